This is an optimization exercise on Yosys and OpenROAD, whose aim is small area, not a production implementation. Where RTL was checked, it was by simulation tests only, not by an equivalence proof against the original. Runs are listed by start time; runs that overlapped did not see each other's results, and the first one shown may already differ from the original design. Some runs may be left out. An edit can pass the tests and still lose a function that they never use. Only the layout flow was run in runs 1 to 3; the RTL was not checked for function there. Power figures rest on the tool's default switching activity, not on a simulated workload.

## flow/run.sh

```bash
#!/bin/bash
# synth_recipe.tcl (not shown) runs the flow's synth.tcl, then flattens the netlist and writes it again
# the make line also repeats each setting of config.mk as NAME=value (left out here)
make -C /OpenROAD-flow-scripts/flow DESIGN_CONFIG=/design/flow/config.mk WORK_HOME=/design/flow/orfs CLKGATE_MAP_FILE= SYNTH_SCRIPT=/design/flow/synth_recipe.tcl finish
```

## flow/config.mk

```make
export PLATFORM = sky130hd
export DESIGN_NAME = Pong
export DESIGN_NICKNAME = Pong
export VERILOG_FILES = /design/flow/design.v
export SDC_FILE = /design/flow/constraint.sdc
export NUM_CORES = 4
export LEC_CHECK = 0
export CAP_MARGIN = 20
export CORE_MARGIN = 2
export CORE_UTILIZATION = 40
export SLEW_MARGIN = 20
```

## flow/constraint.sdc

```tcl
create_clock -name core_clock -period 12.0 [get_ports {clock}]
set_input_delay 2.4000 -clock core_clock [delete_from_list [all_inputs] [get_ports {clock}]]
set_output_delay 2.4000 -clock core_clock [all_outputs]
set_load 0.01 [all_outputs]
```

## flow/design.v

```verilog
module Pong #(
    parameter CLOCK_FREQ = 25000
)(    
    input clock, 
    input reset,    
    input key0,  
    input key1,  
    input key2,  
    input key3,  
    output [6:0] segZero, 
    output [6:0] segOne,
    output [6:0] segFour, 
    output [6:0] segFive,
    output             resetApp,
    output             LT24Wr_n,
    output             LT24Rd_n,
    output             LT24CS_n,
    output             LT24RS,
    output             LT24Reset_n,
    output [15:0]      LT24Data,
    output             LT24LCDOn
); 
wire engineReset;
wire synchronisedkey2;
wire synchronisedkey3;
GameEngine #(
    .CLOCK_FREQ         (CLOCK_FREQ     )
) GameEngine (
    .clock              (clock          ),
    .reset              (engineReset    ),
    .rightPaddleUp      (key0           ),
    .rightPaddleDown    (key1           ),
    .segFour            (segFour        ),
    .segFive            (segFive        ),
    .segZero            (segZero        ),
    .segOne             (segOne         ),
    .resetApp           (resetApp       ),
    .LT24Wr_n           (LT24Wr_n       ),
    .LT24Rd_n           (LT24Rd_n       ),
    .LT24CS_n           (LT24CS_n       ),
    .LT24RS             (LT24RS         ),
    .LT24Reset_n        (LT24Reset_n    ),
    .LT24Data           (LT24Data       ),
    .LT24LCDOn          (LT24LCDOn      )
);
Debouncer DebouncerKey2 (
    .clock      (clock),
    .asyncIn    (key2),
    .syncOut    (synchronisedkey2)
);
Debouncer DebouncerKey3 (
    .clock      (clock),
    .asyncIn    (key3),
    .syncOut    (synchronisedkey3)
);
reg state, nextState;
localparam PLAY_STATE = 1'b0;
localparam MENU_STATE = 1'b1;
assign engineReset = reset || (state == MENU_STATE) || !synchronisedkey3;
always @* begin
    nextState = state;
    case (state)
        PLAY_STATE: begin
            if (!synchronisedkey3 && !key3) begin 
                nextState = MENU_STATE;
            end
        end
        MENU_STATE: begin 
            if (!synchronisedkey2) begin
                nextState = PLAY_STATE;
            end
        end
    endcase
end
always @(posedge clock) begin 
    if (reset) begin
        state <= MENU_STATE;
    end else begin
        state <= nextState;
    end
end
endmodule
module GameEngine #(
    parameter CLOCK_FREQ = 50000000,
    parameter BALL_SIZE = 5,
    parameter PADDLE_WIDTH = 5,
    parameter PADDLE_HIGHT = 15
)(
    input              clock,
    input              reset,
    output             resetApp,
    input              rightPaddleUp,
    input              rightPaddleDown,
    output [6:0]       segFour,
    output [6:0]       segFive,
    output [6:0]       segZero,
    output [6:0]       segOne,
    output             LT24Wr_n,
    output             LT24Rd_n,
    output             LT24CS_n,
    output             LT24RS,
    output             LT24Reset_n,
    output [15:0]      LT24Data,
    output             LT24LCDOn
);
reg  [ 7:0] xAddr;
reg  [ 8:0] yAddr;
reg  [15:0] pixelData;
wire        pixelReady;
reg         pixelWrite;
wire        refreshClockPaddles;
wire        refreshClockBall;
wire [7:0] xBallPosition;
wire [8:0] yBallPosition;
wire       ballPaddleCollision;  
wire [1:0] ballPaddleHalfCollision;  
wire       direction;
reg        resetBall;
wire       tickPaddles;
wire       tickBall;
wire [7:0] xPaddleRightPosition;
wire [8:0] yPaddleRightPosition;
reg       leftPaddleUp;
reg       leftPaddleDown;
wire [7:0] xPaddleLeftPosition;
wire [8:0] yPaddleLeftPosition;
reg  [7:0] leftPaddleScore;
reg  [7:0] rightPaddleScore;
wire [11:0] leftPaddleBCD;
wire [11:0] rightPaddleBCD;
assign ballPaddleCollision = (yBallPosition >= yPaddleRightPosition - PADDLE_HIGHT - BALL_SIZE &&
                              yBallPosition <= yPaddleRightPosition + PADDLE_HIGHT + BALL_SIZE &&
                              xBallPosition == xPaddleRightPosition - PADDLE_WIDTH - BALL_SIZE ||
                              yBallPosition >= yPaddleLeftPosition - PADDLE_HIGHT - BALL_SIZE &&
                              yBallPosition <= yPaddleLeftPosition + PADDLE_HIGHT + BALL_SIZE &&
                              xBallPosition == xPaddleLeftPosition + PADDLE_WIDTH + BALL_SIZE 
                             ) ? 1'b1 : 1'b0;
assign ballPaddleHalfCollision[1] = (yBallPosition >= yPaddleRightPosition - PADDLE_HIGHT - BALL_SIZE &&
                                  yBallPosition <= yPaddleRightPosition &&
                                  xBallPosition == xPaddleRightPosition - PADDLE_WIDTH - BALL_SIZE ||
                                  yBallPosition >= yPaddleLeftPosition - PADDLE_HIGHT - BALL_SIZE &&
                                  yBallPosition <= yPaddleLeftPosition &&
                                  xBallPosition == xPaddleLeftPosition + PADDLE_WIDTH + BALL_SIZE  
                                 ) ? 1'b1 : 1'b0;
assign ballPaddleHalfCollision[0] = (yBallPosition <= yPaddleRightPosition + PADDLE_HIGHT + BALL_SIZE &&
                                  yBallPosition >= yPaddleRightPosition &&
                                  xBallPosition == xPaddleRightPosition - PADDLE_WIDTH - BALL_SIZE ||
                                  yBallPosition <= yPaddleLeftPosition + PADDLE_HIGHT + BALL_SIZE &&
                                  yBallPosition >= yPaddleLeftPosition &&
                                  xBallPosition == xPaddleLeftPosition - PADDLE_WIDTH - BALL_SIZE  
                                 ) ? 1'b1 : 1'b0;
localparam LCD_WIDTH  = 240;
localparam LCD_HEIGHT = 320;
LT24Display #(
    .WIDTH       (LCD_WIDTH  ),
    .HEIGHT      (LCD_HEIGHT ),
    .CLOCK_FREQ  (CLOCK_FREQ )
) Display (
    .clock       (clock      ),
    .globalReset (reset      ),
    .resetApp    (resetApp   ),
    .xAddr       (xAddr      ),
    .yAddr       (yAddr      ),
    .pixelData   (pixelData  ),
    .pixelWrite  (pixelWrite ),
    .pixelReady  (pixelReady ),
    .pixelRawMode(1'b0       ),
    .cmdData     (8'b0       ),
    .cmdWrite    (1'b0       ),
    .cmdDone     (1'b0       ),
    .cmdReady    (           ),
    .LT24Wr_n    (LT24Wr_n   ),
    .LT24Rd_n    (LT24Rd_n   ),
    .LT24CS_n    (LT24CS_n   ),
    .LT24RS      (LT24RS     ),
    .LT24Reset_n (LT24Reset_n),
    .LT24Data    (LT24Data   ),
    .LT24LCDOn   (LT24LCDOn  )
);
wire [7:0] xCount;
UpCounterNbit #(
    .WIDTH     (         8 ),
    .MAX_VALUE (LCD_WIDTH-1)
) xCounter (
    .clock     (clock     ),
    .reset     (resetApp  ),
    .enable    (pixelReady),
    .countValue(xCount    )
);
wire [8:0] yCount;
wire yCntEnable = pixelReady && (xCount == (LCD_WIDTH-1));
UpCounterNbit #(
    .WIDTH     (           9),
    .MAX_VALUE (LCD_HEIGHT-1)
) yCounter (
    .clock     (clock     ),
    .reset     (resetApp  ),
    .enable    (yCntEnable),
    .countValue(yCount    )
);
RefreshRate #(
    .CLOCK_FREQ   (CLOCK_FREQ),
    .REFRESH_RATE (110)				
) RefreshRatePaddles (
    .clock              (clock	  	            ),			
    .reset		  	    (reset	                ),
    .refreshRate    	(refreshClockPaddles    ),
    .tick               (tickPaddles            )
);
RefreshRate #(
    .CLOCK_FREQ   (CLOCK_FREQ),
    .REFRESH_RATE (140)				
) RefreshRateBall (
    .clock              (clock	  	        ),			
    .reset		  	    (reset	            ),
    .refreshRate    	(refreshClockBall   ),
    .tick               (tickBall           )
);
MoveBall #(
    .BALL_X_VELOCITY      (1),
    .BALL_Y_VELOCITY      (1)
) MoveBall (
    .clock              (clock                      ),
    .globalReset        (reset                      ),
    .enable             (tickBall                   ),
    .reset              (resetBall                  ),
    .changeXDirection   (ballPaddleCollision        ),
    .changeYDirection   (ballPaddleHalfCollision    ),
    .ballXValue         (xBallPosition              ),
    .ballYValue         (yBallPosition              ),
    .direction          (direction                  )
);
MovePaddle #(
    .PADDLE_X_START_POSITION    (220),
    .PADDLE_Y_START_POSITION    (240)
) MovePaddleRight (
    .clock              (clock                           ),
    .globalReset        (reset                           ),
    .enable             (tickPaddles                     ),
    .reset              (resetApp                        ),
    .button             ({rightPaddleUp,rightPaddleDown} ),
    .paddleXValue       (xPaddleRightPosition            ),
    .paddleYValue       (yPaddleRightPosition            )
);
MovePaddle #(
    .PADDLE_X_START_POSITION    (20 ),
    .PADDLE_Y_START_POSITION    (240)
) MovePaddleLeft (
    .clock              (clock                            ),
    .globalReset        (reset                            ),
    .enable             (tickPaddles                      ),
    .reset              (resetApp                         ),
    .button             ({leftPaddleUp,leftPaddleDown}    ),
    .paddleXValue       (xPaddleLeftPosition              ),
    .paddleYValue       (yPaddleLeftPosition              )
);
HexTo7Segment LeftPaddleScoreFive (
	.hex (leftPaddleBCD[7:4]),
	.seg (segFive)   
);
HexTo7Segment LeftPaddleScoreFour (
	.hex (leftPaddleBCD[3:0]),
	.seg (segFour)   
);
BinaryToBCD LeftPaddleBCD (
    .bin (leftPaddleScore),
    .bcd (leftPaddleBCD)
);
HexTo7Segment RightPaddleScoreOne (
	.hex (rightPaddleBCD[7:4]),
	.seg (segOne)   
);
HexTo7Segment RightPaddleScoreZero (
	.hex (rightPaddleBCD[3:0]),
	.seg (segZero)   
);
BinaryToBCD RightPaddleBCD (
    .bin (rightPaddleScore),
    .bcd (rightPaddleBCD)
);
always @ (posedge clock) begin
    if (resetApp) begin
        pixelWrite <= 1'b0;
    end else begin
        pixelWrite <= 1'b1;
    end
end
always @ (posedge clock) begin
    if (resetApp) begin
        pixelData           <= 16'b0;
        xAddr               <= 8'b0;
        yAddr               <= 9'b0;
    end else if (pixelReady) begin
        xAddr               <= xCount;
        yAddr               <= yCount;
        pixelData    <= 16'h0000;  
        if (xCount > xBallPosition - BALL_SIZE && xCount < xBallPosition + BALL_SIZE && 
        yCount > yBallPosition - BALL_SIZE && yCount < yBallPosition + BALL_SIZE) begin 
            pixelData    <= 16'hFFFF;
        end 
        if (xCount > xPaddleRightPosition - PADDLE_WIDTH && xCount < xPaddleRightPosition + PADDLE_WIDTH && 
        yCount > yPaddleRightPosition - PADDLE_HIGHT && yCount < yPaddleRightPosition + PADDLE_HIGHT) begin 
            pixelData    <= 16'hFFFF;
        end 
        if (xCount > xPaddleLeftPosition - PADDLE_WIDTH && xCount < xPaddleLeftPosition + PADDLE_WIDTH && 
        yCount > yPaddleLeftPosition - PADDLE_HIGHT && yCount < yPaddleLeftPosition + PADDLE_HIGHT) begin 
            pixelData    <= 16'hFFFF;
        end 
        if (xCount > 0 && xCount < 239 && 
        yCount > 165 && yCount < 170) begin 
            pixelData    <= 16'h3186;
        end
    end
end
always @(posedge clock) begin
    leftPaddleDown <= 1'b1;
    leftPaddleUp <= 1'b1;
    if (direction == 0) begin
        if (yPaddleLeftPosition >= yBallPosition) begin
            leftPaddleDown <= 1'b1;
            leftPaddleUp <= 1'b0;
        end else if (yPaddleLeftPosition < yBallPosition)begin
            leftPaddleUp <= 1'b1;
            leftPaddleDown <= 1'b0;
        end
    end else begin 
        if (yPaddleLeftPosition > 241) begin
            leftPaddleDown <= 1'b1;
            leftPaddleUp <= 1'b0;
        end else if (yPaddleLeftPosition < 239)begin
            leftPaddleUp <= 1'b1;
            leftPaddleDown <= 1'b0;
        end else begin
            leftPaddleDown <= 1'b1;
            leftPaddleUp <= 1'b1;
        end 
    end 
end
always @(posedge clock) begin 
    if (reset) begin
        leftPaddleScore <= 8'b0;
        rightPaddleScore <= 8'b0;
        resetBall <= 1'b0;
    end else if (!tickBall) begin
    end else if (resetApp) begin
        leftPaddleScore <= 4'b0;
        rightPaddleScore <= 4'b0;
    end else begin
        resetBall <= 1'b0;
        if (xBallPosition == 230) begin 
            resetBall <= 1'b1;
            leftPaddleScore <= (leftPaddleScore + 1'b1);
        end else if (xBallPosition == 5) begin 
            resetBall <= 1'b1;
            rightPaddleScore <= (rightPaddleScore + 1'b1);
        end 
    end
    if (!reset && tickBall && (rightPaddleScore == 11 || leftPaddleScore == 11)) begin
        leftPaddleScore <= 4'b0;
        rightPaddleScore <= 4'b0;
    end
end 
endmodule
module LT24Display #(
    parameter CLOCK_FREQ = 50000000,
    parameter WIDTH = 240,
    parameter HEIGHT = 320,
    parameter XBITS = 
    (WIDTH <= 2) ? 1 : 
    (WIDTH <= 4) ? 2 : 
    (WIDTH <= 8) ? 3 : 
    (WIDTH <= 16) ? 4 : 
    (WIDTH <= 32) ? 5 : 
    (WIDTH <= 64) ? 6 : 
    (WIDTH <= 128) ? 7 : 
    (WIDTH <= 256) ? 8 : 
    (WIDTH <= 512) ? 9 : 
    (WIDTH <= 1024) ? 10 : 
    (WIDTH <= 2048) ? 11 : 
    (WIDTH <= 4096) ? 12 : 
    (WIDTH <= 8192) ? 13 : 
    (WIDTH <= 16384) ? 14 : 
    (WIDTH <= 32768) ? 15 : 
    (WIDTH <= 65536) ? 16 : 
    (WIDTH <= 131072) ? 17 : 
    (WIDTH <= 262144) ? 18 : 
    (WIDTH <= 524288) ? 19 : 
    (WIDTH <= 1048576) ? 20 : 
    (WIDTH <= 2097152) ? 21 : 
    (WIDTH <= 4194304) ? 22 : 
    (WIDTH <= 8388608) ? 23 : 
    (WIDTH <= 16777216) ? 24 : 
    -1,
    parameter YBITS = 
    (HEIGHT <= 2) ? 1 : 
    (HEIGHT <= 4) ? 2 : 
    (HEIGHT <= 8) ? 3 : 
    (HEIGHT <= 16) ? 4 : 
    (HEIGHT <= 32) ? 5 : 
    (HEIGHT <= 64) ? 6 : 
    (HEIGHT <= 128) ? 7 : 
    (HEIGHT <= 256) ? 8 : 
    (HEIGHT <= 512) ? 9 : 
    (HEIGHT <= 1024) ? 10 : 
    (HEIGHT <= 2048) ? 11 : 
    (HEIGHT <= 4096) ? 12 : 
    (HEIGHT <= 8192) ? 13 : 
    (HEIGHT <= 16384) ? 14 : 
    (HEIGHT <= 32768) ? 15 : 
    (HEIGHT <= 65536) ? 16 : 
    (HEIGHT <= 131072) ? 17 : 
    (HEIGHT <= 262144) ? 18 : 
    (HEIGHT <= 524288) ? 19 : 
    (HEIGHT <= 1048576) ? 20 : 
    (HEIGHT <= 2097152) ? 21 : 
    (HEIGHT <= 4194304) ? 22 : 
    (HEIGHT <= 8388608) ? 23 : 
    (HEIGHT <= 16777216) ? 24 : 
    -1
)(
    input              clock,
    input              globalReset,
    output             resetApp,
    input  [XBITS-1:0] xAddr,
    input  [YBITS-1:0] yAddr,
    input  [     15:0] pixelData,
    input              pixelWrite,
    output reg         pixelReady,
    input              pixelRawMode,
    input  [      7:0] cmdData,
    input              cmdWrite,
    input              cmdDone,
    output reg         cmdReady,
    output             LT24Wr_n,
    output             LT24Rd_n,
    output             LT24CS_n,
    output             LT24RS,
    output             LT24Reset_n,
    output [     15:0] LT24Data,
    output             LT24LCDOn
);
assign LT24LCDOn = 1'b1;  
wire reset;  
ResetSynchroniser resetGen (
    .clock   (clock      ),  
    .resetIn (globalReset),  
    .resetOut(reset      )   
);
reg  [6:0] initDataRomAddr;
wire [6:0] initRomMaxAddr;
wire [8:0] initData;
LT24InitialData #(
    .WIDTH(WIDTH),
    .HEIGHT(HEIGHT)
) initDataRom (
    .clock   (clock          ),
    .addr    (initDataRomAddr),
    .initData(initData       ),
    .maxAddr (initRomMaxAddr )
);
reg        displayInitialised;
wire       displayReady;
reg        displayRegSelect;
reg [15:0] displayData;
reg        displayWrite;
reg [15:0] xAddrTemp;  
reg [15:0] yAddrTemp;  
reg [15:0] pixelDataTemp;
reg [3:0] stateMachine;
localparam INIT_STATE   = 4'b0000;  
localparam LOAD_STATE   = 4'b0001;  
localparam IDLE_STATE   = 4'b1111;  
localparam CASET_STATE  = 4'b1110;  
localparam XHADDR_STATE = 4'b1101;  
localparam XLADDR_STATE = 4'b1100;  
localparam PASET_STATE  = 4'b1011;  
localparam YHADDR_STATE = 4'b1010;  
localparam YLADDR_STATE = 4'b1001;  
localparam WRITE_STATE  = 4'b1000;  
localparam CMD_STATE    = 4'b0111;  
always @ (posedge clock) begin
    if (reset) begin
        displayRegSelect                <= 1'b1;
        displayData                     <= 16'b0;
        displayWrite                    <= 1'b0;
        displayInitialised              <= 1'b0;
        initDataRomAddr                 <= 7'b0;
        cmdReady                        <= 1'b0;                         
        pixelReady                      <= 1'b0;                         
        stateMachine                    <= INIT_STATE;                   
    end else begin
        case (stateMachine)
            INIT_STATE: begin  
                displayInitialised      <= 1'b0;                         
                initDataRomAddr         <= 7'b0;                         
                stateMachine            <= LOAD_STATE;                   
            end
            LOAD_STATE: begin  
                if (displayReady) begin  
                    displayData         <= {8'b0,initData[7:0]};         
                    displayRegSelect    <= initData[8];                  
                    displayWrite        <= 1'b1;                         
                    if (initDataRomAddr < initRomMaxAddr) begin
                        initDataRomAddr <= initDataRomAddr + 7'b1;       
                    end else begin
                        stateMachine    <= IDLE_STATE;                   
                    end
                end
            end
            IDLE_STATE: begin
                displayInitialised      <= 1'b1;                         
                if (displayReady && cmdWrite) begin
                    cmdReady            <= 1'b1;                         
                    pixelReady          <= 1'b0;                         
                    displayData         <= {8'b0,cmdData};               
                    displayWrite        <= 1'b1;                         
                    displayRegSelect    <= 1'b0;                         
                    stateMachine        <= CMD_STATE;                    
                end else if (displayReady && pixelWrite) begin
                    cmdReady            <= 1'b0;                         
                    pixelReady          <= 1'b1;                         
                    xAddrTemp           <= {{(16-XBITS){1'b0}},xAddr};   
                    yAddrTemp           <= {{(16-YBITS){1'b0}},yAddr};   
                    pixelDataTemp       <= pixelData;                    
                    if (pixelRawMode) begin
                        displayRegSelect<= 1'b1;                         
                        displayData     <= pixelData;                    
                    end else begin
                        displayRegSelect<= 1'b0;                         
                        displayData     <= 16'h2A;                       
                        stateMachine    <= CASET_STATE;                  
                    end
                    displayWrite        <= 1'b1;                         
                end else begin
                    cmdReady            <= 1'b0;                         
                    pixelReady          <= 1'b0;                         
                    displayWrite        <= 1'b0;                         
                end
            end
            CMD_STATE: begin
                cmdReady                <= displayReady;                 
                if (displayReady && cmdWrite) begin
                    displayData         <= {8'b0,cmdData};               
                    displayWrite        <= 1'b1;                         
                    if (cmdDone) begin
                        stateMachine    <= IDLE_STATE;
                    end
                end else begin
                    displayWrite        <= 1'b0;                         
                end
            end
            CASET_STATE: begin  
                pixelReady              <= 1'b0;                         
                if (displayReady) begin
                    displayRegSelect    <= 1'b1;                         
                    displayData         <= {8'b0,xAddrTemp[15:8]};       
                    displayWrite        <= 1'b1;                         
                    stateMachine        <= XHADDR_STATE;                 
                end
            end
            XHADDR_STATE: begin  
                if (displayReady) begin
                    displayRegSelect    <= 1'b1;                         
                    displayData         <= {8'b0,xAddrTemp[7:0]};        
                    displayWrite        <= 1'b1;                         
                    stateMachine        <= XLADDR_STATE;                 
                end
            end
            XLADDR_STATE: begin  
                if (displayReady) begin
                    stateMachine        <= PASET_STATE;                  
                    displayRegSelect    <= 1'b0;                         
                    displayData         <= 16'h2B;                       
                    displayWrite        <= 1'b1;                         
                end
            end
            PASET_STATE: begin  
                if (displayReady) begin
                    stateMachine        <= YHADDR_STATE;                 
                    displayRegSelect    <= 1'b1;                         
                    displayData         <= {8'b0,yAddrTemp[15:8]};       
                    displayWrite        <= 1'b1;                         
                end
            end
            YHADDR_STATE: begin  
                if (displayReady) begin
                    stateMachine        <= YLADDR_STATE;                 
                    displayRegSelect    <= 1'b1;                         
                    displayData         <= {8'b0,yAddrTemp[7:0]};        
                    displayWrite        <= 1'b1;                         
                end
            end
            YLADDR_STATE: begin  
                if (displayReady) begin
                    stateMachine        <= WRITE_STATE;                  
                    displayRegSelect    <= 1'b0;                         
                    displayData         <= 16'h2C;                       
                    displayWrite        <= 1'b1;                         
                end
            end
            WRITE_STATE: begin  
                if (displayReady) begin
                    stateMachine        <= IDLE_STATE;                   
                    displayRegSelect    <= 1'b1;                         
                    displayData         <= pixelDataTemp;                
                    displayWrite        <= 1'b1;                         
                end
            end
            default: begin
                stateMachine            <= INIT_STATE;                   
            end
        endcase        
    end
end
assign resetApp = reset || !displayInitialised;
LT24DisplayInterface #(
    .CLOCK_FREQ(CLOCK_FREQ)
) LT24Interface (
    .clock      (clock           ),  
    .reset      (reset           ),  
    .regSelect  (displayRegSelect),
    .data       (displayData     ),
    .write      (displayWrite    ),
    .ready      (displayReady    ),
    .LT24Wr_n   (LT24Wr_n        ),
    .LT24Rd_n   (LT24Rd_n        ),
    .LT24CS_n   (LT24CS_n        ),
    .LT24RS     (LT24RS          ),
    .LT24Reset_n(LT24Reset_n     ),
    .LT24Data   (LT24Data        )
);
endmodule
module LT24DisplayInterface #(
    parameter CLOCK_FREQ = 64'd50000000
)(
    input              clock,
    input              reset,
    input              regSelect,  
    input      [ 15:0] data,
    input              write,      
    output             ready,      
    output             LT24Wr_n,
    output             LT24Rd_n,
    output             LT24CS_n,
    output             LT24RS,
    output             LT24Reset_n,
    output     [ 15:0] LT24Data
);
localparam RESETTIME = 64'd120;  
localparam RESETCOUNT = (RESETTIME * CLOCK_FREQ) / 64'd1000;
localparam RESETBITS = 
    (RESETCOUNT+1 <= 2) ? 1 : 
    (RESETCOUNT+1 <= 4) ? 2 : 
    (RESETCOUNT+1 <= 8) ? 3 : 
    (RESETCOUNT+1 <= 16) ? 4 : 
    (RESETCOUNT+1 <= 32) ? 5 : 
    (RESETCOUNT+1 <= 64) ? 6 : 
    (RESETCOUNT+1 <= 128) ? 7 : 
    (RESETCOUNT+1 <= 256) ? 8 : 
    (RESETCOUNT+1 <= 512) ? 9 : 
    (RESETCOUNT+1 <= 1024) ? 10 : 
    (RESETCOUNT+1 <= 2048) ? 11 : 
    (RESETCOUNT+1 <= 4096) ? 12 : 
    (RESETCOUNT+1 <= 8192) ? 13 : 
    (RESETCOUNT+1 <= 16384) ? 14 : 
    (RESETCOUNT+1 <= 32768) ? 15 : 
    (RESETCOUNT+1 <= 65536) ? 16 : 
    (RESETCOUNT+1 <= 131072) ? 17 : 
    (RESETCOUNT+1 <= 262144) ? 18 : 
    (RESETCOUNT+1 <= 524288) ? 19 : 
    (RESETCOUNT+1 <= 1048576) ? 20 : 
    (RESETCOUNT+1 <= 2097152) ? 21 : 
    (RESETCOUNT+1 <= 4194304) ? 22 : 
    (RESETCOUNT+1 <= 8388608) ? 23 : 
    (RESETCOUNT+1 <= 16777216) ? 24 : 
    -1;  
localparam ZERO = 0;
localparam ONE = 1;
reg [RESETBITS-1:0] counter;
always @ (posedge clock) begin
    if (reset) begin
        counter <= ZERO[RESETBITS-1:0];                  
    end else if (counter < RESETCOUNT) begin  
        counter <= counter + ONE[RESETBITS-1:0];         
    end
end
reg writeDly;
always @ (posedge clock) begin
    if (reset) begin
        writeDly <= 1'b0;
    end else begin
        writeDly <= write && !writeDly;
    end
end
assign ready = !(counter < RESETCOUNT) && !(write && !writeDly);
assign LT24CS_n     = 1'b0;
assign LT24Rd_n     = 1'b1;
assign LT24Data     = data;
assign LT24RS       = regSelect;
assign LT24Wr_n     = writeDly;
assign LT24Reset_n  = !reset;
endmodule
module ResetSynchroniser (
    input clock,
    input resetIn,
    output resetOut
);
reg [3:0] resetSync;
always @ (posedge clock) begin
    if (resetIn) begin
        resetSync <= 4'hF;  
    end else begin
        resetSync <= {resetSync[2:0],1'b0};  
    end
end
assign resetOut = resetSync[3];
endmodule
module LT24InitialData #(
    parameter WIDTH  = 240,
    parameter HEIGHT = 320
)(
    input            clock,
    input      [6:0] addr,
    output reg [8:0] initData,
    output     [6:0] maxAddr
);
localparam MAX_X_PIXEL = WIDTH - 1;
localparam MAX_Y_PIXEL = HEIGHT - 1;
localparam INIT_LENGTH = 102;
assign maxAddr = INIT_LENGTH[6:0];  
localparam ROM_LENGTH = 2**(
    (INIT_LENGTH <= 2) ? 1 : 
    (INIT_LENGTH <= 4) ? 2 : 
    (INIT_LENGTH <= 8) ? 3 : 
    (INIT_LENGTH <= 16) ? 4 : 
    (INIT_LENGTH <= 32) ? 5 : 
    (INIT_LENGTH <= 64) ? 6 : 
    (INIT_LENGTH <= 128) ? 7 : 
    (INIT_LENGTH <= 256) ? 8 : 
    (INIT_LENGTH <= 512) ? 9 : 
    (INIT_LENGTH <= 1024) ? 10 : 
    (INIT_LENGTH <= 2048) ? 11 : 
    (INIT_LENGTH <= 4096) ? 12 : 
    (INIT_LENGTH <= 8192) ? 13 : 
    (INIT_LENGTH <= 16384) ? 14 : 
    (INIT_LENGTH <= 32768) ? 15 : 
    (INIT_LENGTH <= 65536) ? 16 : 
    (INIT_LENGTH <= 131072) ? 17 : 
    (INIT_LENGTH <= 262144) ? 18 : 
    (INIT_LENGTH <= 524288) ? 19 : 
    (INIT_LENGTH <= 1048576) ? 20 : 
    (INIT_LENGTH <= 2097152) ? 21 : 
    (INIT_LENGTH <= 4194304) ? 22 : 
    (INIT_LENGTH <= 8388608) ? 23 : 
    (INIT_LENGTH <= 16777216) ? 24 : 
    -1);  
reg [8:0] romData;
always @* begin
    case (addr)
        7'd000: romData = {1'b0,8'hEF};
        7'd001: romData = {1'b1,8'h03};
        7'd002: romData = {1'b1,8'h80};
        7'd003: romData = {1'b1,8'h02};
        7'd004: romData = {1'b0,8'hCF};
        7'd005: romData = {1'b1,8'h00};
        7'd006: romData = {1'b1,8'h81};
        7'd007: romData = {1'b1,8'hc0};
        7'd008: romData = {1'b0,8'hED};
        7'd009: romData = {1'b1,8'h64};
        7'd010: romData = {1'b1,8'h03};
        7'd011: romData = {1'b1,8'h12};
        7'd012: romData = {1'b1,8'h81};
        7'd013: romData = {1'b0,8'hE8};
        7'd014: romData = {1'b1,8'h85};
        7'd015: romData = {1'b1,8'h01};
        7'd016: romData = {1'b1,8'h78};
        7'd017: romData = {1'b0,8'hCB};
        7'd018: romData = {1'b1,8'h39};
        7'd019: romData = {1'b1,8'h2C};
        7'd020: romData = {1'b1,8'h00};
        7'd021: romData = {1'b1,8'h34};
        7'd022: romData = {1'b1,8'h02};
        7'd023: romData = {1'b0,8'hF7};
        7'd024: romData = {1'b1,8'h20};
        7'd025: romData = {1'b0,8'hEA};
        7'd026: romData = {1'b1,8'h00};
        7'd027: romData = {1'b1,8'h00};
        7'd028: romData = {1'b0,8'hC0};
        7'd029: romData = {1'b1,8'h23};
        7'd030: romData = {1'b0,8'hC1};
        7'd031: romData = {1'b1,8'h10};
        7'd032: romData = {1'b0,8'hC5};
        7'd033: romData = {1'b1,8'h3E};
        7'd034: romData = {1'b1,8'h28};
        7'd035: romData = {1'b0,8'hC7};
        7'd036: romData = {1'b1,8'h86};
        7'd037: romData = {1'b0,8'h36};
        7'd038: romData = {1'b1,8'h48};
        7'd039: romData = {1'b0,8'h3A};
        7'd040: romData = {1'b1,8'h55};
        7'd041: romData = {1'b0,8'hB1};
        7'd042: romData = {1'b1,8'h00};
        7'd043: romData = {1'b1,8'h1b};
        7'd044: romData = {1'b0,8'hB6};
        7'd045: romData = {1'b1,8'h08};
        7'd046: romData = {1'b1,8'h82};
        7'd047: romData = {1'b1,8'h27};
        7'd048: romData = {1'b0,8'hF2};
        7'd049: romData = {1'b1,8'h00};
        7'd050: romData = {1'b0,8'h26};
        7'd051: romData = {1'b1,8'h01};
        7'd052: romData = {1'b0,8'hE0};
        7'd053: romData = {1'b1,8'h0F};
        7'd054: romData = {1'b1,8'h31};
        7'd055: romData = {1'b1,8'h2B};
        7'd056: romData = {1'b1,8'h0C};
        7'd057: romData = {1'b1,8'h0E};
        7'd058: romData = {1'b1,8'h08};
        7'd059: romData = {1'b1,8'h4E};
        7'd060: romData = {1'b1,8'hF1};
        7'd061: romData = {1'b1,8'h37};
        7'd062: romData = {1'b1,8'h07};
        7'd063: romData = {1'b1,8'h10};
        7'd064: romData = {1'b1,8'h03};
        7'd065: romData = {1'b1,8'h0E};
        7'd066: romData = {1'b1,8'h09};
        7'd067: romData = {1'b1,8'h00};
        7'd068: romData = {1'b0,8'hE1};
        7'd069: romData = {1'b1,8'h00};
        7'd070: romData = {1'b1,8'h0E};
        7'd071: romData = {1'b1,8'h14};
        7'd072: romData = {1'b1,8'h03};
        7'd073: romData = {1'b1,8'h11};
        7'd074: romData = {1'b1,8'h07};
        7'd075: romData = {1'b1,8'h31};
        7'd076: romData = {1'b1,8'hC1};
        7'd077: romData = {1'b1,8'h48};
        7'd078: romData = {1'b1,8'h08};
        7'd079: romData = {1'b1,8'h0F};
        7'd080: romData = {1'b1,8'h0C};
        7'd081: romData = {1'b1,8'h31};
        7'd082: romData = {1'b1,8'h36};
        7'd083: romData = {1'b1,8'h0f};
        7'd084: romData = {1'b0,8'hB1};
        7'd085: romData = {1'b1,8'h00};
        7'd086: romData = {1'b1,8'h01};
        7'd087: romData = {1'b0,8'hf6};
        7'd088: romData = {1'b1,8'h01};
        7'd089: romData = {1'b1,8'h10};
        7'd090: romData = {1'b1,8'h00};
        7'd091: romData = {1'b0,8'h11};
        7'd092: romData = {1'b0,8'h2A};
        7'd093: romData = {1'b1,8'h00};
        7'd094: romData = {1'b1,8'h00};
        7'd095: romData = {1'b1,MAX_X_PIXEL[15:8]};
        7'd096: romData = {1'b1,MAX_X_PIXEL[ 7:0]};
        7'd097: romData = {1'b0,8'h2B};
        7'd098: romData = {1'b1,8'h00};
        7'd099: romData = {1'b1,8'h00};
        7'd100: romData = {1'b1,MAX_Y_PIXEL[15:8]};
        7'd101: romData = {1'b1,MAX_Y_PIXEL[ 7:0]};
        7'd102: romData = {1'b0,8'h29};
        default: romData = {1'b0,8'h00};  
    endcase
end
always @ (posedge clock) begin
    initData <= romData;
end
endmodule
module MoveBall #(
    parameter BALL_X_START_POSITION = 115,
    parameter BALL_Y_START_POSITION = 240,
    parameter BALL_X_VELOCITY = 1,
    parameter BALL_Y_VELOCITY = 1,
    parameter MAX_TOP_POSITION = 175,
    parameter MIN_BOTTOM_POSITION = 310
)(   
    input           clock,
    input           globalReset,  
    input           enable,       
    input           reset,
    input           changeXDirection,  
    input   [1:0]   changeYDirection,  
    output  [7:0]   ballXValue,
    output  [8:0]   ballYValue,
    output          direction
);
reg  [7:0]  xBallPosition;
reg  [8:0]  yBallPosition; 
reg         xDirection;  
reg         yDirection;  
always @ (posedge clock) begin
    if (globalReset) begin
        xBallPosition <= BALL_X_START_POSITION;
        yBallPosition <= BALL_Y_START_POSITION;
        xDirection <= 1'b0;
        yDirection <= 1'b0;
    end else if (!enable) begin
    end else if (reset) begin 
        xBallPosition <= BALL_X_START_POSITION;
    end else begin
        if (changeXDirection) begin
            if (ballXValue >= 220 - 5 - 5) begin
                 xDirection <= 1'b0;
            end
            if (ballXValue <= 20 + 5 + 5) begin
                 xDirection <= 1'b1;
            end
        end
        if (xDirection) begin
            xBallPosition <= xBallPosition + BALL_X_VELOCITY;
        end else if (~xDirection) begin
            xBallPosition <= xBallPosition - BALL_X_VELOCITY;
        end
        if (changeYDirection[1]) begin
            if (yDirection == 1'b1) begin
                yDirection <= 1'b0;  
            end
        end else if (changeYDirection[0]) begin 
            if (yDirection == 1'b0) begin
                yDirection <= 1'b1;  
            end
        end
        if (yDirection && yBallPosition >  MIN_BOTTOM_POSITION) begin 
            yDirection <= ~yDirection;
        end else if (~yDirection && yBallPosition <  MAX_TOP_POSITION) begin
            yDirection <= ~yDirection;
        end 
        if (yDirection) begin
            yBallPosition <= yBallPosition + BALL_Y_VELOCITY;
        end else if (~yDirection ) begin
            yBallPosition <= yBallPosition - BALL_Y_VELOCITY;
        end
    end
end
assign ballXValue = xBallPosition;
assign ballYValue = yBallPosition;
assign direction = xDirection;
endmodule
module MovePaddle #(
    parameter PADDLE_X_START_POSITION = 115,
    parameter PADDLE_Y_START_POSITION = 240,
    parameter PADDLE_Y_VELOCITY = 1,
    parameter MAX_TOP_POSITION = 185,
    parameter MIN_BOTTOM_POSITION = 305
)(   
    input           clock,
    input           globalReset,  
    input           enable,       
    input           reset,
    input   [1:0]   button,
    output  [7:0]   paddleXValue,
    output  [8:0]   paddleYValue
);
reg  [7:0]  xPaddlePosition;
reg  [8:0]  yPaddlePosition;  
always @ (posedge clock) begin
    if (globalReset) begin
        xPaddlePosition <= PADDLE_X_START_POSITION;
        yPaddlePosition <= PADDLE_Y_START_POSITION;
    end else if (!enable) begin
    end else if (reset) begin 
        xPaddlePosition <= PADDLE_X_START_POSITION;
        yPaddlePosition <= PADDLE_Y_START_POSITION;
    end else begin
        if (~button[0] && yPaddlePosition < MIN_BOTTOM_POSITION) begin
            yPaddlePosition <= yPaddlePosition + PADDLE_Y_VELOCITY;
        end else if (~button[1] && yPaddlePosition > MAX_TOP_POSITION) begin
            yPaddlePosition <= yPaddlePosition - PADDLE_Y_VELOCITY;
        end
    end
end
assign paddleXValue = xPaddlePosition;
assign paddleYValue = yPaddlePosition;
endmodule
module RefreshRate #(														
	parameter   CLOCK_FREQ = 50000000,           
	parameter 	REFRESH_RATE = 100,				 
	parameter 	MAX_VALUE = (CLOCK_FREQ/REFRESH_RATE)/2,     
	parameter	WIDTH = 32,								
	parameter   INCREMENT = 1                                   
)(
    input     	clock,														
    input       reset,														
    output reg 	refreshRate,
    output      tick           
);
wire [(WIDTH-1):0] countValue; 								
CounterNBit #(
	.WIDTH			(WIDTH   	),
	.MAX_VALUE	  	(MAX_VALUE	),
	.INCREMENT	  	(INCREMENT	)
) CounterNBit(
	.clock		  	(clock		),
	.reset	  		(reset		),
	.enable      	(1'b1		),
	.countValue	    (countValue	)
);
always @(posedge clock) begin
	if (reset) begin
		refreshRate <= 1'b0;	
	end else if (countValue == MAX_VALUE - 1 ) begin 
		refreshRate <= ~ refreshRate;							
	end
end
assign tick = (countValue == MAX_VALUE - 1) && !refreshRate;
endmodule
module CounterNBit #(
    parameter WIDTH = 10,                 
    parameter INCREMENT = 1,              
    parameter MAX_VALUE = (2**WIDTH)-1    
)(
    input                    clock, 
    input                    reset,
    input                    enable,
    output reg [(WIDTH-1):0] countValue   
);
localparam ZERO = {(WIDTH){1'b0}};  
always @(posedge clock) begin
    if (reset) begin
    countValue <= ZERO;
    end else if (countValue == MAX_VALUE) begin
    countValue <= ZERO;
    end else if (enable) begin 
    countValue <= countValue + INCREMENT;
    end
end
endmodule
module UpCounterNbit #(
    parameter WIDTH = 10,                
    parameter INCREMENT = 1,             
    parameter MAX_VALUE = (2**WIDTH)-1   
)(   
    input                    clock,
    input                    reset,
    input                    enable,     
    output reg [(WIDTH-1):0] countValue  
);
always @ (posedge clock) begin
    if (reset) begin
        countValue <= {(WIDTH){1'b0}};
    end else if (enable) begin
        if (countValue >= MAX_VALUE[WIDTH-1:0]) begin
            countValue <= {(WIDTH){1'b0}};    
        end else begin
            countValue <= countValue + INCREMENT[WIDTH-1:0];
        end
    end
end
endmodule
module BinaryToBCD(
    bin,
    bcd
    );
    input [7:0] bin;
    output [11:0] bcd;
    reg [11 : 0] bcd; 
     reg [3:0] i;   
     always @(bin)
        begin
            bcd = 0;  
            for (i = 0; i < 8; i = i+1)  
            begin
                bcd = {bcd[10:0],bin[7-i]};  
                if(i < 7 && bcd[3:0] > 4) 
                    bcd[3:0] = bcd[3:0] + 3;
                if(i < 7 && bcd[7:4] > 4)
                    bcd[7:4] = bcd[7:4] + 3;
                if(i < 7 && bcd[11:8] > 4)
                    bcd[11:8] = bcd[11:8] + 3;  
            end
        end     
endmodule
 module HexTo7Segment#(
	parameter INVERT_OUTPUT = 1
 )( 
    input  [3:0] hex,
    output reg [6:0] seg
);
    always @ * begin
        case (hex)
            4'b0000 :      	 
					if (INVERT_OUTPUT) begin 
						seg = ~7'b1111110;
					end else begin
						seg = 7'b1111110;
					end
            4'b0001 :    	 
					if (INVERT_OUTPUT) begin 
						seg = ~7'b0110000;
					end else begin
						seg = 7'b0110000;
					end
            4'b0010 :  		 
					if (INVERT_OUTPUT) begin 
						seg = ~7'b1101101;
					end else begin
						seg = 7'b1101101;
					end
            4'b0011 : 		 
					if (INVERT_OUTPUT) begin 
						seg = ~7'b1111001;
					end else begin
						seg = 7'b1111001;
					end
            4'b0100 :		 
					if (INVERT_OUTPUT) begin 
						seg = ~7'b0110011;
					end else begin
						seg = 7'b0110011;
					end
            4'b0101 :		 
					if (INVERT_OUTPUT) begin 
						seg = ~7'b1011011;
					end else begin
						seg = 7'b1011011;
					end	
            4'b0110 :		 
					if (INVERT_OUTPUT) begin 
						seg = ~7'b1011111;
					end else begin
						seg = 7'b1011111;
					end
            4'b0111 :		 
					if (INVERT_OUTPUT) begin 
						seg = ~7'b1110000;
					end else begin
						seg = 7'b1110000;
					end
            4'b1000 :     	 
					if (INVERT_OUTPUT) begin 
						seg = ~7'b1111111;
					end else begin
						seg = 7'b1111111;
					end
            4'b1001 :    	 
					if (INVERT_OUTPUT) begin 
						seg = ~7'b1111011;
					end else begin
						seg = 7'b1111011;
					end
            4'b1010 :  		 
					if (INVERT_OUTPUT) begin 
						seg = ~7'b1110111;
					end else begin
						seg = 7'b1110111;
					end
            4'b1011 : 		 
					if (INVERT_OUTPUT) begin 
						seg = ~7'b0011111;
					end else begin
						seg = 7'b0011111;
					end
            4'b1100 :		 
					if (INVERT_OUTPUT) begin 
						seg = ~7'b1001110;
					end else begin
						seg = 7'b1001110;
					end
            4'b1101 :		 
					if (INVERT_OUTPUT) begin 
						seg = ~7'b0111101;
					end else begin
						seg = 7'b0111101;
					end
            4'b1110 :		 
					if (INVERT_OUTPUT) begin 
						seg = ~7'b1001111;
					end else begin
						seg = 7'b1001111;
					end
            4'b1111 :		 
					if (INVERT_OUTPUT) begin 
						seg = ~7'b1000111;
					end else begin
						seg = 7'b1000111;
					end
        endcase
    end
endmodule
module Debouncer #(
    parameter WIDTH = 1,   
    parameter LENGTH = 2   
)(
    input  [WIDTH-1:0] asyncIn,
    input              clock,
    output [WIDTH-1:0] syncOut
);
reg [WIDTH-1:0] syncChain [LENGTH-1:0];
always @ (posedge clock) begin
    syncChain[0] <= asyncIn;
end
genvar i;
generate for (i = 1; i < LENGTH; i = i + 1) begin : sync_loop
    always @ (posedge clock) begin
        syncChain[i] <= syncChain[i-1];
    end
end endgenerate
assign syncOut = syncChain[LENGTH-1];
endmodule
```

==> flow_results.xml, run 1 <==
<?xml version="1.0" encoding="UTF-8"?>
<metrics>
  <group name="worst_setup_path">
    <metric name="worstSetupStartpointType" unit="">flop</metric>
    <metric name="cp_common_cell" unit="">sky130_fd_sc_hd__ha_1</metric>
    <metric name="crit_type" unit="">reg2out</metric>
    <metric name="critical_path.max_stage_delay" unit="ns">0.58</metric>
    <metric name="crit_fanout" unit="">10</metric>
    <metric name="worstSetupEndpointType" unit="">output port</metric>
    <metric name="timing.critical_path.slowest_stage_cell" unit="">sky130_fd_sc_hd__o41ai_1</metric>
    <metric name="crit_arrival" unit="ns">8.43</metric>
    <metric name="required" unit="ns">9.60</metric>
  </group>
  <group name="final_layout">
    <metric name="area.sequential" unit="sq um">4870</metric>
    <metric name="ratio_of_cells_with_drive_above_1_in_the_final_layout" unit="%">4.73</metric>
    <metric name="final.fill_count" unit="">4689</metric>
    <metric name="antennaDiodeCount" unit="">0</metric>
    <metric name="area_delta_synth_final" unit="%">9.37</metric>
    <metric name="nets" unit="">2651</metric>
    <metric name="final_cell_area" unit="sq um">21100</metric>
    <metric name="multiInputGateArea" unit="sq um">13500</metric>
  </group>
  <group name="clock_network">
    <metric name="cts_resized" unit="">0</metric>
    <metric name="clkLatencyLatePin" unit="ns">0.56</metric>
    <metric name="cts_buffers" unit="">28</metric>
    <metric name="root_buffer" unit="">sky130_fd_sc_hd__clkbuf_16</metric>
    <metric name="cts.hold.buffers_added" unit="">0</metric>
    <metric name="clk_pin_slew_worst_paths" unit="ns">0.06</metric>
    <metric name="cts_post_setup_buffers_inserted" unit="">0</metric>
    <metric name="htreeDepth" unit="">1</metric>
    <metric name="cts-root-to-sink-buffers" unit="">3</metric>
    <metric name="clock_sink_count" unit="">234</metric>
    <metric name="cts_tree" unit="">done</metric>
  </group>
  <group name="routing">
    <metric name="drt_first_iter_violations" unit="">1210</metric>
    <metric name="post_detailed_route_drc_marker_count" unit="">0</metric>
    <metric name="vias" unit="">17400</metric>
    <metric name="detailedRoute.firstPassIterationCount" unit="">7</metric>
    <metric name="ant_nets" unit="">0</metric>
    <metric name="avgViaCountPerCell" unit="">5.68</metric>
    <metric name="wl_per_cell" unit="microns">15.8</metric>
    <metric name="finalWirelength" unit="mm">48.4</metric>
  </group>
  <group name="synthesis">
    <metric name="ys.warnings.count" unit="">19</metric>
    <metric name="ys_seq_elements" unit="">234</metric>
    <metric name="async_sr_flop_fraction" unit="%">0</metric>
    <metric name="syn-cell-area" unit="sq um">19300</metric>
    <metric name="synth.avg_cell_area" unit="sq um">7.85</metric>
    <metric name="synthTopCellsByArea" unit="">sky130_fd_sc_hd__dfxtp_1, sky130_fd_sc_hd__ha_1, sky130_fd_sc_hd__xnor2_1, sky130_fd_sc_hd__nor2_1, sky130_fd_sc_hd__a21oi_1</metric>
    <metric name="synth_ff_type" unit="">sky130_fd_sc_hd__dfxtp_1</metric>
    <metric name="synth_seq_area_share" unit="%">25.2</metric>
    <metric name="synth_enable_flop_cells" unit="">19</metric>
    <metric name="postSynthCellCount" unit="">2461</metric>
    <metric name="number_of_different_library_cells_in_the_post_synthesis_netlist" unit="">103</metric>
    <metric name="yosys.area.top_type_share" unit="%">22.3</metric>
    <metric name="yosysTopAreaCell" unit="">sky130_fd_sc_hd__dfxtp_1</metric>
  </group>
  <group name="timing">
    <metric name="final_hold_viol_count" unit="">0</metric>
    <metric name="rsz0062_at_grt" unit="">no</metric>
    <metric name="final.min_clock_period" unit="ns">10.83</metric>
    <metric name="clock-skew-final" unit="ns">0.0136</metric>
    <metric name="worst_slew_pin_slew" unit="ns">1.02</metric>
    <metric name="min_period_over_period" unit="%">90.3</metric>
    <metric name="setup_total_negative_slack" unit="ns">0</metric>
    <metric name="relSlewSlack" unit="%">31.9</metric>
    <metric name="timing.fmax" unit="MHz">92.3</metric>
    <metric name="setup-violations-final" unit="">0</metric>
    <metric name="final_critical_path_setup_slack" unit="ns">1.17</metric>
    <metric name="maxSlewViolCount" unit="">0</metric>
  </group>
  <group name="place">
    <metric name="place_worst_setup_slack" unit="ns">1.74</metric>
    <metric name="globalplace.congestion" unit="">0.880</metric>
    <metric name="hpwlAfterDp" unit="mm">35.2</metric>
    <metric name="place.port_buffers" unit="">53</metric>
    <metric name="placed_cell_area" unit="sq um">20200</metric>
  </group>
  <group name="die">
    <metric name="ios" unit="">57</metric>
    <metric name="initial_utilization" unit="%">40.5</metric>
    <metric name="core_area" unit="sq um">47700</metric>
    <metric name="floorplan.die.width" unit="microns">224</metric>
    <metric name="fp.dieH" unit="microns">224</metric>
    <metric name="area_enclosed_by_the_die_boundary" unit="sq um">50100</metric>
    <metric name="fp-row-count" unit="">80</metric>
  </group>
  <group name="min_path">
    <metric name="hold_class" unit="">reg2reg</metric>
  </group>
  <group name="outcome">
    <metric name="status" unit="">complete, no violations</metric>
  </group>
  <group name="grt">
    <metric name="grt_first_pass_wirelength" unit="mm">79.3</metric>
    <metric name="grt_max_degree" unit="">58</metric>
    <metric name="grt.overflow.total" unit="">0</metric>
    <metric name="grtUsageTotal" unit="%">18.7</metric>
    <metric name="grt_antenna_before_repair" unit="">1</metric>
    <metric name="first_global_vias" unit="">16100</metric>
  </group>
  <group name="run">
    <metric name="drv_cap" unit="">0</metric>
  </group>
</metrics>
-- registers in the layout (all words and copies together), names as in the netlist, 10 cells and up --
signal	cells
GameEngine.Display.displayData	10
GameEngine.RefreshRateBall.CounterNBit.countValue	32
GameEngine.RefreshRatePaddles.CounterNBit.countValue	32
GameEngine.Display.LT24Interface.counter	12
-- logic make-up after synthesis --
| group | count (synthesis) | share of synthesized area (%) |
|---|---|---|
| simple gates | 912 | 22.8 |
| xor+xnor | 221 | 10.2 |
| mux | 60 | 3.29 |
| compound gates | 573 | 19.3 |
| fa+ha+maj | 216 | 14.2 |
| other cells | 2 | 0.0389 |
| flops | 234 | 25.2 |
| buf+inv | 243 | 4.97 |
-- layout make-up --
cell class | instances | area share, %
Clock inverter | 12 | 0.551
Tap cell | 615 | 3.64
Inverter | 115 | 2.04
Clock buffer | 39 | 3.80
Timing Repair Buffer | 68 | 3.04
Multi-Input combinational cell | 1985 | 63.8
Sequential cell | 234 | 23.1
-- worst paths after layout --
kind                                                 from  slack (ns)                             end  depth (start not counted)
max                         GameEngine.leftPaddleScore[5]        1.17                      segFour[1]                         28
min                            DebouncerKey2.syncChain[0]        0.32      DebouncerKey2.syncChain[1]                          0
max reg2reg  GameEngine.MovePaddleLeft.yPaddlePosition[0]        7.57  GameEngine.MoveBall.xDirection                         16
min reg2reg                    DebouncerKey2.syncChain[0]        0.32      DebouncerKey2.syncChain[1]                          0
-- through the flow --
step	utilization, %	hold WS, ns	std cells
CTS	44.2	0.324	3068
global placement	42.3	0.315	3017
detailed placement	42.3	0.312	3017
finish	44.2	0.323	3068
global route	44.2	0.331	3068
floorplan	-	0.310	2462
-- critical path, delay by kind of cell, from the launching register on --
| family | cells | cell delay (ns) |
|---|---|---|
| AO/OA/AOI/OAI | 6 | 1.73 |
| XOR/XNOR | 2 | 0.60 |
| adder cells (fa/ha/maj) | 7 | 2.11 |
| buffers and inverters | 7 | 1.16 |
| flip-flops | 1 | 0.42 |
| multiplexers | 2 | 0.83 |
| AND/OR/NAND/NOR | 4 | 1.02 |
-- placed cells by master (no fill, tap or decap), types with 9 or more instances in the layout --
cell type and n:
sky130_fd_sc_hd__dfxtp_1 215, sky130_fd_sc_hd__and2_1 13, sky130_fd_sc_hd__nor3_1 71, sky130_fd_sc_hd__clkdlybuf4s50_1 53, sky130_fd_sc_hd__mux2i_1 45, sky130_fd_sc_hd__mux2_2 12, sky130_fd_sc_hd__nand4_1 44, sky130_fd_sc_hd__xor2_1 91
sky130_fd_sc_hd__inv_1 108, sky130_fd_sc_hd__a2111oi_0 10, sky130_fd_sc_hd__a21oi_1 173, sky130_fd_sc_hd__edfxtp_1 19, sky130_fd_sc_hd__xnor2_1 127, sky130_fd_sc_hd__o21ai_0 116, sky130_fd_sc_hd__nand2_1 202, sky130_fd_sc_hd__a211oi_1 24
sky130_fd_sc_hd__o21bai_1 11, sky130_fd_sc_hd__o31ai_1 13, sky130_fd_sc_hd__nand2b_1 39, sky130_fd_sc_hd__ha_1 208, sky130_fd_sc_hd__o21a_1 32, sky130_fd_sc_hd__clkbuf_16 28, sky130_fd_sc_hd__nor2b_1 31, sky130_fd_sc_hd__o211ai_1 21
sky130_fd_sc_hd__o221ai_1 10, sky130_fd_sc_hd__o22ai_1 15, sky130_fd_sc_hd__nor2_1 291, sky130_fd_sc_hd__nand3_1 77, sky130_fd_sc_hd__nor4_1 31, sky130_fd_sc_hd__buf_4 15, sky130_fd_sc_hd__a21o_1 25, sky130_fd_sc_hd__or4_1 9
sky130_fd_sc_hd__and3_1 31, sky130_fd_sc_hd__a31oi_1 25, sky130_fd_sc_hd__or3_1 23
-- cell usage after synthesis, types with 9 or more instances --
| master | instances |
|---|---|
| sky130_fd_sc_hd__o31ai_1 | 13 |
| sky130_fd_sc_hd__a2111oi_0 | 10 |
| sky130_fd_sc_hd__ha_1 | 208 |
| sky130_fd_sc_hd__inv_1 | 108 |
| sky130_fd_sc_hd__o21a_1 | 32 |
| sky130_fd_sc_hd__nor2b_1 | 31 |
| sky130_fd_sc_hd__a21o_1 | 25 |
| sky130_fd_sc_hd__o221ai_1 | 10 |
| sky130_fd_sc_hd__buf_4 | 9 |
| sky130_fd_sc_hd__and2_1 | 13 |
| sky130_fd_sc_hd__edfxtp_1 | 19 |
| sky130_fd_sc_hd__clkbuf_1 | 99 |
| sky130_fd_sc_hd__or4_1 | 9 |
| sky130_fd_sc_hd__o211ai_1 | 21 |
| sky130_fd_sc_hd__nand2b_1 | 39 |
| sky130_fd_sc_hd__xor2_1 | 91 |
| sky130_fd_sc_hd__mux2i_1 | 45 |
| sky130_fd_sc_hd__or3_1 | 23 |
| sky130_fd_sc_hd__nor3_1 | 71 |
| sky130_fd_sc_hd__buf_1 | 14 |
| sky130_fd_sc_hd__nand3_1 | 77 |
| sky130_fd_sc_hd__o21ai_0 | 116 |
| sky130_fd_sc_hd__nand4_1 | 44 |
| sky130_fd_sc_hd__mux2_2 | 12 |
| sky130_fd_sc_hd__a21oi_1 | 173 |
| sky130_fd_sc_hd__xnor2_1 | 127 |
| sky130_fd_sc_hd__and3_1 | 31 |
| sky130_fd_sc_hd__o21bai_1 | 11 |
| sky130_fd_sc_hd__nand2_1 | 203 |
| sky130_fd_sc_hd__dfxtp_1 | 215 |
| sky130_fd_sc_hd__o22ai_1 | 15 |
| sky130_fd_sc_hd__a211oi_1 | 24 |
| sky130_fd_sc_hd__a31oi_1 | 25 |
| sky130_fd_sc_hd__nor2_1 | 291 |
| sky130_fd_sc_hd__nor4_1 | 31 |
-- layer usage --
layer | part of all wire [%] | vias to the layer above | global-route usage (%)
met1 | 47 | 8198 | 25.0
met4 | 2.2 | 2 | 4.04
met5 | 0.027 | - | 0
li1 | - | 8737 | -
met3 | 4.1 | 81 | 2.44
met2 | 46 | 403 | 32.0
Power of run 1 is not shown: the default activity estimate is doubtful for this run.
==> run 2: changes to the inputs <==
==> flow/design.v (replaced) <==
module Pong #(
    parameter CLOCK_FREQ = 25000
)(
    input clock,
    input reset,
    input key0,
    input key1,
    input key2,
    input key3,
    output [6:0] segZero,
    output [6:0] segOne,
    output [6:0] segFour,
    output [6:0] segFive,
    output             resetApp,
    output             LT24Wr_n,
    output             LT24Rd_n,
    output             LT24CS_n,
    output             LT24RS,
    output             LT24Reset_n,
    output [15:0]      LT24Data,
    output             LT24LCDOn
);
reg syncKey2a, syncKey2, syncKey3a, syncKey3;
reg menuState;
always @(posedge clock) begin
    syncKey2a <= key2;
    syncKey2  <= syncKey2a;
    syncKey3a <= key3;
    syncKey3  <= syncKey3a;
    if (reset)          menuState <= 1'b1;
    else if (menuState) menuState <= syncKey2;
    else                menuState <= !syncKey3 && !key3;
end
wire engineReset = reset || menuState || !syncKey3;
reg        engineResetDly;
reg [11:0] seqCnt;
localparam [11:0] SEQ_START = 12'd68;
localparam [7:0]  LOOP_BLK  = 8'hCE;      
wire loopBlk = (seqCnt[11:4] == LOOP_BLK);
always @(posedge clock) begin
    engineResetDly <= engineReset;
    if (engineResetDly) seqCnt <= SEQ_START;
    else seqCnt <= {seqCnt[11:4] + {7'b0, (&seqCnt[3:0]) & !loopBlk}, seqCnt[3:0] + 4'd1};
end
wire rstStates  = (seqCnt < SEQ_START + 12'd3);
wire dispReset  = engineResetDly || rstStates;
wire appRun     = (seqCnt >= 12'hCCD);      
wire sendRegion = (seqCnt >= 12'hC00);
wire pixMode    = (seqCnt >= 12'hCCF);
wire [3:0] phase = seqCnt[3:0];             
assign resetApp    = engineResetDly || !appRun;
assign LT24Reset_n = !dispReset;
assign LT24CS_n    = 1'b0;
assign LT24Rd_n    = 1'b1;
assign LT24LCDOn   = 1'b1;
reg [5:0] padTimer, ballTimer;
wire stepSlot  = (seqCnt[1:0] == 2'd0);
wire tickSlot  = (seqCnt[1:0] == 2'd3);
wire tickPaddles = tickSlot && (padTimer == 6'd28);
wire tickBall    = tickSlot && (ballTimer == 6'd22);
always @(posedge clock) begin
    if (engineReset || engineResetDly) begin
        padTimer  <= 6'd0;
        ballTimer <= 6'd0;
    end else if (stepSlot) begin
        padTimer  <= (padTimer == 6'd56) ? 6'd0 : padTimer + 6'd1;
        ballTimer <= (ballTimer == 6'd44) ? 6'd0 : ballTimer + 6'd1;
    end
end
reg [7:0] xBall;
reg [8:0] yBall;
reg       xDir, yDir;
reg [8:0] yPadR, yPadL;
reg [3:0] scoreL, scoreR;
reg       resetBall;
wire [9:0] dR = {1'b0, yBall} - {1'b0, yPadR};
wire [9:0] dL = {1'b0, yBall} - {1'b0, yPadL};
wire inR20 = ($signed(dR) >= -10'sd20) && ($signed(dR) <= 10'sd20);
wire inL20 = ($signed(dL) >= -10'sd20) && ($signed(dL) <= 10'sd20);
wire rLe0  = dR[9] || (dR == 10'd0);
wire lLe0  = dL[9] || (dL == 10'd0);
wire rGe0  = !dR[9];
wire lGe0  = !dL[9];
wire x210  = (xBall == 8'd210);
wire x30   = (xBall == 8'd30);
wire x10   = (xBall == 8'd10);
wire colR  = x210 && inR20;
wire colL  = x30 && inL20;
wire hc1   = (colR && rLe0) || (colL && lLe0);
wire hc0   = (colR && rGe0) || (x10 && inL20 && lGe0);
always @(posedge clock) begin
    if (engineReset) begin
        xBall <= 8'd115;
        yBall <= 9'd240;
        xDir  <= 1'b0;
        yDir  <= 1'b0;
    end else if (tickBall) begin
        if (resetBall) begin
            xBall <= 8'd115;
        end else begin
            if (colR)      xDir <= 1'b0;
            else if (colL) xDir <= 1'b1;
            xBall <= xDir ? xBall + 8'd1 : xBall - 8'd1;
            if (yDir) yDir <= !(hc1 || yBall > 9'd310);
            else      yDir <= (!hc1 && hc0) || yBall < 9'd175;
            yBall <= yDir ? yBall + 9'd1 : yBall - 9'd1;
        end
    end
end
wire leftDown = xDir ? (yPadL < 9'd239) : !lLe0;
wire leftUp   = xDir ? (yPadL > 9'd241) : lLe0;
always @(posedge clock) begin
    if (engineReset) begin
        yPadR <= 9'd240;
        yPadL <= 9'd240;
    end else if (tickPaddles) begin
        if (resetApp) begin
            yPadR <= 9'd240;
            yPadL <= 9'd240;
        end else begin
            if (!key1 && yPadR < 9'd305)      yPadR <= yPadR + 9'd1;
            else if (!key0 && yPadR > 9'd185) yPadR <= yPadR - 9'd1;
            if (leftDown && yPadL < 9'd305)   yPadL <= yPadL + 9'd1;
            else if (leftUp && yPadL > 9'd185) yPadL <= yPadL - 9'd1;
        end
    end
end
wire scoreWrap = (scoreL == 4'd11) || (scoreR == 4'd11);
always @(posedge clock) begin
    if (engineReset) begin
        scoreL <= 4'd0;
        scoreR <= 4'd0;
        resetBall <= 1'b0;
    end else if (tickBall) begin
        if (!resetApp) resetBall <= (xBall == 8'd230) || (xBall == 8'd5);
        if (resetApp || scoreWrap) begin
            scoreL <= 4'd0;
            scoreR <= 4'd0;
        end else if (xBall == 8'd230) begin
            scoreL <= scoreL + 4'd1;
        end else if (xBall == 8'd5) begin
            scoreR <= scoreR + 4'd1;
        end
    end
end
function [6:0] units7;
    input [3:0] s;
    case (s)
        4'd0, 4'd10: units7 = 7'b0000001;
        4'd1, 4'd11: units7 = 7'b1001111;
        4'd2: units7 = 7'b0010010;
        4'd3: units7 = 7'b0000110;
        4'd4: units7 = 7'b1001100;
        4'd5: units7 = 7'b0100100;
        4'd6: units7 = 7'b0100000;
        4'd7: units7 = 7'b0001111;
        4'd8: units7 = 7'b0000000;
        4'd9: units7 = 7'b0000100;
        default: units7 = 7'b0000001;
    endcase
endfunction
function [6:0] tens7;
    input [3:0] s;
    tens7 = (s >= 4'd10) ? 7'b1001111 : 7'b0000001;
endfunction
assign segZero = units7(scoreR);
assign segOne  = tens7(scoreR);
assign segFour = units7(scoreL);
assign segFive = tens7(scoreL);
reg [7:0] xPix;        
reg [8:0] yPix;
reg nbNext, whNext;    
reg nbCur, whCur;      
wire [8:0] dxBall = {1'b0, xPix} - {1'b0, xBall};
wire [9:0] dyBall = {1'b0, yPix} - {1'b0, yBall};
wire [9:0] dyPR   = {1'b0, yPix} - {1'b0, yPadR};
wire [9:0] dyPL   = {1'b0, yPix} - {1'b0, yPadL};
wire drawBall = (xBall >= 8'd5) && ($signed(dxBall) >= -9'sd5) && ($signed(dxBall) <= 9'sd3)
             && ($signed(dyBall) >= -10'sd4) && ($signed(dyBall) <= 10'sd4);
wire drawPR   = (xPix >= 8'd215) && (xPix <= 8'd223) && ($signed(dyPR) >= -10'sd14) && ($signed(dyPR) <= 10'sd14);
wire drawPL   = (xPix >= 8'd15) && (xPix <= 8'd23) && ($signed(dyPL) >= -10'sd14) && ($signed(dyPL) <= 10'sd14);
wire drawWall = (xPix <= 8'd237) && (yPix >= 9'd166) && (yPix <= 9'd169);
wire white    = drawBall || drawPR || drawPL;
wire advance = loopBlk && (phase == 4'hE);
always @(posedge clock) begin
    if (resetApp) begin
        xPix <= 8'd0;
        yPix <= 9'd0;
        nbNext <= 1'b0;
        whNext <= 1'b0;
        nbCur <= 1'b0;
        whCur <= 1'b0;
    end else begin
        if (advance) begin
            if (xPix == 8'd239) begin
                xPix <= 8'd0;
                yPix <= (yPix == 9'd319) ? 9'd0 : yPix + 9'd1;
            end else begin
                xPix <= xPix + 8'd1;
            end
        end
        if (phase == 4'hF) begin
            nbNext <= drawWall || white;
            whNext <= !drawWall && white;
        end
        if (phase == 4'hE) begin
            nbCur <= nbNext;
            whCur <= whNext;
        end
    end
end
reg [8:0] romv;
always @* begin
    case (seqCnt[7:1])
        7'd0: romv = 9'h0ef;
        7'd1: romv = 9'h103;
        7'd2: romv = 9'h180;
        7'd3: romv = 9'h102;
        7'd4: romv = 9'h0cf;
        7'd5: romv = 9'h100;
        7'd6: romv = 9'h181;
        7'd7: romv = 9'h1c0;
        7'd8: romv = 9'h0ed;
        7'd9: romv = 9'h164;
        7'd10: romv = 9'h103;
        7'd11: romv = 9'h112;
        7'd12: romv = 9'h181;
        7'd13: romv = 9'h0e8;
        7'd14: romv = 9'h185;
        7'd15: romv = 9'h101;
        7'd16: romv = 9'h178;
        7'd17: romv = 9'h0cb;
        7'd18: romv = 9'h139;
        7'd19: romv = 9'h12c;
        7'd20: romv = 9'h100;
        7'd21: romv = 9'h134;
        7'd22: romv = 9'h102;
        7'd23: romv = 9'h0f7;
        7'd24: romv = 9'h120;
        7'd25: romv = 9'h0ea;
        7'd26: romv = 9'h100;
        7'd27: romv = 9'h100;
        7'd28: romv = 9'h0c0;
        7'd29: romv = 9'h123;
        7'd30: romv = 9'h0c1;
        7'd31: romv = 9'h110;
        7'd32: romv = 9'h0c5;
        7'd33: romv = 9'h13e;
        7'd34: romv = 9'h128;
        7'd35: romv = 9'h0c7;
        7'd36: romv = 9'h186;
        7'd37: romv = 9'h036;
        7'd38: romv = 9'h148;
        7'd39: romv = 9'h03a;
        7'd40: romv = 9'h155;
        7'd41: romv = 9'h0b1;
        7'd42: romv = 9'h100;
        7'd43: romv = 9'h11b;
        7'd44: romv = 9'h0b6;
        7'd45: romv = 9'h108;
        7'd46: romv = 9'h182;
        7'd47: romv = 9'h127;
        7'd48: romv = 9'h0f2;
        7'd49: romv = 9'h100;
        7'd50: romv = 9'h026;
        7'd51: romv = 9'h101;
        7'd52: romv = 9'h0e0;
        7'd53: romv = 9'h10f;
        7'd54: romv = 9'h131;
        7'd55: romv = 9'h12b;
        7'd56: romv = 9'h10c;
        7'd57: romv = 9'h10e;
        7'd58: romv = 9'h108;
        7'd59: romv = 9'h14e;
        7'd60: romv = 9'h1f1;
        7'd61: romv = 9'h137;
        7'd62: romv = 9'h107;
        7'd63: romv = 9'h110;
        7'd64: romv = 9'h103;
        7'd65: romv = 9'h10e;
        7'd66: romv = 9'h109;
        7'd67: romv = 9'h100;
        7'd68: romv = 9'h0e1;
        7'd69: romv = 9'h100;
        7'd70: romv = 9'h10e;
        7'd71: romv = 9'h114;
        7'd72: romv = 9'h103;
        7'd73: romv = 9'h111;
        7'd74: romv = 9'h107;
        7'd75: romv = 9'h131;
        7'd76: romv = 9'h1c1;
        7'd77: romv = 9'h148;
        7'd78: romv = 9'h108;
        7'd79: romv = 9'h10f;
        7'd80: romv = 9'h10c;
        7'd81: romv = 9'h131;
        7'd82: romv = 9'h136;
        7'd83: romv = 9'h10f;
        7'd84: romv = 9'h0b1;
        7'd85: romv = 9'h100;
        7'd86: romv = 9'h101;
        7'd87: romv = 9'h0f6;
        7'd88: romv = 9'h101;
        7'd89: romv = 9'h110;
        7'd90: romv = 9'h100;
        7'd91: romv = 9'h011;
        7'd92: romv = 9'h02a;
        7'd93: romv = 9'h100;
        7'd94: romv = 9'h100;
        7'd95: romv = 9'h100;
        7'd96: romv = 9'h1ef;
        7'd97: romv = 9'h02b;
        7'd98: romv = 9'h100;
        7'd99: romv = 9'h100;
        7'd100: romv = 9'h101;
        7'd101: romv = 9'h13f;
        7'd102: romv = 9'h029;
        7'd103: romv = 9'h029;
        default: romv = 9'h029;
    endcase
end
localparam [15:0] PIXMASK = 16'h3186;
reg [15:0] pixData;
reg        pixRS;
always @* begin
    case (phase)
        4'hF, 4'h0: begin pixData = 16'h002A; pixRS = 1'b0; end
        4'h1, 4'h2: begin pixData = 16'h0000; pixRS = 1'b1; end
        4'h3, 4'h4: begin pixData = {8'h00, xPix}; pixRS = 1'b1; end
        4'h5, 4'h6: begin pixData = 16'h002B; pixRS = 1'b0; end
        4'h7, 4'h8: begin pixData = {15'h0000, yPix[8]}; pixRS = 1'b1; end
        4'h9, 4'hA: begin pixData = {8'h00, yPix[7:0]}; pixRS = 1'b1; end
        4'hB, 4'hC: begin pixData = 16'h002C; pixRS = 1'b0; end
        default:    begin pixData = (PIXMASK & {16{nbCur}}) | (~PIXMASK & {16{whCur}}); pixRS = 1'b1; end
    endcase
end
assign LT24Data = pixMode ? pixData : (sendRegion ? {8'b0, romv[7:0]} : 16'h0000);
assign LT24RS   = pixMode ? pixRS   : (sendRegion ? romv[8] : 1'b1);
assign LT24Wr_n = pixMode ? !seqCnt[0] : (sendRegion && seqCnt[0]);
endmodule
==> flow_results.xml, run 2 <==
<?xml version="1.0" encoding="UTF-8"?>
<metrics>
  <group name="timing">
    <metric name="relSlewSlack" unit="%">29.2</metric>
    <metric name="final_hold_viol_count" unit="">0</metric>
    <metric name="rsz0062_at_grt" unit="">no</metric>
    <metric name="clock-skew-final" unit="ns">0.0153</metric>
    <metric name="worst_slew_pin_slew" unit="ns">1.06</metric>
    <metric name="min_period_over_period" unit="%">49.8</metric>
    <metric name="maxSlewViolCount" unit="">0</metric>
    <metric name="final.min_clock_period" unit="ns">5.98</metric>
    <metric name="setup-violations-final" unit="">0</metric>
    <metric name="final_hold_slack" unit="ns">0.328</metric>
    <metric name="timing.fmax" unit="MHz">167</metric>
    <metric name="setup_total_negative_slack" unit="ns">0</metric>
  </group>
  <group name="place">
    <metric name="place.port_buffers" unit="">47</metric>
    <metric name="placed_cell_area" unit="sq um">11800</metric>
    <metric name="hpwlAfterDp" unit="mm">22.3</metric>
    <metric name="globalplace.congestion" unit="">0.894</metric>
  </group>
  <group name="synthesis">
    <metric name="yosys.area.top_type_share" unit="%">21.5</metric>
    <metric name="async_sr_flop_fraction" unit="%">0</metric>
    <metric name="yosysTopAreaCell" unit="">sky130_fd_sc_hd__dfxtp_1</metric>
    <metric name="synth_ff_type" unit="">sky130_fd_sc_hd__dfxtp_1</metric>
    <metric name="ys.warnings.count" unit="">1</metric>
    <metric name="synth_seq_area_share" unit="%">21.5</metric>
    <metric name="postSynthCellCount" unit="">1455</metric>
    <metric name="synthTopCellsByArea" unit="">sky130_fd_sc_hd__dfxtp_1, sky130_fd_sc_hd__ha_1, sky130_fd_sc_hd__nor2_1, sky130_fd_sc_hd__a21oi_1, sky130_fd_sc_hd__xnor2_1</metric>
    <metric name="netlist_top_cells_count" unit="">sky130_fd_sc_hd__nor2_1, sky130_fd_sc_hd__ha_1, sky130_fd_sc_hd__dfxtp_1, sky130_fd_sc_hd__nand2_1, sky130_fd_sc_hd__a21oi_1</metric>
    <metric name="synth_enable_flop_cells" unit="">0</metric>
    <metric name="number_of_different_library_cells_in_the_post_synthesis_netlist" unit="">96</metric>
    <metric name="syn-cell-area" unit="sq um">11200</metric>
    <metric name="ys_seq_elements" unit="">120</metric>
    <metric name="synth.avg_cell_area" unit="sq um">7.68</metric>
    <metric name="yosysMostFrequentCell" unit="">sky130_fd_sc_hd__nor2_1</metric>
  </group>
  <group name="die">
    <metric name="fp.dieH" unit="microns">171</metric>
    <metric name="floorplan.die.width" unit="microns">171</metric>
    <metric name="area_enclosed_by_the_die_boundary" unit="sq um">29300</metric>
    <metric name="fp-row-count" unit="">61</metric>
    <metric name="ios" unit="">57</metric>
    <metric name="initial_utilization" unit="%">40.4</metric>
    <metric name="core_area" unit="sq um">27600</metric>
  </group>
  <group name="routing">
    <metric name="wl_per_cell" unit="microns">16.5</metric>
    <metric name="finalWirelength" unit="mm">30.5</metric>
    <metric name="avgViaCountPerCell" unit="">5.75</metric>
    <metric name="vias" unit="">10600</metric>
    <metric name="post_detailed_route_drc_marker_count" unit="">0</metric>
    <metric name="detailedRoute.firstPassIterationCount" unit="">6</metric>
    <metric name="drt_first_iter_violations" unit="">907</metric>
    <metric name="ant_nets" unit="">0</metric>
  </group>
  <group name="clock_network">
    <metric name="root_buffer" unit="">sky130_fd_sc_hd__clkbuf_16</metric>
    <metric name="cts_tree" unit="">done</metric>
    <metric name="cts-root-to-sink-buffers" unit="">2</metric>
    <metric name="cts_buffers" unit="">17</metric>
    <metric name="clk_pin_slew_worst_paths" unit="ns">0.06</metric>
    <metric name="clkLatencyLatePin" unit="ns">0.43</metric>
    <metric name="cts.hold.buffers_added" unit="">0</metric>
    <metric name="clock_sink_count" unit="">120</metric>
    <metric name="cts_post_setup_buffers_inserted" unit="">0</metric>
    <metric name="cts_resized" unit="">0</metric>
    <metric name="htreeDepth" unit="">4</metric>
  </group>
  <group name="final_layout">
    <metric name="most_frequent_cells_in_the_layout" unit="">sky130_fd_sc_hd__nor2_1, sky130_fd_sc_hd__ha_1, sky130_fd_sc_hd__nand2_1, sky130_fd_sc_hd__dfxtp_1, sky130_fd_sc_hd__a21oi_1</metric>
    <metric name="antennaDiodeCount" unit="">0</metric>
    <metric name="flip_flop_count_of_the_largest_register_after_layout" unit="">12</metric>
    <metric name="finish.utilization" unit="%">44.7</metric>
    <metric name="area_delta_synth_final" unit="%">10.5</metric>
    <metric name="final_cell_area" unit="sq um">12300</metric>
    <metric name="nets" unit="">1593</metric>
    <metric name="ratio_of_cells_with_drive_above_1_in_the_final_layout" unit="%">6.13</metric>
    <metric name="layout.cells.most_common" unit="">sky130_fd_sc_hd__nor2_1</metric>
    <metric name="register_bank_with_the_most_flops" unit="">seqCnt</metric>
  </group>
  <group name="grt">
    <metric name="first_global_vias" unit="">9904</metric>
    <metric name="grt_max_degree" unit="">40</metric>
    <metric name="grtUsageTotal" unit="%">21.1</metric>
    <metric name="grt_first_pass_wirelength" unit="mm">49.9</metric>
    <metric name="grt_antenna_before_repair" unit="">0</metric>
    <metric name="grt.overflow.total" unit="">0</metric>
  </group>
  <group name="worst_setup_path">
    <metric name="worstSetupEndpointType" unit="">output port</metric>
    <metric name="crit_type" unit="">reg2out</metric>
    <metric name="crit_fanout" unit="">10</metric>
    <metric name="required" unit="ns">9.60</metric>
    <metric name="setup.reg_to_reg.worst_slack" unit="ns">6.94</metric>
    <metric name="crit_arrival" unit="ns">3.58</metric>
    <metric name="worstSetupStartpointType" unit="">flop</metric>
  </group>
  <group name="min_path">
    <metric name="hold_class" unit="">reg2reg</metric>
  </group>
  <group name="outcome">
    <metric name="status" unit="">complete, no violations</metric>
  </group>
  <group name="run">
    <metric name="drv_cap" unit="">0</metric>
  </group>
</metrics>
==> run 2: cell types whose count changed in the layout (fill, tap and decap cells not counted), sizes merged, moves of 37 or more <==
cell / delta
dfxtp: -95
nand3: -45
xor2: -52
xnor2: -72
nor2: -155
nand2: -84
mux2i: -37
a21oi: -72
ha: -85
==> run 2: layout make-up <==
type / count / area [sq um]
Sequential cell: 120 / 2400
Tap cell: 378 / 473
Clock inverter: 12 / 103
Multi-Input combinational cell: 1166 / 8030
Timing Repair Buffer: 58 / 553
Clock buffer: 20 / 437
Inverter: 91 / 342
Fill cell: 2829 / 15300
==> run 2: layer usage <==
layer / track usage [%] / part of all wire [%] / vias up
li1: - / - / 5269
met1: 28.5 / 48 / 4944
met2: 34.1 / 44 / 340
met3: 3.35 / 5.4 / 58
met4: 7.44 / 2.1 / 0
met5: 0 / 0 / -
==> run 2: logic make-up after synthesis <==
kind of cell    synth area share (%)
compound gates                  24.9
simple gates                    21.9
buf+inv                         6.82
xor+xnor                        7.60
other cells                   0.0672
mux                             1.59
flops                           21.5
fa+ha+maj                       15.6
==> run 2: path summary, 6_finish.rpt <==
kind	from	to	cells after the start
worst max-delay path	seqCnt[0]	LT24Data[2]	9
worst min register to register	syncKey3a	syncKey3	0
worst min-delay path	syncKey3a	syncKey3	0
worst max register to register	yPadL[0]	yPadL[8]	22
==> run 2: metrics by stage <==
step                setup WS (ns)  std cells
global route                 5.69       1845
CTS                          5.99       1845
global placement             6.53       1813
finish                       6.02       1845
floorplan                    7.43       1462
detailed placement           6.45       1813
==> run 2: critical path, cell delays in order (launching register included) <==
cell and delay, ns:
sky130_fd_sc_hd__dfxtp_1 0.42, sky130_fd_sc_hd__ha_1 0.38, sky130_fd_sc_hd__and2_1 0.25, sky130_fd_sc_hd__nand2_1 0.10, sky130_fd_sc_hd__nand2_1 0.10, sky130_fd_sc_hd__nand2_1 0.05
sky130_fd_sc_hd__a21oi_1 0.40, sky130_fd_sc_hd__nor2b_1 0.60, sky130_fd_sc_hd__a221o_1 0.29, sky130_fd_sc_hd__clkdlybuf4s50_1 0.55
Power of run 2 is not shown: the default activity estimate is doubtful for this run.
==> run 3: changes to the inputs <==
==> flow/design.v (replaced) <==
module Pong #(
    parameter CLOCK_FREQ = 25000
)(
    input clock,
    input reset,
    input key0,
    input key1,
    input key2,
    input key3,
    output [6:0] segZero,
    output [6:0] segOne,
    output [6:0] segFour,
    output [6:0] segFive,
    output             resetApp,
    output             LT24Wr_n,
    output             LT24Rd_n,
    output             LT24CS_n,
    output             LT24RS,
    output             LT24Reset_n,
    output [15:0]      LT24Data,
    output             LT24LCDOn
);
reg syncKey2a, syncKey2, syncKey3a, syncKey3;
reg menuState;
always @(posedge clock) begin
    syncKey2a <= key2;
    syncKey2  <= syncKey2a;
    syncKey3a <= key3;
    syncKey3  <= syncKey3a;
    if (reset)          menuState <= 1'b1;
    else if (menuState) menuState <= syncKey2;
    else                menuState <= !syncKey3 && !key3;
end
wire engineReset = reset || menuState || !syncKey3;
reg        engineResetDly;
reg [11:0] seqCnt;
wire loopBlk = (seqCnt[11:4] == 8'hCB);
always @(posedge clock) begin
    engineResetDly <= engineReset;
    if (engineResetDly) seqCnt <= 12'd16;
    else seqCnt <= {seqCnt[11:4] + {7'b0, (&seqCnt[3:0]) && !loopBlk}, seqCnt[3:0] + 4'd1};
end
wire dispReset  = engineResetDly || (seqCnt[11:2] == 10'd4 && !(seqCnt[1] && seqCnt[0]));
wire appRun     = (seqCnt >= 12'hC99);      
wire sendRegion = (seqCnt >= 12'hBCC);      
wire pixMode    = (seqCnt >= 12'hC9B);      
wire [3:0] phase = seqCnt[3:0];             
assign resetApp    = engineResetDly || !appRun;
assign LT24Reset_n = !dispReset;
assign LT24CS_n    = 1'b0;
assign LT24Rd_n    = 1'b1;
assign LT24LCDOn   = 1'b1;
reg [5:0] padTimer, ballTimer;
wire stepSlot    = (seqCnt[1:0] == 2'd0);
wire tickSlot    = (seqCnt[1:0] == 2'd3);
wire tickPaddles = tickSlot && (padTimer == 6'd28);
wire tickBall    = tickSlot && (ballTimer == 6'd22);
always @(posedge clock) begin
    if (engineReset || engineResetDly || (stepSlot && padTimer == 6'd56)) padTimer <= 6'd0;
    else padTimer <= padTimer + {5'd0, stepSlot};
    if (engineReset || engineResetDly || (stepSlot && ballTimer == 6'd44)) ballTimer <= 6'd0;
    else ballTimer <= ballTimer + {5'd0, stepSlot};
end
reg [7:0] xBall;
reg [8:0] yBall;
reg       xDir, yDir;
reg [8:0] yPadR, yPadL;
reg [3:0] scoreL, scoreR;
reg       resetBall;
reg [7:0] xPix;        
reg [8:0] yPix;
wire       xDirNext, yDirNext, nonBlack, white;
wire       padRUp, padRDown, padLUp, padLDown;
GameLogic gameLogic (
    .xBall(xBall), .yBall(yBall), .xDir(xDir), .yDir(yDir),
    .yPadR(yPadR), .yPadL(yPadL), .xPix(xPix), .yPix(yPix),
    .key0(key0), .key1(key1),
    .xDirNext(xDirNext), .yDirNext(yDirNext),
    .padRUp(padRUp), .padRDown(padRDown), .padLUp(padLUp), .padLDown(padLDown),
    .nonBlack(nonBlack), .white(white)
);
wire ballMove = tickBall && !resetBall;
always @(posedge clock) begin
    if (engineReset || (tickBall && resetBall)) xBall <= 8'd115;
    else xBall <= xBall + {{7{ballMove && !xDir}}, ballMove};
    if (engineReset) yBall <= 9'd240;
    else yBall <= yBall + {{8{ballMove && !yDir}}, ballMove};
    if (engineReset) begin
        xDir <= 1'b0;
        yDir <= 1'b0;
    end else if (ballMove) begin
        xDir <= xDirNext;
        yDir <= yDirNext;
    end
end
wire padReset = engineReset || (tickPaddles && resetApp);
wire padStep  = tickPaddles && !resetApp;
always @(posedge clock) begin
    if (padReset) begin
        yPadR <= 9'd240;
        yPadL <= 9'd240;
    end else begin
        yPadR <= yPadR + {{8{padStep && padRUp}}, padStep && (padRUp || padRDown)};
        yPadL <= yPadL + {{8{padStep && padLUp}}, padStep && (padLUp || padLDown)};
    end
end
wire scoreWrap = (scoreL == 4'd11) || (scoreR == 4'd11);
always @(posedge clock) begin
    if (engineReset) begin
        scoreL <= 4'd0;
        scoreR <= 4'd0;
        resetBall <= 1'b0;
    end else if (tickBall) begin
        if (!resetApp) resetBall <= (xBall == 8'd230) || (xBall == 8'd5);
        if (resetApp || scoreWrap) begin
            scoreL <= 4'd0;
            scoreR <= 4'd0;
        end else begin
            scoreL <= scoreL + {3'd0, xBall == 8'd230};
            scoreR <= scoreR + {3'd0, xBall == 8'd5};
        end
    end
end
ScoreTo7Segment scoreRightSeg (.score(scoreR), .seg({segOne, segZero}));
ScoreTo7Segment scoreLeftSeg  (.score(scoreL), .seg({segFive, segFour}));
reg nbNext, whNext;    
reg nbCur, whCur;      
wire advance = loopBlk && (phase == 4'h7);
always @(posedge clock) begin
    if (resetApp) begin
        xPix <= 8'd0;
        yPix <= 9'd0;
        nbNext <= 1'b0;
        whNext <= 1'b0;
        nbCur <= 1'b0;
        whCur <= 1'b0;
    end else begin
        if (advance) begin
            if (xPix == 8'd239) begin
                xPix <= 8'd0;
                yPix <= (yPix == 9'd319) ? 9'd0 : yPix + 9'd1;
            end else begin
                xPix <= xPix + 8'd1;
            end
        end
        if (phase == 4'hB) begin
            nbNext <= nonBlack;
            whNext <= white;
        end
        if (phase == 4'hA) begin
            nbCur <= nbNext;
            whCur <= whNext;
        end
    end
end
wire [8:0] romv;
InitRom initRom (.romIdx(seqCnt[7:1]), .romv(romv));
localparam [15:0] PIXMASK = 16'h3186;
reg [15:0] pixData;
reg        pixRS;
always @* begin
    case (phase)
        4'hB, 4'hC: begin pixData = 16'h002A; pixRS = 1'b0; end
        4'hD, 4'hE: begin pixData = 16'h0000; pixRS = 1'b1; end
        4'hF, 4'h0: begin pixData = {8'h00, xPix}; pixRS = 1'b1; end
        4'h1, 4'h2: begin pixData = 16'h002B; pixRS = 1'b0; end
        4'h3, 4'h4: begin pixData = {15'h0000, yPix[8]}; pixRS = 1'b1; end
        4'h5, 4'h6: begin pixData = {8'h00, yPix[7:0]}; pixRS = 1'b1; end
        4'h7, 4'h8: begin pixData = 16'h002C; pixRS = 1'b0; end
        default:    begin pixData = (PIXMASK & {16{nbCur}}) | (~PIXMASK & {16{whCur}}); pixRS = 1'b1; end
    endcase
end
assign LT24Data = pixMode ? pixData : (sendRegion ? {8'h00, romv[7:0]} : 16'h0000);
assign LT24RS   = pixMode ? pixRS   : (sendRegion ? romv[8] : 1'b1);
assign LT24Wr_n = pixMode ? !seqCnt[0] : (sendRegion && seqCnt[0]);
endmodule
module GameLogic (
    input  [7:0] xBall,
    input  [8:0] yBall,
    input        xDir,
    input        yDir,
    input  [8:0] yPadR,
    input  [8:0] yPadL,
    input  [7:0] xPix,
    input  [8:0] yPix,
    input        key0,
    input        key1,
    output       xDirNext,
    output       yDirNext,
    output       padRUp,
    output       padRDown,
    output       padLUp,
    output       padLDown,
    output       nonBlack,
    output       white
);
wire [9:0] dR = {1'b0, yBall} - {1'b0, yPadR};
wire [9:0] dL = {1'b0, yBall} - {1'b0, yPadL};
wire inR20 = ($signed(dR) >= -10'sd20) && ($signed(dR) <= 10'sd20);
wire inL20 = ($signed(dL) >= -10'sd20) && ($signed(dL) <= 10'sd20);
wire rLe0  = dR[9] || (dR == 10'd0);
wire lLe0  = dL[9] || (dL == 10'd0);
wire rGe0  = !dR[9];
wire lGe0  = !dL[9];
wire x210  = (xBall == 8'd210);
wire x30   = (xBall == 8'd30);
wire x10   = (xBall == 8'd10);
wire colR  = x210 && inR20;
wire colL  = x30 && inL20;
wire hc1   = (colR && rLe0) || (colL && lLe0);
wire hc0   = (colR && rGe0) || (x10 && inL20 && lGe0);
assign xDirNext = colR ? 1'b0 : (colL ? 1'b1 : xDir);
assign yDirNext = yDir ? !(hc1 || yBall > 9'd310) : ((!hc1 && hc0) || yBall < 9'd175);
wire leftDown = xDir ? (yPadL < 9'd239) : !lLe0;
wire leftUp   = xDir ? (yPadL > 9'd241) : lLe0;
assign padRDown = !key1 && (yPadR < 9'd305);
assign padRUp   = !padRDown && !key0 && (yPadR > 9'd185);
assign padLDown = leftDown && (yPadL < 9'd305);
assign padLUp   = !padLDown && leftUp && (yPadL > 9'd185);
wire [8:0] dxBall = {1'b0, xPix} - {1'b0, xBall};
wire [9:0] dyBall = {1'b0, yPix} - {1'b0, yBall};
wire [8:0] yPad   = xPix[7] ? yPadR : yPadL;
wire [9:0] dyPad  = {1'b0, yPix} - {1'b0, yPad};
wire drawBall = (xBall >= 8'd5) && ($signed(dxBall) >= -9'sd5) && ($signed(dxBall) <= 9'sd3)
             && ($signed(dyBall) >= -10'sd4) && ($signed(dyBall) <= 10'sd4);
wire padCol   = ((xPix >= 8'd215) && (xPix <= 8'd223)) || ((xPix >= 8'd15) && (xPix <= 8'd23));
wire drawPad  = padCol && ($signed(dyPad) >= -10'sd14) && ($signed(dyPad) <= 10'sd14);
wire drawWall = (xPix <= 8'd237) && (yPix >= 9'd166) && (yPix <= 9'd169);
wire drawWhite = drawBall || drawPad;
assign nonBlack = drawWall || drawWhite;
assign white    = !drawWall && drawWhite;
endmodule
module InitRom(romIdx, romv);
  input [6:0] romIdx;
  wire [6:0] romIdx;
  output [8:0] romv;
  wire [8:0] romv;
  wire _0_;
  wire _100_;
  wire _101_;
  wire _102_;
  wire _103_;
  wire _104_;
  wire _105_;
  wire _106_;
  wire _107_;
  wire _108_;
  wire _109_;
  wire _10_;
  wire _110_;
  wire _111_;
  wire _112_;
  wire _113_;
  wire _114_;
  wire _115_;
  wire _116_;
  wire _117_;
  wire _118_;
  wire _119_;
  wire _11_;
  wire _120_;
  wire _121_;
  wire _122_;
  wire _123_;
  wire _124_;
  wire _125_;
  wire _126_;
  wire _127_;
  wire _128_;
  wire _129_;
  wire _12_;
  wire _130_;
  wire _131_;
  wire _132_;
  wire _133_;
  wire _134_;
  wire _135_;
  wire _136_;
  wire _137_;
  wire _138_;
  wire _139_;
  wire _13_;
  wire _140_;
  wire _141_;
  wire _142_;
  wire _143_;
  wire _144_;
  wire _145_;
  wire _146_;
  wire _147_;
  wire _148_;
  wire _149_;
  wire _14_;
  wire _150_;
  wire _151_;
  wire _152_;
  wire _153_;
  wire _154_;
  wire _155_;
  wire _156_;
  wire _157_;
  wire _158_;
  wire _159_;
  wire _15_;
  wire _160_;
  wire _161_;
  wire _162_;
  wire _163_;
  wire _164_;
  wire _165_;
  wire _166_;
  wire _167_;
  wire _168_;
  wire _169_;
  wire _16_;
  wire _170_;
  wire _171_;
  wire _172_;
  wire _173_;
  wire _174_;
  wire _175_;
  wire _176_;
  wire _177_;
  wire _178_;
  wire _179_;
  wire _17_;
  wire _180_;
  wire _181_;
  wire _182_;
  wire _183_;
  wire _184_;
  wire _185_;
  wire _186_;
  wire _187_;
  wire _188_;
  wire _189_;
  wire _18_;
  wire _190_;
  wire _191_;
  wire _192_;
  wire _193_;
  wire _194_;
  wire _195_;
  wire _196_;
  wire _197_;
  wire _198_;
  wire _199_;
  wire _19_;
  wire _1_;
  wire _200_;
  wire _201_;
  wire _202_;
  wire _203_;
  wire _204_;
  wire _205_;
  wire _206_;
  wire _207_;
  wire _208_;
  wire _209_;
  wire _20_;
  wire _210_;
  wire _211_;
  wire _212_;
  wire _213_;
  wire _214_;
  wire _215_;
  wire _216_;
  wire _217_;
  wire _218_;
  wire _219_;
  wire _21_;
  wire _220_;
  wire _221_;
  wire _222_;
  wire _223_;
  wire _224_;
  wire _225_;
  wire _226_;
  wire _227_;
  wire _228_;
  wire _229_;
  wire _22_;
  wire _230_;
  wire _231_;
  wire _232_;
  wire _233_;
  wire _234_;
  wire _235_;
  wire _236_;
  wire _237_;
  wire _238_;
  wire _239_;
  wire _23_;
  wire _240_;
  wire _241_;
  wire _242_;
  wire _243_;
  wire _244_;
  wire _245_;
  wire _246_;
  wire _247_;
  wire _248_;
  wire _249_;
  wire _24_;
  wire _250_;
  wire _251_;
  wire _25_;
  wire _26_;
  wire _27_;
  wire _28_;
  wire _29_;
  wire _2_;
  wire _30_;
  wire _31_;
  wire _32_;
  wire _33_;
  wire _34_;
  wire _35_;
  wire _36_;
  wire _37_;
  wire _38_;
  wire _39_;
  wire _3_;
  wire _40_;
  wire _41_;
  wire _42_;
  wire _43_;
  wire _44_;
  wire _45_;
  wire _46_;
  wire _47_;
  wire _48_;
  wire _49_;
  wire _4_;
  wire _50_;
  wire _51_;
  wire _52_;
  wire _53_;
  wire _54_;
  wire _55_;
  wire _56_;
  wire _57_;
  wire _58_;
  wire _59_;
  wire _5_;
  wire _60_;
  wire _61_;
  wire _62_;
  wire _63_;
  wire _64_;
  wire _65_;
  wire _66_;
  wire _67_;
  wire _68_;
  wire _69_;
  wire _6_;
  wire _70_;
  wire _71_;
  wire _72_;
  wire _73_;
  wire _74_;
  wire _75_;
  wire _76_;
  wire _77_;
  wire _78_;
  wire _79_;
  wire _7_;
  wire _80_;
  wire _81_;
  wire _82_;
  wire _83_;
  wire _84_;
  wire _85_;
  wire _86_;
  wire _87_;
  wire _88_;
  wire _89_;
  wire _8_;
  wire _90_;
  wire _91_;
  wire _92_;
  wire _93_;
  wire _94_;
  wire _95_;
  wire _96_;
  wire _97_;
  wire _98_;
  wire _99_;
  wire _9_;
  assign _235_ = ~romIdx[6];
  assign _234_ = romIdx[5] | ~(romIdx[3]);
  assign _233_ = romIdx[4] ? _235_ : _234_;
  assign _232_ = romIdx[2] | ~(romIdx[1]);
  assign _231_ = _232_ | _233_;
  assign _230_ = ~(romIdx[4] | romIdx[6]);
  assign _229_ = romIdx[5] | ~(romIdx[1]);
  assign _228_ = _230_ & ~(_229_);
  assign _227_ = _231_ & ~(_228_);
  assign _226_ = romIdx[3] & ~(_227_);
  assign _225_ = ~romIdx[0];
  assign _224_ = romIdx[1] | ~(romIdx[4]);
  assign _223_ = ~(romIdx[3] & romIdx[2]);
  assign _222_ = _223_ | _224_;
  assign _221_ = romIdx[5] & ~(_222_);
  assign _220_ = _221_ | _225_;
  assign _219_ = ~romIdx[5];
  assign _218_ = romIdx[3] | ~(romIdx[1]);
  assign _217_ = _218_ | _219_;
  assign _216_ = ~romIdx[2];
  assign _215_ = romIdx[4] | romIdx[6];
  assign _214_ = _215_ | _216_;
  assign _213_ = _217_ & ~(_214_);
  assign _212_ = romIdx[5] & ~(romIdx[6]);
  assign _211_ = ~romIdx[4];
  assign _210_ = ~(romIdx[1] & romIdx[2]);
  assign _209_ = _210_ | _211_;
  assign _208_ = _212_ & ~(_209_);
  assign _207_ = _208_ | _213_;
  assign _206_ = _207_ | _220_;
  assign _205_ = _206_ | _226_;
  assign _204_ = romIdx[3] | romIdx[1];
  assign _203_ = ~_204_;
  assign _202_ = _230_ | romIdx[2];
  assign _201_ = _203_ & ~(_202_);
  assign _200_ = _201_ | _205_;
  assign _199_ = romIdx[2] | ~(romIdx[5]);
  assign _198_ = romIdx[0] | ~(romIdx[4]);
  assign _197_ = _198_ | _218_;
  assign _196_ = _199_ & ~(_197_);
  assign _195_ = _196_ | _212_;
  assign _194_ = romIdx[3] & ~(romIdx[2]);
  assign _193_ = _212_ & ~(_194_);
  assign _192_ = _193_ | _211_;
  assign _191_ = _195_ & ~(_192_);
  assign _190_ = _225_ & ~(_191_);
  assign _189_ = romIdx[6] & ~(_224_);
  assign _188_ = _189_ & _194_;
  assign _187_ = _219_ & ~(_222_);
  assign _186_ = _187_ | _188_;
  assign _185_ = _190_ & ~(_186_);
  assign _184_ = _200_ & ~(_185_);
  assign _183_ = _234_ | romIdx[4];
  assign _182_ = ~(_210_ | _183_);
  assign _181_ = _211_ & ~(_199_);
  assign _180_ = _181_ & ~(_218_);
  assign _179_ = _180_ | _182_;
  assign romv[4] = _179_ | _184_;
  assign _178_ = _235_ & ~(_183_);
  assign _177_ = _178_ & ~(_205_);
  assign _176_ = romIdx[2] & ~(_212_);
  assign _175_ = romIdx[0] | ~(romIdx[5]);
  assign _174_ = _175_ | _204_;
  assign _173_ = _176_ & ~(_174_);
  assign _172_ = _173_ | _177_;
  assign _171_ = romIdx[6] & ~(romIdx[2]);
  assign _170_ = _171_ & ~(_217_);
  assign _169_ = ~(_210_ | _233_);
  assign _168_ = romIdx[4] | ~(romIdx[6]);
  assign _167_ = romIdx[5] & ~(_168_);
  assign _166_ = romIdx[2] ? romIdx[1] : romIdx[5];
  assign _165_ = _167_ & ~(_166_);
  assign _164_ = _165_ | _220_;
  assign _163_ = _164_ | _169_;
  assign _162_ = _176_ | ~(_232_);
  assign _161_ = ~(_223_ & _235_);
  assign _160_ = _162_ & ~(_161_);
  assign _159_ = ~(_160_ | _167_);
  assign _158_ = _210_ | _235_;
  assign _157_ = _219_ & ~(_158_);
  assign _156_ = _157_ | romIdx[0];
  assign _155_ = _159_ & ~(_156_);
  assign _154_ = _163_ & ~(_155_);
  assign _153_ = _154_ | _170_;
  assign romv[7] = _153_ | _172_;
  assign _152_ = ~_166_;
  assign _151_ = ~romIdx[3];
  assign _150_ = _215_ | _151_;
  assign _149_ = _151_ & ~(_168_);
  assign _148_ = _149_ | ~(_150_);
  assign _147_ = _148_ & ~(_152_);
  assign _146_ = _211_ & ~(_148_);
  assign _145_ = _224_ | romIdx[6];
  assign _144_ = romIdx[3] & ~(_145_);
  assign _143_ = romIdx[0] | ~(romIdx[2]);
  assign _142_ = _143_ | _144_;
  assign _141_ = _142_ | _146_;
  assign _140_ = romIdx[3] | ~(romIdx[4]);
  assign _139_ = romIdx[4] | ~(romIdx[1]);
  assign _138_ = _225_ & ~(_139_);
  assign _137_ = _140_ & ~(_138_);
  assign _136_ = _137_ | _219_;
  assign _135_ = ~(romIdx[2] | romIdx[0]);
  assign _134_ = romIdx[2] & romIdx[0];
  assign _133_ = ~(_134_ | _135_);
  assign _132_ = _133_ | _189_;
  assign _131_ = _136_ & ~(_132_);
  assign _130_ = _141_ & ~(_131_);
  assign _129_ = _130_ | _147_;
  assign _128_ = _129_ | _172_;
  assign _127_ = _178_ | romIdx[1];
  assign _126_ = romIdx[1] & ~(_150_);
  assign _125_ = _234_ & ~(_230_);
  assign _124_ = _125_ | _225_;
  assign _123_ = _124_ | _126_;
  assign _122_ = _127_ & ~(_123_);
  assign _121_ = ~(romIdx[5] | romIdx[0]);
  assign _120_ = _218_ | _230_;
  assign _119_ = _121_ & ~(_120_);
  assign _118_ = ~_224_;
  assign _117_ = _223_ | _235_;
  assign _116_ = _118_ & ~(_117_);
  assign _115_ = _116_ | _119_;
  assign _114_ = ~(_115_ | _122_);
  assign _113_ = ~(_168_ | _204_);
  assign _112_ = romIdx[2] | ~(romIdx[0]);
  assign _111_ = _112_ | ~(_145_);
  assign _110_ = _111_ | _113_;
  assign _109_ = _114_ & ~(_110_);
  assign _108_ = _128_ & ~(_109_);
  assign _107_ = _203_ & ~(_108_);
  assign _106_ = romIdx[6] ? _211_ : _223_;
  assign _105_ = _157_ | _178_;
  assign _104_ = _106_ & ~(_105_);
  assign _103_ = _225_ & ~(_104_);
  assign _102_ = ~(romIdx[1] & romIdx[0]);
  assign _101_ = _104_ & ~(_102_);
  assign _100_ = romIdx[5] & ~(romIdx[1]);
  assign _99_ = ~_100_;
  assign _98_ = _99_ & ~(_193_);
  assign _97_ = _222_ & ~(_98_);
  assign _96_ = _97_ | _101_;
  assign _95_ = _96_ | _103_;
  assign _94_ = _95_ | _107_;
  assign _93_ = _167_ & ~(_94_);
  assign _92_ = _94_ & ~(_216_);
  assign _91_ = _230_ & ~(_92_);
  assign _90_ = _122_ & ~(_91_);
  assign _89_ = _90_ | _93_;
  assign _88_ = _99_ & ~(_117_);
  assign _87_ = _88_ | _180_;
  assign _86_ = ~(romIdx[4] & romIdx[0]);
  assign _85_ = _86_ | romIdx[5];
  assign _84_ = ~(_194_ & romIdx[6]);
  assign _83_ = _175_ & ~(_84_);
  assign _82_ = _83_ | ~(_85_);
  assign romv[8] = _82_ | _94_;
  assign _81_ = _87_ & ~(romv[8]);
  assign _80_ = ~romIdx[1];
  assign _79_ = _80_ & ~(_234_);
  assign _78_ = ~(_79_ | _150_);
  assign _77_ = _197_ & ~(_78_);
  assign _76_ = _152_ & ~(_77_);
  assign _75_ = _100_ | _171_;
  assign _74_ = _86_ | _151_;
  assign _73_ = _75_ & ~(_74_);
  assign _72_ = _73_ | _76_;
  assign _71_ = _216_ & ~(_72_);
  assign _70_ = _224_ & ~(_216_);
  assign _69_ = _235_ & ~(_70_);
  assign _68_ = _212_ & ~(romIdx[0]);
  assign _67_ = _158_ & ~(_68_);
  assign _66_ = _67_ & ~(_69_);
  assign _65_ = romIdx[3] & ~(_168_);
  assign _64_ = _65_ | _66_;
  assign _63_ = _64_ | _71_;
  assign _62_ = romIdx[4] & romIdx[5];
  assign _61_ = ~(_62_ & _223_);
  assign _60_ = ~(_61_ | _63_);
  assign _59_ = _157_ | _188_;
  assign _58_ = _79_ & _134_;
  assign _57_ = _138_ & _149_;
  assign _56_ = _57_ | _58_;
  assign _55_ = _56_ | _59_;
  assign _54_ = _181_ & ~(_204_);
  assign _53_ = ~(_209_ | _234_);
  assign _52_ = _53_ | _54_;
  assign _51_ = _112_ | _140_;
  assign _50_ = _99_ & ~(_51_);
  assign _49_ = ~(romIdx[1] | romIdx[0]);
  assign _48_ = _49_ & ~(_150_);
  assign _47_ = _48_ | _50_;
  assign _46_ = _47_ | _52_;
  assign _45_ = _46_ | _55_;
  assign _44_ = _45_ | _60_;
  assign _43_ = _44_ | _81_;
  assign romv[3] = _43_ | _89_;
  assign _42_ = _234_ | ~(_139_);
  assign _41_ = _42_ | ~(_69_);
  assign _40_ = ~(_41_ & _190_);
  assign _39_ = _140_ | romIdx[6];
  assign _38_ = _39_ | _152_;
  assign _37_ = _38_ | _160_;
  assign _36_ = _220_ | ~(_227_);
  assign _35_ = _37_ & ~(_36_);
  assign _34_ = _40_ & ~(_35_);
  assign _33_ = _80_ & ~(_85_);
  assign _32_ = ~(romIdx[3] & romIdx[1]);
  assign _31_ = _68_ & ~(_32_);
  assign _30_ = ~(_31_ | _33_);
  assign _29_ = ~(_30_ | _133_);
  assign _28_ = _55_ | _87_;
  assign _27_ = _28_ | _29_;
  assign romv[5] = _27_ | _34_;
  assign _26_ = ~(_68_ | _140_);
  assign _25_ = _135_ & ~(_145_);
  assign _24_ = _25_ & ~(_26_);
  assign _23_ = romIdx[3] | ~(romIdx[0]);
  assign _22_ = _181_ & ~(_23_);
  assign _21_ = _22_ | _24_;
  assign _20_ = _21_ | _89_;
  assign _19_ = _20_ & ~(romIdx[2]);
  assign _18_ = _198_ & ~(_63_);
  assign _17_ = _135_ | romIdx[5];
  assign _16_ = _17_ & ~(_171_);
  assign _15_ = _16_ | _140_;
  assign _14_ = _167_ & ~(_112_);
  assign _13_ = _15_ & ~(_14_);
  assign _12_ = _13_ | romIdx[1];
  assign _11_ = ~(_12_ & _114_);
  assign _10_ = _11_ | _18_;
  assign romv[1] = _10_ | _19_;
  assign _9_ = _234_ | _235_;
  assign _8_ = _9_ | ~(_162_);
  assign _7_ = ~(_8_ & _30_);
  assign romv[0] = _7_ | _108_;
  assign _6_ = _18_ & ~(_204_);
  assign _5_ = _121_ | ~(_140_);
  assign _4_ = _5_ | _65_;
  assign _3_ = _26_ | _210_;
  assign _2_ = _4_ & ~(_3_);
  assign _1_ = _2_ | _72_;
  assign _0_ = _1_ | _172_;
  assign _251_ = _0_ | _6_;
  assign romv[2] = _251_ | _20_;
  assign _250_ = ~(_136_ | _159_);
  assign _249_ = _183_ & ~(_232_);
  assign _248_ = _249_ & ~(_125_);
  assign _247_ = _218_ & ~(_230_);
  assign _246_ = _176_ & ~(_247_);
  assign _245_ = _246_ | romIdx[0];
  assign _244_ = _245_ | _248_;
  assign _243_ = romIdx[5] & ~(_117_);
  assign _242_ = romIdx[4] & romIdx[6];
  assign _241_ = _242_ & ~(_218_);
  assign _240_ = _241_ | _54_;
  assign _239_ = _240_ | _243_;
  assign _238_ = _239_ | _220_;
  assign _237_ = ~(_238_ | _172_);
  assign _236_ = _244_ & ~(_237_);
  assign romv[6] = _236_ | _250_;
endmodule
module ScoreTo7Segment(score, seg);
  input [3:0] score;
  wire [3:0] score;
  output [13:0] seg;
  wire [13:0] seg;
  wire _0_;
  wire _1_;
  wire _2_;
  wire _3_;
  wire _4_;
  wire _5_;
  wire _6_;
  wire _7_;
  wire _8_;
  wire _9_;
  assign _7_ = score[0] | score[1];
  assign _6_ = score[2] & ~(_7_);
  assign _5_ = ~score[0];
  assign _4_ = ~(score[2] | score[3]);
  assign _8_ = score[1] ? score[3] : _4_;
  assign _9_ = _8_ & ~(_5_);
  assign seg[6] = _9_ | _6_;
  assign seg[2] = _6_ | score[0];
  assign _0_ = ~(score[0] & score[1]);
  assign _1_ = ~(_4_ & _7_);
  assign seg[1] = ~(_1_ & _0_);
  assign _2_ = score[2] & ~(_0_);
  assign seg[3] = _2_ | seg[6];
  assign _3_ = ~(_7_ & score[2]);
  assign seg[5] = _0_ & ~(_3_);
  assign seg[0] = _2_ | _8_;
  assign seg[8] = score[1] & score[3];
  assign seg[4] = _5_ & ~(_1_);
  assign { seg[13:9], seg[7] } = { seg[8], 2'h0, seg[8], seg[8], 1'h1 };
endmodule
==> flow_results.xml, run 3 <==
<?xml version="1.0" encoding="UTF-8"?>
<metrics>
  <group name="final_layout">
    <metric name="register_bank_with_the_most_flops" unit="">seqCnt</metric>
    <metric name="most_frequent_cells_in_the_layout" unit="">sky130_fd_sc_hd__nor2_1, sky130_fd_sc_hd__nand2_1, sky130_fd_sc_hd__ha_1</metric>
    <metric name="nets" unit="">1370</metric>
    <metric name="antennaDiodeCount" unit="">0</metric>
    <metric name="final.fill_count" unit="">2397</metric>
    <metric name="flip_flop_count_of_the_largest_register_after_layout" unit="">12</metric>
    <metric name="layout.cells.most_common" unit="">sky130_fd_sc_hd__nor2_1</metric>
    <metric name="ratio_of_cells_with_drive_above_1_in_the_final_layout" unit="%">3.57</metric>
    <metric name="area_delta_synth_final" unit="%">9.82</metric>
    <metric name="finish.utilization" unit="%">44.3</metric>
  </group>
  <group name="grt">
    <metric name="grt.overflow.total" unit="">0</metric>
    <metric name="grt_antenna_before_repair" unit="">0</metric>
    <metric name="grt_max_degree" unit="">43</metric>
    <metric name="grtUsageTotal" unit="%">20.9</metric>
    <metric name="grt_first_pass_wirelength" unit="mm">41.8</metric>
    <metric name="first_global_vias" unit="">8182</metric>
  </group>
  <group name="clock_network">
    <metric name="cts-root-to-sink-buffers" unit="">2</metric>
    <metric name="cts_post_setup_buffers_inserted" unit="">0</metric>
    <metric name="clkLatencyLatePin" unit="ns">0.36</metric>
    <metric name="clk_pin_slew_worst_paths" unit="ns">0.07</metric>
    <metric name="cts.hold.buffers_added" unit="">0</metric>
    <metric name="cts_tree" unit="">done</metric>
    <metric name="cts_resized" unit="">0</metric>
    <metric name="clock_sink_count" unit="">97</metric>
    <metric name="cts_buffers" unit="">9</metric>
    <metric name="htreeDepth" unit="">3</metric>
    <metric name="root_buffer" unit="">sky130_fd_sc_hd__clkbuf_16</metric>
  </group>
  <group name="routing">
    <metric name="vias" unit="">8937</metric>
    <metric name="finalWirelength" unit="mm">25.9</metric>
    <metric name="detailedRoute.firstPassIterationCount" unit="">5</metric>
    <metric name="avgViaCountPerCell" unit="">5.66</metric>
    <metric name="ant_nets" unit="">0</metric>
    <metric name="drt_first_iter_violations" unit="">573</metric>
    <metric name="wl_per_cell" unit="microns">16.4</metric>
    <metric name="post_detailed_route_drc_marker_count" unit="">0</metric>
  </group>
  <group name="timing">
    <metric name="final.min_clock_period" unit="ns">6.23</metric>
    <metric name="maxSlewViolCount" unit="">0</metric>
    <metric name="final_hold_viol_count" unit="">0</metric>
    <metric name="setup_total_negative_slack" unit="ns">0</metric>
    <metric name="rsz0062_at_grt" unit="">no</metric>
    <metric name="min_period_over_period" unit="%">51.9</metric>
    <metric name="worst_slew_pin_slew" unit="ns">1.00</metric>
    <metric name="clock-skew-final" unit="ns">0.00978</metric>
    <metric name="setup-violations-final" unit="">0</metric>
    <metric name="relSlewSlack" unit="%">32.8</metric>
    <metric name="timing.fmax" unit="MHz">161</metric>
  </group>
  <group name="synthesis">
    <metric name="synth_seq_area_share" unit="%">20.7</metric>
    <metric name="async_sr_flop_fraction" unit="%">0</metric>
    <metric name="synth_enable_flop_cells" unit="">0</metric>
    <metric name="synthTopCellsByArea" unit="">sky130_fd_sc_hd__dfxtp_1, sky130_fd_sc_hd__ha_1, sky130_fd_sc_hd__nor2_1, sky130_fd_sc_hd__xnor2_1, sky130_fd_sc_hd__a21oi_1</metric>
    <metric name="synth_ff_type" unit="">sky130_fd_sc_hd__dfxtp_1</metric>
    <metric name="synth.avg_cell_area" unit="sq um">7.50</metric>
    <metric name="syn-cell-area" unit="sq um">9390</metric>
    <metric name="number_of_different_library_cells_in_the_post_synthesis_netlist" unit="">78</metric>
    <metric name="yosys.area.top_type_share" unit="%">20.7</metric>
    <metric name="postSynthCellCount" unit="">1252</metric>
    <metric name="ys.warnings.count" unit="">1</metric>
    <metric name="yosysMostFrequentCell" unit="">sky130_fd_sc_hd__nor2_1</metric>
    <metric name="netlist_top_cells_count" unit="">sky130_fd_sc_hd__nor2_1, sky130_fd_sc_hd__nand2_1, sky130_fd_sc_hd__ha_1, sky130_fd_sc_hd__dfxtp_1, sky130_fd_sc_hd__a21oi_1</metric>
    <metric name="ys_seq_elements" unit="">97</metric>
    <metric name="yosysTopAreaCell" unit="">sky130_fd_sc_hd__dfxtp_1</metric>
  </group>
  <group name="die">
    <metric name="initial_utilization" unit="%">40.4</metric>
    <metric name="floorplan.die.width" unit="microns">157</metric>
    <metric name="ios" unit="">57</metric>
    <metric name="core_area" unit="sq um">23300</metric>
    <metric name="area_enclosed_by_the_die_boundary" unit="sq um">24700</metric>
    <metric name="fp.dieH" unit="microns">157</metric>
    <metric name="fp-row-count" unit="">56</metric>
  </group>
  <group name="worst_setup_path">
    <metric name="critical_path.max_stage_delay" unit="ns">0.91</metric>
    <metric name="required" unit="ns">9.60</metric>
    <metric name="critical_path.cell_chain" unit="">inv_1 &gt; nand2_1 &gt; a32oi_1 &gt; o211ai_1 &gt; nand2_1 &gt; o31ai_1 &gt; o21ai_0 &gt; a221o_1 &gt; clkdlybuf4s50_1</metric>
    <metric name="worstSetupEndpointType" unit="">output port</metric>
    <metric name="cp_common_cell" unit="">sky130_fd_sc_hd__nand2_1</metric>
    <metric name="crit_arrival" unit="ns">3.83</metric>
    <metric name="critPathLaunch" unit="">seqCnt[4]</metric>
    <metric name="timing.critical_path.max_delay_family" unit="">compound AO/OA/AOI/OAI gates</metric>
    <metric name="worst_r2r_startpoint" unit="">yBall[0]</metric>
    <metric name="r2r_cells" unit="">23</metric>
    <metric name="crit_type" unit="">reg2out</metric>
    <metric name="timing.critical_path.slowest_stage_cell" unit="">sky130_fd_sc_hd__dfxtp_1</metric>
    <metric name="cp.depth" unit="">9</metric>
    <metric name="setup.reg_to_reg.worst_slack" unit="ns">6.96</metric>
    <metric name="path_buf_inv" unit="">2</metric>
    <metric name="crit_fanout" unit="">25</metric>
    <metric name="worstSetupStartpointType" unit="">flop</metric>
  </group>
  <group name="min_path">
    <metric name="hold_class" unit="">reg2reg</metric>
    <metric name="launch_instance_of_the_worst_min_delay_path" unit="">syncKey3a</metric>
    <metric name="holdPathStages" unit="">0</metric>
  </group>
  <group name="place">
    <metric name="hpwlAfterDp" unit="mm">19.6</metric>
    <metric name="place.port_buffers" unit="">47</metric>
    <metric name="globalplace.congestion" unit="">0.949</metric>
  </group>
  <group name="run">
    <metric name="drv_cap" unit="">0</metric>
  </group>
  <group name="outcome">
    <metric name="status" unit="">complete, no violations</metric>
  </group>
</metrics>
run 3: cell count changes after synthesis, sizes merged, moves of 8 or more:
cell,delta
ha,-24
or3,-9
o21ai,-23
a21oi,-11
clkbuf,-14
nor2b,+8
a31oi,-10
inv,-9
nand2,-19
dfxtp,-23
a22oi,-9
xor2,-9
o311ai,-9
run 3: cell type report:
class                      instances  area [sq um]  area share [%]
timing repair buffer              58           553            5.36
multi-input combinational       1008          6810            66.1
clock inverter                     7          72.6           0.704
clock buffer                       9           225            2.18
tap                              319           399            3.87
sequential                        97          1940            18.8
inverter                          82           308            2.99
run 3: cell families after synthesis:
kind of cell	after synthesis	synth area share, %
AO/OA/AOI/OAI	339	23.7
XOR/XNOR	87	8.12
adder cells (fa/ha/maj)	109	15.2
buffers and inverters	154	7.12
flip-flops	97	20.7
multiplexers	13	1.41
other	2	0.0800
AND/OR/NAND/NOR	451	23.6
run 3: stage by stage:
stage / area, sq um / cells / setup slack [ns] / hold slack (ns)
floorplan: 9410 / 1259 / 7.28 / 0.310
global placement: 10000 / 1564 / 6.20 / 0.313
detailed placement: 10000 / 1564 / 6.26 / 0.316
CTS: 10300 / 1580 / 5.87 / 0.338
global route: 10300 / 1580 / 5.44 / 0.347
finish: 10300 / 1580 / 5.77 / 0.336
run 3: worst paths after layout:
path,end
worst max-delay path,LT24Data[6]
worst min register to register,syncKey3
worst max register to register,yPadL[8]
worst min-delay path,syncKey3
run 3: worst register-to-register path, delay by kind of cell, from the launching register on:
family | cells | cell delay (ns)
AO/OA/AOI/OAI | 8 | 1.79
adder cells (fa/ha/maj) | 4 | 1.16
AND/OR/NAND/NOR | 5 | 0.89
buffers and inverters | 4 | 0.45
flip-flops | 1 | 0.34
XOR/XNOR | 2 | 0.28
run 3: routing by layer:
metal	global-route usage (%)	part of all wire (%)	routed length, microns
met1	29.5	49	12700
met2	33.1	44	11400
met3	2.81	5.2	1340
met4	5.89	2.0	517
met5	0	0	0
Power of run 3 is not shown: the default activity estimate is doubtful for this run.
==> run 4: changes to the inputs <==
--- a/flow/design.v
+++ b/flow/design.v
@@ -72,5 +72,13 @@
 wire       xDirNext, yDirNext, nonBlack, white;
 wire       padRUp, padRDown, padLUp, padLDown;
+reg        aiFlag, drawFlag;
+wire       aiFlagNext, drawFlagNext;
+always @(posedge clock) begin
+    aiFlag   <= aiFlagNext;
+    drawFlag <= drawFlagNext;
+end
 GameLogic gameLogic (
+    .slot(seqCnt[1:0]), .aiFlag(aiFlag), .drawFlag(drawFlag),
+    .aiFlagNext(aiFlagNext), .drawFlagNext(drawFlagNext),
     .xBall(xBall), .yBall(yBall), .xDir(xDir), .yDir(yDir),
     .yPadR(yPadR), .yPadL(yPadL), .xPix(xPix), .yPix(yPix),
@@ -176,4 +184,5 @@
 endmodule
 module GameLogic (
+    input  [1:0] slot,
     input  [7:0] xBall,
     input  [8:0] yBall,
@@ -186,4 +195,8 @@
     input        key0,
     input        key1,
+    input        aiFlag,
+    input        drawFlag,
+    output       aiFlagNext,
+    output       drawFlagNext,
     output       xDirNext,
     output       yDirNext,
@@ -195,23 +208,29 @@
     output       white
 );
-wire [9:0] dR = {1'b0, yBall} - {1'b0, yPadR};
-wire [9:0] dL = {1'b0, yBall} - {1'b0, yPadL};
-wire inR20 = ($signed(dR) >= -10'sd20) && ($signed(dR) <= 10'sd20);
-wire inL20 = ($signed(dL) >= -10'sd20) && ($signed(dL) <= 10'sd20);
-wire rLe0  = dR[9] || (dR == 10'd0);
-wire lLe0  = dL[9] || (dL == 10'd0);
-wire rGe0  = !dR[9];
-wire lGe0  = !dL[9];
+wire s0 = (slot == 2'd0);
+wire s1 = (slot == 2'd1);
+wire s2 = (slot == 2'd2);
+wire       padSel = s2 ? xPix[7] : (!s0 && xBall[7]);
+wire [8:0] opA = (s1 || s2) ? yPix : yBall;
+wire [8:0] opB = s1 ? yBall : (padSel ? yPadR : yPadL);
+wire [9:0] d   = {1'b0, opA} - {1'b0, opB};
+wire dZero = (d == 10'd0);
+wire dLe0  = d[9] || dZero;
+wire dGe0  = !d[9];
+wire in4   = d[9] ? (d >= 10'd1020) : (d <= 10'd4);      
+wire in14  = d[9] ? (d >= 10'd1010) : (d <= 10'd14);     
+wire in20  = d[9] ? (d >= 10'd1004) : (d <= 10'd20);     
 wire x210  = (xBall == 8'd210);
 wire x30   = (xBall == 8'd30);
 wire x10   = (xBall == 8'd10);
-wire colR  = x210 && inR20;
-wire colL  = x30 && inL20;
-wire hc1   = (colR && rLe0) || (colL && lLe0);
-wire hc0   = (colR && rGe0) || (x10 && inL20 && lGe0);
+wire colR  = x210 && in20;
+wire colL  = x30 && in20;
+wire hc1   = (colR || colL) && dLe0;
+wire hc0   = (colR || (x10 && in20)) && dGe0;
 assign xDirNext = colR ? 1'b0 : (colL ? 1'b1 : xDir);
 assign yDirNext = yDir ? !(hc1 || yBall > 9'd310) : ((!hc1 && hc0) || yBall < 9'd175);
-wire leftDown = xDir ? (yPadL < 9'd239) : !lLe0;
-wire leftUp   = xDir ? (yPadL > 9'd241) : lLe0;
+assign aiFlagNext = s0 ? dLe0 : aiFlag;
+wire leftDown = xDir ? (yPadL < 9'd239) : !aiFlag;
+wire leftUp   = xDir ? (yPadL > 9'd241) : aiFlag;
 assign padRDown = !key1 && (yPadR < 9'd305);
 assign padRUp   = !padRDown && !key0 && (yPadR > 9'd185);
@@ -219,15 +238,10 @@
 assign padLUp   = !padLDown && leftUp && (yPadL > 9'd185);
 wire [8:0] dxBall = {1'b0, xPix} - {1'b0, xBall};
-wire [9:0] dyBall = {1'b0, yPix} - {1'b0, yBall};
-wire [8:0] yPad   = xPix[7] ? yPadR : yPadL;
-wire [9:0] dyPad  = {1'b0, yPix} - {1'b0, yPad};
-wire drawBall = (xBall >= 8'd5) && ($signed(dxBall) >= -9'sd5) && ($signed(dxBall) <= 9'sd3)
-             && ($signed(dyBall) >= -10'sd4) && ($signed(dyBall) <= 10'sd4);
+wire ballCol  = (xBall >= 8'd5) && (dxBall[8] ? (dxBall >= 9'd507) : (dxBall <= 9'd3));   
 wire padCol   = ((xPix >= 8'd215) && (xPix <= 8'd223)) || ((xPix >= 8'd15) && (xPix <= 8'd23));
-wire drawPad  = padCol && ($signed(dyPad) >= -10'sd14) && ($signed(dyPad) <= 10'sd14);
+assign drawFlagNext = s1 ? (ballCol && in4) : (s2 ? (drawFlag || (padCol && in14)) : drawFlag);
 wire drawWall = (xPix <= 8'd237) && (yPix >= 9'd166) && (yPix <= 9'd169);
-wire drawWhite = drawBall || drawPad;
-assign nonBlack = drawWall || drawWhite;
-assign white    = !drawWall && drawWhite;
+assign nonBlack = drawWall || drawFlag;
+assign white    = !drawWall && drawFlag;
 endmodule
 module InitRom(romIdx, romv);
==> flow_results.xml, run 4 <==
<?xml version="1.0" encoding="UTF-8"?>
<metrics>
  <group name="clock_network">
    <metric name="cts_buffers" unit="">9</metric>
    <metric name="cts.hold.buffers_added" unit="">0</metric>
    <metric name="cts_post_setup_buffers_inserted" unit="">0</metric>
    <metric name="clkLatencyLatePin" unit="ns">0.36</metric>
    <metric name="htreeDepth" unit="">3</metric>
    <metric name="clk_pin_slew_worst_paths" unit="ns">0.07</metric>
    <metric name="cts_tree" unit="">done</metric>
    <metric name="root_buffer" unit="">sky130_fd_sc_hd__clkbuf_16</metric>
    <metric name="clock_sink_count" unit="">99</metric>
    <metric name="cts_resized" unit="">0</metric>
    <metric name="cts-root-to-sink-buffers" unit="">2</metric>
  </group>
  <group name="final_layout">
    <metric name="layout.cells.most_common" unit="">sky130_fd_sc_hd__nor2_1</metric>
    <metric name="final_cell_area" unit="sq um">9410</metric>
    <metric name="nets" unit="">1217</metric>
    <metric name="register_bank_with_the_most_flops" unit="">seqCnt</metric>
    <metric name="area_delta_synth_final" unit="%">9.60</metric>
    <metric name="most_frequent_cells_in_the_layout" unit="">sky130_fd_sc_hd__nor2_1, sky130_fd_sc_hd__dfxtp_1, sky130_fd_sc_hd__nand2_1</metric>
    <metric name="final.fill_count" unit="">2111</metric>
    <metric name="flip_flop_count_of_the_largest_register_after_layout" unit="">12</metric>
    <metric name="final_cells" unit="">1412</metric>
    <metric name="antennaDiodeCount" unit="">0</metric>
    <metric name="ratio_of_cells_with_drive_above_1_in_the_final_layout" unit="%">4.05</metric>
  </group>
  <group name="power">
    <metric name="p_per_area" unit="nW/um^2">72.4</metric>
    <metric name="worst_voltage_drop_across_the_vdd_grid" unit="mV">0.0580</metric>
    <metric name="power_leakage" unit="nW">3.64</metric>
  </group>
  <group name="synthesis">
    <metric name="synth.avg_cell_area" unit="sq um">7.54</metric>
    <metric name="syn-cell-area" unit="sq um">8590</metric>
    <metric name="number_of_different_library_cells_in_the_post_synthesis_netlist" unit="">83</metric>
    <metric name="yosysTopAreaCell" unit="">sky130_fd_sc_hd__dfxtp_1</metric>
    <metric name="synthTopCellsByArea" unit="">sky130_fd_sc_hd__dfxtp_1, sky130_fd_sc_hd__ha_1, sky130_fd_sc_hd__nor2_1, sky130_fd_sc_hd__a21oi_1, sky130_fd_sc_hd__nand2_1</metric>
    <metric name="netlist_top_cells_count" unit="">sky130_fd_sc_hd__nor2_1, sky130_fd_sc_hd__dfxtp_1, sky130_fd_sc_hd__nand2_1, sky130_fd_sc_hd__a21oi_1, sky130_fd_sc_hd__ha_1</metric>
    <metric name="synth_seq_area_share" unit="%">23.3</metric>
    <metric name="synth_enable_flop_cells" unit="">2</metric>
    <metric name="ys_seq_elements" unit="">99</metric>
    <metric name="async_sr_flop_fraction" unit="%">0</metric>
    <metric name="postSynthCellCount" unit="">1139</metric>
    <metric name="yosys.area.top_type_share" unit="%">22.6</metric>
    <metric name="yosysMostFrequentCell" unit="">sky130_fd_sc_hd__nor2_1</metric>
    <metric name="synth_ff_type" unit="">sky130_fd_sc_hd__dfxtp_1</metric>
    <metric name="ys.warnings.count" unit="">1</metric>
  </group>
  <group name="grt">
    <metric name="grtUsageMet1" unit="%">29.9</metric>
    <metric name="met3_usage" unit="%">3.58</metric>
    <metric name="gr-usage-met2" unit="%">31.8</metric>
    <metric name="globalRoute.busiestLayer" unit="">met2</metric>
    <metric name="grtUsageTotal" unit="%">20.6</metric>
    <metric name="grt_antenna_before_repair" unit="">0</metric>
    <metric name="grt_max_degree" unit="">39</metric>
    <metric name="first_global_vias" unit="">7454</metric>
    <metric name="grt.overflow.total" unit="">0</metric>
    <metric name="grt_first_pass_wirelength" unit="mm">38.2</metric>
  </group>
  <group name="die">
    <metric name="area_enclosed_by_the_die_boundary" unit="sq um">22700</metric>
    <metric name="initial_utilization" unit="%">40.9</metric>
    <metric name="core_area" unit="sq um">21000</metric>
    <metric name="fp.dieH" unit="microns">151</metric>
    <metric name="fp-row-count" unit="">53</metric>
    <metric name="floorplan.die.width" unit="microns">151</metric>
    <metric name="ios" unit="">57</metric>
  </group>
  <group name="routing">
    <metric name="wl_per_cell" unit="microns">16.2</metric>
    <metric name="drt_first_iter_violations" unit="">724</metric>
    <metric name="finalWirelength" unit="mm">22.9</metric>
    <metric name="vias" unit="">8189</metric>
    <metric name="post_detailed_route_drc_marker_count" unit="">0</metric>
    <metric name="detailedRoute.firstPassIterationCount" unit="">5</metric>
    <metric name="ant_nets" unit="">0</metric>
    <metric name="avgViaCountPerCell" unit="">5.80</metric>
  </group>
  <group name="place">
    <metric name="placedCellCount" unit="">1397</metric>
    <metric name="hpwlAfterDp" unit="mm">17.0</metric>
    <metric name="globalplace.congestion" unit="">0.942</metric>
    <metric name="place.port_buffers" unit="">47</metric>
    <metric name="place_worst_setup_slack" unit="ns">5.73</metric>
    <metric name="placed_cell_area" unit="sq um">9100</metric>
  </group>
  <group name="timing">
    <metric name="setup-violations-final" unit="">0</metric>
    <metric name="setup_total_negative_slack" unit="ns">0</metric>
    <metric name="maxSlewViolCount" unit="">0</metric>
    <metric name="clock-skew-final" unit="ns">0.0139</metric>
    <metric name="timing.fmax" unit="MHz">149</metric>
    <metric name="worst_slew_pin_slew" unit="ns">1.09</metric>
    <metric name="rsz0062_at_grt" unit="">no</metric>
    <metric name="final_hold_viol_count" unit="">0</metric>
    <metric name="final_critical_path_setup_slack" unit="ns">5.30</metric>
    <metric name="min_period_over_period" unit="%">55.8</metric>
    <metric name="relSlewSlack" unit="%">27.5</metric>
    <metric name="final.min_clock_period" unit="ns">6.70</metric>
  </group>
  <group name="worst_setup_path">
    <metric name="crit_type" unit="">reg2out</metric>
    <metric name="crit_fanout" unit="">28</metric>
    <metric name="path_buf_inv" unit="">2</metric>
    <metric name="critical_path.cell_chain" unit="">inv_1 &gt; ha_1 &gt; nor2_1 &gt; nor2_1 &gt; nor3_1 &gt; nor2_1 &gt; a22oi_1 &gt; o2111ai_1 &gt; a311oi_1 &gt; a211oi_1 &gt; clkdlybuf4s50_1</metric>
    <metric name="cp_common_cell" unit="">sky130_fd_sc_hd__nor2_1</metric>
    <metric name="worstSetupStartpointType" unit="">flop</metric>
    <metric name="crit_arrival" unit="ns">4.30</metric>
    <metric name="timing.critical_path.slowest_stage_cell" unit="">sky130_fd_sc_hd__dfxtp_1</metric>
    <metric name="required" unit="ns">9.60</metric>
    <metric name="timing.critical_path.max_delay_family" unit="">buffers and inverters</metric>
    <metric name="setup.reg_to_reg.worst_slack" unit="ns">5.94</metric>
    <metric name="critical_path.max_stage_delay" unit="ns">0.87</metric>
    <metric name="worstSetupEndpointType" unit="">output port</metric>
  </group>
  <group name="outcome">
    <metric name="status" unit="">complete, no violations</metric>
  </group>
  <group name="run">
    <metric name="drv_cap" unit="">0</metric>
  </group>
  <group name="min_path">
    <metric name="hold_class" unit="">reg2reg</metric>
  </group>
</metrics>
-- run 4: through the flow --
step                      total power, mW  hold WS [ns]  util [%]
after floorplan                     0.371         0.310         -
after global placement              0.379         0.311      43.3
after detailed placement            0.380         0.314      43.3
after CTS                           0.691         0.332      44.8
after global routing                0.709         0.348      44.8
final                               0.682         0.328      44.8
-- run 4: kinds of logic after synthesis --
logic type,share of synthesized area (%)
other,0.0874
buffers and inverters,6.86
AO/OA/AOI/OAI,23.7
adder cells (fa/ha/maj),12.0
XOR/XNOR,6.83
flip-flops,23.3
multiplexers,3.28
AND/OR/NAND/NOR,24.0
-- run 4: per-layer routing --
metal,part of all wire [%],vias up
met5,0,-
met4,1.6,0
met3,5.9,35
met2,44,286
met1,48,3804
li1,-,4064
-- run 4: layout make-up --
type,instances,area [sq um],area share (%)
multi-input cells,916,6030,64.1
clock inverters,4,57.6,0.611
repair buffers,55,531,5.64
inverters,52,195,2.07
clock buffers,11,254,2.70
well taps,275,344,3.66
flip-flops and latches,99,2000,21.3
-- run 4: path summary, 6_finish.rpt --
path | startpoint | endpoint | cells after the start
max | seqCnt[1] | LT24Data[1] | 11
min | syncKey3a | syncKey3 | 0
max reg2reg | seqCnt[1] | xDir | 16
min reg2reg | syncKey3a | syncKey3 | 0
-- run 4: report_power, final --
group / internal (mW) / switching (mW)
sequential: 0.332 / 0.00178
combinational: 0.0149 / 0.0242
clock: 0.176 / 0.133
total: 0.523 / 0.159
==> run 5: changes to the inputs <==
==> flow/flow/run.sh (new file) <==
#!/bin/bash
# Layout flow: the standard layout (standard.sh, all ORFS steps and settings)
# with two changes:
#  - synthesis: the final ABC technology mapping uses the area-oriented script
#    flow/area.abc instead of ORFS's; the rest of synth_recipe.tcl is unchanged,
#    so the registers are the standard synthesis's;
#  - port buffering uses the smallest buffer cell (sky130_fd_sc_hd__buf_1).
# The make output goes to flow_make.log; ORFS writes each step's log under orfs/logs.
set -euo pipefail
W=$(pwd)
cat "$W/flow/abc_override.tcl" "$W/synth_recipe.tcl" > "$W/area_synth.tcl"
export AREA_ABC_SCRIPT="$W/flow/area.abc"
sed -e "s#SYNTH_SCRIPT=[^ ]*#SYNTH_SCRIPT=$W/area_synth.tcl 'BUFFER_PORTS_ARGS=-buffer_cell sky130_fd_sc_hd__buf_1'#" \
    "$W/standard.sh" > "$W/area_standard.sh"
bash "$W/area_standard.sh" > "$W/flow_make.log" 2>&1
test -s "$W/out/final.def"
==> flow/flow/abc_override.tcl (new file) <==
# Run ABC's final technology mapping with an area-oriented script (AREA_ABC_SCRIPT)
# instead of ORFS's; everything else in the standard synthesis is unchanged.
proc abc {args} {
  set out {}
  set i 0
  while {$i < [llength $args]} {
    set a [lindex $args $i]
    if {$a eq "-script"} {
      incr i
      lappend out -script $::env(AREA_ABC_SCRIPT)
    } else {
      lappend out $a
    }
    incr i
  }
  yosys abc {*}$out
}
==> flow/flow/area.abc (new file) <==
strash
dc2
dch -f
amap
strash
dc2
dch -f
amap
==> flow/standard.sh (new file) <==
#!/bin/bash
# synth_recipe.tcl (not shown) runs the flow's synth.tcl, then flattens the netlist and writes it again
# the make line also repeats each setting of config.mk as NAME=value (left out here)
make -C /OpenROAD-flow-scripts/flow DESIGN_CONFIG=/design/flow/config.mk WORK_HOME=/design/flow/orfs CLKGATE_MAP_FILE= SYNTH_SCRIPT=/design/flow/synth_recipe.tcl "${@:-finish}"
removed: flow/run.sh
==> flow_results.xml, run 5 <==
<?xml version="1.0" encoding="UTF-8"?>
<metrics>
  <group name="routing">
    <metric name="finalWirelength" unit="mm">20.9</metric>
    <metric name="vias" unit="">7623</metric>
    <metric name="post_detailed_route_drc_marker_count" unit="">0</metric>
    <metric name="wl_per_cell" unit="microns">15.5</metric>
    <metric name="drt_first_iter_violations" unit="">595</metric>
    <metric name="ant_nets" unit="">0</metric>
    <metric name="avgViaCountPerCell" unit="">5.65</metric>
    <metric name="detailedRoute.firstPassIterationCount" unit="">7</metric>
  </group>
  <group name="die">
    <metric name="area_enclosed_by_the_die_boundary" unit="sq um">20000</metric>
    <metric name="initial_utilization" unit="%">40.6</metric>
    <metric name="fp-row-count" unit="">50</metric>
    <metric name="core_area" unit="sq um">18600</metric>
    <metric name="ios" unit="">57</metric>
    <metric name="fp.dieH" unit="microns">142</metric>
    <metric name="floorplan.die.width" unit="microns">142</metric>
  </group>
  <group name="clock_network">
    <metric name="root_buffer" unit="">sky130_fd_sc_hd__clkbuf_16</metric>
    <metric name="clock_sink_count" unit="">99</metric>
    <metric name="cts.hold.buffers_added" unit="">0</metric>
    <metric name="cts_resized" unit="">0</metric>
    <metric name="clkLatencyLatePin" unit="ns">0.35</metric>
    <metric name="cts_tree" unit="">done</metric>
    <metric name="cts_post_setup_buffers_inserted" unit="">0</metric>
    <metric name="cts-root-to-sink-buffers" unit="">2</metric>
    <metric name="cts_buffers" unit="">9</metric>
    <metric name="clk_pin_slew_worst_paths" unit="ns">0.07</metric>
    <metric name="htreeDepth" unit="">3</metric>
  </group>
  <group name="timing">
    <metric name="timing.fmax" unit="MHz">135</metric>
    <metric name="clock-skew-final" unit="ns">0.00558</metric>
    <metric name="rsz0062_at_grt" unit="">no</metric>
    <metric name="final_critical_path_setup_slack" unit="ns">4.58</metric>
    <metric name="worst_slew_pin_slew" unit="ns">1.03</metric>
    <metric name="setup_total_negative_slack" unit="ns">0</metric>
    <metric name="min_period_over_period" unit="%">61.9</metric>
    <metric name="setup-violations-final" unit="">0</metric>
    <metric name="final_hold_viol_count" unit="">0</metric>
    <metric name="relSlewSlack" unit="%">31.5</metric>
    <metric name="final.min_clock_period" unit="ns">7.42</metric>
    <metric name="maxSlewViolCount" unit="">0</metric>
  </group>
  <group name="grt">
    <metric name="grt_antenna_before_repair" unit="">0</metric>
    <metric name="gr-usage-met2" unit="%">32.8</metric>
    <metric name="met3_usage" unit="%">3.14</metric>
    <metric name="globalRoute.busiestLayer" unit="">met2</metric>
    <metric name="grtUsageTotal" unit="%">21.2</metric>
    <metric name="grt_max_degree" unit="">21</metric>
    <metric name="grt_first_pass_wirelength" unit="mm">34.5</metric>
    <metric name="grt.overflow.total" unit="">0</metric>
    <metric name="first_global_vias" unit="">6925</metric>
    <metric name="grtUsageMet1" unit="%">30.7</metric>
  </group>
  <group name="final_layout">
    <metric name="area_delta_synth_final" unit="%">8.32</metric>
    <metric name="layout.cells.most_common" unit="">sky130_fd_sc_hd__nor2_1</metric>
    <metric name="register_bank_with_the_most_flops" unit="">seqCnt</metric>
    <metric name="most_frequent_cells_in_the_layout" unit="">sky130_fd_sc_hd__nor2_1, sky130_fd_sc_hd__clkinv_1, sky130_fd_sc_hd__dfxtp_1</metric>
    <metric name="ratio_of_cells_with_drive_above_1_in_the_final_layout" unit="%">1.52</metric>
    <metric name="finish.utilization" unit="%">44.0</metric>
    <metric name="final.fill_count" unit="">1924</metric>
    <metric name="final_cell_area" unit="sq um">8200</metric>
    <metric name="flip_flop_count_of_the_largest_register_after_layout" unit="">12</metric>
    <metric name="nets" unit="">1195</metric>
    <metric name="antennaDiodeCount" unit="">0</metric>
  </group>
  <group name="power">
    <metric name="worst_voltage_drop_across_the_vdd_grid" unit="mV">0.0830</metric>
    <metric name="report.power.total" unit="mW">0.639</metric>
    <metric name="p_per_area" unit="nW/um^2">78.0</metric>
    <metric name="power_leakage" unit="nW">2.76</metric>
  </group>
  <group name="worst_setup_path">
    <metric name="critical_path.max_stage_delay" unit="ns">0.81</metric>
    <metric name="required" unit="ns">9.60</metric>
    <metric name="timing.critical_path.slowest_stage_cell" unit="">sky130_fd_sc_hd__nor2_1</metric>
    <metric name="critical_path.cell_chain" unit="">clkinv_1 &gt; nor2_1 &gt; clkinv_1 &gt; nor3_1 &gt; nor3_1 &gt; nor2_1 &gt; a21oi_1 &gt; nor2_1 &gt; o21ai_0 &gt; a21oi_1 &gt; o22ai_1 &gt; a311oi_1 &gt; or2_0 &gt; a31oi_1 &gt; or3_1 &gt; buf_1</metric>
    <metric name="crit_type" unit="">reg2out</metric>
    <metric name="worstSetupEndpointType" unit="">output port</metric>
    <metric name="crit_fanout" unit="">18</metric>
    <metric name="worstSetupStartpointType" unit="">flop</metric>
    <metric name="cp_common_cell" unit="">sky130_fd_sc_hd__nor2_1</metric>
    <metric name="crit_arrival" unit="ns">5.02</metric>
  </group>
  <group name="min_path">
    <metric name="hold_class" unit="">reg2reg</metric>
  </group>
  <group name="place">
    <metric name="hpwlAfterDp" unit="mm">16.4</metric>
    <metric name="placed_cell_area" unit="sq um">7910</metric>
    <metric name="place_worst_setup_slack" unit="ns">5.16</metric>
    <metric name="globalplace.congestion" unit="">1.06</metric>
    <metric name="place.port_buffers" unit="">47</metric>
  </group>
  <group name="synthesis">
    <metric name="synth.avg_cell_area" unit="sq um">7.10</metric>
    <metric name="syn-cell-area" unit="sq um">7570</metric>
    <metric name="netlist_top_cells_count" unit="">sky130_fd_sc_hd__nor2_1, sky130_fd_sc_hd__clkinv_1, sky130_fd_sc_hd__dfxtp_1, sky130_fd_sc_hd__ha_1, sky130_fd_sc_hd__a21oi_1</metric>
    <metric name="synth_enable_flop_cells" unit="">2</metric>
    <metric name="yosysTopAreaCell" unit="">sky130_fd_sc_hd__dfxtp_1</metric>
    <metric name="yosysMostFrequentCell" unit="">sky130_fd_sc_hd__nor2_1</metric>
    <metric name="synth_ff_type" unit="">sky130_fd_sc_hd__dfxtp_1</metric>
    <metric name="postSynthCellCount" unit="">1066</metric>
    <metric name="synthTopCellsByArea" unit="">sky130_fd_sc_hd__dfxtp_1, sky130_fd_sc_hd__ha_1, sky130_fd_sc_hd__nor2_1, sky130_fd_sc_hd__clkinv_1, sky130_fd_sc_hd__a21oi_1</metric>
    <metric name="async_sr_flop_fraction" unit="%">0</metric>
    <metric name="yosys.area.top_type_share" unit="%">25.7</metric>
    <metric name="synth_seq_area_share" unit="%">26.5</metric>
    <metric name="ys_seq_elements" unit="">99</metric>
    <metric name="number_of_different_library_cells_in_the_post_synthesis_netlist" unit="">49</metric>
    <metric name="ys.warnings.count" unit="">1</metric>
  </group>
  <group name="outcome">
    <metric name="status" unit="">complete, no violations</metric>
  </group>
  <group name="run">
    <metric name="drv_cap" unit="">0</metric>
  </group>
</metrics>
[run 5: worst paths after layout]
kind	startpoint	to	slack (ns)	depth (start not counted)
min reg2reg	syncKey2a	syncKey2	0.33	0
min	syncKey2a	syncKey2	0.33	0
max reg2reg	seqCnt[3]	yPadL[8]	5.52	26
max	seqCnt[3]	LT24Data[1]	4.58	16
[run 5: kinds of logic after synthesis]
group,synth area share (%)
AOI/OAI and AO/OA,25.9
adders and majority gates,13.5
buffers and inverters,8.73
other,0.0992
and+or+nand+nor,25.4
DFF,26.5
[run 5: where the power goes]
| part | internal, mW | switching (mW) | total, mW |
|---|---|---|---|
| clock network | 0.146 | 0.129 | 0.275 |
| logic | 0.0103 | 0.0201 | 0.0304 |
| registers | 0.332 | 0.00212 | 0.334 |
| total | 0.489 | 0.151 | 0.639 |
[run 5: final cells by class]
| cell class | count | area [sq um] | share of cell area [%] |
|---|---|---|---|
| clock buffer | 12 | 246 | 3.01 |
| clock inverter | 4 | 25.0 | 0.305 |
| sequential | 99 | 2000 | 24.4 |
| inverter | 134 | 503 | 6.14 |
| tap | 234 | 293 | 3.57 |
| timing repair buffer | 48 | 184 | 2.24 |
| multi-input combinational | 819 | 4940 | 60.3 |
[run 5: critical path: cells and delay by family, from the launching register on]
kind | cells | cell delay [ns]
simple gates | 7 | 2.05
buf+inv | 3 | 0.97
compound gates | 6 | 0.91
flops | 1 | 0.75
[run 5: stage by stage]
step	instances	hold WS, ns
after floorplan	1073	0.310
after global placement	1334	0.310
after detailed placement	1334	0.315
after CTS	1350	0.332
after global routing	1350	0.335
final	1350	0.329
[run 5: routing by layer]
layer,part of all wire [%],up-vias
met5,0,-
met4,2.1,0
met3,6.0,37
met2,42,268
met1,50,3428
li1,-,3890
==> run 6: changes to the inputs <==
--- a/flow/design.v
+++ b/flow/design.v
@@ -63,7 +63,7 @@
 end
 reg [7:0] xBall;
-reg [8:0] yBall;
+reg [7:0] yBallOff;    
 reg       xDir, yDir;
-reg [8:0] yPadR, yPadL;
+reg [6:0] yPadROff, yPadLOff;    
 reg [3:0] scoreL, scoreR;
 reg       resetBall;
@@ -81,6 +81,6 @@
     .slot(seqCnt[1:0]), .aiFlag(aiFlag), .drawFlag(drawFlag),
     .aiFlagNext(aiFlagNext), .drawFlagNext(drawFlagNext),
-    .xBall(xBall), .yBall(yBall), .xDir(xDir), .yDir(yDir),
-    .yPadR(yPadR), .yPadL(yPadL), .xPix(xPix), .yPix(yPix),
+    .xBall(xBall), .yBallOff(yBallOff), .xDir(xDir), .yDir(yDir),
+    .yPadROff(yPadROff), .yPadLOff(yPadLOff), .xPix(xPix), .yPix(yPix),
     .key0(key0), .key1(key1),
     .xDirNext(xDirNext), .yDirNext(yDirNext),
@@ -92,6 +92,6 @@
     if (engineReset || (tickBall && resetBall)) xBall <= 8'd115;
     else xBall <= xBall + {{7{ballMove && !xDir}}, ballMove};
-    if (engineReset) yBall <= 9'd240;
-    else yBall <= yBall + {{8{ballMove && !yDir}}, ballMove};
+    if (engineReset) yBallOff <= 8'd67;    
+    else yBallOff <= yBallOff + {{7{ballMove && !yDir}}, ballMove};
     if (engineReset) begin
         xDir <= 1'b0;
@@ -106,9 +106,9 @@
 always @(posedge clock) begin
     if (padReset) begin
-        yPadR <= 9'd240;
-        yPadL <= 9'd240;
+        yPadROff <= 7'd55;    
+        yPadLOff <= 7'd55;
     end else begin
-        yPadR <= yPadR + {{8{padStep && padRUp}}, padStep && (padRUp || padRDown)};
-        yPadL <= yPadL + {{8{padStep && padLUp}}, padStep && (padLUp || padLDown)};
+        yPadROff <= yPadROff + {{6{padStep && padRUp}}, padStep && (padRUp || padRDown)};
+        yPadLOff <= yPadLOff + {{6{padStep && padLUp}}, padStep && (padLUp || padLDown)};
     end
 end
@@ -186,9 +186,9 @@
     input  [1:0] slot,
     input  [7:0] xBall,
-    input  [8:0] yBall,
+    input  [7:0] yBallOff,
     input        xDir,
     input        yDir,
-    input  [8:0] yPadR,
-    input  [8:0] yPadL,
+    input  [6:0] yPadROff,
+    input  [6:0] yPadLOff,
     input  [7:0] xPix,
     input  [8:0] yPix,
@@ -212,13 +212,13 @@
 wire s2 = (slot == 2'd2);
 wire       padSel = s2 ? xPix[7] : (!s0 && xBall[7]);
-wire [8:0] opA = (s1 || s2) ? yPix : yBall;
-wire [8:0] opB = s1 ? yBall : (padSel ? yPadR : yPadL);
-wire [9:0] d   = {1'b0, opA} - {1'b0, opB};
-wire dZero = (d == 10'd0);
-wire dLe0  = d[9] || dZero;
-wire dGe0  = !d[9];
-wire in4   = d[9] ? (d >= 10'd1020) : (d <= 10'd4);      
-wire in14  = d[9] ? (d >= 10'd1010) : (d <= 10'd14);     
-wire in20  = d[9] ? (d >= 10'd1004) : (d <= 10'd20);     
+wire [8:0] opA = (s1 || s2) ? yPix : {1'b0, yBallOff};
+wire [7:0] opB = s1 ? yBallOff : {1'b0, (padSel ? yPadROff : yPadLOff)};
+wire [9:0] d   = {1'b0, opA} - {2'b0, opB};
+wire [9:0] dB  = d + 10'd8;            
+wire padLe0 = d[9] || (d <= 10'd12);
+wire padGe0 = !d[9] && (d >= 10'd12);
+wire in20   = (dB <= 10'd40);
+wire in4    = (d >= 10'd169) && (d <= 10'd177);
+wire in14   = (d >= 10'd171) && (d <= 10'd199);
 wire x210  = (xBall == 8'd210);
 wire x30   = (xBall == 8'd30);
@@ -226,15 +226,15 @@
 wire colR  = x210 && in20;
 wire colL  = x30 && in20;
-wire hc1   = (colR || colL) && dLe0;
-wire hc0   = (colR || (x10 && in20)) && dGe0;
+wire hc1   = (colR || colL) && padLe0;
+wire hc0   = (colR || (x10 && in20)) && padGe0;
 assign xDirNext = colR ? 1'b0 : (colL ? 1'b1 : xDir);
-assign yDirNext = yDir ? !(hc1 || yBall > 9'd310) : ((!hc1 && hc0) || yBall < 9'd175);
-assign aiFlagNext = s0 ? dLe0 : aiFlag;
-wire leftDown = xDir ? (yPadL < 9'd239) : !aiFlag;
-wire leftUp   = xDir ? (yPadL > 9'd241) : aiFlag;
-assign padRDown = !key1 && (yPadR < 9'd305);
-assign padRUp   = !padRDown && !key0 && (yPadR > 9'd185);
-assign padLDown = leftDown && (yPadL < 9'd305);
-assign padLUp   = !padLDown && leftUp && (yPadL > 9'd185);
+assign yDirNext = yDir ? !(hc1 || yBallOff > 8'd137) : ((!hc1 && hc0) || yBallOff < 8'd2);
+assign aiFlagNext = s0 ? padLe0 : aiFlag;
+wire leftDown = xDir ? (yPadLOff < 7'd54) : !aiFlag;    
+wire leftUp   = xDir ? (yPadLOff > 7'd56) : aiFlag;     
+assign padRDown = !key1 && (yPadROff != 7'd120);
+assign padRUp   = !padRDown && !key0 && (yPadROff != 7'd0);
+assign padLDown = leftDown && (yPadLOff != 7'd120);
+assign padLUp   = !padLDown && leftUp && (yPadLOff != 7'd0);
 wire [8:0] dxBall = {1'b0, xPix} - {1'b0, xBall};
 wire ballCol  = (xBall >= 8'd5) && (dxBall[8] ? (dxBall >= 9'd507) : (dxBall <= 9'd3));   
==> flow/flow/run.sh (replaced) <==
#!/bin/bash
# Layout flow: the standard layout (standard.sh, all ORFS steps and settings)
# with two changes:
#  - synthesis: the final ABC technology mapping uses the area-oriented script
#    flow/area.abc instead of ORFS's; the rest of synth_recipe.tcl is unchanged,
#    so the registers are the standard synthesis's;
#  - port buffering uses the smallest buffer cell (sky130_fd_sc_hd__buf_1);
#  - adders are left to ABC (ADDER_MAP_FILE empty) instead of being mapped to
#    half/full adder cells before it.
# The make output goes to flow_make.log; ORFS writes each step's log under orfs/logs.
set -euo pipefail
W=$(pwd)
cat "$W/flow/abc_override.tcl" "$W/synth_recipe.tcl" > "$W/area_synth.tcl"
export AREA_ABC_SCRIPT="$W/flow/area.abc"
sed -e "s#SYNTH_SCRIPT=[^ ]*#SYNTH_SCRIPT=$W/area_synth.tcl 'BUFFER_PORTS_ARGS=-buffer_cell sky130_fd_sc_hd__buf_1' ADDER_MAP_FILE=#" \
    "$W/standard.sh" > "$W/area_standard.sh"
bash "$W/area_standard.sh" > "$W/flow_make.log" 2>&1
test -s "$W/out/final.def"
==> flow_results.xml, run 6 <==
<?xml version="1.0" encoding="UTF-8"?>
<metrics>
  <group name="outcome">
    <metric name="status" unit="">complete, no violations</metric>
  </group>
  <group name="clock_network">
    <metric name="cts_buffers" unit="">9</metric>
    <metric name="clock_sink_count" unit="">94</metric>
    <metric name="clkLatencyLatePin" unit="ns">0.35</metric>
    <metric name="cts_tree" unit="">done</metric>
    <metric name="cts-root-to-sink-buffers" unit="">2</metric>
    <metric name="cts_resized" unit="">0</metric>
    <metric name="cts_post_setup_buffers_inserted" unit="">0</metric>
    <metric name="cts.hold.buffers_added" unit="">0</metric>
    <metric name="root_buffer" unit="">sky130_fd_sc_hd__clkbuf_16</metric>
    <metric name="clk_pin_slew_worst_paths" unit="ns">0.07</metric>
    <metric name="htreeDepth" unit="">3</metric>
  </group>
  <group name="worst_setup_path">
    <metric name="timing.critical_path.slowest_stage_cell" unit="">sky130_fd_sc_hd__dfxtp_1</metric>
    <metric name="cp_common_cell" unit="">sky130_fd_sc_hd__o21ai_0</metric>
    <metric name="crit_fanout" unit="">17</metric>
    <metric name="worstSetupStartpointType" unit="">flop</metric>
    <metric name="worstSetupEndpointType" unit="">output port</metric>
    <metric name="required" unit="ns">9.60</metric>
    <metric name="critical_path.cell_chain" unit="">clkinv_1 &gt; nor2_1 &gt; a211oi_1 &gt; a311oi_1 &gt; o21ai_0 &gt; o31ai_1 &gt; o21ai_0 &gt; a221oi_1 &gt; o21ai_0 &gt; a21oi_1 &gt; o22ai_1 &gt; a311oi_1 &gt; or2_0 &gt; a31oi_1 &gt; or3_1 &gt; buf_1</metric>
    <metric name="critical_path.max_stage_delay" unit="ns">0.65</metric>
    <metric name="crit_arrival" unit="ns">5.36</metric>
    <metric name="crit_type" unit="">reg2out</metric>
  </group>
  <group name="grt">
    <metric name="first_global_vias" unit="">6530</metric>
    <metric name="grt_max_degree" unit="">19</metric>
    <metric name="grt.overflow.total" unit="">0</metric>
    <metric name="grt_first_pass_wirelength" unit="mm">32.5</metric>
    <metric name="grtUsageTotal" unit="%">22.7</metric>
    <metric name="grt_antenna_before_repair" unit="">0</metric>
  </group>
  <group name="final_layout">
    <metric name="nets" unit="">1067</metric>
    <metric name="most_frequent_cells_in_the_layout" unit="">sky130_fd_sc_hd__nor2_1, sky130_fd_sc_hd__clkinv_1, sky130_fd_sc_hd__o21ai_0</metric>
    <metric name="register_bank_with_the_most_flops" unit="">seqCnt</metric>
    <metric name="layout.cells.most_common" unit="">sky130_fd_sc_hd__nor2_1</metric>
    <metric name="ratio_of_cells_with_drive_above_1_in_the_final_layout" unit="%">1.59</metric>
    <metric name="biggestRegsByFlops" unit="">seqCnt x12, yPix x9</metric>
    <metric name="final.fill_count" unit="">1769</metric>
    <metric name="flip_flop_count_of_the_largest_register_after_layout" unit="">12</metric>
    <metric name="area_delta_synth_final" unit="%">9.51</metric>
    <metric name="antennaDiodeCount" unit="">0</metric>
  </group>
  <group name="routing">
    <metric name="drt_first_iter_violations" unit="">778</metric>
    <metric name="wl_per_cell" unit="microns">15.3</metric>
    <metric name="finalWirelength" unit="mm">19.6</metric>
    <metric name="avgViaCountPerCell" unit="">5.63</metric>
    <metric name="detailedRoute.firstPassIterationCount" unit="">5</metric>
    <metric name="post_detailed_route_drc_marker_count" unit="">0</metric>
    <metric name="ant_nets" unit="">0</metric>
    <metric name="vias" unit="">7219</metric>
  </group>
  <group name="place">
    <metric name="place_worst_setup_slack" unit="ns">4.85</metric>
    <metric name="place.port_buffers" unit="">47</metric>
    <metric name="hpwlAfterDp" unit="mm">15.3</metric>
    <metric name="globalplace.congestion" unit="">0.972</metric>
  </group>
  <group name="synthesis">
    <metric name="yosys.area.top_type_share" unit="%">28.2</metric>
    <metric name="async_sr_flop_fraction" unit="%">0</metric>
    <metric name="ys.warnings.count" unit="">1</metric>
    <metric name="synth_enable_flop_cells" unit="">2</metric>
    <metric name="synth_ff_type" unit="">sky130_fd_sc_hd__dfxtp_1</metric>
    <metric name="yosysTopAreaCell" unit="">sky130_fd_sc_hd__dfxtp_1</metric>
    <metric name="number_of_different_library_cells_in_the_post_synthesis_netlist" unit="">49</metric>
    <metric name="synth_seq_area_share" unit="%">29.1</metric>
    <metric name="postSynthCellCount" unit="">1015</metric>
    <metric name="synthTopCellsByArea" unit="">sky130_fd_sc_hd__dfxtp_1, sky130_fd_sc_hd__nor2_1, sky130_fd_sc_hd__clkinv_1, sky130_fd_sc_hd__o21ai_0, sky130_fd_sc_hd__a21oi_1</metric>
    <metric name="ys_seq_elements" unit="">94</metric>
    <metric name="yosysMostFrequentCell" unit="">sky130_fd_sc_hd__nor2_1</metric>
    <metric name="synth.avg_cell_area" unit="sq um">6.43</metric>
    <metric name="syn-cell-area" unit="sq um">6530</metric>
    <metric name="netlist_top_cells_count" unit="">sky130_fd_sc_hd__nor2_1, sky130_fd_sc_hd__clkinv_1, sky130_fd_sc_hd__o21ai_0, sky130_fd_sc_hd__dfxtp_1, sky130_fd_sc_hd__nand2_1</metric>
  </group>
  <group name="power">
    <metric name="power_leakage" unit="nW">2.14</metric>
    <metric name="p_per_area" unit="nW/um^2">88.1</metric>
    <metric name="worst_voltage_drop_across_the_vdd_grid" unit="mV">0.0672</metric>
  </group>
  <group name="timing">
    <metric name="relSlewSlack" unit="%">26.3</metric>
    <metric name="worst_slew_pin_slew" unit="ns">1.08</metric>
    <metric name="min_period_over_period" unit="%">64.6</metric>
    <metric name="clock-skew-final" unit="ns">0.0105</metric>
    <metric name="setup_total_negative_slack" unit="ns">0</metric>
    <metric name="final_critical_path_setup_slack" unit="ns">4.24</metric>
    <metric name="final_hold_viol_count" unit="">0</metric>
    <metric name="timing.fmax" unit="MHz">129</metric>
    <metric name="rsz0062_at_grt" unit="">no</metric>
    <metric name="setup-violations-final" unit="">0</metric>
    <metric name="final.min_clock_period" unit="ns">7.76</metric>
    <metric name="maxSlewViolCount" unit="">0</metric>
  </group>
  <group name="die">
    <metric name="fp.dieH" unit="microns">132</metric>
    <metric name="initial_utilization" unit="%">40.9</metric>
    <metric name="fp-row-count" unit="">46</metric>
    <metric name="floorplan.die.width" unit="microns">132</metric>
    <metric name="area_enclosed_by_the_die_boundary" unit="sq um">17400</metric>
    <metric name="ios" unit="">57</metric>
    <metric name="core_area" unit="sq um">15900</metric>
  </group>
  <group name="run">
    <metric name="drv_cap" unit="">0</metric>
  </group>
  <group name="min_path">
    <metric name="hold_class" unit="">reg2reg</metric>
  </group>
</metrics>
-- run 6: changes by cell type in the layout (fill, tap and decap cells not counted), sizes merged, moves of 6 or more --
| cell | change |
|---|---|
| a21oi | -11 |
| fa | -6 |
| ha | -72 |
| nand2b | -6 |
| nor2 | +28 |
| nor2b | -7 |
| o21a | -21 |
| o21ai | +50 |
| o21bai | -6 |
| o22ai | -8 |
-- run 6: worst paths after layout --
kind | cells after the start | slack, ns | end | from
worst max-delay path | 16 | 4.24 | LT24Data[1] | seqCnt[2]
worst min-delay path | 0 | 0.33 | syncKey3 | syncKey3a
worst max register to register | 29 | 5.70 | drawFlag | seqCnt[1]
worst min register to register | 0 | 0.33 | syncKey3 | syncKey3a
-- run 6: critical path: cells and delay by family (launching register included) --
kind / cells / cell delay, ns
AND/OR/NAND/NOR: 3 / 1.08
flip-flops: 1 / 0.65
AO/OA/AOI/OAI: 11 / 2.54
buffers and inverters: 2 / 0.71
-- run 6: area by class of cell --
cell class                 count  area [sq um]  area share [%]
clock buffer                  10           229            3.20
clock inverter                 6          61.3           0.858
inverter                     136           510            7.14
multi-input combinational    771          3980            55.7
sequential                    94          1900            26.6
tap                          216           270            3.78
timing repair buffer          49           191            2.68
-- run 6: where the power goes --
group          internal [mW]  leakage [nW]  switching (mW)  total (mW)
Clock                  0.161         0.143           0.126       0.287
Combinational        0.00749          1.24          0.0182      0.0257
Sequential             0.315         0.763         0.00141       0.317
-- run 6: per-stage QoR --
stage	hold WS, ns	instance area (sq um)	instances	total power [mW]	utilization [%]
after floorplan	0.310	6550	1022	0.344	-
after global placement	0.311	6860	1266	0.349	43.0
after detailed placement	0.314	6860	1266	0.349	43.0
after CTS	0.331	7150	1282	0.638	44.8
after global routing	0.336	7150	1282	0.657	44.8
final	0.328	7150	1282	0.630	44.8
-- run 6: kinds of logic (layout without fill, tap and decap cells) --
group / Yosys count / in the layout / synth area share [%]
simple gates: 449 / 449 / 30.1
compound gates: 312 / 312 / 30.3
buf+inv: 157 / 201 / 10.2
flops: 94 / 94 / 29.1
other cells: 2 / 9 / 0.115
xor+xnor: 1 / 1 / 0.134
-- run 6: per-layer routing --
metal  global-route usage [%]  wire length (microns)
met5                        0                      0
met4                     7.85                    476
met3                     4.15                   1040
met2                     34.4                   8250
met1                     32.3                   9860
==> run 7: changes to the inputs <==
==> flow/design.v (replaced) <==
module Pong #(
    parameter CLOCK_FREQ = 25000
)(
    input clock,
    input reset,
    input key0,
    input key1,
    input key2,
    input key3,
    output [6:0] segZero,
    output [6:0] segOne,
    output [6:0] segFour,
    output [6:0] segFive,
    output             resetApp,
    output             LT24Wr_n,
    output             LT24Rd_n,
    output             LT24CS_n,
    output             LT24RS,
    output             LT24Reset_n,
    output [15:0]      LT24Data,
    output             LT24LCDOn
);
reg syncKey2a, syncKey2, syncKey3a, syncKey3;
reg menuState;
always @(posedge clock) begin
    syncKey2a <= key2;
    syncKey2  <= syncKey2a;
    syncKey3a <= key3;
    syncKey3  <= syncKey3a;
    if (reset)          menuState <= 1'b1;
    else if (menuState) menuState <= syncKey2;
    else                menuState <= !syncKey3 && !key3;
end
wire engineReset = reset || menuState || !syncKey3;
reg        engineResetDly;
reg [3:0]  phase;
reg [7:0]  xPix;       
reg [8:0]  yPix;       
reg        pixLoop;
wire phaseWrap = &phase;
wire xZero     = (xPix == 8'd0);
wire enterLoop = !pixLoop && xZero && phaseWrap;
always @(posedge clock) begin
    engineResetDly <= engineReset;
    if (engineResetDly) begin
        phase   <= 4'd8;
        xPix    <= 8'h37;
        yPix    <= 9'd0;
        pixLoop <= 1'b0;
    end else begin
        phase <= phase + 4'd1;
        if (enterLoop) pixLoop <= 1'b1;
        if (phaseWrap && !enterLoop) begin
            if (pixLoop && xPix == 8'd239) begin
                xPix <= 8'd0;
                yPix <= (yPix == 9'd319) ? 9'd0 : yPix + 9'd1;
            end else begin
                xPix <= xPix + 8'd1;
            end
        end
    end
end
wire dispReset  = engineResetDly ||
                  (!pixLoop && xPix == 8'h37 && phase[3:2] == 2'b10 && !(phase[1] && phase[0]));
wire appRun     = pixLoop || (xZero && phase != 4'd0);    
wire pixMode    = pixLoop || (xZero && phase >= 4'd3);    
wire sendRegion = xZero || (xPix[7:4] == 4'hF &&           
                  (xPix[3:0] > 4'd3 || (xPix[3:0] == 4'd3 && phase >= 4'd4)));
assign resetApp    = engineResetDly || !appRun;
assign LT24Reset_n = !dispReset;
assign LT24CS_n    = 1'b0;
assign LT24Rd_n    = 1'b1;
assign LT24LCDOn   = 1'b1;
reg [5:0] padTimer, ballTimer;
wire stepSlot    = (phase[1:0] == 2'd0);
wire tickSlot    = (phase[1:0] == 2'd3);
wire tickPaddles = tickSlot && (padTimer == 6'd28);
wire tickBall    = tickSlot && (ballTimer == 6'd22);
always @(posedge clock) begin
    if (engineReset || engineResetDly || (stepSlot && padTimer == 6'd56)) padTimer <= 6'd0;
    else padTimer <= padTimer + {5'd0, stepSlot};
    if (engineReset || engineResetDly || (stepSlot && ballTimer == 6'd44)) ballTimer <= 6'd0;
    else ballTimer <= ballTimer + {5'd0, stepSlot};
end
reg [7:0] xBall;
reg [7:0] yBallOff;    
reg       xDir, yDir;
reg [6:0] yPadROff, yPadLOff;    
reg [3:0] scoreL, scoreR;
reg       resetBall;
wire       xDirNext, yDirNext;
wire       padRUp, padRDown, padLUp, padLDown;
reg        aiFlag, drawFlag;
wire       aiFlagNext, drawFlagNext;
always @(posedge clock) begin
    aiFlag   <= aiFlagNext;
    drawFlag <= drawFlagNext;
end
GameLogic gameLogic (
    .slot(phase[1:0]), .aiFlag(aiFlag), .drawFlag(drawFlag),
    .aiFlagNext(aiFlagNext), .drawFlagNext(drawFlagNext),
    .xBall(xBall), .yBallOff(yBallOff), .xDir(xDir), .yDir(yDir),
    .yPadROff(yPadROff), .yPadLOff(yPadLOff), .xPix(xPix), .yPix(yPix),
    .key0(key0), .key1(key1),
    .xDirNext(xDirNext), .yDirNext(yDirNext),
    .padRUp(padRUp), .padRDown(padRDown), .padLUp(padLUp), .padLDown(padLDown)
);
wire ballMove = tickBall && !resetBall;
always @(posedge clock) begin
    if (engineReset || (tickBall && resetBall)) xBall <= 8'd115;
    else xBall <= xBall + {{7{ballMove && !xDir}}, ballMove};
    if (engineReset) yBallOff <= 8'd67;    
    else yBallOff <= yBallOff + {{7{ballMove && !yDir}}, ballMove};
    if (engineReset) begin
        xDir <= 1'b0;
        yDir <= 1'b0;
    end else if (ballMove) begin
        xDir <= xDirNext;
        yDir <= yDirNext;
    end
end
wire padReset = engineReset || (tickPaddles && resetApp);
wire padStep  = tickPaddles && !resetApp;
always @(posedge clock) begin
    if (padReset) begin
        yPadROff <= 7'd55;    
        yPadLOff <= 7'd55;
    end else begin
        yPadROff <= yPadROff + {{6{padStep && padRUp}}, padStep && (padRUp || padRDown)};
        yPadLOff <= yPadLOff + {{6{padStep && padLUp}}, padStep && (padLUp || padLDown)};
    end
end
wire scoreWrap = (scoreL == 4'd11) || (scoreR == 4'd11);
always @(posedge clock) begin
    if (engineReset) begin
        scoreL <= 4'd0;
        scoreR <= 4'd0;
        resetBall <= 1'b0;
    end else if (tickBall) begin
        if (!resetApp) resetBall <= (xBall == 8'd230) || (xBall == 8'd5);
        if (resetApp || scoreWrap) begin
            scoreL <= 4'd0;
            scoreR <= 4'd0;
        end else begin
            scoreL <= scoreL + {3'd0, xBall == 8'd230};
            scoreR <= scoreR + {3'd0, xBall == 8'd5};
        end
    end
end
ScoreTo7Segment scoreRightSeg (.score(scoreR), .seg({segOne, segZero}));
ScoreTo7Segment scoreLeftSeg  (.score(scoreL), .seg({segFive, segFour}));
reg objNext, objCur;
always @(posedge clock) begin
    if (resetApp) begin
        objNext <= 1'b0;
        objCur  <= 1'b0;
    end else begin
        if (phase == 4'h3) objNext <= drawFlag;
        if (phase == 4'h2) objCur  <= objNext;
    end
end
wire wallCur = (xPix >= 8'd2) && (yPix >= 9'd166) && (yPix <= 9'd169);
wire [8:0] romv;
InitRom initRom (.romIdx({xPix[3:0], phase[3:1]}), .romv(romv));
localparam [15:0] PIXMASK = 16'h3186;
reg [15:0] pixData;
reg        pixRS;
always @* begin
    case (phase)
        4'h3, 4'h4: begin pixData = 16'h002A; pixRS = 1'b0; end
        4'h5, 4'h6: begin pixData = 16'h0000; pixRS = 1'b1; end
        4'h7, 4'h8: begin pixData = {8'h00, xPix}; pixRS = 1'b1; end
        4'h9, 4'hA: begin pixData = 16'h002B; pixRS = 1'b0; end
        4'hB, 4'hC: begin pixData = {15'h0000, yPix[8]}; pixRS = 1'b1; end
        4'hD, 4'hE: begin pixData = {8'h00, yPix[7:0]}; pixRS = 1'b1; end
        4'hF, 4'h0: begin pixData = 16'h002C; pixRS = 1'b0; end
        default:    begin pixData = (PIXMASK & {16{wallCur || objCur}}) | (~PIXMASK & {16{!wallCur && objCur}}); pixRS = 1'b1; end
    endcase
end
assign LT24Data = pixMode ? pixData : (sendRegion ? {8'h00, romv[7:0]} : 16'h0000);
assign LT24RS   = pixMode ? pixRS   : (sendRegion ? romv[8] : 1'b1);
assign LT24Wr_n = pixMode ? !phase[0] : (sendRegion && phase[0]);
endmodule
module GameLogic (
    input  [1:0] slot,
    input  [7:0] xBall,
    input  [7:0] yBallOff,
    input        xDir,
    input        yDir,
    input  [6:0] yPadROff,
    input  [6:0] yPadLOff,
    input  [7:0] xPix,
    input  [8:0] yPix,
    input        key0,
    input        key1,
    input        aiFlag,
    input        drawFlag,
    output       aiFlagNext,
    output       drawFlagNext,
    output       xDirNext,
    output       yDirNext,
    output       padRUp,
    output       padRDown,
    output       padLUp,
    output       padLDown
);
wire s0 = (slot == 2'd0);
wire s1 = (slot == 2'd1);
wire s2 = (slot == 2'd2);
wire       padSel = s2 ? xPix[7] : (!s0 && xBall[7]);
wire [8:0] opA = (s1 || s2) ? yPix : {1'b0, yBallOff};
wire [7:0] opB = s1 ? yBallOff : {1'b0, (padSel ? yPadROff : yPadLOff)};
wire [9:0] d   = {1'b0, opA} - {2'b0, opB};
wire [9:0] dB  = d + 10'd8;            
wire padLe0 = d[9] || (d <= 10'd12);
wire padGe0 = !d[9] && (d >= 10'd12);
wire in20   = (dB <= 10'd40);
wire in4    = (d >= 10'd169) && (d <= 10'd177);
wire in14   = (d >= 10'd171) && (d <= 10'd199);
wire x210  = (xBall == 8'd210);
wire x30   = (xBall == 8'd30);
wire x10   = (xBall == 8'd10);
wire colR  = x210 && in20;
wire colL  = x30 && in20;
wire hc1   = (colR || colL) && padLe0;
wire hc0   = (colR || (x10 && in20)) && padGe0;
assign xDirNext = colR ? 1'b0 : (colL ? 1'b1 : xDir);
assign yDirNext = yDir ? !(hc1 || yBallOff > 8'd137) : ((!hc1 && hc0) || yBallOff < 8'd2);
assign aiFlagNext = s0 ? padLe0 : aiFlag;
wire leftDown = xDir ? (yPadLOff < 7'd54) : !aiFlag;    
wire leftUp   = xDir ? (yPadLOff > 7'd56) : aiFlag;     
assign padRDown = !key1 && (yPadROff != 7'd120);
assign padRUp   = !padRDown && !key0 && (yPadROff != 7'd0);
assign padLDown = leftDown && (yPadLOff != 7'd120);
assign padLUp   = !padLDown && leftUp && (yPadLOff != 7'd0);
wire [8:0] dxBall = {1'b0, xPix} - {1'b0, xBall};
wire ballCol  = (xBall >= 8'd5) && (dxBall[8] ? (dxBall >= 9'd507) : (dxBall <= 9'd3));   
wire padCol   = ((xPix >= 8'd215) && (xPix <= 8'd223)) || ((xPix >= 8'd15) && (xPix <= 8'd23));
assign drawFlagNext = s1 ? (ballCol && in4) : (s2 ? (drawFlag || (padCol && in14)) : drawFlag);
endmodule
module InitRom(romIdx, romv);
  input [6:0] romIdx;
  wire [6:0] romIdx;
  output [8:0] romv;
  wire [8:0] romv;
  wire _0_;
  wire _100_;
  wire _101_;
  wire _102_;
  wire _103_;
  wire _104_;
  wire _105_;
  wire _106_;
  wire _107_;
  wire _108_;
  wire _109_;
  wire _10_;
  wire _110_;
  wire _111_;
  wire _112_;
  wire _113_;
  wire _114_;
  wire _115_;
  wire _116_;
  wire _117_;
  wire _118_;
  wire _119_;
  wire _11_;
  wire _120_;
  wire _121_;
  wire _122_;
  wire _123_;
  wire _124_;
  wire _125_;
  wire _126_;
  wire _127_;
  wire _128_;
  wire _129_;
  wire _12_;
  wire _130_;
  wire _131_;
  wire _132_;
  wire _133_;
  wire _134_;
  wire _135_;
  wire _136_;
  wire _137_;
  wire _138_;
  wire _139_;
  wire _13_;
  wire _140_;
  wire _141_;
  wire _142_;
  wire _143_;
  wire _144_;
  wire _145_;
  wire _146_;
  wire _147_;
  wire _148_;
  wire _149_;
  wire _14_;
  wire _150_;
  wire _151_;
  wire _152_;
  wire _153_;
  wire _154_;
  wire _155_;
  wire _156_;
  wire _157_;
  wire _158_;
  wire _159_;
  wire _15_;
  wire _160_;
  wire _161_;
  wire _162_;
  wire _163_;
  wire _164_;
  wire _165_;
  wire _166_;
  wire _167_;
  wire _168_;
  wire _169_;
  wire _16_;
  wire _170_;
  wire _171_;
  wire _172_;
  wire _173_;
  wire _174_;
  wire _175_;
  wire _176_;
  wire _177_;
  wire _178_;
  wire _179_;
  wire _17_;
  wire _180_;
  wire _181_;
  wire _182_;
  wire _183_;
  wire _184_;
  wire _185_;
  wire _186_;
  wire _187_;
  wire _188_;
  wire _189_;
  wire _18_;
  wire _190_;
  wire _191_;
  wire _192_;
  wire _193_;
  wire _194_;
  wire _195_;
  wire _196_;
  wire _197_;
  wire _198_;
  wire _199_;
  wire _19_;
  wire _1_;
  wire _200_;
  wire _201_;
  wire _202_;
  wire _203_;
  wire _204_;
  wire _205_;
  wire _206_;
  wire _207_;
  wire _208_;
  wire _209_;
  wire _20_;
  wire _210_;
  wire _211_;
  wire _212_;
  wire _213_;
  wire _214_;
  wire _215_;
  wire _216_;
  wire _217_;
  wire _218_;
  wire _219_;
  wire _21_;
  wire _220_;
  wire _221_;
  wire _222_;
  wire _223_;
  wire _224_;
  wire _225_;
  wire _226_;
  wire _227_;
  wire _228_;
  wire _229_;
  wire _22_;
  wire _230_;
  wire _231_;
  wire _232_;
  wire _233_;
  wire _234_;
  wire _235_;
  wire _236_;
  wire _237_;
  wire _238_;
  wire _239_;
  wire _23_;
  wire _240_;
  wire _241_;
  wire _242_;
  wire _243_;
  wire _244_;
  wire _245_;
  wire _246_;
  wire _247_;
  wire _248_;
  wire _249_;
  wire _24_;
  wire _250_;
  wire _251_;
  wire _252_;
  wire _253_;
  wire _254_;
  wire _255_;
  wire _256_;
  wire _257_;
  wire _258_;
  wire _259_;
  wire _25_;
  wire _260_;
  wire _261_;
  wire _262_;
  wire _263_;
  wire _264_;
  wire _265_;
  wire _266_;
  wire _267_;
  wire _268_;
  wire _269_;
  wire _26_;
  wire _27_;
  wire _28_;
  wire _29_;
  wire _2_;
  wire _30_;
  wire _31_;
  wire _32_;
  wire _33_;
  wire _34_;
  wire _35_;
  wire _36_;
  wire _37_;
  wire _38_;
  wire _39_;
  wire _3_;
  wire _40_;
  wire _41_;
  wire _42_;
  wire _43_;
  wire _44_;
  wire _45_;
  wire _46_;
  wire _47_;
  wire _48_;
  wire _49_;
  wire _4_;
  wire _50_;
  wire _51_;
  wire _52_;
  wire _53_;
  wire _54_;
  wire _55_;
  wire _56_;
  wire _57_;
  wire _58_;
  wire _59_;
  wire _5_;
  wire _60_;
  wire _61_;
  wire _62_;
  wire _63_;
  wire _64_;
  wire _65_;
  wire _66_;
  wire _67_;
  wire _68_;
  wire _69_;
  wire _6_;
  wire _70_;
  wire _71_;
  wire _72_;
  wire _73_;
  wire _74_;
  wire _75_;
  wire _76_;
  wire _77_;
  wire _78_;
  wire _79_;
  wire _7_;
  wire _80_;
  wire _81_;
  wire _82_;
  wire _83_;
  wire _84_;
  wire _85_;
  wire _86_;
  wire _87_;
  wire _88_;
  wire _89_;
  wire _8_;
  wire _90_;
  wire _91_;
  wire _92_;
  wire _93_;
  wire _94_;
  wire _95_;
  wire _96_;
  wire _97_;
  wire _98_;
  wire _99_;
  wire _9_;
  assign _253_ = ~(romIdx[1] & romIdx[2]);
  assign _252_ = romIdx[6] | ~(romIdx[4]);
  assign _251_ = ~romIdx[5];
  assign _250_ = romIdx[6] & ~(romIdx[4]);
  assign _249_ = _250_ | _251_;
  assign _248_ = _252_ & ~(_249_);
  assign _247_ = ~(_248_ | _253_);
  assign _246_ = romIdx[5] | romIdx[4];
  assign _245_ = _246_ | romIdx[2];
  assign _244_ = ~romIdx[1];
  assign _243_ = ~(romIdx[5] | romIdx[6]);
  assign _242_ = ~romIdx[2];
  assign _241_ = romIdx[6] | romIdx[4];
  assign _240_ = _242_ & ~(_241_);
  assign _239_ = _240_ ? _244_ : _243_;
  assign _238_ = _245_ & ~(_239_);
  assign _237_ = romIdx[3] & ~(_238_);
  assign _236_ = _237_ | _247_;
  assign _235_ = romIdx[3] | romIdx[4];
  assign _234_ = _235_ | romIdx[6];
  assign _233_ = _234_ | _253_;
  assign _232_ = romIdx[2] & ~(romIdx[3]);
  assign _231_ = romIdx[2] | ~(romIdx[3]);
  assign _230_ = _232_ | ~(_231_);
  assign _229_ = ~(_230_ | _252_);
  assign _228_ = _233_ & ~(_229_);
  assign _227_ = romIdx[2] | ~(romIdx[1]);
  assign _226_ = ~(_227_ | _246_);
  assign _225_ = _228_ & ~(_226_);
  assign _224_ = ~(_225_ | _236_);
  assign _223_ = ~romIdx[0];
  assign _222_ = ~(romIdx[1] & romIdx[3]);
  assign _221_ = _222_ | romIdx[2];
  assign _220_ = ~(_221_ | _241_);
  assign _219_ = _220_ | _223_;
  assign _218_ = _219_ | _224_;
  assign _217_ = romIdx[3] & romIdx[4];
  assign _216_ = romIdx[2] | romIdx[6];
  assign _215_ = _217_ & ~(_216_);
  assign _214_ = _215_ | romIdx[0];
  assign _213_ = _253_ | _251_;
  assign _212_ = _250_ & ~(_213_);
  assign _211_ = _212_ | _214_;
  assign _210_ = ~(_211_ | _236_);
  assign _209_ = _218_ & ~(_210_);
  assign _208_ = romIdx[1] | romIdx[4];
  assign _207_ = romIdx[5] & romIdx[6];
  assign _206_ = romIdx[1] | romIdx[3];
  assign _205_ = _207_ & ~(_206_);
  assign _204_ = romIdx[0] & ~(_205_);
  assign _203_ = _208_ & ~(_204_);
  assign _202_ = _228_ & ~(_203_);
  assign _201_ = romIdx[1] | romIdx[2];
  assign _200_ = romIdx[5] & ~(_201_);
  assign _199_ = _200_ | ~(_202_);
  assign _198_ = _199_ & ~(_234_);
  assign _197_ = _198_ | _209_;
  assign _196_ = _232_ & ~(_244_);
  assign _195_ = ~_196_;
  assign _194_ = ~(_195_ | _197_);
  assign _193_ = romIdx[5] & romIdx[3];
  assign _192_ = ~_193_;
  assign _191_ = _230_ | romIdx[6];
  assign _190_ = ~(_191_ | _192_);
  assign _189_ = _190_ & _197_;
  assign _188_ = _189_ | romIdx[0];
  assign _187_ = _188_ | _194_;
  assign _186_ = _250_ & ~(_251_);
  assign _185_ = _186_ | romIdx[3];
  assign _184_ = _193_ | romIdx[2];
  assign _183_ = _185_ & ~(_184_);
  assign _182_ = _183_ | _187_;
  assign _181_ = ~(_182_ | _236_);
  assign _180_ = romIdx[4] & ~(romIdx[5]);
  assign _179_ = _180_ & _232_;
  assign _178_ = _244_ & ~(_231_);
  assign _177_ = _178_ & _250_;
  assign _176_ = _177_ | _179_;
  assign _175_ = _176_ | _190_;
  assign _174_ = ~(_201_ | _204_);
  assign _173_ = _175_ ? _204_ : _174_;
  assign _172_ = _173_ & ~(_181_);
  assign _171_ = ~_243_;
  assign _170_ = ~romIdx[3];
  assign _169_ = _170_ & ~(_246_);
  assign _168_ = _171_ & ~(_169_);
  assign _167_ = _168_ | romIdx[0];
  assign _166_ = ~(_180_ & romIdx[6]);
  assign _165_ = _166_ | _223_;
  assign _164_ = romIdx[0] | ~(romIdx[3]);
  assign _163_ = _207_ & ~(_164_);
  assign _162_ = _180_ & ~(romIdx[3]);
  assign _161_ = _162_ | ~(_234_);
  assign _160_ = _161_ | _163_;
  assign _159_ = _165_ & ~(_160_);
  assign _158_ = _242_ & ~(_159_);
  assign _157_ = _167_ & ~(_158_);
  assign _156_ = romIdx[1] & ~(_157_);
  assign _155_ = _223_ & ~(_246_);
  assign _154_ = _186_ | romIdx[1];
  assign _153_ = _154_ | _155_;
  assign _152_ = romIdx[5] & romIdx[4];
  assign _151_ = _246_ & ~(_152_);
  assign _150_ = romIdx[0] & ~(_151_);
  assign _149_ = romIdx[1] & ~(_150_);
  assign _148_ = romIdx[5] & ~(romIdx[0]);
  assign _147_ = _170_ & ~(_148_);
  assign _146_ = _147_ | _242_;
  assign _145_ = _146_ | _149_;
  assign _144_ = _153_ & ~(_145_);
  assign _143_ = romIdx[1] | ~(romIdx[0]);
  assign _142_ = _179_ & ~(_143_);
  assign _141_ = _152_ & ~(_222_);
  assign _140_ = _201_ & _253_;
  assign _139_ = _148_ | ~(_217_);
  assign _138_ = ~(_139_ & _140_);
  assign _137_ = _141_ & ~(_138_);
  assign _136_ = ~(romIdx[2] | romIdx[3]);
  assign _135_ = _143_ | ~(_152_);
  assign _134_ = _136_ & ~(_135_);
  assign _133_ = _134_ | _137_;
  assign _132_ = _133_ | _142_;
  assign _131_ = romIdx[1] & ~(_193_);
  assign _130_ = _131_ | _252_;
  assign _129_ = romIdx[1] & ~(_130_);
  assign _128_ = _129_ | _132_;
  assign _127_ = _128_ | _144_;
  assign _126_ = _127_ | _156_;
  assign romv[2] = _126_ | _172_;
  assign _125_ = ~romIdx[4];
  assign _124_ = ~(_193_ & _125_);
  assign _123_ = _138_ | _191_;
  assign _122_ = _222_ & ~(_245_);
  assign _121_ = _207_ | ~(_213_);
  assign _120_ = romIdx[1] | ~(romIdx[2]);
  assign _119_ = ~(_120_ | _235_);
  assign _118_ = ~romIdx[6];
  assign _117_ = _221_ & ~(_118_);
  assign _116_ = _117_ & ~(_119_);
  assign _115_ = _121_ & ~(_116_);
  assign _114_ = _115_ | _122_;
  assign _113_ = _141_ | _223_;
  assign _112_ = ~(_113_ | _133_);
  assign _111_ = _114_ | ~(_112_);
  assign _110_ = _232_ & ~(romIdx[4]);
  assign _109_ = ~(_110_ | _217_);
  assign _108_ = _109_ | ~(_156_);
  assign _107_ = _222_ | ~(_216_);
  assign _106_ = romIdx[2] & romIdx[3];
  assign _105_ = _244_ & ~(_106_);
  assign _104_ = _105_ | _252_;
  assign _103_ = romIdx[3] ? romIdx[1] : _180_;
  assign _102_ = _104_ & ~(_103_);
  assign _101_ = _107_ & ~(_102_);
  assign _100_ = _101_ | _177_;
  assign _99_ = _112_ & ~(_100_);
  assign _98_ = _182_ & ~(_99_);
  assign _97_ = _108_ & ~(_98_);
  assign _96_ = _236_ & ~(_97_);
  assign _95_ = _96_ | ~(_187_);
  assign _94_ = _106_ & ~(_246_);
  assign _93_ = _94_ | _110_;
  assign _92_ = _97_ & ~(_93_);
  assign _91_ = _92_ | _95_;
  assign _90_ = _118_ ? romIdx[2] : _253_;
  assign _89_ = _251_ & ~(_90_);
  assign _88_ = _240_ & ~(_244_);
  assign _87_ = ~(_222_ | _246_);
  assign _86_ = _106_ & _250_;
  assign _85_ = _86_ | _87_;
  assign _84_ = _85_ | _88_;
  assign _83_ = ~(_84_ | _89_);
  assign _82_ = ~(_83_ & _223_);
  assign _81_ = _91_ & ~(_82_);
  assign _80_ = _111_ & ~(_81_);
  assign _79_ = _123_ & ~(_80_);
  assign _78_ = ~(_79_ | _124_);
  assign _77_ = _162_ & ~(_140_);
  assign _76_ = _226_ | romIdx[0];
  assign _75_ = _76_ | _77_;
  assign _74_ = _75_ | _78_;
  assign _73_ = _248_ & ~(_221_);
  assign _72_ = _136_ & ~(romIdx[5]);
  assign _71_ = _72_ | _73_;
  assign _70_ = ~(_71_ | _74_);
  assign _69_ = ~_180_;
  assign _68_ = _202_ & ~(_71_);
  assign _67_ = _69_ & ~(_68_);
  assign _66_ = _67_ | _70_;
  assign _65_ = romIdx[3] & ~(romIdx[6]);
  assign _64_ = ~(_65_ | _83_);
  assign _63_ = _253_ | _125_;
  assign _62_ = _192_ & ~(_63_);
  assign _61_ = ~(_62_ | _214_);
  assign _60_ = _61_ & ~(_64_);
  assign romv[8] = _60_ | ~(_66_);
  assign _59_ = romIdx[0] & ~(_213_);
  assign _58_ = _195_ & ~(_59_);
  assign _57_ = romv[2] & ~(_58_);
  assign _56_ = _186_ & ~(_244_);
  assign _55_ = _130_ & ~(_56_);
  assign _54_ = _242_ & ~(_55_);
  assign _53_ = _178_ | _69_;
  assign _52_ = ~(_136_ & romIdx[6]);
  assign _51_ = _119_ | _180_;
  assign _50_ = _52_ & ~(_51_);
  assign _49_ = _53_ & ~(_50_);
  assign _48_ = _49_ | _54_;
  assign _47_ = _204_ & ~(_48_);
  assign _46_ = _74_ & ~(_47_);
  assign romv[4] = _46_ | _57_;
  assign _45_ = romIdx[3] | romIdx[6];
  assign _44_ = romIdx[0] & ~(romIdx[5]);
  assign _43_ = _44_ & ~(_206_);
  assign _42_ = _45_ & ~(_43_);
  assign _41_ = _48_ & ~(_42_);
  assign _40_ = _41_ | _144_;
  assign romv[1] = _40_ | ~(_97_);
  assign _39_ = romIdx[6] & ~(romIdx[2]);
  assign _38_ = _39_ & _141_;
  assign _37_ = _38_ | _77_;
  assign romv[5] = _37_ | ~(_79_);
  assign romv[7] = _133_ | _197_;
  assign _36_ = _61_ | _71_;
  assign _35_ = _197_ & ~(_36_);
  assign _34_ = _39_ & ~(_235_);
  assign _33_ = romIdx[2] & ~(_166_);
  assign _32_ = _33_ | _34_;
  assign _31_ = ~(_32_ | _190_);
  assign _30_ = _31_ & _222_;
  assign _29_ = _155_ & ~(_30_);
  assign _28_ = _186_ & _196_;
  assign _27_ = _28_ | _88_;
  assign _26_ = _27_ | _132_;
  assign _25_ = _26_ | _29_;
  assign romv[6] = _25_ | _35_;
  assign _24_ = _223_ & ~(_31_);
  assign _23_ = _120_ | romIdx[0];
  assign _22_ = _124_ | ~(_216_);
  assign _21_ = _169_ | romIdx[1];
  assign _20_ = _21_ | _43_;
  assign _19_ = _22_ & ~(_20_);
  assign _18_ = _23_ & ~(_19_);
  assign _17_ = _18_ | _24_;
  assign _16_ = _171_ & ~(_240_);
  assign _15_ = _16_ & ~(_158_);
  assign _14_ = _219_ & ~(_15_);
  assign _13_ = _14_ | _244_;
  assign _12_ = _91_ & ~(_13_);
  assign romv[3] = _17_ & ~(_12_);
  assign _11_ = _244_ & ~(_39_);
  assign _10_ = _95_ & ~(_11_);
  assign _9_ = _10_ | _66_;
  assign _8_ = _66_ & ~(_11_);
  assign _7_ = _95_ & ~(_114_);
  assign _6_ = _7_ | _8_;
  assign _5_ = _9_ & ~(_6_);
  assign _4_ = _242_ & ~(_124_);
  assign _3_ = _250_ & ~(_120_);
  assign _2_ = _94_ | _223_;
  assign _1_ = _2_ | _3_;
  assign _0_ = _1_ | _4_;
  assign _269_ = _243_ & ~(_244_);
  assign _268_ = _166_ & ~(_269_);
  assign _267_ = _268_ | _170_;
  assign _266_ = _222_ & ~(_241_);
  assign _265_ = _152_ & ~(_52_);
  assign _264_ = _265_ | _266_;
  assign _263_ = _264_ | _211_;
  assign _262_ = _267_ & ~(_263_);
  assign _261_ = _0_ & ~(_262_);
  assign _260_ = _227_ | _235_;
  assign _259_ = _260_ & ~(_141_);
  assign _258_ = romIdx[6] & ~(_259_);
  assign _257_ = _243_ & ~(romIdx[2]);
  assign _256_ = _257_ | _77_;
  assign _255_ = _256_ | _258_;
  assign _254_ = _255_ | _261_;
  assign romv[0] = _254_ | _5_;
endmodule
module ScoreTo7Segment(score, seg);
  input [3:0] score;
  wire [3:0] score;
  output [13:0] seg;
  wire [13:0] seg;
  wire _0_;
  wire _1_;
  wire _2_;
  wire _3_;
  wire _4_;
  wire _5_;
  wire _6_;
  wire _7_;
  wire _8_;
  wire _9_;
  assign _7_ = score[0] | score[1];
  assign _6_ = score[2] & ~(_7_);
  assign _5_ = ~score[0];
  assign _4_ = ~(score[2] | score[3]);
  assign _8_ = score[1] ? score[3] : _4_;
  assign _9_ = _8_ & ~(_5_);
  assign seg[6] = _9_ | _6_;
  assign seg[2] = _6_ | score[0];
  assign _0_ = ~(score[0] & score[1]);
  assign _1_ = ~(_4_ & _7_);
  assign seg[1] = ~(_1_ & _0_);
  assign _2_ = score[2] & ~(_0_);
  assign seg[3] = _2_ | seg[6];
  assign _3_ = ~(_7_ & score[2]);
  assign seg[5] = _0_ & ~(_3_);
  assign seg[0] = _2_ | _8_;
  assign seg[8] = score[1] & score[3];
  assign seg[4] = _5_ & ~(_1_);
  assign { seg[13:9], seg[7] } = { seg[8], 2'h0, seg[8], seg[8], 1'h1 };
endmodule
--- a/flow/flow/run.sh
+++ b/flow/flow/run.sh
@@ -1,5 +1,5 @@
 #!/bin/bash
 # Layout flow: the standard layout (standard.sh, all ORFS steps and settings)
-# with two changes:
+# with three changes:
 #  - synthesis: the final ABC technology mapping uses the area-oriented script
 #    flow/area.abc instead of ORFS's; the rest of synth_recipe.tcl is unchanged,
==> flow_results.xml, run 7 <==
<?xml version="1.0" encoding="UTF-8"?>
<metrics>
  <group name="outcome">
    <metric name="status" unit="">complete, no violations</metric>
  </group>
  <group name="synthesis">
    <metric name="syn-cell-area" unit="sq um">6250</metric>
    <metric name="yosys.area.top_type_share" unit="%">26.6</metric>
    <metric name="synth_ff_type" unit="">sky130_fd_sc_hd__dfxtp_1</metric>
    <metric name="ys_seq_elements" unit="">85</metric>
    <metric name="yosysTopAreaCell" unit="">sky130_fd_sc_hd__dfxtp_1</metric>
    <metric name="netlist_top_cells_count" unit="">sky130_fd_sc_hd__nor2_1, sky130_fd_sc_hd__clkinv_1, sky130_fd_sc_hd__o21ai_0, sky130_fd_sc_hd__nand2_1, sky130_fd_sc_hd__dfxtp_1</metric>
    <metric name="number_of_different_library_cells_in_the_post_synthesis_netlist" unit="">52</metric>
    <metric name="synth_enable_flop_cells" unit="">2</metric>
    <metric name="yosysMostFrequentCell" unit="">sky130_fd_sc_hd__nor2_1</metric>
    <metric name="synthTopCellsByArea" unit="">sky130_fd_sc_hd__dfxtp_1, sky130_fd_sc_hd__nor2_1, sky130_fd_sc_hd__clkinv_1, sky130_fd_sc_hd__o21ai_0, sky130_fd_sc_hd__nand2_1</metric>
    <metric name="postSynthCellCount" unit="">997</metric>
    <metric name="synth_seq_area_share" unit="%">27.5</metric>
    <metric name="ys.warnings.count" unit="">1</metric>
    <metric name="synth.avg_cell_area" unit="sq um">6.27</metric>
    <metric name="async_sr_flop_fraction" unit="%">0</metric>
  </group>
  <group name="routing">
    <metric name="avgViaCountPerCell" unit="">5.76</metric>
    <metric name="post_detailed_route_drc_marker_count" unit="">0</metric>
    <metric name="ant_nets" unit="">0</metric>
    <metric name="finalWirelength" unit="mm">20.7</metric>
    <metric name="drt_first_iter_violations" unit="">693</metric>
    <metric name="detailedRoute.firstPassIterationCount" unit="">5</metric>
    <metric name="wl_per_cell" unit="microns">16.4</metric>
    <metric name="vias" unit="">7280</metric>
  </group>
  <group name="min_path">
    <metric name="launch_instance_of_the_worst_min_delay_path" unit="">syncKey3a</metric>
    <metric name="hold_class" unit="">reg2reg</metric>
    <metric name="holdPathStages" unit="">0</metric>
    <metric name="min_to" unit="">syncKey3</metric>
  </group>
  <group name="place">
    <metric name="place.port_buffers" unit="">47</metric>
    <metric name="placed_cell_area" unit="sq um">6610</metric>
    <metric name="globalplace.congestion" unit="">1.00</metric>
    <metric name="hpwlAfterDp" unit="mm">16.2</metric>
  </group>
  <group name="grt">
    <metric name="grtUsageMet1" unit="%">34.7</metric>
    <metric name="met3_usage" unit="%">4.87</metric>
    <metric name="grt_first_pass_wirelength" unit="mm">32.5</metric>
    <metric name="grt.overflow.total" unit="">0</metric>
    <metric name="first_global_vias" unit="">6291</metric>
    <metric name="globalRoute.busiestLayer" unit="">met2</metric>
    <metric name="grt_max_degree" unit="">22</metric>
    <metric name="grtUsageTotal" unit="%">25.0</metric>
    <metric name="grt_antenna_before_repair" unit="">0</metric>
    <metric name="gr-usage-met2" unit="%">37.5</metric>
  </group>
  <group name="timing">
    <metric name="final_hold_slack" unit="ns">0.330</metric>
    <metric name="maxSlewViolCount" unit="">0</metric>
    <metric name="timing.fmax" unit="MHz">123</metric>
    <metric name="rsz0062_at_grt" unit="">no</metric>
    <metric name="worst_slew_pin_slew" unit="ns">0.902</metric>
    <metric name="min_period_over_period" unit="%">67.7</metric>
    <metric name="clock-skew-final" unit="ns">0.00787</metric>
    <metric name="relSlewSlack" unit="%">39.2</metric>
    <metric name="setup_total_negative_slack" unit="ns">0</metric>
    <metric name="final_hold_viol_count" unit="">0</metric>
    <metric name="setup-violations-final" unit="">0</metric>
    <metric name="final.min_clock_period" unit="ns">8.12</metric>
  </group>
  <group name="worst_setup_path">
    <metric name="setup.reg_to_reg.worst_slack" unit="ns">5.42</metric>
    <metric name="worstSetupEndpointType" unit="">output port</metric>
    <metric name="r2r_cells" unit="">34</metric>
    <metric name="required" unit="ns">9.60</metric>
    <metric name="crit_fanout" unit="">21</metric>
    <metric name="endpoint_of_the_lowest_slack_register_to_register_path" unit="">yDir</metric>
    <metric name="crit_type" unit="">reg2out</metric>
    <metric name="worst_r2r_startpoint" unit="">phase[1]</metric>
    <metric name="worstSetupStartpointType" unit="">flop</metric>
    <metric name="crit_arrival" unit="ns">5.72</metric>
  </group>
  <group name="power">
    <metric name="worst_voltage_drop_across_the_vdd_grid" unit="mV">0.0638</metric>
    <metric name="report.power.total" unit="mW">0.645</metric>
    <metric name="p_per_area" unit="nW/um^2">92.7</metric>
    <metric name="power_leakage" unit="nW">2.28</metric>
  </group>
  <group name="final_layout">
    <metric name="layout.cells.most_common" unit="">sky130_fd_sc_hd__nor2_1</metric>
    <metric name="antennaDiodeCount" unit="">0</metric>
    <metric name="register_bank_with_the_most_flops" unit="">yPix</metric>
    <metric name="ratio_of_cells_with_drive_above_1_in_the_final_layout" unit="%">2.09</metric>
    <metric name="flip_flop_count_of_the_largest_register_after_layout" unit="">9</metric>
    <metric name="nets" unit="">1053</metric>
    <metric name="final.fill_count" unit="">1634</metric>
    <metric name="final_cell_area" unit="sq um">6960</metric>
    <metric name="area_delta_synth_final" unit="%">11.3</metric>
    <metric name="most_frequent_cells_in_the_layout" unit="">sky130_fd_sc_hd__nor2_1, sky130_fd_sc_hd__clkinv_1, sky130_fd_sc_hd__o21ai_0</metric>
  </group>
  <group name="die">
    <metric name="fp-row-count" unit="">45</metric>
    <metric name="floorplan.die.width" unit="microns">129</metric>
    <metric name="area_enclosed_by_the_die_boundary" unit="sq um">16600</metric>
    <metric name="initial_utilization" unit="%">41.0</metric>
    <metric name="core_area" unit="sq um">15300</metric>
    <metric name="fp.dieH" unit="microns">129</metric>
    <metric name="ios" unit="">57</metric>
  </group>
  <group name="clock_network">
    <metric name="clkLatencyLatePin" unit="ns">0.36</metric>
    <metric name="cts_buffers" unit="">9</metric>
    <metric name="cts.hold.buffers_added" unit="">0</metric>
    <metric name="clk_pin_slew_worst_paths" unit="ns">0.07</metric>
    <metric name="cts-root-to-sink-buffers" unit="">2</metric>
    <metric name="cts_resized" unit="">0</metric>
    <metric name="cts_tree" unit="">done</metric>
    <metric name="htreeDepth" unit="">3</metric>
    <metric name="cts_post_setup_buffers_inserted" unit="">0</metric>
    <metric name="root_buffer" unit="">sky130_fd_sc_hd__clkbuf_16</metric>
    <metric name="clock_sink_count" unit="">85</metric>
  </group>
  <group name="run">
    <metric name="drv_cap" unit="">0</metric>
  </group>
</metrics>
run 7: cell types whose count changed after synthesis, sizes merged, moves of 5 or more:
| cell | before | now |
|---|---|---|
| nand2 | 67 | 87 |
| a2111oi | 5 | 0 |
| nand4 | 10 | 5 |
| o32ai | 2 | 11 |
| nor3 | 47 | 42 |
| dfxtp | 92 | 83 |
| o21ai | 97 | 88 |
run 7: power by group:
group	internal [mW]	total (mW)	leakage, nW	switching [mW]
logic	0.00875	0.0288	1.41	0.0200
clock network	0.198	0.329	0.171	0.131
registers	0.285	0.287	0.691	0.00155
total	0.493	0.645	2.28	0.152
run 7: cell type report:
type                       count  area [sq um]  share of cell area (%)
clock buffer                  10           250                    3.60
timing repair buffer          53           221                    3.18
inverter                     134           503                    7.23
multi-input combinational    764          3890                    56.0
tap                          211           264                    3.79
clock inverter                 6           103                    1.47
sequential                    85          1720                    24.7
run 7: cell families (layout without fill, tap and decap cells):
kind of cell              count (synthesis)  after routing  synth area share (%)
xor gates and xnor gates                  2              2                 0.280
other                                     2              9                 0.120
and+or+nand+nor                         456            456                  31.4
AOI/OAI and AO/OA                       297            297                  30.1
DFF                                      85             85                  27.5
buffers and inverters                   155            203                  10.6
run 7: worst max-delay path by stage:
stage                        endpoint  slack [ns]  cells after the start     start
after global routing      LT24Data[0]        3.45                     22  phase[3]
final                     LT24Data[0]        3.88                     21  phase[3]
after global placement    LT24Data[0]        4.43                     21  phase[3]
after detailed placement  LT24Data[0]        4.46                     21  phase[3]
after floorplan           LT24Data[0]        5.37                     20  phase[3]
after CTS                 LT24Data[0]        4.01                     21  phase[3]
run 7: worst max-delay path, cell delays in order, from the launching register on:
cell and delay [ns]:
sky130_fd_sc_hd__dfxtp_1 0.81, sky130_fd_sc_hd__clkinv_1 0.47, sky130_fd_sc_hd__nor2_1 0.55, sky130_fd_sc_hd__clkinv_1 0.25
sky130_fd_sc_hd__o22ai_1 0.30, sky130_fd_sc_hd__a21oi_1 0.07, sky130_fd_sc_hd__o22ai_1 0.17, sky130_fd_sc_hd__o31ai_1 0.13
sky130_fd_sc_hd__o211ai_1 0.24, sky130_fd_sc_hd__a211oi_1 0.10, sky130_fd_sc_hd__o32a_1 0.22, sky130_fd_sc_hd__o21ai_0 0.26
sky130_fd_sc_hd__a21oi_1 0.11, sky130_fd_sc_hd__o32ai_1 0.24, sky130_fd_sc_hd__o21a_1 0.19, sky130_fd_sc_hd__o2111ai_1 0.16
sky130_fd_sc_hd__o22a_1 0.24, sky130_fd_sc_hd__o21a_1 0.12, sky130_fd_sc_hd__o311ai_0 0.32, sky130_fd_sc_hd__a21oi_1 0.12
sky130_fd_sc_hd__o21ai_0 0.10, sky130_fd_sc_hd__buf_1 0.17
run 7: metal layers:
metal,vias to the layer above,routed length [microns]
li1,3612,-
met1,3268,9480
met2,324,8420
met3,76,1670
met4,0,1100
met5,-,0
run 7: stage by stage:
step / utilization (%) / cells / worst slack (ns)
2_1_floorplan: - / 1004 / 5.37
3_3_place_gp: 43.3 / 1247 / 4.43
3_5_place_dp: 43.3 / 1247 / 4.46
4_1_cts: 45.6 / 1263 / 4.01
5_1_grt: 45.6 / 1263 / 3.45
6_report: 45.6 / 1263 / 3.88
==> run 8: changes to the inputs <==
--- a/flow/design.v
+++ b/flow/design.v
@@ -98,5 +98,5 @@
 end
 GameLogic gameLogic (
-    .slot(phase[1:0]), .aiFlag(aiFlag), .drawFlag(drawFlag),
+    .slot(phase[1:0]), .drawGroup(phase[3:2] == 2'd0), .aiFlag(aiFlag), .drawFlag(drawFlag),
     .aiFlagNext(aiFlagNext), .drawFlagNext(drawFlagNext),
     .xBall(xBall), .yBallOff(yBallOff), .xDir(xDir), .yDir(yDir),
@@ -184,4 +184,5 @@
 module GameLogic (
     input  [1:0] slot,
+    input        drawGroup,
     input  [7:0] xBall,
     input  [7:0] yBallOff,
@@ -208,14 +209,15 @@
 wire s1 = (slot == 2'd1);
 wire s2 = (slot == 2'd2);
+wire xSlot = s0 && drawGroup;
 wire       padSel = s2 ? xPix[7] : (!s0 && xBall[7]);
-wire [8:0] opA = (s1 || s2) ? yPix : {1'b0, yBallOff};
-wire [7:0] opB = s1 ? yBallOff : {1'b0, (padSel ? yPadROff : yPadLOff)};
+wire [8:0] opA = (s1 || s2) ? yPix : (xSlot ? {1'b0, xPix} : {1'b0, yBallOff});
+wire [7:0] opB = s1 ? yBallOff : (xSlot ? xBall : {1'b0, (padSel ? yPadROff : yPadLOff)});
 wire [9:0] d   = {1'b0, opA} - {2'b0, opB};
-wire [9:0] dB  = d + 10'd8;            
 wire padLe0 = d[9] || (d <= 10'd12);
 wire padGe0 = !d[9] && (d >= 10'd12);
-wire in20   = (dB <= 10'd40);
+wire in20   = d[9] ? (d >= 10'd1016) : (d <= 10'd32);
 wire in4    = (d >= 10'd169) && (d <= 10'd177);
 wire in14   = (d >= 10'd171) && (d <= 10'd199);
+wire inX    = d[9] ? (d >= 10'd1019) : (d <= 10'd3);
 wire x210  = (xBall == 8'd210);
 wire x30   = (xBall == 8'd30);
@@ -227,5 +229,5 @@
 assign xDirNext = colR ? 1'b0 : (colL ? 1'b1 : xDir);
 assign yDirNext = yDir ? !(hc1 || yBallOff > 8'd137) : ((!hc1 && hc0) || yBallOff < 8'd2);
-assign aiFlagNext = s0 ? padLe0 : aiFlag;
+assign aiFlagNext = (s0 && !drawGroup) ? padLe0 : aiFlag;
 wire leftDown = xDir ? (yPadLOff < 7'd54) : !aiFlag;    
 wire leftUp   = xDir ? (yPadLOff > 7'd56) : aiFlag;     
@@ -234,8 +236,8 @@
 assign padLDown = leftDown && (yPadLOff != 7'd120);
 assign padLUp   = !padLDown && leftUp && (yPadLOff != 7'd0);
-wire [8:0] dxBall = {1'b0, xPix} - {1'b0, xBall};
-wire ballCol  = (xBall >= 8'd5) && (dxBall[8] ? (dxBall >= 9'd507) : (dxBall <= 9'd3));   
 wire padCol   = ((xPix >= 8'd215) && (xPix <= 8'd223)) || ((xPix >= 8'd15) && (xPix <= 8'd23));
-assign drawFlagNext = s1 ? (ballCol && in4) : (s2 ? (drawFlag || (padCol && in14)) : drawFlag);
+assign drawFlagNext = xSlot ? ((xBall >= 8'd5) && inX) :
+                      s1    ? (drawFlag && in4) :
+                      s2    ? (drawFlag || (padCol && in14)) : drawFlag;
 endmodule
 module InitRom(romIdx, romv);
==> flow/flow/run.sh (replaced) <==
#!/bin/bash
# Layout flow: the standard layout (standard.sh, all ORFS steps and settings)
# with these changes:
#  - synthesis: the final ABC technology mapping uses the area-oriented script
#    flow/area.abc instead of ORFS's; the rest of synth_recipe.tcl is unchanged,
#    so the registers are the standard synthesis's;
#  - port buffering uses the smallest buffer cell (sky130_fd_sc_hd__buf_1);
#  - adders are left to ABC (ADDER_MAP_FILE empty) instead of being mapped to
#    half/full adder cells before it;
#  - clock tree: clkbuf_8 buffers and no dummy loads (CTS_ARGS).
# The make output goes to flow_make.log; ORFS writes each step's log under orfs/logs.
set -euo pipefail
W=$(pwd)
cat "$W/flow/abc_override.tcl" "$W/synth_recipe.tcl" > "$W/area_synth.tcl"
export AREA_ABC_SCRIPT="$W/flow/area.abc"
sed -e "s#SYNTH_SCRIPT=[^ ]*#SYNTH_SCRIPT=$W/area_synth.tcl 'BUFFER_PORTS_ARGS=-buffer_cell sky130_fd_sc_hd__buf_1' ADDER_MAP_FILE= 'CTS_ARGS=-sink_clustering_enable -repair_clock_nets -buf_list sky130_fd_sc_hd__clkbuf_8 -dont_use_dummy_load'#" \
    "$W/standard.sh" > "$W/area_standard.sh"
bash "$W/area_standard.sh" > "$W/flow_make.log" 2>&1
test -s "$W/out/final.def"
==> flow_results.xml, run 8 <==
<?xml version="1.0" encoding="UTF-8"?>
<metrics>
  <group name="grt">
    <metric name="grt_antenna_before_repair" unit="">0</metric>
    <metric name="first_global_vias" unit="">6322</metric>
    <metric name="grt_first_pass_wirelength" unit="mm">34.0</metric>
    <metric name="grtUsageTotal" unit="%">26.4</metric>
    <metric name="grt.overflow.total" unit="">0</metric>
    <metric name="grt_max_degree" unit="">23</metric>
  </group>
  <group name="clock_network">
    <metric name="clkLatencyLatePin" unit="ns">0.38</metric>
    <metric name="cts.hold.buffers_added" unit="">0</metric>
    <metric name="cts-root-to-sink-buffers" unit="">2</metric>
    <metric name="clock_sink_count" unit="">85</metric>
    <metric name="root_buffer" unit="">sky130_fd_sc_hd__clkbuf_8</metric>
    <metric name="cts_resized" unit="">0</metric>
    <metric name="cts_buffers" unit="">9</metric>
    <metric name="cts_tree" unit="">done</metric>
    <metric name="htreeDepth" unit="">3</metric>
    <metric name="cts_post_setup_buffers_inserted" unit="">0</metric>
    <metric name="clk_pin_slew_worst_paths" unit="ns">0.09</metric>
  </group>
  <group name="power">
    <metric name="p_per_area" unit="nW/um^2">73.0</metric>
    <metric name="power_leakage" unit="nW">2.08</metric>
    <metric name="worst_voltage_drop_across_the_vdd_grid" unit="mV">0.0803</metric>
  </group>
  <group name="synthesis">
    <metric name="synth.avg_cell_area" unit="sq um">6.33</metric>
    <metric name="number_of_different_library_cells_in_the_post_synthesis_netlist" unit="">44</metric>
    <metric name="netlist_top_cells_count" unit="">sky130_fd_sc_hd__nor2_1, sky130_fd_sc_hd__clkinv_1, sky130_fd_sc_hd__o21ai_0, sky130_fd_sc_hd__dfxtp_1, sky130_fd_sc_hd__nand2_1</metric>
    <metric name="postSynthCellCount" unit="">974</metric>
    <metric name="synth_ff_type" unit="">sky130_fd_sc_hd__dfxtp_1</metric>
    <metric name="synth_seq_area_share" unit="%">27.9</metric>
    <metric name="syn-cell-area" unit="sq um">6160</metric>
    <metric name="yosysMostFrequentCell" unit="">sky130_fd_sc_hd__nor2_1</metric>
    <metric name="yosysTopAreaCell" unit="">sky130_fd_sc_hd__dfxtp_1</metric>
    <metric name="synth_enable_flop_cells" unit="">2</metric>
    <metric name="ys.warnings.count" unit="">1</metric>
    <metric name="synthTopCellsByArea" unit="">sky130_fd_sc_hd__dfxtp_1, sky130_fd_sc_hd__nor2_1, sky130_fd_sc_hd__clkinv_1, sky130_fd_sc_hd__o21ai_0, sky130_fd_sc_hd__a21oi_1</metric>
    <metric name="async_sr_flop_fraction" unit="%">0</metric>
    <metric name="yosys.area.top_type_share" unit="%">27.0</metric>
    <metric name="ys_seq_elements" unit="">85</metric>
  </group>
  <group name="worst_setup_path">
    <metric name="worst_r2r_startpoint" unit="">phase[1]</metric>
    <metric name="worstSetupStartpointType" unit="">flop</metric>
    <metric name="crit_fanout" unit="">22</metric>
    <metric name="required" unit="ns">9.60</metric>
    <metric name="crit_arrival" unit="ns">5.97</metric>
    <metric name="critPathLaunch" unit="">phase[3]</metric>
    <metric name="setup.reg_to_reg.worst_slack" unit="ns">4.91</metric>
    <metric name="crit_type" unit="">reg2out</metric>
    <metric name="worstSetupEndpointType" unit="">output port</metric>
  </group>
  <group name="routing">
    <metric name="route.top_layer_used" unit="">met4</metric>
    <metric name="finalWirelength" unit="mm">21.3</metric>
    <metric name="met2_wirelength" unit="mm">8.83</metric>
    <metric name="detailedRoute.firstPassIterationCount" unit="">7</metric>
    <metric name="wl_per_cell" unit="microns">17.6</metric>
    <metric name="avgViaCountPerCell" unit="">5.79</metric>
    <metric name="vias" unit="">6997</metric>
    <metric name="post_detailed_route_drc_marker_count" unit="">0</metric>
    <metric name="drt_first_iter_violations" unit="">743</metric>
    <metric name="wl_met3" unit="mm">1.94</metric>
    <metric name="ant_nets" unit="">0</metric>
    <metric name="routedLengthMet1" unit="mm">10.2</metric>
  </group>
  <group name="timing">
    <metric name="worst_slew_pin_slew" unit="ns">0.963</metric>
    <metric name="min_period_over_period" unit="%">69.8</metric>
    <metric name="rsz0062_at_grt" unit="">no</metric>
    <metric name="relSlewSlack" unit="%">35.3</metric>
    <metric name="maxSlewViolCount" unit="">0</metric>
    <metric name="setup-violations-final" unit="">0</metric>
    <metric name="final_hold_slack" unit="ns">0.332</metric>
    <metric name="final.min_clock_period" unit="ns">8.37</metric>
    <metric name="setup_total_negative_slack" unit="ns">0</metric>
    <metric name="clock-skew-final" unit="ns">0.0271</metric>
    <metric name="timing.fmax" unit="MHz">119</metric>
    <metric name="final_hold_viol_count" unit="">0</metric>
  </group>
  <group name="final_layout">
    <metric name="ratio_of_cells_with_drive_above_1_in_the_final_layout" unit="%">1.27</metric>
    <metric name="most_frequent_cells_in_the_layout" unit="">sky130_fd_sc_hd__nor2_1, sky130_fd_sc_hd__clkinv_1, sky130_fd_sc_hd__o21ai_0</metric>
    <metric name="flip_flop_count_of_the_largest_register_after_layout" unit="">9</metric>
    <metric name="area_delta_synth_final" unit="%">7.05</metric>
    <metric name="nets" unit="">1028</metric>
    <metric name="antennaDiodeCount" unit="">0</metric>
    <metric name="register_bank_with_the_most_flops" unit="">yPix</metric>
    <metric name="layout.cells.most_common" unit="">sky130_fd_sc_hd__nor2_1</metric>
    <metric name="final_cells" unit="">1208</metric>
  </group>
  <group name="outcome">
    <metric name="status" unit="">complete, no violations</metric>
  </group>
  <group name="die">
    <metric name="fp-row-count" unit="">45</metric>
    <metric name="ios" unit="">57</metric>
    <metric name="core_area" unit="sq um">15100</metric>
    <metric name="initial_utilization" unit="%">40.7</metric>
    <metric name="fp.dieH" unit="microns">128</metric>
    <metric name="floorplan.die.width" unit="microns">128</metric>
    <metric name="area_enclosed_by_the_die_boundary" unit="sq um">16400</metric>
  </group>
  <group name="place">
    <metric name="globalplace.congestion" unit="">1.01</metric>
    <metric name="place.port_buffers" unit="">47</metric>
    <metric name="hpwlAfterDp" unit="mm">16.9</metric>
    <metric name="placedCellCount" unit="">1199</metric>
  </group>
  <group name="min_path">
    <metric name="launch_instance_of_the_worst_min_delay_path" unit="">syncKey3a</metric>
    <metric name="hold_class" unit="">reg2reg</metric>
  </group>
  <group name="run">
    <metric name="drv_cap" unit="">0</metric>
  </group>
</metrics>
==> run 8: cell types whose count changed after synthesis, sizes merged, moves of 6 or more <==
| cell | change |
|---|---|
| nor2 | -13 |
| nor3 | -9 |
| a221oi | +8 |
| nand2 | -8 |
| a21o | +6 |
| nor4 | -6 |
==> run 8: final timing paths <==
kind / endpoint / cells after the start
min reg2reg: syncKey3 / 0
max reg2reg: yDir / 35
min: syncKey3 / 0
max: LT24Data[0] / 22
==> run 8: logic make-up (layout without fill, tap and decap cells) <==
kind of cell | Yosys count | count (layout) | synth area share, %
and+or+nand+nor | 416 | 416 | 28.7
xor gates and xnor gates | 1 | 1 | 0.142
other | 2 | 9 | 0.122
DFF | 85 | 85 | 27.9
AOI/OAI and AO/OA | 313 | 313 | 32.3
buffers and inverters | 157 | 196 | 10.8
==> run 8: worst max-delay path, cell delays in order, from the launching register on <==
cell                        delay (ns)
sky130_fd_sc_hd__dfxtp_1          0.32
sky130_fd_sc_hd__buf_4            0.25
sky130_fd_sc_hd__clkinv_1         0.47
sky130_fd_sc_hd__nor2_1           0.57
sky130_fd_sc_hd__clkinv_1         0.33
sky130_fd_sc_hd__o22ai_1          0.36
sky130_fd_sc_hd__a21oi_1          0.08
sky130_fd_sc_hd__o22ai_1          0.16
sky130_fd_sc_hd__o21ai_0          0.16
sky130_fd_sc_hd__o211ai_1         0.24
sky130_fd_sc_hd__a221oi_1         0.10
sky130_fd_sc_hd__o21a_1           0.24
sky130_fd_sc_hd__o21ai_0          0.32
sky130_fd_sc_hd__a21oi_1          0.11
sky130_fd_sc_hd__o32ai_1          0.25
sky130_fd_sc_hd__o21a_1           0.18
sky130_fd_sc_hd__o2111ai_1        0.14
sky130_fd_sc_hd__o21ai_0          0.35
sky130_fd_sc_hd__a221oi_1         0.15
sky130_fd_sc_hd__nor4_1           0.20
sky130_fd_sc_hd__a21oi_1          0.09
sky130_fd_sc_hd__or3_1            0.36
sky130_fd_sc_hd__buf_1            0.14
==> run 8: per-layer routing <==
metal	up-vias	track usage (%)
met4	0	5.62
met5	-	0
met1	3174	37.8
met3	27	8.56
met2	267	38.5
li1	3529	-
==> run 8: power breakdown <==
part,internal (mW),switching (mW)
Sequential,0.285,0.00155
Combinational,0.0101,0.0225
Clock,0.0672,0.0945
==> run 8: cell type report <==
class	count	area, sq um
Clock buffer	9	124
Fill cell	1659	8550
Inverter	136	510
Multi-Input combinational cell	739	3800
Sequential cell	85	1720
Tap cell	188	235
Timing Repair Buffer	51	206
==> run 8: per-stage QoR <==
stage	worst slack [ns]	total power [mW]	utilization, %	area [sq um]
after floorplan	5.05	0.319	-	6190
after global placement	4.30	0.325	42.7	6470
after detailed placement	4.27	0.325	42.7	6470
after CTS	3.80	0.489	43.5	6600
after global routing	3.18	0.503	43.5	6600
final	3.63	0.481	43.5	6600
==> run 9: changes to the inputs <==
--- a/flow/design.v
+++ b/flow/design.v
@@ -52,7 +52,7 @@
         if (enterLoop) pixLoop <= 1'b1;
         if (phaseWrap && !enterLoop) begin
-            if (pixLoop && xPix == 8'd239) begin
+            if (pixLoop && xPix[7:5] == 3'b111 && xPix[3:0] == 4'hF) begin    
                 xPix <= 8'd0;
-                yPix <= (yPix == 9'd319) ? 9'd0 : yPix + 9'd1;
+                yPix <= (yPix[8] && yPix[5:0] == 6'h3F) ? 9'd0 : yPix + 9'd1;    
             end else begin
                 xPix <= xPix + 8'd1;
@@ -78,7 +78,7 @@
 wire tickBall    = tickSlot && (ballTimer == 6'd22);
 always @(posedge clock) begin
-    if (engineReset || engineResetDly || (stepSlot && padTimer == 6'd56)) padTimer <= 6'd0;
+    if (engineReset || engineResetDly || (stepSlot && padTimer[5:3] == 3'b111)) padTimer <= 6'd0;    
     else padTimer <= padTimer + {5'd0, stepSlot};
-    if (engineReset || engineResetDly || (stepSlot && ballTimer == 6'd44)) ballTimer <= 6'd0;
+    if (engineReset || engineResetDly || (stepSlot && ballTimer[5] && ballTimer[3] && ballTimer[2])) ballTimer <= 6'd0;    
     else ballTimer <= ballTimer + {5'd0, stepSlot};
 end
@@ -107,9 +107,18 @@
 );
 wire ballMove = tickBall && !resetBall;
+wire [7:0] xBallT, yBallT;
+wire [6:0] yPadRT, yPadLT;
+assign xBallT[0] = ballMove;
+assign yBallT[0] = ballMove;
+genvar gi;
+generate for (gi = 1; gi < 8; gi = gi + 1) begin : ballToggle
+    assign xBallT[gi] = xBallT[gi-1] && (xBall[gi-1] ^ !xDir);
+    assign yBallT[gi] = yBallT[gi-1] && (yBallOff[gi-1] ^ !yDir);
+end endgenerate
 always @(posedge clock) begin
     if (engineReset || (tickBall && resetBall)) xBall <= 8'd115;
-    else xBall <= xBall + {{7{ballMove && !xDir}}, ballMove};
+    else xBall <= xBall ^ xBallT;
     if (engineReset) yBallOff <= 8'd67;    
-    else yBallOff <= yBallOff + {{7{ballMove && !yDir}}, ballMove};
+    else yBallOff <= yBallOff ^ yBallT;
     if (engineReset) begin
         xDir <= 1'b0;
@@ -127,9 +136,17 @@
         yPadLOff <= 7'd55;
     end else begin
-        yPadROff <= yPadROff + {{6{padStep && padRUp}}, padStep && (padRUp || padRDown)};
-        yPadLOff <= yPadLOff + {{6{padStep && padLUp}}, padStep && (padLUp || padLDown)};
+        yPadROff <= yPadROff ^ yPadRT;
+        yPadLOff <= yPadLOff ^ yPadLT;
     end
 end
-wire scoreWrap = (scoreL == 4'd11) || (scoreR == 4'd11);
+assign yPadRT[0] = padStep && (padRUp || padRDown);
+assign yPadLT[0] = padStep && (padLUp || padLDown);
+generate for (gi = 1; gi < 7; gi = gi + 1) begin : padToggle
+    assign yPadRT[gi] = yPadRT[gi-1] && (yPadROff[gi-1] ^ padRUp);
+    assign yPadLT[gi] = yPadLT[gi-1] && (yPadLOff[gi-1] ^ padLUp);
+end endgenerate
+wire xAt230 = (xBall[7:5] == 3'b111) && (xBall[2:0] == 3'b110);
+wire xAt5   = (xBall[7:3] == 5'd0) && (xBall[1:0] == 2'b01);
+wire scoreWrap = (scoreL[3] && scoreL[1] && scoreL[0]) || (scoreR[3] && scoreR[1] && scoreR[0]);
 always @(posedge clock) begin
     if (engineReset) begin
@@ -138,11 +155,11 @@
         resetBall <= 1'b0;
     end else if (tickBall) begin
-        if (!resetApp) resetBall <= (xBall == 8'd230) || (xBall == 8'd5);
+        if (!resetApp) resetBall <= xAt230 || xAt5;
         if (resetApp || scoreWrap) begin
             scoreL <= 4'd0;
             scoreR <= 4'd0;
         end else begin
-            scoreL <= scoreL + {3'd0, xBall == 8'd230};
-            scoreR <= scoreR + {3'd0, xBall == 8'd5};
+            scoreL <= scoreL + {3'd0, xAt230};
+            scoreR <= scoreR + {3'd0, xAt5};
         end
     end
@@ -228,5 +245,7 @@
 wire hc0   = (colR || (x10 && in20)) && padGe0;
 assign xDirNext = colR ? 1'b0 : (colL ? 1'b1 : xDir);
-assign yDirNext = yDir ? !(hc1 || yBallOff > 8'd137) : ((!hc1 && hc0) || yBallOff < 8'd2);
+wire yBallLow  = (yBallOff[7:1] == 7'd0);                       
+wire yBallHigh = yBallOff[7] && yBallOff[3] && yBallOff[1];     
+assign yDirNext = yDir ? !(hc1 || yBallHigh) : ((!hc1 && hc0) || yBallLow);
 assign aiFlagNext = (s0 && !drawGroup) ? padLe0 : aiFlag;
 wire leftDown = xDir ? (yPadLOff < 7'd54) : !aiFlag;    
@@ -237,5 +256,6 @@
 assign padLUp   = !padLDown && leftUp && (yPadLOff != 7'd0);
 wire padCol   = ((xPix >= 8'd215) && (xPix <= 8'd223)) || ((xPix >= 8'd15) && (xPix <= 8'd23));
-assign drawFlagNext = xSlot ? ((xBall >= 8'd5) && inX) :
+wire xBallIs4 = (xBall[7:3] == 5'd0) && (xBall[1:0] == 2'd0);
+assign drawFlagNext = xSlot ? (!xBallIs4 && inX) :
                       s1    ? (drawFlag && in4) :
                       s2    ? (drawFlag || (padCol && in14)) : drawFlag;
==> flow_results.xml, run 9 <==
<?xml version="1.0" encoding="UTF-8"?>
<metrics>
  <group name="routing">
    <metric name="vias" unit="">6843</metric>
    <metric name="avgViaCountPerCell" unit="">5.83</metric>
    <metric name="drt_first_iter_violations" unit="">724</metric>
    <metric name="finalWirelength" unit="mm">20.2</metric>
    <metric name="post_detailed_route_drc_marker_count" unit="">0</metric>
    <metric name="detailedRoute.firstPassIterationCount" unit="">5</metric>
    <metric name="wl_per_cell" unit="microns">17.3</metric>
    <metric name="ant_nets" unit="">0</metric>
  </group>
  <group name="grt">
    <metric name="grtUsageMet1" unit="%">34.7</metric>
    <metric name="met3_usage" unit="%">5.15</metric>
    <metric name="grtUsageTotal" unit="%">25.1</metric>
    <metric name="globalRoute.busiestLayer" unit="">met2</metric>
    <metric name="gr-usage-met2" unit="%">37.8</metric>
    <metric name="grt_antenna_before_repair" unit="">0</metric>
    <metric name="grt_max_degree" unit="">21</metric>
    <metric name="grt.overflow.total" unit="">0</metric>
    <metric name="grt_first_pass_wirelength" unit="mm">31.9</metric>
    <metric name="first_global_vias" unit="">6118</metric>
  </group>
  <group name="timing">
    <metric name="final.min_clock_period" unit="ns">8.67</metric>
    <metric name="relSlewSlack" unit="%">32.3</metric>
    <metric name="rsz0062_at_grt" unit="">no</metric>
    <metric name="final_hold_viol_count" unit="">0</metric>
    <metric name="setup-violations-final" unit="">0</metric>
    <metric name="min_period_over_period" unit="%">72.3</metric>
    <metric name="maxSlewViolCount" unit="">0</metric>
    <metric name="final_critical_path_setup_slack" unit="ns">3.33</metric>
    <metric name="clock-skew-final" unit="ns">0.0428</metric>
    <metric name="worst_slew_pin_slew" unit="ns">1.00</metric>
    <metric name="setup_total_negative_slack" unit="ns">0</metric>
    <metric name="timing.fmax" unit="MHz">115</metric>
    <metric name="final_hold_slack" unit="ns">0.338</metric>
  </group>
  <group name="clock_network">
    <metric name="cts_resized" unit="">0</metric>
    <metric name="clk_pin_slew_worst_paths" unit="ns">0.11</metric>
    <metric name="cts-root-to-sink-buffers" unit="">2</metric>
    <metric name="cts_buffers" unit="">9</metric>
    <metric name="htreeDepth" unit="">3</metric>
    <metric name="clock_sink_count" unit="">85</metric>
    <metric name="cts_tree" unit="">done</metric>
    <metric name="root_buffer" unit="">sky130_fd_sc_hd__clkbuf_8</metric>
    <metric name="cts_post_setup_buffers_inserted" unit="">0</metric>
    <metric name="cts.hold.buffers_added" unit="">0</metric>
    <metric name="clkLatencyLatePin" unit="ns">0.39</metric>
  </group>
  <group name="synthesis">
    <metric name="ys_seq_elements" unit="">85</metric>
    <metric name="yosys.area.top_type_share" unit="%">27.8</metric>
    <metric name="yosysMostFrequentCell" unit="">sky130_fd_sc_hd__nor2_1</metric>
    <metric name="synth.avg_cell_area" unit="sq um">6.36</metric>
    <metric name="yosysTopAreaCell" unit="">sky130_fd_sc_hd__dfxtp_1</metric>
    <metric name="number_of_different_library_cells_in_the_post_synthesis_netlist" unit="">44</metric>
    <metric name="synth_seq_area_share" unit="%">28.8</metric>
    <metric name="async_sr_flop_fraction" unit="%">0</metric>
    <metric name="synth_enable_flop_cells" unit="">2</metric>
    <metric name="netlist_top_cells_count" unit="">sky130_fd_sc_hd__nor2_1, sky130_fd_sc_hd__clkinv_1, sky130_fd_sc_hd__dfxtp_1, sky130_fd_sc_hd__o21ai_0, sky130_fd_sc_hd__nand2_1</metric>
    <metric name="ys.warnings.count" unit="">1</metric>
    <metric name="postSynthCellCount" unit="">941</metric>
    <metric name="synth_ff_type" unit="">sky130_fd_sc_hd__dfxtp_1</metric>
    <metric name="synthTopCellsByArea" unit="">sky130_fd_sc_hd__dfxtp_1, sky130_fd_sc_hd__nor2_1, sky130_fd_sc_hd__clkinv_1, sky130_fd_sc_hd__o21ai_0, sky130_fd_sc_hd__nand2_1</metric>
    <metric name="syn-cell-area" unit="sq um">5980</metric>
  </group>
  <group name="final_layout">
    <metric name="area_delta_synth_final" unit="%">7.42</metric>
    <metric name="most_frequent_cells_in_the_layout" unit="">sky130_fd_sc_hd__nor2_1, sky130_fd_sc_hd__clkinv_1, sky130_fd_sc_hd__o21ai_0, sky130_fd_sc_hd__dfxtp_1, sky130_fd_sc_hd__nand2_1</metric>
    <metric name="antennaDiodeCount" unit="">0</metric>
    <metric name="flip_flop_count_of_the_largest_register_after_layout" unit="">9</metric>
    <metric name="layout.cells.most_common" unit="">sky130_fd_sc_hd__nor2_1</metric>
    <metric name="nets" unit="">997</metric>
    <metric name="register_bank_with_the_most_flops" unit="">yPix</metric>
    <metric name="final_cells" unit="">1173</metric>
    <metric name="ratio_of_cells_with_drive_above_1_in_the_final_layout" unit="%">1.52</metric>
  </group>
  <group name="min_path">
    <metric name="hold_class" unit="">reg2reg</metric>
    <metric name="launch_instance_of_the_worst_min_delay_path" unit="">syncKey2a</metric>
    <metric name="holdPathStages" unit="">0</metric>
    <metric name="min_to" unit="">syncKey2</metric>
  </group>
  <group name="power">
    <metric name="p_per_area" unit="nW/um^2">75.7</metric>
    <metric name="power_leakage" unit="nW">2.04</metric>
    <metric name="worst_voltage_drop_across_the_vdd_grid" unit="mV">0.0919</metric>
    <metric name="report.power.total" unit="mW">0.487</metric>
  </group>
  <group name="worst_setup_path">
    <metric name="r2r_cells" unit="">36</metric>
    <metric name="crit_arrival" unit="ns">6.27</metric>
    <metric name="worstSetupEndpointType" unit="">output port</metric>
    <metric name="setup.reg_to_reg.worst_slack" unit="ns">4.66</metric>
    <metric name="crit_fanout" unit="">20</metric>
    <metric name="required" unit="ns">9.60</metric>
    <metric name="crit_type" unit="">reg2out</metric>
    <metric name="worst_r2r_startpoint" unit="">phase[1]</metric>
    <metric name="critPathLaunch" unit="">phase[3]</metric>
    <metric name="worstSetupStartpointType" unit="">flop</metric>
    <metric name="endpoint_of_the_lowest_slack_register_to_register_path" unit="">yDir</metric>
  </group>
  <group name="place">
    <metric name="place.port_buffers" unit="">47</metric>
    <metric name="hpwlAfterDp" unit="mm">15.7</metric>
    <metric name="place_worst_setup_slack" unit="ns">4.00</metric>
    <metric name="globalplace.congestion" unit="">0.995</metric>
    <metric name="placedCellCount" unit="">1164</metric>
  </group>
  <group name="die">
    <metric name="initial_utilization" unit="%">41.0</metric>
    <metric name="area_enclosed_by_the_die_boundary" unit="sq um">16000</metric>
    <metric name="fp-row-count" unit="">44</metric>
    <metric name="floorplan.die.width" unit="microns">126</metric>
    <metric name="fp.dieH" unit="microns">126</metric>
    <metric name="core_area" unit="sq um">14600</metric>
    <metric name="ios" unit="">57</metric>
  </group>
  <group name="outcome">
    <metric name="status" unit="">complete, no violations</metric>
  </group>
  <group name="run">
    <metric name="drv_cap" unit="">0</metric>
  </group>
</metrics>
## run 9: cell count changes after synthesis, moves of 4 or more
cell,change
sky130_fd_sc_hd__o221ai_1,+10
sky130_fd_sc_hd__nor2_1,+4
sky130_fd_sc_hd__o21a_1,-6
sky130_fd_sc_hd__o22ai_1,-12
sky130_fd_sc_hd__a22oi_1,+5
sky130_fd_sc_hd__a21oi_1,-12
sky130_fd_sc_hd__o21ai_0,-9
## run 9: cells by family after synthesis
logic type      count (synthesis)  share of synthesized area [%]
compound gates                284                           30.8
buf+inv                       158                           11.2
flops                          85                           28.8
other cells                     2                          0.126
simple gates                  412                           29.1
## run 9: power breakdown
| group | leakage (nW) | internal [mW] | switching (mW) |
|---|---|---|---|
| sequential | 0.691 | 0.286 | 0.00149 |
| clock | 0.0647 | 0.0672 | 0.0940 |
| combinational | 1.29 | 0.0111 | 0.0270 |
## run 9: final cells by class
cell class / count / area [sq um]
fill: 1570 / 8160
inverter: 137 / 514
clock buffer: 9 / 124
multi-input combinational: 705 / 3620
sequential: 85 / 1720
timing repair buffer: 53 / 221
tap: 184 / 230
## run 9: how the worst max path moves through the flow
stage | endpoint | slack (ns) | cells after the start
3_5_place_dp | LT24Data[0] | 4.00 | 21
5_1_grt | LT24Data[0] | 3.05 | 21
3_3_place_gp | LT24Data[0] | 3.95 | 21
2_1_floorplan | LT24Data[0] | 5.27 | 20
6_report | LT24Data[0] | 3.33 | 21
4_1_cts | LT24Data[0] | 3.58 | 21
## run 9: worst max-delay path, stage by stage (launching register included)
cell and delay, ns:
sky130_fd_sc_hd__dfxtp_1 0.80, sky130_fd_sc_hd__clkinv_1 0.60, sky130_fd_sc_hd__nor2_1 0.58, sky130_fd_sc_hd__clkinv_1 0.32, sky130_fd_sc_hd__o22ai_1 0.34, sky130_fd_sc_hd__o22ai_1 0.14, sky130_fd_sc_hd__o31ai_1 0.13, sky130_fd_sc_hd__clkinv_1 0.19
sky130_fd_sc_hd__o221ai_1 0.25, sky130_fd_sc_hd__a21oi_1 0.10, sky130_fd_sc_hd__o32a_1 0.23, sky130_fd_sc_hd__o21ai_0 0.33, sky130_fd_sc_hd__a21oi_1 0.11, sky130_fd_sc_hd__o32ai_1 0.27, sky130_fd_sc_hd__o21a_1 0.19, sky130_fd_sc_hd__o2111ai_1 0.15
sky130_fd_sc_hd__o21ai_0 0.34, sky130_fd_sc_hd__a21oi_1 0.07, sky130_fd_sc_hd__a221oi_1 0.29, sky130_fd_sc_hd__a2111oi_0 0.11, sky130_fd_sc_hd__o21ai_0 0.20, sky130_fd_sc_hd__buf_1 0.17
## run 9: metrics by stage
step	utilization (%)	cell area [sq um]
2_1_floorplan	-	6010
3_3_place_gp	43.2	6300
3_5_place_dp	43.2	6300
4_1_cts	44.1	6430
5_1_grt	44.1	6430
6_report	44.1	6430
## run 9: layer usage
metal | vias up | wire length, microns
li1 | 3404 | -
met1 | 3084 | 9440
met2 | 295 | 8700
met3 | 60 | 1340
met4 | 0 | 760
met5 | - | 0
==> run 10: changes to the inputs <==
--- a/flow/design.v
+++ b/flow/design.v
@@ -51,14 +51,26 @@
         phase <= phase + 4'd1;
         if (enterLoop) pixLoop <= 1'b1;
-        if (phaseWrap && !enterLoop) begin
-            if (pixLoop && xPix[7:5] == 3'b111 && xPix[3:0] == 4'hF) begin    
-                xPix <= 8'd0;
-                yPix <= (yPix[8] && yPix[5:0] == 6'h3F) ? 9'd0 : yPix + 9'd1;    
-            end else begin
-                xPix <= xPix + 8'd1;
-            end
-        end
+        if (xWrap) xPix <= 8'd0;
+        else       xPix <= xPix ^ xPixT;
+        if (yWrap) yPix <= 9'd0;
+        else       yPix <= yPix ^ yPixT;
     end
 end
+wire xStep = phaseWrap && !enterLoop;
+wire xAt239 = pixLoop && xPix[7:5] == 3'b111 && xPix[3:0] == 4'hF;
+wire xWrap = xStep && xAt239;
+wire yStep = xWrap;
+wire yWrap = yStep && yPix[8] && yPix[5:0] == 6'h3F;    
+wire [7:0] xPixT;
+wire [8:0] yPixT;
+assign xPixT[0] = xStep;
+assign yPixT[0] = yStep;
+genvar gp;
+generate for (gp = 1; gp < 9; gp = gp + 1) begin : pixToggle
+    if (gp < 8) begin : gx
+        assign xPixT[gp] = xPixT[gp-1] && xPix[gp-1];
+    end
+    assign yPixT[gp] = yPixT[gp-1] && yPix[gp-1];
+end endgenerate
 wire dispReset  = engineResetDly ||
                   (!pixLoop && xPix == 8'h37 && phase[3:2] == 2'b10 && !(phase[1] && phase[0]));
@@ -160,6 +172,6 @@
             scoreR <= 4'd0;
         end else begin
-            scoreL <= scoreL + {3'd0, xAt230};
-            scoreR <= scoreR + {3'd0, xAt5};
+            scoreL <= scoreL ^ {xAt230 && scoreL[2] && scoreL[1] && scoreL[0], xAt230 && scoreL[1] && scoreL[0], xAt230 && scoreL[0], xAt230};
+            scoreR <= scoreR ^ {xAt5 && scoreR[2] && scoreR[1] && scoreR[0], xAt5 && scoreR[1] && scoreR[0], xAt5 && scoreR[0], xAt5};
         end
     end
--- a/flow/flow/run.sh
+++ b/flow/flow/run.sh
@@ -3,5 +3,5 @@
 # with these changes:
 #  - synthesis: the final ABC technology mapping uses the area-oriented script
-#    flow/area.abc instead of ORFS's; the rest of synth_recipe.tcl is unchanged,
+#    flow/area.abc (3 minutes of &deepsyn, then area mapping) instead of ORFS's; the rest of synth_recipe.tcl is unchanged,
 #    so the registers are the standard synthesis's;
 #  - port buffering uses the smallest buffer cell (sky130_fd_sc_hd__buf_1);
==> flow/flow/area.abc (replaced) <==
strash
&get -n
&deepsyn -T 180 -S 3
&put
dch -f
amap
==> flow_results.xml, run 10 <==
<?xml version="1.0" encoding="UTF-8"?>
<metrics>
  <group name="outcome">
    <metric name="status" unit="">complete, no violations</metric>
  </group>
  <group name="place">
    <metric name="globalplace.congestion" unit="">1.05</metric>
    <metric name="place.port_buffers" unit="">47</metric>
    <metric name="hpwlAfterDp" unit="mm">14.1</metric>
    <metric name="placed_cell_area" unit="sq um">6020</metric>
  </group>
  <group name="grt">
    <metric name="grt_max_degree" unit="">23</metric>
    <metric name="grt_first_pass_wirelength" unit="mm">29.4</metric>
    <metric name="grtUsageTotal" unit="%">24.8</metric>
    <metric name="grt_antenna_before_repair" unit="">0</metric>
    <metric name="grt.overflow.total" unit="">0</metric>
    <metric name="first_global_vias" unit="">5653</metric>
  </group>
  <group name="timing">
    <metric name="setup-violations-final" unit="">0</metric>
    <metric name="timing.fmax" unit="MHz">141</metric>
    <metric name="worst_slew_pin_slew" unit="ns">0.824</metric>
    <metric name="final.min_clock_period" unit="ns">7.09</metric>
    <metric name="relSlewSlack" unit="%">44.5</metric>
    <metric name="clock-skew-final" unit="ns">0.0186</metric>
    <metric name="min_period_over_period" unit="%">59.1</metric>
    <metric name="final_hold_viol_count" unit="">0</metric>
    <metric name="maxSlewViolCount" unit="">0</metric>
    <metric name="final_hold_slack" unit="ns">0.330</metric>
    <metric name="rsz0062_at_grt" unit="">no</metric>
    <metric name="setup_total_negative_slack" unit="ns">0</metric>
  </group>
  <group name="min_path">
    <metric name="holdPathStages" unit="">0</metric>
    <metric name="hold_class" unit="">reg2reg</metric>
  </group>
  <group name="synthesis">
    <metric name="synth-compound-area-share" unit="%">30.8</metric>
    <metric name="ys_seq_elements" unit="">85</metric>
    <metric name="ys.warnings.count" unit="">1</metric>
    <metric name="yosysTopAreaCell" unit="">sky130_fd_sc_hd__dfxtp_1</metric>
    <metric name="number_of_different_library_cells_in_the_post_synthesis_netlist" unit="">50</metric>
    <metric name="synth_seq_area_share" unit="%">30.1</metric>
    <metric name="synthMuxAreaShare" unit="%">0</metric>
    <metric name="synth_enable_flop_cells" unit="">2</metric>
    <metric name="yosys.area.top_type_share" unit="%">29.1</metric>
    <metric name="postSynthCellCount" unit="">879</metric>
    <metric name="yosysMostFrequentCell" unit="">sky130_fd_sc_hd__nor2_1</metric>
    <metric name="netlist_top_cells_count" unit="">sky130_fd_sc_hd__nor2_1, sky130_fd_sc_hd__clkinv_1, sky130_fd_sc_hd__dfxtp_1, sky130_fd_sc_hd__o21ai_0, sky130_fd_sc_hd__nand2_1</metric>
    <metric name="synth_simple_gate_area_share" unit="%">28.0</metric>
    <metric name="synthTopCellsByArea" unit="">sky130_fd_sc_hd__dfxtp_1, sky130_fd_sc_hd__nor2_1, sky130_fd_sc_hd__clkinv_1, sky130_fd_sc_hd__o21ai_0, sky130_fd_sc_hd__nand2_1</metric>
    <metric name="synth.avg_cell_area" unit="sq um">6.50</metric>
    <metric name="yosys.area_share.adder" unit="%">0</metric>
    <metric name="synth_ff_type" unit="">sky130_fd_sc_hd__dfxtp_1</metric>
    <metric name="synth_xor_area_share" unit="%">0</metric>
    <metric name="async_sr_flop_fraction" unit="%">0</metric>
    <metric name="synth_top_family_by_area" unit="">compound AO/OA/AOI/OAI gates</metric>
    <metric name="syn-cell-area" unit="sq um">5710</metric>
  </group>
  <group name="worst_setup_path">
    <metric name="crit_fanout" unit="">12</metric>
    <metric name="worstSetupEndpointType" unit="">output port</metric>
    <metric name="timing.critical_path.slowest_stage_cell" unit="">sky130_fd_sc_hd__dfxtp_1</metric>
    <metric name="setup.reg_to_reg.worst_slack" unit="ns">5.70</metric>
    <metric name="critical_path.cell_chain" unit="">clkinv_1 &gt; nor2_1 &gt; clkinv_1 &gt; nor2_1 &gt; clkinv_1 &gt; o21ai_0 &gt; nor4_1 &gt; nor2_1 &gt; nor2_1 &gt; nor2_1 &gt; nor2_1 &gt; nand2_1 &gt; nand2_1 &gt; a32oi_1 &gt; nor3_1 &gt; a2111oi_0 &gt; a31oi_1 &gt; a31oi_1 &gt; o221ai_1 &gt; buf_1</metric>
    <metric name="critical_path.max_stage_delay" unit="ns">0.55</metric>
    <metric name="cp_common_cell" unit="">sky130_fd_sc_hd__nor2_1</metric>
    <metric name="r2r_cells" unit="">28</metric>
    <metric name="path_buf_inv" unit="">4</metric>
    <metric name="required" unit="ns">9.60</metric>
    <metric name="timing.critical_path.max_delay_family" unit="">compound AO/OA/AOI/OAI gates</metric>
    <metric name="cp.depth" unit="">20</metric>
    <metric name="worstSetupStartpointType" unit="">flop</metric>
    <metric name="crit_arrival" unit="ns">4.69</metric>
    <metric name="crit_type" unit="">reg2out</metric>
  </group>
  <group name="final_layout">
    <metric name="layout.cells.most_common" unit="">sky130_fd_sc_hd__nor2_1</metric>
    <metric name="ratio_of_cells_with_drive_above_1_in_the_final_layout" unit="%">1.51</metric>
    <metric name="final.fill_count" unit="">1552</metric>
    <metric name="flip_flop_count_of_the_largest_register_after_layout" unit="">9</metric>
    <metric name="final_cell_area" unit="sq um">6140</metric>
    <metric name="area_delta_synth_final" unit="%">7.56</metric>
    <metric name="antennaDiodeCount" unit="">0</metric>
    <metric name="nets" unit="">934</metric>
    <metric name="most_frequent_cells_in_the_layout" unit="">sky130_fd_sc_hd__nor2_1, sky130_fd_sc_hd__clkinv_1, sky130_fd_sc_hd__dfxtp_1</metric>
    <metric name="register_bank_with_the_most_flops" unit="">yPix</metric>
  </group>
  <group name="routing">
    <metric name="wl_met3" unit="mm">1.57</metric>
    <metric name="route.top_layer_used" unit="">met4</metric>
    <metric name="routedLengthMet1" unit="mm">8.41</metric>
    <metric name="ant_nets" unit="">0</metric>
    <metric name="finalWirelength" unit="mm">18.3</metric>
    <metric name="drt_first_iter_violations" unit="">765</metric>
    <metric name="avgViaCountPerCell" unit="">5.84</metric>
    <metric name="post_detailed_route_drc_marker_count" unit="">0</metric>
    <metric name="met2_wirelength" unit="mm">7.65</metric>
    <metric name="wl_per_cell" unit="microns">16.5</metric>
    <metric name="detailedRoute.firstPassIterationCount" unit="">6</metric>
    <metric name="vias" unit="">6461</metric>
  </group>
  <group name="die">
    <metric name="fp-row-count" unit="">43</metric>
    <metric name="ios" unit="">57</metric>
    <metric name="core_area" unit="sq um">13900</metric>
    <metric name="fp.dieH" unit="microns">123</metric>
    <metric name="area_enclosed_by_the_die_boundary" unit="sq um">15200</metric>
    <metric name="initial_utilization" unit="%">41.0</metric>
    <metric name="floorplan.die.width" unit="microns">123</metric>
  </group>
  <group name="clock_network">
    <metric name="cts.hold.buffers_added" unit="">0</metric>
    <metric name="htreeDepth" unit="">3</metric>
    <metric name="root_buffer" unit="">sky130_fd_sc_hd__clkbuf_8</metric>
    <metric name="clkLatencyLatePin" unit="ns">0.37</metric>
    <metric name="clock_sink_count" unit="">85</metric>
    <metric name="clk_pin_slew_worst_paths" unit="ns">0.09</metric>
    <metric name="cts-root-to-sink-buffers" unit="">2</metric>
    <metric name="cts_buffers" unit="">9</metric>
    <metric name="cts_resized" unit="">0</metric>
    <metric name="cts_post_setup_buffers_inserted" unit="">0</metric>
    <metric name="cts_tree" unit="">done</metric>
  </group>
  <group name="power">
    <metric name="p_per_area" unit="nW/um^2">78.5</metric>
    <metric name="worst_voltage_drop_across_the_vdd_grid" unit="mV">0.0745</metric>
    <metric name="power_leakage" unit="nW">1.99</metric>
  </group>
  <group name="run">
    <metric name="drv_cap" unit="">0</metric>
  </group>
</metrics>
run 10: cell types whose count changed after synthesis, moves of 7 or more:
| cell | change |
|---|---|
| sky130_fd_sc_hd__nor2_1 | -15 |
| sky130_fd_sc_hd__a221oi_1 | -7 |
| sky130_fd_sc_hd__clkinv_1 | -14 |
| sky130_fd_sc_hd__a22oi_1 | -9 |
| sky130_fd_sc_hd__nand2_1 | -13 |
| sky130_fd_sc_hd__a21oi_1 | -7 |
| sky130_fd_sc_hd__nand3_1 | -8 |
| sky130_fd_sc_hd__a222oi_1 | +8 |
| sky130_fd_sc_hd__a31oi_1 | +7 |
run 10: area by class of cell:
| cell class | instances | area, sq um | share of cell area (%) |
|---|---|---|---|
| tap | 180 | 225 | 3.67 |
| sequential | 85 | 1720 | 28.0 |
| inverter | 123 | 462 | 7.52 |
| timing repair buffer | 52 | 214 | 3.48 |
| clock buffer | 9 | 124 | 2.02 |
| multi-input combinational | 657 | 3400 | 55.3 |
run 10: metal layers:
metal,vias up,GRT usage (%)
li1,3213,-
met1,2861,34.6
met2,322,36.9
met3,65,5.44
met4,0,10.0
met5,-,0
run 10: final timing paths:
check / start / to
worst max-delay path: xPix[0] / LT24Data[4]
worst min-delay path: syncKey2a / syncKey2
worst max register to register: phase[1] / yDir
worst min register to register: syncKey2a / syncKey2
run 10: cells by family after synthesis:
logic type | after synthesis
buffers and inverters | 144
DFF | 85
AOI/OAI and AO/OA | 270
and+or+nand+nor | 378
other | 2
run 10: stage by stage:
step	cells	utilization [%]	power [mW]	worst slack [ns]
final	1106	44.1	0.482	4.91
after CTS	1106	44.1	0.487	5.09
after global routing	1106	44.1	0.501	4.38
after floorplan	886	-	0.318	6.36
after detailed placement	1097	43.2	0.323	5.54
after global placement	1097	43.2	0.324	5.51
run 10: where the power goes:
part           total (mW)  switching [mW]  internal (mW)
registers           0.287         0.00169          0.285
logic              0.0306          0.0214        0.00925
clock network       0.164          0.0970         0.0673
==> run 11: changes to the inputs <==
--- a/flow/design.v
+++ b/flow/design.v
@@ -100,5 +100,4 @@
 reg [6:0] yPadROff, yPadLOff;    
 reg [3:0] scoreL, scoreR;
-reg       resetBall;
 wire       xDirNext, yDirNext;
 wire       padRUp, padRDown, padLUp, padLDown;
@@ -118,4 +117,6 @@
     .padRUp(padRUp), .padRDown(padRDown), .padLUp(padLUp), .padLDown(padLDown)
 );
+wire resetBall = (xBall[7:5] == 3'b111 && xBall[2:0] == 3'b111) ||    
+                 (xBall[7:3] == 5'd0 && xBall[1:0] == 2'b00);          
 wire ballMove = tickBall && !resetBall;
 wire [7:0] xBallT, yBallT;
@@ -165,7 +166,5 @@
         scoreL <= 4'd0;
         scoreR <= 4'd0;
-        resetBall <= 1'b0;
     end else if (tickBall) begin
-        if (!resetApp) resetBall <= xAt230 || xAt5;
         if (resetApp || scoreWrap) begin
             scoreL <= 4'd0;
==> flow_results.xml, run 11 <==
<?xml version="1.0" encoding="UTF-8"?>
<metrics>
  <group name="worst_setup_path">
    <metric name="worst_r2r_startpoint" unit="">phase[2]</metric>
    <metric name="worstSetupEndpointType" unit="">output port</metric>
    <metric name="crit_arrival" unit="ns">5.13</metric>
    <metric name="crit_fanout" unit="">12</metric>
    <metric name="r2r_cells" unit="">29</metric>
    <metric name="worstSetupStartpointType" unit="">flop</metric>
    <metric name="worst_setup_path_endpoint" unit="">LT24Data[0]</metric>
    <metric name="crit_type" unit="">reg2out</metric>
    <metric name="setup.reg_to_reg.worst_slack" unit="ns">4.72</metric>
    <metric name="critPathLaunch" unit="">xPix[0]</metric>
    <metric name="endpoint_of_the_lowest_slack_register_to_register_path" unit="">yDir</metric>
    <metric name="required" unit="ns">9.60</metric>
  </group>
  <group name="power">
    <metric name="p_per_area" unit="nW/um^2">77.6</metric>
    <metric name="report.power.total" unit="mW">0.476</metric>
    <metric name="cell_internal_pwr" unit="mW">0.358</metric>
    <metric name="p_seq_share" unit="%">59.6</metric>
    <metric name="clock_power_share" unit="%">33.9</metric>
    <metric name="sw_frac_of_total" unit="%">24.7</metric>
    <metric name="worst_voltage_drop_across_the_vdd_grid" unit="mV">0.0780</metric>
    <metric name="p_switching" unit="mW">0.118</metric>
    <metric name="power_leakage" unit="nW">1.87</metric>
    <metric name="share_comb_of_total_power" unit="%">6.5</metric>
  </group>
  <group name="synthesis">
    <metric name="yosysTopAreaCell" unit="">sky130_fd_sc_hd__dfxtp_1</metric>
    <metric name="synth.avg_cell_area" unit="sq um">6.55</metric>
    <metric name="async_sr_flop_fraction" unit="%">0</metric>
    <metric name="number_of_different_library_cells_in_the_post_synthesis_netlist" unit="">44</metric>
    <metric name="yosysMostFrequentCell" unit="">sky130_fd_sc_hd__nor2_1</metric>
    <metric name="synth_ff_type" unit="">sky130_fd_sc_hd__dfxtp_1</metric>
    <metric name="synth_seq_area_share" unit="%">29.7</metric>
    <metric name="postSynthCellCount" unit="">874</metric>
    <metric name="synth_enable_flop_cells" unit="">2</metric>
    <metric name="yosys.area.top_type_share" unit="%">28.7</metric>
    <metric name="ys_seq_elements" unit="">84</metric>
    <metric name="ys.warnings.count" unit="">1</metric>
    <metric name="syn-cell-area" unit="sq um">5720</metric>
    <metric name="netlist_top_cells_count" unit="">sky130_fd_sc_hd__nor2_1, sky130_fd_sc_hd__clkinv_1, sky130_fd_sc_hd__dfxtp_1, sky130_fd_sc_hd__o21ai_0, sky130_fd_sc_hd__nand2_1</metric>
    <metric name="synthTopCellsByArea" unit="">sky130_fd_sc_hd__dfxtp_1, sky130_fd_sc_hd__nor2_1, sky130_fd_sc_hd__clkinv_1, sky130_fd_sc_hd__o21ai_0, sky130_fd_sc_hd__o221ai_1</metric>
  </group>
  <group name="timing">
    <metric name="worst_slew_pin_slew" unit="ns">0.937</metric>
    <metric name="final_hold_viol_count" unit="">0</metric>
    <metric name="final.min_clock_period" unit="ns">7.53</metric>
    <metric name="setup-violations-final" unit="">0</metric>
    <metric name="timing.fmax" unit="MHz">133</metric>
    <metric name="setup_total_negative_slack" unit="ns">0</metric>
    <metric name="maxSlewViolCount" unit="">0</metric>
    <metric name="relSlewSlack" unit="%">37.5</metric>
    <metric name="final_critical_path_setup_slack" unit="ns">4.47</metric>
    <metric name="clock-skew-final" unit="ns">0.0221</metric>
    <metric name="rsz0062_at_grt" unit="">no</metric>
    <metric name="min_period_over_period" unit="%">62.8</metric>
  </group>
  <group name="routing">
    <metric name="ant_nets" unit="">0</metric>
    <metric name="drt_first_iter_violations" unit="">995</metric>
    <metric name="wl_per_cell" unit="microns">17.3</metric>
    <metric name="vias" unit="">6540</metric>
    <metric name="finalWirelength" unit="mm">19.0</metric>
    <metric name="detailedRoute.firstPassIterationCount" unit="">5</metric>
    <metric name="post_detailed_route_drc_marker_count" unit="">0</metric>
    <metric name="avgViaCountPerCell" unit="">5.95</metric>
  </group>
  <group name="place">
    <metric name="hpwlAfterDp" unit="mm">14.9</metric>
    <metric name="placedCellCount" unit="">1090</metric>
    <metric name="place.port_buffers" unit="">47</metric>
    <metric name="place_worst_setup_slack" unit="ns">5.04</metric>
    <metric name="globalplace.congestion" unit="">1.10</metric>
  </group>
  <group name="min_path">
    <metric name="holdPathStages" unit="">0</metric>
    <metric name="hold_class" unit="">reg2reg</metric>
  </group>
  <group name="grt">
    <metric name="grtUsageTotal" unit="%">25.3</metric>
    <metric name="grtUsageMet1" unit="%">37.3</metric>
    <metric name="first_global_vias" unit="">5455</metric>
    <metric name="grt_first_pass_wirelength" unit="mm">29.7</metric>
    <metric name="met3_usage" unit="%">5.45</metric>
    <metric name="grt_max_degree" unit="">21</metric>
    <metric name="grt_antenna_before_repair" unit="">0</metric>
    <metric name="grt.overflow.total" unit="">0</metric>
    <metric name="globalRoute.busiestLayer" unit="">met1</metric>
    <metric name="gr-usage-met2" unit="%">35.8</metric>
  </group>
  <group name="clock_network">
    <metric name="cts.hold.buffers_added" unit="">0</metric>
    <metric name="clk_pin_slew_worst_paths" unit="ns">0.08</metric>
    <metric name="clkLatencyLatePin" unit="ns">0.38</metric>
    <metric name="cts-root-to-sink-buffers" unit="">2</metric>
    <metric name="root_buffer" unit="">sky130_fd_sc_hd__clkbuf_8</metric>
    <metric name="cts_buffers" unit="">9</metric>
    <metric name="htreeDepth" unit="">3</metric>
    <metric name="clock_sink_count" unit="">84</metric>
    <metric name="cts_tree" unit="">done</metric>
    <metric name="cts_post_setup_buffers_inserted" unit="">0</metric>
    <metric name="cts_resized" unit="">0</metric>
  </group>
  <group name="run">
    <metric name="drv_cap" unit="">0</metric>
  </group>
  <group name="die">
    <metric name="fp-row-count" unit="">43</metric>
    <metric name="initial_utilization" unit="%">41.1</metric>
    <metric name="area_enclosed_by_the_die_boundary" unit="sq um">15300</metric>
    <metric name="ios" unit="">57</metric>
    <metric name="core_area" unit="sq um">13900</metric>
    <metric name="floorplan.die.width" unit="microns">124</metric>
    <metric name="fp.dieH" unit="microns">124</metric>
  </group>
  <group name="final_layout">
    <metric name="register_bank_with_the_most_flops" unit="">yPix</metric>
    <metric name="antennaDiodeCount" unit="">0</metric>
    <metric name="nets" unit="">927</metric>
    <metric name="ratio_of_cells_with_drive_above_1_in_the_final_layout" unit="%">1.31</metric>
    <metric name="final_cells" unit="">1099</metric>
    <metric name="most_frequent_cells_in_the_layout" unit="">sky130_fd_sc_hd__nor2_1, sky130_fd_sc_hd__clkinv_1, sky130_fd_sc_hd__dfxtp_1</metric>
    <metric name="area_delta_synth_final" unit="%">7.28</metric>
    <metric name="flip_flop_count_of_the_largest_register_after_layout" unit="">9</metric>
    <metric name="layout.cells.most_common" unit="">sky130_fd_sc_hd__nor2_1</metric>
  </group>
  <group name="outcome">
    <metric name="status" unit="">complete, no violations</metric>
  </group>
</metrics>
[run 11: critical path, cell delays in order, from the launching register on]
cell and delay [ns]:
sky130_fd_sc_hd__dfxtp_1 0.62, sky130_fd_sc_hd__clkinv_1 0.43, sky130_fd_sc_hd__nor2_1 0.29, sky130_fd_sc_hd__clkinv_1 0.26, sky130_fd_sc_hd__nor2_1 0.31, sky130_fd_sc_hd__clkinv_1 0.17, sky130_fd_sc_hd__nor2_1 0.15, sky130_fd_sc_hd__nand2_1 0.09
sky130_fd_sc_hd__a21oi_1 0.20, sky130_fd_sc_hd__nor4_1 0.09, sky130_fd_sc_hd__o22a_1 0.26, sky130_fd_sc_hd__o21ai_0 0.26, sky130_fd_sc_hd__clkinv_1 0.14, sky130_fd_sc_hd__a31oi_1 0.22, sky130_fd_sc_hd__o31ai_1 0.12, sky130_fd_sc_hd__o21ai_0 0.15
sky130_fd_sc_hd__clkinv_1 0.13, sky130_fd_sc_hd__or3_1 0.35, sky130_fd_sc_hd__a31oi_1 0.14, sky130_fd_sc_hd__nor3_1 0.09, sky130_fd_sc_hd__o41ai_1 0.10, sky130_fd_sc_hd__buf_1 0.18
[run 11: how the worst min path moves through the flow]
stage | start | to | slack (ns)
3_5_place_dp | syncKey2a | syncKey2 | 0.31
6_report | syncKey2a | syncKey2 | 0.33
5_1_grt | syncKey2a | syncKey2 | 0.35
2_1_floorplan | syncKey2a | syncKey2 | 0.31
3_3_place_gp | syncKey2a | syncKey2 | 0.31
4_1_cts | syncKey2a | syncKey2 | 0.33
[run 11: logic make-up (layout without fill, tap and decap cells)]
family / after synthesis / count (layout) / synth area share [%]
AND/OR/NAND/NOR: 369 / 369 / 27.5
AO/OA/AOI/OAI: 263 / 263 / 31.0
buffers and inverters: 156 / 194 / 11.6
flip-flops: 84 / 84 / 29.7
other: 2 / 9 / 0.131
[run 11: power by group through the flow]
stage          registers, mW  logic, mW  clock network [mW]
2_1_floorplan          0.290     0.0246                   0
3_3_place_gp           0.290     0.0304                   0
3_5_place_dp           0.290     0.0301                   0
4_1_cts                0.284     0.0302               0.168
5_1_grt                0.284     0.0347               0.178
6_report               0.284     0.0311               0.161
[run 11: cell type report]
| cell class | instances | area, sq um |
|---|---|---|
| Multi-Input combinational cell | 641 | 3380 |
| Timing Repair Buffer | 50 | 199 |
| Inverter | 135 | 507 |
| Clock buffer | 9 | 124 |
| Tap cell | 180 | 225 |
| Fill cell | 1514 | 7800 |
| Sequential cell | 84 | 1700 |
[run 11: metrics by stage]
step                      util (%)  area (sq um)  hold WS (ns)
final                         44.1          6140         0.332
after global routing          44.1          6140         0.349
after CTS                     44.1          6140         0.335
after detailed placement      43.2          6010         0.315
after global placement        43.2          6010         0.311
after floorplan                  -          5750         0.310
[run 11: metal layers]
metal	vias to the layer above	part of all wire [%]	wire length, microns
met3	70	8.9	1700
met5	-	0	0
met1	2929	47	8910
met4	0	3.7	712
li1	3207	-	-
met2	334	40	7680
==> run 12: changes to the inputs <==
--- a/flow/design.v
+++ b/flow/design.v
@@ -41,20 +41,4 @@
 wire xZero     = (xPix == 8'd0);
 wire enterLoop = !pixLoop && xZero && phaseWrap;
-always @(posedge clock) begin
-    engineResetDly <= engineReset;
-    if (engineResetDly) begin
-        phase   <= 4'd8;
-        xPix    <= 8'h37;
-        yPix    <= 9'd0;
-        pixLoop <= 1'b0;
-    end else begin
-        phase <= phase + 4'd1;
-        if (enterLoop) pixLoop <= 1'b1;
-        if (xWrap) xPix <= 8'd0;
-        else       xPix <= xPix ^ xPixT;
-        if (yWrap) yPix <= 9'd0;
-        else       yPix <= yPix ^ yPixT;
-    end
-end
 wire xStep = phaseWrap && !enterLoop;
 wire xAt239 = pixLoop && xPix[7:5] == 3'b111 && xPix[3:0] == 4'hF;
@@ -73,4 +57,20 @@
     assign yPixT[gp] = yPixT[gp-1] && yPix[gp-1];
 end endgenerate
+always @(posedge clock) begin
+    engineResetDly <= engineReset;
+    if (engineResetDly) begin
+        phase   <= 4'd8;
+        xPix    <= 8'h37;
+        yPix    <= 9'd0;
+        pixLoop <= 1'b0;
+    end else begin
+        phase <= phase + 4'd1;
+        if (enterLoop) pixLoop <= 1'b1;
+        if (xWrap) xPix <= 8'd0;
+        else       xPix <= xPix ^ xPixT;
+        if (yWrap) yPix <= 9'd0;
+        else       yPix <= yPix ^ yPixT;
+    end
+end
 wire dispReset  = engineResetDly ||
                   (!pixLoop && xPix == 8'h37 && phase[3:2] == 2'b10 && !(phase[1] && phase[0]));
@@ -276,5 +276,13 @@
   wire [6:0] romIdx;
   output [8:0] romv;
-  wire [8:0] romv;
+  wire romv_0;
+  wire romv_1;
+  wire romv_2;
+  wire romv_3;
+  wire romv_4;
+  wire romv_5;
+  wire romv_6;
+  wire romv_7;
+  wire romv_8;
   wire _0_;
   wire _100_;
@@ -675,5 +683,5 @@
   assign _127_ = _128_ | _144_;
   assign _126_ = _127_ | _156_;
-  assign romv[2] = _126_ | _172_;
+  assign romv_2 = _126_ | _172_;
   assign _125_ = ~romIdx[4];
   assign _124_ = ~(_193_ & _125_);
@@ -742,8 +750,8 @@
   assign _61_ = ~(_62_ | _214_);
   assign _60_ = _61_ & ~(_64_);
-  assign romv[8] = _60_ | ~(_66_);
+  assign romv_8 = _60_ | ~(_66_);
   assign _59_ = romIdx[0] & ~(_213_);
   assign _58_ = _195_ & ~(_59_);
-  assign _57_ = romv[2] & ~(_58_);
+  assign _57_ = romv_2 & ~(_58_);
   assign _56_ = _186_ & ~(_244_);
   assign _55_ = _130_ & ~(_56_);
@@ -757,5 +765,5 @@
   assign _47_ = _204_ & ~(_48_);
   assign _46_ = _74_ & ~(_47_);
-  assign romv[4] = _46_ | _57_;
+  assign romv_4 = _46_ | _57_;
   assign _45_ = romIdx[3] | romIdx[6];
   assign _44_ = romIdx[0] & ~(romIdx[5]);
@@ -764,10 +772,10 @@
   assign _41_ = _48_ & ~(_42_);
   assign _40_ = _41_ | _144_;
-  assign romv[1] = _40_ | ~(_97_);
+  assign romv_1 = _40_ | ~(_97_);
   assign _39_ = romIdx[6] & ~(romIdx[2]);
   assign _38_ = _39_ & _141_;
   assign _37_ = _38_ | _77_;
-  assign romv[5] = _37_ | ~(_79_);
-  assign romv[7] = _133_ | _197_;
+  assign romv_5 = _37_ | ~(_79_);
+  assign romv_7 = _133_ | _197_;
   assign _36_ = _61_ | _71_;
   assign _35_ = _197_ & ~(_36_);
@@ -782,5 +790,5 @@
   assign _26_ = _27_ | _132_;
   assign _25_ = _26_ | _29_;
-  assign romv[6] = _25_ | _35_;
+  assign romv_6 = _25_ | _35_;
   assign _24_ = _223_ & ~(_31_);
   assign _23_ = _120_ | romIdx[0];
@@ -796,5 +804,5 @@
   assign _13_ = _14_ | _244_;
   assign _12_ = _91_ & ~(_13_);
-  assign romv[3] = _17_ & ~(_12_);
+  assign romv_3 = _17_ & ~(_12_);
   assign _11_ = _244_ & ~(_39_);
   assign _10_ = _95_ & ~(_11_);
@@ -825,5 +833,6 @@
   assign _255_ = _256_ | _258_;
   assign _254_ = _255_ | _261_;
-  assign romv[0] = _254_ | _5_;
+  assign romv_0 = _254_ | _5_;
+  assign romv = {romv_8, romv_7, romv_6, romv_5, romv_4, romv_3, romv_2, romv_1, romv_0};
 endmodule
 module ScoreTo7Segment(score, seg);
@@ -831,5 +840,18 @@
   wire [3:0] score;
   output [13:0] seg;
-  wire [13:0] seg;
+  wire seg_0;
+  wire seg_1;
+  wire seg_2;
+  wire seg_3;
+  wire seg_4;
+  wire seg_5;
+  wire seg_6;
+  wire seg_7;
+  wire seg_8;
+  wire seg_9;
+  wire seg_10;
+  wire seg_11;
+  wire seg_12;
+  wire seg_13;
   wire _0_;
   wire _1_;
@@ -848,16 +870,17 @@
   assign _8_ = score[1] ? score[3] : _4_;
   assign _9_ = _8_ & ~(_5_);
-  assign seg[6] = _9_ | _6_;
-  assign seg[2] = _6_ | score[0];
+  assign seg_6 = _9_ | _6_;
+  assign seg_2 = _6_ | score[0];
   assign _0_ = ~(score[0] & score[1]);
   assign _1_ = ~(_4_ & _7_);
-  assign seg[1] = ~(_1_ & _0_);
+  assign seg_1 = ~(_1_ & _0_);
   assign _2_ = score[2] & ~(_0_);
-  assign seg[3] = _2_ | seg[6];
+  assign seg_3 = _2_ | seg_6;
   assign _3_ = ~(_7_ & score[2]);
-  assign seg[5] = _0_ & ~(_3_);
-  assign seg[0] = _2_ | _8_;
-  assign seg[8] = score[1] & score[3];
-  assign seg[4] = _5_ & ~(_1_);
-  assign { seg[13:9], seg[7] } = { seg[8], 2'h0, seg[8], seg[8], 1'h1 };
+  assign seg_5 = _0_ & ~(_3_);
+  assign seg_0 = _2_ | _8_;
+  assign seg_8 = score[1] & score[3];
+  assign seg_4 = _5_ & ~(_1_);
+  assign { seg_13, seg_12, seg_11, seg_10, seg_9, seg_7 } = { seg_8, 2'h0, seg_8, seg_8, 1'h1 };
+  assign seg = {seg_13, seg_12, seg_11, seg_10, seg_9, seg_8, seg_7, seg_6, seg_5, seg_4, seg_3, seg_2, seg_1, seg_0};
 endmodule
==> flow_results.xml, run 12 <==
<?xml version="1.0" encoding="UTF-8"?>
<metrics>
  <group name="synthesis">
    <metric name="number_of_different_library_cells_in_the_post_synthesis_netlist" unit="">44</metric>
    <metric name="syn-cell-area" unit="sq um">5840</metric>
    <metric name="synth_ff_type" unit="">sky130_fd_sc_hd__dfxtp_1</metric>
    <metric name="postSynthCellCount" unit="">890</metric>
    <metric name="ys_seq_elements" unit="">84</metric>
    <metric name="synth.avg_cell_area" unit="sq um">6.56</metric>
    <metric name="yosysTopAreaCell" unit="">sky130_fd_sc_hd__dfxtp_1</metric>
    <metric name="ys.warnings.count" unit="">1</metric>
    <metric name="synth_seq_area_share" unit="%">29.1</metric>
    <metric name="synthTopCellsByArea" unit="">sky130_fd_sc_hd__dfxtp_1, sky130_fd_sc_hd__nor2_1, sky130_fd_sc_hd__clkinv_1, sky130_fd_sc_hd__o21ai_0, sky130_fd_sc_hd__buf_4</metric>
    <metric name="netlist_top_cells_count" unit="">sky130_fd_sc_hd__nor2_1, sky130_fd_sc_hd__clkinv_1, sky130_fd_sc_hd__dfxtp_1, sky130_fd_sc_hd__o21ai_0, sky130_fd_sc_hd__nand2_1</metric>
    <metric name="yosysMostFrequentCell" unit="">sky130_fd_sc_hd__nor2_1</metric>
    <metric name="async_sr_flop_fraction" unit="%">0</metric>
    <metric name="yosys.area.top_type_share" unit="%">28.1</metric>
    <metric name="synth_enable_flop_cells" unit="">2</metric>
  </group>
  <group name="worst_setup_path">
    <metric name="crit_arrival" unit="ns">5.35</metric>
    <metric name="required" unit="ns">9.60</metric>
    <metric name="crit_type" unit="">reg2out</metric>
    <metric name="worstSetupStartpointType" unit="">flop</metric>
    <metric name="worstSetupEndpointType" unit="">output port</metric>
    <metric name="crit_fanout" unit="">12</metric>
  </group>
  <group name="clock_network">
    <metric name="cts-root-to-sink-buffers" unit="">2</metric>
    <metric name="cts_post_setup_buffers_inserted" unit="">0</metric>
    <metric name="htreeDepth" unit="">3</metric>
    <metric name="cts.hold.buffers_added" unit="">0</metric>
    <metric name="root_buffer" unit="">sky130_fd_sc_hd__clkbuf_8</metric>
    <metric name="cts_resized" unit="">0</metric>
    <metric name="clkLatencyLatePin" unit="ns">0.38</metric>
    <metric name="clk_pin_slew_worst_paths" unit="ns">0.08</metric>
    <metric name="clock_sink_count" unit="">84</metric>
    <metric name="cts_buffers" unit="">9</metric>
    <metric name="cts_tree" unit="">done</metric>
  </group>
  <group name="place">
    <metric name="place.port_buffers" unit="">47</metric>
    <metric name="placedCellCount" unit="">1095</metric>
    <metric name="hpwlAfterDp" unit="mm">15.3</metric>
    <metric name="globalplace.congestion" unit="">0.993</metric>
  </group>
  <group name="final_layout">
    <metric name="area_delta_synth_final" unit="%">5.29</metric>
    <metric name="final_cells" unit="">1104</metric>
    <metric name="most_frequent_cells_in_the_layout" unit="">sky130_fd_sc_hd__nor2_1, sky130_fd_sc_hd__clkinv_1, sky130_fd_sc_hd__dfxtp_1</metric>
    <metric name="antennaDiodeCount" unit="">0</metric>
    <metric name="nets" unit="">928</metric>
    <metric name="register_bank_with_the_most_flops" unit="">yPix</metric>
    <metric name="ratio_of_cells_with_drive_above_1_in_the_final_layout" unit="%">1.41</metric>
    <metric name="flip_flop_count_of_the_largest_register_after_layout" unit="">9</metric>
    <metric name="finish.utilization" unit="%">42.6</metric>
    <metric name="layout.cells.most_common" unit="">sky130_fd_sc_hd__nor2_1</metric>
  </group>
  <group name="power">
    <metric name="power_leakage" unit="nW">1.87</metric>
    <metric name="p_per_area" unit="nW/um^2">77.1</metric>
    <metric name="report.power.total" unit="mW">0.474</metric>
    <metric name="worst_voltage_drop_across_the_vdd_grid" unit="mV">0.0733</metric>
  </group>
  <group name="grt">
    <metric name="grt.overflow.total" unit="">0</metric>
    <metric name="grt_antenna_before_repair" unit="">1</metric>
    <metric name="first_global_vias" unit="">5870</metric>
    <metric name="grtUsageMet1" unit="%">35.1</metric>
    <metric name="grt_first_pass_wirelength" unit="mm">31.5</metric>
    <metric name="gr-usage-met2" unit="%">37.2</metric>
    <metric name="grt_max_degree" unit="">21</metric>
    <metric name="grtUsageTotal" unit="%">25.0</metric>
    <metric name="globalRoute.busiestLayer" unit="">met2</metric>
    <metric name="met3_usage" unit="%">5.76</metric>
  </group>
  <group name="routing">
    <metric name="detailedRoute.firstPassIterationCount" unit="">6</metric>
    <metric name="drt_first_iter_violations" unit="">803</metric>
    <metric name="ant_nets" unit="">0</metric>
    <metric name="avgViaCountPerCell" unit="">5.95</metric>
    <metric name="finalWirelength" unit="mm">19.6</metric>
    <metric name="post_detailed_route_drc_marker_count" unit="">0</metric>
    <metric name="vias" unit="">6571</metric>
    <metric name="wl_per_cell" unit="microns">17.8</metric>
  </group>
  <group name="run">
    <metric name="drv_cap" unit="">0</metric>
  </group>
  <group name="die">
    <metric name="fp.dieH" unit="microns">125</metric>
    <metric name="core_area" unit="sq um">14400</metric>
    <metric name="fp-row-count" unit="">44</metric>
    <metric name="area_enclosed_by_the_die_boundary" unit="sq um">15600</metric>
    <metric name="floorplan.die.width" unit="microns">125</metric>
    <metric name="ios" unit="">57</metric>
    <metric name="initial_utilization" unit="%">40.5</metric>
  </group>
  <group name="timing">
    <metric name="relSlewSlack" unit="%">35.6</metric>
    <metric name="final_hold_viol_count" unit="">0</metric>
    <metric name="rsz0062_at_grt" unit="">no</metric>
    <metric name="setup_total_negative_slack" unit="ns">0</metric>
    <metric name="final.min_clock_period" unit="ns">7.75</metric>
    <metric name="maxSlewViolCount" unit="">0</metric>
    <metric name="timing.fmax" unit="MHz">129</metric>
    <metric name="setup-violations-final" unit="">0</metric>
    <metric name="final_hold_slack" unit="ns">0.330</metric>
    <metric name="worst_slew_pin_slew" unit="ns">0.963</metric>
    <metric name="clock-skew-final" unit="ns">0.0364</metric>
    <metric name="min_period_over_period" unit="%">64.6</metric>
  </group>
  <group name="outcome">
    <metric name="status" unit="">complete, no violations</metric>
  </group>
  <group name="min_path">
    <metric name="hold_class" unit="">reg2reg</metric>
  </group>
</metrics>
-- run 12: kinds of logic (layout without fill, tap and decap cells) --
logic type,Yosys count,in the layout,synth area share [%]
simple gates,369,369,27.0
other cells,2,9,0.129
compound gates,263,263,30.3
flops,84,84,29.1
buf+inv,172,195,13.4
-- run 12: final timing paths --
kind | start | endpoint | slack [ns] | depth (start not counted)
hold reg to reg | syncKey2a | syncKey2 | 0.33 | 0
setup / recovery | xPix[0] | LT24Data[0] | 4.25 | 23
hold / removal | syncKey2a | syncKey2 | 0.33 | 0
setup reg to reg | phase[2] | yDir | 4.77 | 29
-- run 12: routing by layer --
layer | wire length (microns) | share of wire (%) | vias up
met3 | 1680 | 8.6 | 58
met1 | 9150 | 47 | 2979
met5 | 13 | 0.066 | -
li1 | - | - | 3198
met2 | 8070 | 41 | 334
met4 | 688 | 3.5 | 2
-- run 12: stage by stage --
step | area, sq um | setup slack (ns)
after CTS | 6150 | 4.38
after global placement | 6030 | 4.78
after global routing | 6150 | 3.84
after floorplan | 5870 | 6.07
after detailed placement | 6030 | 4.82
final | 6150 | 4.25
-- run 12: layout make-up --
| type | instances | area, sq um |
|---|---|---|
| flip-flops and latches | 84 | 1700 |
| inverters | 135 | 507 |
| multi-input cells | 641 | 3380 |
| fillers | 1575 | 8270 |
| repair buffers | 51 | 206 |
| clock buffers | 9 | 124 |
| well taps | 184 | 230 |
-- run 12: report_power, final --
group,leakage (nW),switching (mW),internal (mW)
Sequential,0.683,0.00157,0.282
Combinational,1.13,0.0221,0.00907
Clock,0.0647,0.0920,0.0671
-- run 12: critical path, stage by stage, from the launching register on --
cell and delay (ns):
sky130_fd_sc_hd__dfxtp_1 0.64, sky130_fd_sc_hd__clkinv_1 0.49, sky130_fd_sc_hd__nor2_1 0.37, sky130_fd_sc_hd__clkinv_1 0.28, sky130_fd_sc_hd__nor2_1 0.30, sky130_fd_sc_hd__clkinv_1 0.18
sky130_fd_sc_hd__nor2_1 0.15, sky130_fd_sc_hd__nand2_1 0.09, sky130_fd_sc_hd__a21oi_1 0.22, sky130_fd_sc_hd__nor4_1 0.10, sky130_fd_sc_hd__clkinv_1 0.10, sky130_fd_sc_hd__o22a_1 0.19
sky130_fd_sc_hd__o21ai_0 0.10, sky130_fd_sc_hd__o21ai_0 0.12, sky130_fd_sc_hd__clkinv_1 0.12, sky130_fd_sc_hd__a31oi_1 0.21, sky130_fd_sc_hd__o31ai_1 0.12, sky130_fd_sc_hd__o21ai_0 0.15
sky130_fd_sc_hd__clkinv_1 0.13, sky130_fd_sc_hd__or3_1 0.35, sky130_fd_sc_hd__a31oi_1 0.15, sky130_fd_sc_hd__nor3_1 0.09, sky130_fd_sc_hd__o41ai_1 0.13, sky130_fd_sc_hd__buf_1 0.20
==> run 13: changes to the inputs <==
--- a/flow/design.v
+++ b/flow/design.v
@@ -84,14 +84,19 @@
 assign LT24Rd_n    = 1'b1;
 assign LT24LCDOn   = 1'b1;
-reg [5:0] padTimer, ballTimer;
+reg [1:0] preTimer;
+reg [3:0] ballTimer;
+reg [4:0] padTimer;
 wire stepSlot    = (phase[1:0] == 2'd0);
 wire tickSlot    = (phase[1:0] == 2'd3);
-wire tickPaddles = tickSlot && (padTimer == 6'd28);
-wire tickBall    = tickSlot && (ballTimer == 6'd22);
-always @(posedge clock) begin
-    if (engineReset || engineResetDly || (stepSlot && padTimer[5:3] == 3'b111)) padTimer <= 6'd0;    
-    else padTimer <= padTimer + {5'd0, stepSlot};
-    if (engineReset || engineResetDly || (stepSlot && ballTimer[5] && ballTimer[3] && ballTimer[2])) ballTimer <= 6'd0;    
-    else ballTimer <= ballTimer + {5'd0, stepSlot};
+wire preWrap     = stepSlot && preTimer[1];                  
+wire tickBall    = tickSlot && preTimer == 2'd1 && ballTimer == 4'd7;
+wire tickPaddles = tickSlot && preTimer == 2'd1 && padTimer == 5'd9;
+always @(posedge clock) begin
+    if (engineReset || engineResetDly || preWrap) preTimer <= 2'd0;
+    else preTimer <= preTimer + {1'b0, stepSlot};
+    if (engineReset || engineResetDly || (preWrap && ballTimer == 4'd14)) ballTimer <= 4'd0;
+    else ballTimer <= ballTimer + {3'd0, preWrap};
+    if (engineReset || engineResetDly || (preWrap && padTimer[4] && padTimer[1])) padTimer <= 5'd0;    
+    else padTimer <= padTimer + {4'd0, preWrap};
 end
 reg [7:0] xBall;
@@ -241,11 +246,11 @@
 wire [8:0] opA = (s1 || s2) ? yPix : (xSlot ? {1'b0, xPix} : {1'b0, yBallOff});
 wire [7:0] opB = s1 ? yBallOff : (xSlot ? xBall : {1'b0, (padSel ? yPadROff : yPadLOff)});
-wire [9:0] d   = {1'b0, opA} - {2'b0, opB};
-wire padLe0 = d[9] || (d <= 10'd12);
-wire padGe0 = !d[9] && (d >= 10'd12);
-wire in20   = d[9] ? (d >= 10'd1016) : (d <= 10'd32);
-wire in4    = (d >= 10'd169) && (d <= 10'd177);
-wire in14   = (d >= 10'd171) && (d <= 10'd199);
-wire inX    = d[9] ? (d >= 10'd1019) : (d <= 10'd3);
+wire [8:0] d   = opA - {1'b0, opB};
+wire padLe0 = (d >= 9'd392) || (d <= 9'd12);
+wire padGe0 = (d >= 9'd12) && (d <= 9'd139);
+wire in20   = (d >= 9'd504) || (d <= 9'd32);
+wire in4    = (d >= 9'd169) && (d <= 9'd177);
+wire in14   = (d >= 9'd171) && (d <= 9'd199);
+wire inX    = (d >= 9'd507) || (d <= 9'd3);
 wire x210  = (xBall == 8'd210);
 wire x30   = (xBall == 8'd30);
==> flow_results.xml, run 13 <==
<?xml version="1.0" encoding="UTF-8"?>
<metrics>
  <group name="timing">
    <metric name="final_critical_path_setup_slack" unit="ns">4.57</metric>
    <metric name="relSlewSlack" unit="%">35.5</metric>
    <metric name="final_hold_viol_count" unit="">0</metric>
    <metric name="final_hold_slack" unit="ns">0.330</metric>
    <metric name="final.min_clock_period" unit="ns">7.43</metric>
    <metric name="maxSlewViolCount" unit="">0</metric>
    <metric name="worst_slew_pin_slew" unit="ns">0.957</metric>
    <metric name="rsz0062_at_grt" unit="">no</metric>
    <metric name="setup_total_negative_slack" unit="ns">0</metric>
    <metric name="timing.fmax" unit="MHz">135</metric>
    <metric name="min_period_over_period" unit="%">61.9</metric>
    <metric name="clock-skew-final" unit="ns">0.0252</metric>
    <metric name="setup-violations-final" unit="">0</metric>
  </group>
  <group name="clock_network">
    <metric name="cts-root-to-sink-buffers" unit="">2</metric>
    <metric name="cts_post_setup_buffers_inserted" unit="">0</metric>
    <metric name="cts.hold.buffers_added" unit="">0</metric>
    <metric name="cts_tree" unit="">done</metric>
    <metric name="cts_resized" unit="">0</metric>
    <metric name="htreeDepth" unit="">3</metric>
    <metric name="clock_sink_count" unit="">83</metric>
    <metric name="root_buffer" unit="">sky130_fd_sc_hd__clkbuf_8</metric>
    <metric name="clk_pin_slew_worst_paths" unit="ns">0.08</metric>
    <metric name="clkLatencyLatePin" unit="ns">0.38</metric>
    <metric name="cts_buffers" unit="">9</metric>
  </group>
  <group name="synthesis">
    <metric name="synth.avg_cell_area" unit="sq um">6.49</metric>
    <metric name="yosysMostFrequentCell" unit="">sky130_fd_sc_hd__nor2_1</metric>
    <metric name="syn-cell-area" unit="sq um">5770</metric>
    <metric name="synth_enable_flop_cells" unit="">2</metric>
    <metric name="synth_top_family_by_area" unit="">compound AO/OA/AOI/OAI gates</metric>
    <metric name="synth_simple_gate_area_share" unit="%">26.6</metric>
    <metric name="synthMuxAreaShare" unit="%">0</metric>
    <metric name="yosys.area.top_type_share" unit="%">28.1</metric>
    <metric name="synth_xor_area_share" unit="%">0</metric>
    <metric name="netlist_top_cells_count" unit="">sky130_fd_sc_hd__nor2_1, sky130_fd_sc_hd__clkinv_1, sky130_fd_sc_hd__dfxtp_1, sky130_fd_sc_hd__o21ai_0, sky130_fd_sc_hd__nand2_1</metric>
    <metric name="number_of_different_library_cells_in_the_post_synthesis_netlist" unit="">47</metric>
    <metric name="synth_ff_type" unit="">sky130_fd_sc_hd__dfxtp_1</metric>
    <metric name="async_sr_flop_fraction" unit="%">0</metric>
    <metric name="synth-compound-area-share" unit="%">31.4</metric>
    <metric name="postSynthCellCount" unit="">889</metric>
    <metric name="synthTopCellsByArea" unit="">sky130_fd_sc_hd__dfxtp_1, sky130_fd_sc_hd__nor2_1, sky130_fd_sc_hd__clkinv_1, sky130_fd_sc_hd__o21ai_0, sky130_fd_sc_hd__buf_4</metric>
    <metric name="synth_seq_area_share" unit="%">29.1</metric>
    <metric name="ys_seq_elements" unit="">83</metric>
    <metric name="ys.warnings.count" unit="">1</metric>
    <metric name="yosys.area_share.adder" unit="%">0</metric>
    <metric name="yosysTopAreaCell" unit="">sky130_fd_sc_hd__dfxtp_1</metric>
  </group>
  <group name="worst_setup_path">
    <metric name="worstSetupEndpointType" unit="">output port</metric>
    <metric name="required" unit="ns">9.60</metric>
    <metric name="crit_arrival" unit="ns">5.03</metric>
    <metric name="crit_type" unit="">reg2out</metric>
    <metric name="worstSetupStartpointType" unit="">flop</metric>
    <metric name="crit_fanout" unit="">16</metric>
    <metric name="setup.reg_to_reg.worst_slack" unit="ns">5.56</metric>
  </group>
  <group name="grt">
    <metric name="grt_antenna_before_repair" unit="">0</metric>
    <metric name="grt_first_pass_wirelength" unit="mm">30.0</metric>
    <metric name="grtUsageTotal" unit="%">25.5</metric>
    <metric name="first_global_vias" unit="">5545</metric>
    <metric name="grt_max_degree" unit="">17</metric>
    <metric name="grt.overflow.total" unit="">0</metric>
  </group>
  <group name="power">
    <metric name="report.power.total" unit="mW">0.473</metric>
    <metric name="share_comb_of_total_power" unit="%">7.1</metric>
    <metric name="worst_voltage_drop_across_the_vdd_grid" unit="mV">0.0565</metric>
    <metric name="clock_power_share" unit="%">33.6</metric>
    <metric name="cell_internal_pwr" unit="mW">0.356</metric>
    <metric name="p_per_area" unit="nW/um^2">77.6</metric>
    <metric name="sw_frac_of_total" unit="%">24.7</metric>
    <metric name="power_leakage" unit="nW">1.90</metric>
    <metric name="p_seq_share" unit="%">59.3</metric>
    <metric name="p_switching" unit="mW">0.116</metric>
  </group>
  <group name="run">
    <metric name="drv_cap" unit="">0</metric>
  </group>
  <group name="routing">
    <metric name="wl_per_cell" unit="microns">17.4</metric>
    <metric name="post_detailed_route_drc_marker_count" unit="">0</metric>
    <metric name="route.top_layer_used" unit="">met4</metric>
    <metric name="wl_met3" unit="mm">1.51</metric>
    <metric name="avgViaCountPerCell" unit="">5.84</metric>
    <metric name="finalWirelength" unit="mm">19.1</metric>
    <metric name="ant_nets" unit="">0</metric>
    <metric name="drt_first_iter_violations" unit="">600</metric>
    <metric name="met2_wirelength" unit="mm">8.19</metric>
    <metric name="vias" unit="">6426</metric>
    <metric name="detailedRoute.firstPassIterationCount" unit="">6</metric>
    <metric name="routedLengthMet1" unit="mm">8.44</metric>
  </group>
  <group name="min_path">
    <metric name="hold_class" unit="">reg2reg</metric>
  </group>
  <group name="final_layout">
    <metric name="flip_flop_count_of_the_largest_register_after_layout" unit="">9</metric>
    <metric name="antennaDiodeCount" unit="">0</metric>
    <metric name="ratio_of_cells_with_drive_above_1_in_the_final_layout" unit="%">1.63</metric>
    <metric name="area_delta_synth_final" unit="%">5.49</metric>
    <metric name="layout.cells.most_common" unit="">sky130_fd_sc_hd__nor2_1</metric>
    <metric name="area.sequential" unit="sq um">1680</metric>
    <metric name="nets" unit="">929</metric>
    <metric name="most_frequent_cells_in_the_layout" unit="">sky130_fd_sc_hd__nor2_1, sky130_fd_sc_hd__clkinv_1, sky130_fd_sc_hd__dfxtp_1</metric>
    <metric name="final.fill_count" unit="">1547</metric>
    <metric name="register_bank_with_the_most_flops" unit="">yPix</metric>
    <metric name="final_cell_area" unit="sq um">6090</metric>
    <metric name="multiInputGateArea" unit="sq um">3380</metric>
  </group>
  <group name="outcome">
    <metric name="status" unit="">complete, no violations</metric>
  </group>
  <group name="die">
    <metric name="initial_utilization" unit="%">41.3</metric>
    <metric name="fp.dieH" unit="microns">124</metric>
    <metric name="ios" unit="">57</metric>
    <metric name="floorplan.die.width" unit="microns">124</metric>
    <metric name="area_enclosed_by_the_die_boundary" unit="sq um">15400</metric>
    <metric name="fp-row-count" unit="">43</metric>
    <metric name="core_area" unit="sq um">14000</metric>
  </group>
  <group name="place">
    <metric name="globalplace.congestion" unit="">1.00</metric>
    <metric name="place.port_buffers" unit="">47</metric>
    <metric name="hpwlAfterDp" unit="mm">15.0</metric>
    <metric name="place_worst_setup_slack" unit="ns">5.19</metric>
    <metric name="placed_cell_area" unit="sq um">5960</metric>
  </group>
</metrics>
[run 13: area by class of cell]
class,count,share of cell area (%)
Timing Repair Buffer,53,3.60
Multi-Input combinational cell,654,55.5
Clock buffer,9,2.03
Inverter,122,7.52
Tap cell,180,3.70
Sequential cell,83,27.6
[run 13: power by group through the flow]
stage / combinational [mW] / sequential [mW] / clock, mW
2_1_floorplan: 0.0270 / 0.286 / 0
3_3_place_gp: 0.0332 / 0.287 / 0
3_5_place_dp: 0.0329 / 0.287 / 0
4_1_cts: 0.0330 / 0.280 / 0.165
5_1_grt: 0.0385 / 0.280 / 0.173
6_report: 0.0336 / 0.280 / 0.159
[run 13: metal layers]
layer | GRT usage (%) | up-vias
met1 | 34.8 | 2857
met5 | 0 | -
met3 | 5.45 | 69
li1 | - | 3195
met2 | 38.1 | 305
met4 | 12.4 | 0
[run 13: kinds of logic (layout without fill, tap and decap cells)]
logic type,count (synthesis),in the layout
other cells,2,9
simple gates,366,366
compound gates,279,279
flops,83,83
buf+inv,159,184
[run 13: metrics by stage]
stage	cells	utilization, %
3_5_place_dp	1092	42.6
5_1_grt	1101	43.5
2_1_floorplan	896	-
4_1_cts	1101	43.5
3_3_place_gp	1091	42.6
6_report	1101	43.5
[run 13: path summary, 6_finish.rpt]
path,startpoint,cells past startpoint,endpoint
worst max-delay path,phase[2],18,LT24Data[6]
worst min-delay path,syncKey2a,0,syncKey2
worst max register to register,phase[1],29,yDir
worst min register to register,syncKey2a,0,syncKey2
[run 13: worst max-delay path: stages (launching register included)]
cell,delay (ns)
sky130_fd_sc_hd__dfxtp_1,0.71
sky130_fd_sc_hd__clkinv_1,0.52
sky130_fd_sc_hd__nor2_1,0.48
sky130_fd_sc_hd__nand2_1,0.17
sky130_fd_sc_hd__o211ai_1,0.11
sky130_fd_sc_hd__a222oi_1,0.18
sky130_fd_sc_hd__clkinv_1,0.10
sky130_fd_sc_hd__o31ai_1,0.09
sky130_fd_sc_hd__o32ai_1,0.31
sky130_fd_sc_hd__a21boi_0,0.35
sky130_fd_sc_hd__o21ai_0,0.23
sky130_fd_sc_hd__nor2_1,0.24
sky130_fd_sc_hd__o22ai_1,0.14
sky130_fd_sc_hd__a211o_1,0.29
sky130_fd_sc_hd__nor2b_1,0.20
sky130_fd_sc_hd__o221ai_1,0.15
sky130_fd_sc_hd__a21oi_1,0.16
sky130_fd_sc_hd__o21ai_0,0.09
sky130_fd_sc_hd__buf_1,0.14

## separate check: timing with driven ports
In the flow no input, the clock included, has a driving cell. The finished layouts below were timed again as built, in two steps. Step 1 sets driving cells, clkbuf_16 on the clock port and buf_2 on the other inputs (assumed; they add their load-dependent delay and slew). Step 2 times the ports against the registers' clock, not the clock port: input delays grow and output delays shrink by t, the midpoint of the rising clock arrivals with the driver on. a / b / c = ideal / step 1 / step 2; a / b = the first two.
run	shift t [ns]	setup WS [ns]	worst setup path at the end	clock arrival spread, ns
run 1	0.602	1.166 / 1.114 / 1.716	register to output	0.014 / 0.014
run 2	0.465	6.019 / 5.972 / 6.437	register to output	0.022 / 0.022
run 3	0.401	5.772 / 5.724 / 6.124	register to output	0.011 / 0.011
run 4	0.392	5.302 / 5.259 / 5.651	register to output	0.014 / 0.014
run 5	0.381	4.576 / 4.538 / 4.918	register to output	0.007 / 0.007
run 6	0.389	4.245 / 4.201 / 4.590	register to output	0.010 / 0.010
run 7	0.392	3.880 / 3.839 / 4.231	register to output	0.008 / 0.008
run 8	0.401	3.630 / 3.596 / 3.997	register to output	0.027 / 0.027
run 9	0.404	3.327 / 3.290 / 3.694	register to output	0.042 / 0.043
run 10	0.403	4.913 / 4.875 / 5.278	register to output	0.018 / 0.019
run 11	0.401	4.469 / 4.432 / 4.722	register to register	0.022 / 0.022
run 12	0.396	4.248 / 4.211 / 4.607	register to output	0.036 / 0.037
run 13	0.400	4.573 / 4.535 / 4.935	register to output	0.026 / 0.025
After both steps every run listed still meets setup and hold.
